This is an optimization exercise on Yosys and OpenROAD, whose aim is a short achievable clock period and few clock cycles, not a production implementation.
Only simulation tests tie the RTL to the original design; equivalence was not proved.
The runs stand in the order in which they began. Some may have run side by side, so a run need not build on the results above it, and the first need not be the original design.
The series may have gaps, and a smaller design here may also do less where the tests do not look.
Power and IR drop assume default switching activity.

===== design/flow/config.mk =====
export PLATFORM = sky130hd
export DESIGN_NAME = SimpleCPU
export DESIGN_NICKNAME = SimpleCPU
export VERILOG_FILES = /design/flow/design.v
export SDC_FILE = /design/flow/constraint.sdc
export NUM_CORES = 4
export LEC_CHECK = 0
export CAP_MARGIN = 20
export CORE_MARGIN = 2
export CORE_UTILIZATION = 40
export SLEW_MARGIN = 20

===== design/flow/constraint.sdc =====
create_clock -name core_clock -period 10.0 [get_ports {clk}]
set_input_delay 2.0000 -clock core_clock [delete_from_list [all_inputs] [get_ports {clk}]]
set_output_delay 2.0000 -clock core_clock [all_outputs]
set_load 0.01 [all_outputs]

===== design/flow/design.v =====
`timescale 1ns / 1ps
module SimpleCPU(clk, rst, data_fromRAM, wrEn, addr_toRAM, data_toRAM);
parameter SIZE = 10;
localparam ADD  = 3'd0;
localparam NAND = 3'd1;
localparam SRL  = 3'd2;
localparam LT   = 3'd3;
localparam CP   = 3'd4;
localparam CPI  = 3'd5;
localparam BZJ  = 3'd6;
localparam MUL  = 3'd7;
localparam S_FETCH = 4'd0;   
localparam S_DEC   = 4'd1;   
localparam S_RDA   = 4'd2;   
localparam S_RDB   = 4'd3;   
localparam S_CPI1  = 4'd4;   
localparam S_CPI2  = 4'd5;   
localparam S_BZ1   = 4'd6;   
localparam S_BZ2   = 4'd7;   
localparam S_MUL1  = 4'd8;
localparam S_MUL2  = 4'd9;
localparam S_WR    = 4'd10;  
input clk, rst;
input wire [31:0] data_fromRAM;
output reg wrEn;
output reg [SIZE-1:0] addr_toRAM;
output reg [31:0] data_toRAM;
reg [3:0]  state, stateNext;
reg [SIZE-1:0] PC, PCNext;
reg [31:0] IW, IWNext;
reg        iwLive, iwLiveNext;    
reg [31:0] R1, R1Next;
reg [31:0] R2, R2Next;
reg [31:0] Res, ResNext;
reg [SIZE-1:0] WA, WANext;        
reg        Z, ZNext;
wire [31:0] iwc = iwLive ? data_fromRAM : IW;
wire [2:0]  opc = iwc[31:29];
wire        imc = iwc[28];
wire [2:0]  op  = IW[31:29];
wire        im  = IW[28];
wire [SIZE-1:0] fA = IW[SIZE+13:14];
wire [SIZE-1:0] fB = IW[SIZE-1:0];
wire [31:0] immB = {18'd0, IW[13:0]};
wire [SIZE-1:0] PC1 = PC + 1'b1;
function [31:0] alu;
	input [2:0] o;
	input [31:0] a;
	input [31:0] b;
	begin
		case (o)
			ADD:  alu = a + b;
			NAND: alu = ~(a & b);
			SRL:  alu = (b < 32) ? (a >> b[4:0]) : ((b[31:6] == 0) ? (a << b[4:0]) : 32'd0);
			LT:   alu = (a < b) ? 32'd1 : 32'd0;
			default: alu = b;
		endcase
	end
endfunction
always @(posedge clk) begin
	state  <= stateNext;
	PC     <= PCNext;
	IW     <= IWNext;
	iwLive <= iwLiveNext;
	R1     <= R1Next;
	R2     <= R2Next;
	Res    <= ResNext;
	WA     <= WANext;
	Z      <= ZNext;
end
always @(*) begin
	stateNext  = state;
	PCNext     = PC;
	IWNext     = IW;
	iwLiveNext = 1'b0;
	R1Next     = R1;
	R2Next     = R2;
	ResNext    = Res;
	WANext     = WA;
	ZNext      = Z;
	wrEn       = 1'b0;
	addr_toRAM = PC;
	data_toRAM = Res;
	if (rst) begin
		addr_toRAM = 0;
		PCNext     = 0;
		stateNext  = S_DEC;
		iwLiveNext = 1'b1;
	end else begin
		case (state)
			S_FETCH: begin
				addr_toRAM = PC;
				iwLiveNext = 1'b1;
				stateNext  = S_DEC;
			end
			S_DEC: begin
				IWNext = iwc;
				WANext = iwc[SIZE+13:14];
				R2Next = {18'd0, iwc[13:0]};
				case (opc)
					CP: begin
						if (imc) begin
							ResNext    = {18'd0, iwc[13:0]};
							addr_toRAM = PC1;
							stateNext  = S_WR;
						end else begin
							addr_toRAM = iwc[SIZE-1:0];
							stateNext  = S_RDB;
						end
					end
					CPI: begin
						if (imc) begin
							addr_toRAM = iwc[SIZE+13:14];
							stateNext  = S_RDA;
						end else begin
							addr_toRAM = iwc[SIZE-1:0];
							stateNext  = S_CPI1;
						end
					end
					BZJ: begin
						if (imc) begin
							addr_toRAM = iwc[SIZE+13:14];
							stateNext  = S_RDA;
						end else begin
							addr_toRAM = iwc[SIZE-1:0];
							stateNext  = S_BZ1;
						end
					end
					default: begin
						addr_toRAM = iwc[SIZE+13:14];
						stateNext  = S_RDA;
					end
				endcase
			end
			S_RDA: begin
				R1Next = data_fromRAM;
				case (op)
					CPI: begin        
						WANext     = data_fromRAM[SIZE-1:0];
						addr_toRAM = fB;
						stateNext  = S_RDB;
					end
					BZJ: begin        
						PCNext    = data_fromRAM[SIZE-1:0] + fB;
						stateNext = S_FETCH;
					end
					MUL: begin
						if (im) stateNext = S_MUL1;
						else begin
							addr_toRAM = fB;
							stateNext  = S_RDB;
						end
					end
					default: begin
						if (im) begin
							ResNext    = alu(op, data_fromRAM, immB);
							addr_toRAM = PC1;
							stateNext  = S_WR;
						end else begin
							addr_toRAM = fB;
							stateNext  = S_RDB;
						end
					end
				endcase
			end
			S_RDB: begin
				R2Next = data_fromRAM;
				if (op == MUL) stateNext = S_MUL1;
				else begin
					ResNext    = alu(op, R1, data_fromRAM);
					addr_toRAM = PC1;
					stateNext  = S_WR;
				end
			end
			S_CPI1: begin
				addr_toRAM = data_fromRAM[SIZE-1:0];
				stateNext  = S_CPI2;
			end
			S_CPI2: begin
				ResNext    = data_fromRAM;
				addr_toRAM = PC1;
				stateNext  = S_WR;
			end
			S_BZ1: begin
				ZNext      = (data_fromRAM == 32'd0);
				addr_toRAM = fA;
				stateNext  = S_BZ2;
			end
			S_BZ2: begin
				PCNext     = Z ? data_fromRAM[SIZE-1:0] : PC1;
				addr_toRAM = PCNext;
				iwLiveNext = 1'b1;
				stateNext  = S_DEC;
			end
			S_MUL1: begin
				ResNext   = R1 * {16'd0, R2[15:0]};
				stateNext = S_MUL2;
			end
			S_MUL2: begin
				ResNext    = Res + {R1[15:0] * R2[31:16], 16'd0};
				addr_toRAM = PC1;
				stateNext  = S_WR;
			end
			S_WR: begin
				wrEn       = 1'b1;
				addr_toRAM = WA;
				data_toRAM = Res;
				PCNext     = PC1;
				IWNext     = (WA == PC1) ? Res : data_fromRAM;
				stateNext  = S_DEC;
			end
			default: stateNext = S_FETCH;
		endcase
	end
end
endmodule

===== design/flow/run.sh =====
#!/bin/bash
# synth_recipe.tcl (not shown) runs the flow's synth.tcl, then flattens the netlist and writes it again
# the make line also repeats each setting of config.mk as NAME=value (left out here)
make -C /OpenROAD-flow-scripts/flow DESIGN_CONFIG=/design/flow/config.mk WORK_HOME=/design/flow/orfs CLKGATE_MAP_FILE= SYNTH_SCRIPT=/design/flow/synth_recipe.tcl finish

==> results of run 1 <==
[stage by stage]
stage,cells,hold slack (ns),instance area [um^2],utilization [%],setup slack [ns]
after floorplan,4383,0.4896,36000,-,3.295
after global placement,5451,0.5386,37920,42.32,2.455
after detailed placement,5454,0.5433,37960,42.37,2.305
after CTS,5486,0.5551,38560,43.03,2.273
after global routing,5486,0.5774,38560,43.03,1.800
final,5494,0.5553,38580,43.06,2.213
[registers in the layout, summed over array words and instances (netlist names)]
register	cells
Z	1
Res	32
PC	10
iwLive	1
state	4
R2	32
R1	32
WA	10
IW	28
[path summary, 6_finish.rpt]
| kind | start | endpoint | slack [ns] | cells past startpoint |
|---|---|---|---|---|
| max | R1[3] | Res[30] | 2.21 | 25 |
| min | PC[3] | PC[3] | 0.56 | 2 |
| min reg2reg | PC[3] | PC[3] | 0.56 | 2 |
| max reg2reg | R1[3] | Res[30] | 2.21 | 25 |
[cell families after synthesis]
group | share of synthesized area [%]
XOR/XNOR | 4.278
adder cells (fa/ha/maj) | 29.30
AO/OA/AOI/OAI | 16.70
multiplexers | 10.67
flip-flops | 12.09
AND/OR/NAND/NOR | 17.42
buffers and inverters | 9.536
[critical path, delay by kind of cell, from the launching register on]
kind,cells,cell delay [ns]
AO/OA/AOI/OAI,9,2.06
XOR/XNOR,1,0.25
buffers and inverters,3,0.53
adder cells (fa/ha/maj),8,3.19
AND/OR/NAND/NOR,4,0.57
flip-flops,1,0.88
[per-layer routing]
metal  up-vias  global-route usage (%)  part of all wire (%)
met5         -                       0                 0.032
met4         8                   20.21                   6.7
met3       498                   8.496                    11
met2      2296                   52.91                    42
met1     17250                   47.38                    40
li1      14730                       -                     -
[cells in the final DEF, fill, tap and decap left out, drive strengths merged, types with 41 or more instances in the layout]
master         Yosys  final
xnor2            138    138
inv              557    563
buf               77    138
mux4              85     85
mux2              57     57
a211oi            51     51
nand2            545    545
o22ai             99     99
ha               224    224
a221oi            42     42
clkdlybuf4s50      0     70
nor3              67     67
a21oi            242    242
nor2             347    347
fa               387    387
o21ai            185    185
nand3             41     41
and2             226    226
a31oi             49     49
mux2i            128    128
edfxtp           135    135
[layout make-up]
class                           count  area share [%]
Sequential cell                   150           11.29
Timing Repair Buffer              208           4.528
Multi-Input combinational cell   3357           73.30
Clock buffer                       17           1.103
Tap cell                         1176           3.814
Antenna cell                        8         0.05189
Clock inverter                     15          0.4379
Inverter                          563           5.478
==> impl_metrics.ini, run 1 <==
[yosys]
avgSynthCellArea_um2 = 8.214
synth_seq_area_share_pct = 12.09
synthFlopType = edfxtp_1
synth_top_area_share_pct = 21.52
async_reset_ff_share_pct = 0
syn-cell-area_um2 = 36000
yosys_warnings = 1
syn-num-nets = 5028
synth-edff-count = 135
synth_top_cell_by_area = fa_1
ys_types = 90
synthTopCellsByArea = fa_1 (22%), edfxtp_1 (11%), ha_1 (7.8%)
syn_inst = 4383
yosysMostFrequentCell = inv_1
ys_top_cells_by_count = inv_1 (554), nand2_1 (545), fa_1 (387)
ys_seq_elements = 150

[routing]
via_per_inst = 6.331
wirelength_um = 166500
drt_first_pass_iters = 8
wl_per_cell_um = 30.31
ant_nets = 0
drt-initial-drc-count = 4376
drc = 0
vias = 34780

[layout]
ff_latch_area_um2 = 4355
area.growth.synth_to_final_pct = 7.152
nets = 4942
fillers = 9090
drive_gt1_share_pct = 8.213
multiInputGateArea_um2 = 28280

[sta]
finalCritPeriodShare_pct = 77.87
tightest_slew_ns = 1.309
finalHoldViolCount = 0
final.setup.tns_ns = 0
rsz0062_at_grt = false
relSlewSlack_pct = 12.24
max_freq_mhz = 128.4
finalClockSkew_ns = 0.02568
final.min_clock_period_ns = 7.787
drv_slew = 0
finalSetupViolCount = 0

[setup_path]
slowest_delay_ns = 0.88
critPathLaunchType = flop
endpoint_kind = flop
cp.arrival_ns = 8.02
required_ns = 10.23
crit_type = flop to flop
crit_slowest_cell = edfxtp_1
crit_top_cell = fa_1
critPathMaxFanout = 24

[clock_tree]
cts.sinks = 150
htreeDepth = 4
cts_tree = yes
clockRootBuffer = clkbuf_16
clk_pin_slew_ns = 0.08
post_cts_buffers = 0
hold_buffers = 0
clock_latency_ns = 0.51
cts-resized-gates = 0
clock_tree.buffer_depth = 2
cts_inserted_buffers = 17

[grt]
overflow = 0
grt_first_pass_wirelength_um = 240900
grt_pass1_vias = 34010
antenna_found_initial = 16
track_usage_pct = 35.58
grt_max_degree = 75

[placed_design]
io_buffer_count = 76
gp_congestion = 1.041
hpwl_um = 124200

[floorplan]
die_x_um = 304.0
die_area_um2 = 92420
initial_core_util_pct = 40.18
core_um2 = 89600
io_pins = 77
row_count = 110
die_h_um = 304.0

[worst_hold_path]
hp-class = flop to flop

[run]
cap_violations = 0

[run_status]
status = complete, no violations
Testbench counts, summed over its fixed seeds: cycles 158,490.
Power of run 1 is left out: the tool's default activity adds up to more than one toggle a clock period on the data nets, which glitch-free logic cannot reach.
==> run 2: changes to the inputs <==
==> design/flow/design.v (replaced) <==
`timescale 1ns / 1ps
module SimpleCPU(clk, rst, data_fromRAM, wrEn, addr_toRAM, data_toRAM);
parameter SIZE = 10;
parameter NC   = 64;         
parameter PW   = 6;          
localparam ADD  = 3'd0;
localparam NAND = 3'd1;
localparam SRL  = 3'd2;
localparam LT   = 3'd3;
localparam CP   = 3'd4;
localparam CPI  = 3'd5;
localparam BZJ  = 3'd6;
localparam MUL  = 3'd7;
localparam S_EX   = 3'd0;    
localparam S_CPI2 = 3'd1;    
localparam S_CPW  = 3'd2;    
localparam S_MUL1 = 3'd3;
localparam S_MUL2 = 3'd4;
input clk, rst;
input wire [31:0] data_fromRAM;
output wire wrEn;
output reg [SIZE-1:0] addr_toRAM;
output wire [31:0] data_toRAM;
reg [2:0]      state;
reg            rflag;           
reg [SIZE-1:0] PC;
reg [31:0]     IW;
reg            IWv;
reg [SIZE-1:0] P;                
reg [31:0]     R1, R2, Res;
reg            wpend;           
reg [SIZE-1:0] WO_A;
reg [31:0]     WO_D;
reg            fillv;           
reg [SIZE-1:0] fillA;
reg            pwen;            
reg [SIZE-1:0] pwaddr;
reg [SIZE-1:0] ctag [0:NC-1];
reg [31:0]     cdat [0:NC-1];
reg [NC-1:0]   cval;
reg [PW-1:0]   ptr;
assign wrEn       = wpend & ~rst;
assign data_toRAM = WO_D;
wire [2:0]      op  = IW[31:29];
wire            im  = IW[28];
wire [SIZE-1:0] fA  = IW[SIZE+13:14];
wire [SIZE-1:0] fB  = IW[SIZE-1:0];
wire [31:0]     immB = {18'd0, IW[13:0]};
wire [SIZE-1:0] PC1 = PC + 1'b1;
wire [SIZE-1:0] laAddr = (state == S_CPW) ? P : fA;
wire [SIZE-1:0] lbAddr = (state == S_CPI2) ? P : fB;
wire [SIZE-1:0] liAddr = IWv ? PC1 : PC;
reg [NC-1:0] mA, mB, mI;
reg [31:0]   vA, vB, vI;
integer i;
always @(*) begin
	vA = 32'd0; vB = 32'd0; vI = 32'd0;
	for (i = 0; i < NC; i = i + 1) begin
		mA[i] = cval[i] && (ctag[i] == laAddr);
		mB[i] = cval[i] && (ctag[i] == lbAddr);
		mI[i] = cval[i] && (ctag[i] == liAddr);
		vA = vA | ({32{mA[i]}} & cdat[i]);
		vB = vB | ({32{mB[i]}} & cdat[i]);
		vI = vI | ({32{mI[i]}} & cdat[i]);
	end
end
wire inA = |mA;
wire inB = |mB;
wire inI = |mI;
wire hitA = inA | (fillv && fillA == laAddr);
wire hitB = inB | (fillv && fillA == lbAddr);
wire hitI = inI | (fillv && fillA == liAddr);
wire [31:0] valA = inA ? vA : data_fromRAM;
wire [31:0] valB = inB ? vB : data_fromRAM;
wire [31:0] valI = inI ? vI : data_fromRAM;
wire isALU = (op == ADD) | (op == NAND) | (op == SRL) | (op == LT);
wire needA = (op != CP) && !(op == CPI && !im);
wire needB = !im || (op == CPI);
wire ready = (!needA || hitA) && (!needB || hitB);
wire [31:0] opB = im ? immB : valB;
reg [31:0] aluOut;
always @(*) begin
	case (op)
		ADD:  aluOut = valA + opB;
		NAND: aluOut = ~(valA & opB);
		SRL:  aluOut = (opB < 32) ? (valA >> opB[4:0]) :
		               ((opB[31:6] == 0) ? (valA << opB[4:0]) : 32'd0);
		LT:   aluOut = (valA < opB) ? 32'd1 : 32'd0;
		default: aluOut = opB;       
	endcase
end
wire [31:0] mulLo = R1 * {16'd0, R2[15:0]};
wire [15:0] mulHi = R1[15:0] * R2[31:16];
reg            wen;              
reg [SIZE-1:0] waddr;
reg [31:0]     wdata;
reg            step;             
reg            rd;               
reg [SIZE-1:0] raddr;
reg [2:0]      stateN;
reg [SIZE-1:0] PCN, PN;
reg [31:0]     IWN, R1N, R2N, ResN;
reg            IWvN;
always @(*) begin
	wen = 1'b0; waddr = fA; wdata = aluOut;
	step = 1'b0;
	rd = 1'b0; raddr = PC;
	stateN = state; PCN = PC; PN = P;
	IWN = IW; IWvN = IWv;
	R1N = R1; R2N = R2; ResN = Res;
	case (state)
		S_EX: begin
			if (!IWv) begin
				if (hitI) begin
					IWN = valI; IWvN = 1'b1;
				end else begin
					rd = 1'b1; raddr = PC;
				end
			end else if (!ready) begin
				rd = 1'b1;
				raddr = (needA && !hitA) ? fA : fB;
			end else begin
				case (op)
					CP, ADD, NAND, SRL, LT: begin
						wen = 1'b1; step = 1'b1;
					end
					CPI: begin
						if (im) begin
							PN = valA[SIZE-1:0]; ResN = valB; stateN = S_CPW;
						end else begin
							PN = valB[SIZE-1:0]; stateN = S_CPI2;
						end
					end
					BZJ: begin
						if (im) begin
							PCN = valA[SIZE-1:0] + fB; IWvN = 1'b0;
						end else if (valB == 32'd0) begin
							PCN = valA[SIZE-1:0]; IWvN = 1'b0;
						end else
							step = 1'b1;
					end
					MUL: begin
						R1N = valA; R2N = opB; stateN = S_MUL1;
					end
				endcase
			end
		end
		S_CPI2: begin
			if (hitB) begin
				wen = 1'b1; wdata = valB; step = 1'b1; stateN = S_EX;
			end else begin
				rd = 1'b1; raddr = P;
			end
		end
		S_CPW: begin
			wen = 1'b1; waddr = P; wdata = Res; step = 1'b1; stateN = S_EX;
		end
		S_MUL1: begin
			ResN = mulLo; stateN = S_MUL2;
		end
		S_MUL2: begin
			wen = 1'b1; wdata = Res + {mulHi, 16'd0}; step = 1'b1; stateN = S_EX;
		end
		default: stateN = S_EX;
	endcase
	if (step) begin
		PCN = PC1;
		IWN = valI;
		IWvN = hitI && !(wen && waddr == PC1);
		if (!rd && !hitI) begin
			rd = 1'b1; raddr = PC1;
		end
	end
	if (state == S_MUL1 && !hitI) begin
		rd = 1'b1; raddr = PC1;
	end
end
wire rdgo = rd && !wpend;
always @(*) begin
	addr_toRAM = wpend ? WO_A : raddr;
end
wire allocW = wen && !inA;
wire fillOK = fillv && !(wen && waddr == fillA) && !(pwen && pwaddr == fillA);
wire [PW-1:0] ptrF = allocW ? ptr + 1'b1 : ptr;
integer j;
always @(posedge clk) begin
	if (rst) begin
		cval <= {NC{1'b0}};
		ptr  <= 0;
	end else begin
		for (j = 0; j < NC; j = j + 1) begin
			if (wen && (mA[j] || (allocW && ptr == j))) begin
				ctag[j] <= waddr; cdat[j] <= wdata; cval[j] <= 1'b1;
			end else if (fillOK && ptrF == j) begin
				ctag[j] <= fillA; cdat[j] <= data_fromRAM; cval[j] <= 1'b1;
			end
		end
		ptr <= ptr + allocW + fillOK;
	end
end
always @(posedge clk) begin
	rflag <= rst;
	if (rst) begin
		state <= S_EX;
		PC    <= 0;
		IWv   <= 1'b0;
		wpend <= 1'b0;
		pwen  <= 1'b0;
		fillv <= rflag;
		fillA <= 0;
	end else begin
		state <= stateN;
		PC    <= PCN;
		IW    <= IWN;
		IWv   <= IWvN;
		P     <= PN;
		R1    <= R1N;
		R2    <= R2N;
		Res   <= ResN;
		wpend <= wen;
		WO_A  <= waddr;
		WO_D  <= wdata;
		pwen  <= wen;
		pwaddr <= waddr;
		fillv <= rdgo;
		fillA <= raddr;
	end
end
endmodule
==> impl_metrics.ini, run 2 <==
[run_status]
status = aborted with a tool error
lastStage = 5_1_grt
error_line = [ERROR GRT-0116] Global routing finished with congestion. Check the congestion regions in the DRC Viewer.

[yosys]
synth-edff-count = 2864
syn-cell-area_um2 = 210300
yosysMostFrequentCell = edfxtp_1
avgSynthCellArea_um2 = 9.606
synthFlopType = edfxtp_1
ys_seq_elements = 2961
syn_inst = 21890
synth_top_cell_by_area = edfxtp_1
synth_top_area_share_pct = 40.90
yosys_warnings = 3
async_reset_ff_share_pct = 0
synthTopCellsByArea = edfxtp_1 (41%), xnor2_1 (5.6%), nand2_1 (4.5%)
syn-num-nets = 22520
synth_seq_area_share_pct = 41.83
ys_types = 118
ys_top_cells_by_count = edfxtp_1 (2,864), nand2_1 (2,510), clkbuf_1 (1,684)

[clock_tree]
cts.sinks = 2961
htreeDepth = 5
clockRootBuffer = clkbuf_16
cts_inserted_buffers = 363
clock_tree.buffer_depth = 4
hold_buffers = 0

[placed_design]
hpwl_um = 1533000
gp_congestion = 1.298
post_dp_cell_area_um2 = 246200
io_buffer_count = 76

[grt]
grt_pass1_vias = 239600
grt_max_degree = 68
grt_first_pass_wirelength_um = 2785000
track_usage_pct = 81.21
overflow = 10

[floorplan]
io_pins = 77
initial_core_util_pct = 40.11
row_count = 266
die_h_um = 729.0
die_x_um = 729.0
==> run 2: repair_timing <==
| item | in CTS |
|---|---|
| pin swaps | 90 |
| endpoints found under the setup margin | 388 |
| buffers inserted | 115 |
| gates cloned | 8 |
| gates resized for setup | 269 |
==> run 2: worst max path at each step <==
stage	start	end	cells after the start
floorplan	state[0]	R1[0]	20
global placement	state[1]	addr_toRAM[3]	34
detailed placement	state[1]	addr_toRAM[8]	32
CTS	state[2]	addr_toRAM[3]	30
==> run 2: per-stage QoR <==
| step | std cells | worst slack [ns] | TNS, ns |
|---|---|---|---|
| 3_3_place_gp | 29550 | -1.870 | -2061.14 |
| 2_1_floorplan | 21890 | 1.038 | 0 |
| 4_1_cts | 30370 | 0.0006617 | 0 |
| 3_5_place_dp | 29570 | -0.5138 | -10.37 |
==> run 2: cell families after synthesis <==
| kind of cell | synth area share, % |
|---|---|
| AO/OA/AOI/OAI | 20.50 |
| XOR/XNOR | 8.893 |
| adder cells (fa/ha/maj) | 4.932 |
| buffers and inverters | 6.194 |
| flip-flops | 41.83 |
| multiplexers | 4.258 |
| AND/OR/NAND/NOR | 13.39 |
==> run 2: per-layer routing <==
| layer | overflow | GRT usage [%] |
|---|---|---|
| met4 | 7 | 76.16 |
| met3 | 1 | 70.83 |
| met2 | 2 | 90.69 |
| met1 | 0 | 83.92 |
| met5 | 0 | 56.89 |
Testbench counts for the RTL of run 2, summed over its fixed seeds: cycles 79,329.
==> run 3: changes to the inputs <==
==> design/flow/design.v (replaced) <==
`timescale 1ns / 1ps
module SimpleCPU(clk, rst, data_fromRAM, wrEn, addr_toRAM, data_toRAM);
parameter SIZE = 10;
localparam ADD  = 3'd0;
localparam NAND = 3'd1;
localparam SRL  = 3'd2;
localparam LT   = 3'd3;
localparam CP   = 3'd4;
localparam CPI  = 3'd5;
localparam BZJ  = 3'd6;
localparam MUL  = 3'd7;
localparam S_FETCH = 4'd0;   
localparam S_DEC   = 4'd1;   
localparam S_RDA   = 4'd2;   
localparam S_RDB   = 4'd3;   
localparam S_CPI1  = 4'd4;   
localparam S_CPI2  = 4'd5;   
localparam S_BZ1   = 4'd6;   
localparam S_BZ2   = 4'd7;   
localparam S_MUL1  = 4'd8;
localparam S_MUL2  = 4'd9;
localparam S_WR    = 4'd10;  
input clk, rst;
input wire [31:0] data_fromRAM;
output reg wrEn;
output reg [SIZE-1:0] addr_toRAM;
output reg [31:0] data_toRAM;
reg [3:0]  state, stateNext;
reg [SIZE-1:0] PC, PCNext;
reg [31:0] IW, IWNext;
reg        iwLive, iwLiveNext;    
reg [31:0] R1, R1Next;
reg [31:0] R2, R2Next;
reg [31:0] Res, ResNext;
reg [SIZE-1:0] WA, WANext;        
reg        Z, ZNext;
wire [31:0] iwc = iwLive ? data_fromRAM : IW;
wire [2:0]  opc = iwc[31:29];
wire        imc = iwc[28];
wire [2:0]  op  = IW[31:29];
wire        im  = IW[28];
wire [SIZE-1:0] fA = IW[SIZE+13:14];
wire [SIZE-1:0] fB = IW[SIZE-1:0];
wire [31:0] immB = {18'd0, IW[13:0]};
wire [SIZE-1:0] PC1;
SimpleCPU_inc #(SIZE) pcinc (.a(PC), .s(PC1));
wire [31:0] aluA = (state == S_RDA) ? data_fromRAM : R1;
wire [31:0] aluB = (state == S_RDA) ? immB : data_fromRAM;
wire [31:0] sum, dif_unused;
wire        sumC, geC;
SimpleCPU_ksadd #(32, 5) add_ (.a(aluA), .b(aluB), .cin(1'b0), .s(sum), .cout(sumC));
SimpleCPU_ksadd #(32, 5) cmp_ (.a(aluA), .b(~aluB), .cin(1'b1), .s(dif_unused), .cout(geC));
reg [31:0] aluOut;
always @(*) begin
	case (op)
		ADD:  aluOut = sum;
		NAND: aluOut = ~(aluA & aluB);
		SRL:  aluOut = (~|aluB[31:5]) ? (aluA >> aluB[4:0]) :
		               ((~|aluB[31:6]) ? (aluA << aluB[4:0]) : 32'd0);
		LT:   aluOut = {31'd0, ~geC};
		default: aluOut = aluB;
	endcase
end
wire [31:0] csaS, csaC, prod;
wire        prodC;
reg  [31:0] MS, MC;
SimpleCPU_mulcsa mulcsa (.a(R1), .b(R2), .s(csaS), .c(csaC));
SimpleCPU_ksadd #(32, 5) mula_ (.a(MS), .b(MC), .cin(1'b0), .s(prod), .cout(prodC));
always @(posedge clk) begin
	MS <= csaS;
	MC <= csaC;
end
always @(posedge clk) begin
	state  <= stateNext;
	PC     <= PCNext;
	IW     <= IWNext;
	iwLive <= iwLiveNext;
	R1     <= R1Next;
	R2     <= R2Next;
	Res    <= ResNext;
	WA     <= WANext;
	Z      <= ZNext;
end
always @(*) begin
	stateNext  = state;
	PCNext     = PC;
	IWNext     = IW;
	iwLiveNext = 1'b0;
	R1Next     = R1;
	R2Next     = R2;
	ResNext    = Res;
	WANext     = WA;
	ZNext      = Z;
	wrEn       = 1'b0;
	addr_toRAM = PC;
	data_toRAM = Res;
	if (rst) begin
		addr_toRAM = 0;
		PCNext     = 0;
		stateNext  = S_DEC;
		iwLiveNext = 1'b1;
	end else begin
		case (state)
			S_FETCH: begin
				addr_toRAM = PC;
				iwLiveNext = 1'b1;
				stateNext  = S_DEC;
			end
			S_DEC: begin
				IWNext = iwc;
				WANext = iwc[SIZE+13:14];
				R2Next = {18'd0, iwc[13:0]};
				case (opc)
					CP: begin
						if (imc) begin
							ResNext    = {18'd0, iwc[13:0]};
							addr_toRAM = PC1;
							stateNext  = S_WR;
						end else begin
							addr_toRAM = iwc[SIZE-1:0];
							stateNext  = S_RDB;
						end
					end
					CPI: begin
						if (imc) begin
							addr_toRAM = iwc[SIZE+13:14];
							stateNext  = S_RDA;
						end else begin
							addr_toRAM = iwc[SIZE-1:0];
							stateNext  = S_CPI1;
						end
					end
					BZJ: begin
						if (imc) begin
							addr_toRAM = iwc[SIZE+13:14];
							stateNext  = S_RDA;
						end else begin
							addr_toRAM = iwc[SIZE-1:0];
							stateNext  = S_BZ1;
						end
					end
					default: begin
						addr_toRAM = iwc[SIZE+13:14];
						stateNext  = S_RDA;
					end
				endcase
			end
			S_RDA: begin
				R1Next = data_fromRAM;
				case (op)
					CPI: begin        
						WANext     = data_fromRAM[SIZE-1:0];
						addr_toRAM = fB;
						stateNext  = S_RDB;
					end
					BZJ: begin        
						PCNext    = data_fromRAM[SIZE-1:0] + fB;
						stateNext = S_FETCH;
					end
					MUL: begin
						if (im) stateNext = S_MUL1;
						else begin
							addr_toRAM = fB;
							stateNext  = S_RDB;
						end
					end
					default: begin
						if (im) begin
							ResNext    = aluOut;
							addr_toRAM = PC1;
							stateNext  = S_WR;
						end else begin
							addr_toRAM = fB;
							stateNext  = S_RDB;
						end
					end
				endcase
			end
			S_RDB: begin
				R2Next = data_fromRAM;
				if (op == MUL) stateNext = S_MUL1;
				else begin
					ResNext    = aluOut;
					addr_toRAM = PC1;
					stateNext  = S_WR;
				end
			end
			S_CPI1: begin
				addr_toRAM = data_fromRAM[SIZE-1:0];
				stateNext  = S_CPI2;
			end
			S_CPI2: begin
				ResNext    = data_fromRAM;
				addr_toRAM = PC1;
				stateNext  = S_WR;
			end
			S_BZ1: begin
				ZNext      = (data_fromRAM == 32'd0);
				addr_toRAM = fA;
				stateNext  = S_BZ2;
			end
			S_BZ2: begin
				PCNext     = Z ? data_fromRAM[SIZE-1:0] : PC1;
				addr_toRAM = PCNext;
				iwLiveNext = 1'b1;
				stateNext  = S_DEC;
			end
			S_MUL1: begin
				stateNext = S_MUL2;
			end
			S_MUL2: begin
				ResNext    = prod;
				addr_toRAM = PC1;
				stateNext  = S_WR;
			end
			S_WR: begin
				wrEn       = 1'b1;
				addr_toRAM = WA;
				data_toRAM = Res;
				PCNext     = PC1;
				IWNext     = (WA == PC1) ? Res : data_fromRAM;
				stateNext  = S_DEC;
			end
			default: stateNext = S_FETCH;
		endcase
	end
end
endmodule
module SimpleCPU_ksadd #(parameter W = 32, parameter L = 5) (a, b, cin, s, cout);
input  [W-1:0] a, b;
input          cin;
output [W-1:0] s;
output         cout;
wire [W-1:0] g [0:L];
wire [W-1:0] p [0:L];
wire [W-1:0] x = a ^ b;
assign g[0] = (a & b) | {{(W-1){1'b0}}, x[0] & cin};
assign p[0] = x;
genvar l, n;
generate
	for (l = 0; l < L; l = l + 1) begin : lv
		for (n = 0; n < W; n = n + 1) begin : bt
			if (n >= (1 << l)) begin : m
				assign g[l+1][n] = g[l][n] | (p[l][n] & g[l][n - (1 << l)]);
				assign p[l+1][n] = p[l][n] & p[l][n - (1 << l)];
			end else begin : c
				assign g[l+1][n] = g[l][n];
				assign p[l+1][n] = p[l][n];
			end
		end
	end
endgenerate
assign s    = x ^ {g[L][W-2:0], cin};
assign cout = g[L][W-1];
endmodule
module SimpleCPU_inc #(parameter W = 10) (a, s);
input  [W-1:0] a;
output [W-1:0] s;
genvar n;
generate
	for (n = 0; n < W; n = n + 1) begin : bt
		if (n == 0) begin : z
			assign s[n] = ~a[0];
		end else begin : o
			assign s[n] = a[n] ^ (&a[n-1:0]);
		end
	end
endgenerate
endmodule
module SimpleCPU_mulcsa(a, b, s, c);
input [31:0] a, b;
output [31:0] s, c;
wire t1;
wire t2;
wire t3;
wire t4;
wire t5;
wire t6;
wire t7;
wire t8;
wire t9;
wire t10;
wire t11;
wire t12;
wire t13;
wire t14;
wire t15;
wire t16;
wire t17;
wire t18;
wire t19;
wire t20;
wire t21;
wire t22;
wire t23;
wire t24;
wire t25;
wire t26;
wire t27;
wire t28;
wire t29;
wire t30;
wire t31;
wire t32;
wire t33;
wire t34;
wire t35;
wire t36;
wire t37;
wire t38;
wire t39;
wire t40;
wire t41;
wire t42;
wire t43;
wire t44;
wire t45;
wire t46;
wire t47;
wire t48;
wire t49;
wire t50;
wire t51;
wire t52;
wire t53;
wire t54;
wire t55;
wire t56;
wire t57;
wire t58;
wire t59;
wire t60;
wire t61;
wire t62;
wire t63;
wire t64;
wire t65;
wire t66;
wire t67;
wire t68;
wire t69;
wire t70;
wire t71;
wire t72;
wire t73;
wire t74;
wire t75;
wire t76;
wire t77;
wire t78;
wire t79;
wire t80;
wire t81;
wire t82;
wire t83;
wire t84;
wire t85;
wire t86;
wire t87;
wire t88;
wire t89;
wire t90;
wire t91;
wire t92;
wire t93;
wire t94;
wire t95;
wire t96;
wire t97;
wire t98;
wire t99;
wire t100;
wire t101;
wire t102;
wire t103;
wire t104;
wire t105;
wire t106;
wire t107;
wire t108;
wire t109;
wire t110;
wire t111;
wire t112;
wire t113;
wire t114;
wire t115;
wire t116;
wire t117;
wire t118;
wire t119;
wire t120;
wire t121;
wire t122;
wire t123;
wire t124;
wire t125;
wire t126;
wire t127;
wire t128;
wire t129;
wire t130;
wire t131;
wire t132;
wire t133;
wire t134;
wire t135;
wire t136;
wire t137;
wire t138;
wire t139;
wire t140;
wire t141;
wire t142;
wire t143;
wire t144;
wire t145;
wire t146;
wire t147;
wire t148;
wire t149;
wire t150;
wire t151;
wire t152;
wire t153;
wire t154;
wire t155;
wire t156;
wire t157;
wire t158;
wire t159;
wire t160;
wire t161;
wire t162;
wire t163;
wire t164;
wire t165;
wire t166;
wire t167;
wire t168;
wire t169;
wire t170;
wire t171;
wire t172;
wire t173;
wire t174;
wire t175;
wire t176;
wire t177;
wire t178;
wire t179;
wire t180;
wire t181;
wire t182;
wire t183;
wire t184;
wire t185;
wire t186;
wire t187;
wire t188;
wire t189;
wire t190;
wire t191;
wire t192;
wire t193;
wire t194;
wire t195;
wire t196;
wire t197;
wire t198;
wire t199;
wire t200;
wire t201;
wire t202;
wire t203;
wire t204;
wire t205;
wire t206;
wire t207;
wire t208;
wire t209;
wire t210;
wire t211;
wire t212;
wire t213;
wire t214;
wire t215;
wire t216;
wire t217;
wire t218;
wire t219;
wire t220;
wire t221;
wire t222;
wire t223;
wire t224;
wire t225;
wire t226;
wire t227;
wire t228;
wire t229;
wire t230;
wire t231;
wire t232;
wire t233;
wire t234;
wire t235;
wire t236;
wire t237;
wire t238;
wire t239;
wire t240;
wire t241;
wire t242;
wire t243;
wire t244;
wire t245;
wire t246;
wire t247;
wire t248;
wire t249;
wire t250;
wire t251;
wire t252;
wire t253;
wire t254;
wire t255;
wire t256;
wire t257;
wire t258;
wire t259;
wire t260;
wire t261;
wire t262;
wire t263;
wire t264;
wire t265;
wire t266;
wire t267;
wire t268;
wire t269;
wire t270;
wire t271;
wire t272;
wire t273;
wire t274;
wire t275;
wire t276;
wire t277;
wire t278;
wire t279;
wire t280;
wire t281;
wire t282;
wire t283;
wire t284;
wire t285;
wire t286;
wire t287;
wire t288;
wire t289;
wire t290;
wire t291;
wire t292;
wire t293;
wire t294;
wire t295;
wire t296;
wire t297;
wire t298;
wire t299;
wire t300;
wire t301;
wire t302;
wire t303;
wire t304;
wire t305;
wire t306;
wire t307;
wire t308;
wire t309;
wire t310;
wire t311;
wire t312;
wire t313;
wire t314;
wire t315;
wire t316;
wire t317;
wire t318;
wire t319;
wire t320;
wire t321;
wire t322;
wire t323;
wire t324;
wire t325;
wire t326;
wire t327;
wire t328;
wire t329;
wire t330;
wire t331;
wire t332;
wire t333;
wire t334;
wire t335;
wire t336;
wire t337;
wire t338;
wire t339;
wire t340;
wire t341;
wire t342;
wire t343;
wire t344;
wire t345;
wire t346;
wire t347;
wire t348;
wire t349;
wire t350;
wire t351;
wire t352;
wire t353;
wire t354;
wire t355;
wire t356;
wire t357;
wire t358;
wire t359;
wire t360;
wire t361;
wire t362;
wire t363;
wire t364;
wire t365;
wire t366;
wire t367;
wire t368;
wire t369;
wire t370;
wire t371;
wire t372;
wire t373;
wire t374;
wire t375;
wire t376;
wire t377;
wire t378;
wire t379;
wire t380;
wire t381;
wire t382;
wire t383;
wire t384;
wire t385;
wire t386;
wire t387;
wire t388;
wire t389;
wire t390;
wire t391;
wire t392;
wire t393;
wire t394;
wire t395;
wire t396;
wire t397;
wire t398;
wire t399;
wire t400;
wire t401;
wire t402;
wire t403;
wire t404;
wire t405;
wire t406;
wire t407;
wire t408;
wire t409;
wire t410;
wire t411;
wire t412;
wire t413;
wire t414;
wire t415;
wire t416;
wire t417;
wire t418;
wire t419;
wire t420;
wire t421;
wire t422;
wire t423;
wire t424;
wire t425;
wire t426;
wire t427;
wire t428;
wire t429;
wire t430;
wire t431;
wire t432;
wire t433;
wire t434;
wire t435;
wire t436;
wire t437;
wire t438;
wire t439;
wire t440;
wire t441;
wire t442;
wire t443;
wire t444;
wire t445;
wire t446;
wire t447;
wire t448;
wire t449;
wire t450;
wire t451;
wire t452;
wire t453;
wire t454;
wire t455;
wire t456;
wire t457;
wire t458;
wire t459;
wire t460;
wire t461;
wire t462;
wire t463;
wire t464;
wire t465;
wire t466;
wire t467;
wire t468;
wire t469;
wire t470;
wire t471;
wire t472;
wire t473;
wire t474;
wire t475;
wire t476;
wire t477;
wire t478;
wire t479;
wire t480;
wire t481;
wire t482;
wire t483;
wire t484;
wire t485;
wire t486;
wire t487;
wire t488;
wire t489;
wire t490;
wire t491;
wire t492;
wire t493;
wire t494;
wire t495;
wire t496;
wire t497;
wire t498;
wire t499;
wire t500;
wire t501;
wire t502;
wire t503;
wire t504;
wire t505;
wire t506;
wire t507;
wire t508;
wire t509;
wire t510;
wire t511;
wire t512;
wire t513;
wire t514;
wire t515;
wire t516;
wire t517;
wire t518;
wire t519;
wire t520;
wire t521;
wire t522;
wire t523;
wire t524;
wire t525;
wire t526;
wire t527;
wire t528;
wire t529;
wire t530;
wire t531;
wire t532;
wire t533;
wire t534;
wire t535;
wire t536;
wire t537;
wire t538;
wire t539;
wire t540;
wire t541;
wire t542;
wire t543;
wire t544;
wire t545;
wire t546;
wire t547;
wire t548;
wire t549;
wire t550;
wire t551;
wire t552;
wire t553;
wire t554;
wire t555;
wire t556;
wire t557;
wire t558;
wire t559;
wire t560;
wire t561;
wire t562;
wire t563;
wire t564;
wire t565;
wire t566;
wire t567;
wire t568;
wire t569;
wire t570;
wire t571;
wire t572;
wire t573;
wire t574;
wire t575;
wire t576;
wire t577;
wire t578;
wire t579;
wire t580;
wire t581;
wire t582;
wire t583;
wire t584;
wire t585;
wire t586;
wire t587;
wire t588;
wire t589;
wire t590;
wire t591;
wire t592;
wire t593;
wire t594;
wire t595;
wire t596;
wire t597;
wire t598;
wire t599;
wire t600;
wire t601;
wire t602;
wire t603;
wire t604;
wire t605;
wire t606;
wire t607;
wire t608;
wire t609;
wire t610;
wire t611;
wire t612;
wire t613;
wire t614;
wire t615;
wire t616;
wire t617;
wire t618;
wire t619;
wire t620;
wire t621;
wire t622;
wire t623;
wire t624;
wire t625;
wire t626;
wire t627;
wire t628;
wire t629;
wire t630;
wire t631;
wire t632;
wire t633;
wire t634;
wire t635;
wire t636;
wire t637;
wire t638;
wire t639;
wire t640;
wire t641;
wire t642;
wire t643;
wire t644;
wire t645;
wire t646;
wire t647;
wire t648;
wire t649;
wire t650;
wire t651;
wire t652;
wire t653;
wire t654;
wire t655;
wire t656;
wire t657;
wire t658;
wire t659;
wire t660;
wire t661;
wire t662;
wire t663;
wire t664;
wire t665;
wire t666;
wire t667;
wire t668;
wire t669;
wire t670;
wire t671;
wire t672;
wire t673;
wire t674;
wire t675;
wire t676;
wire t677;
wire t678;
wire t679;
wire t680;
wire t681;
wire t682;
wire t683;
wire t684;
wire t685;
wire t686;
wire t687;
wire t688;
wire t689;
wire t690;
wire t691;
wire t692;
wire t693;
wire t694;
wire t695;
wire t696;
wire t697;
wire t698;
wire t699;
wire t700;
wire t701;
wire t702;
wire t703;
wire t704;
wire t705;
wire t706;
wire t707;
wire t708;
wire t709;
wire t710;
wire t711;
wire t712;
wire t713;
wire t714;
wire t715;
wire t716;
wire t717;
wire t718;
wire t719;
wire t720;
wire t721;
wire t722;
wire t723;
wire t724;
wire t725;
wire t726;
wire t727;
wire t728;
wire t729;
wire t730;
wire t731;
wire t732;
wire t733;
wire t734;
wire t735;
wire t736;
wire t737;
wire t738;
wire t739;
wire t740;
wire t741;
wire t742;
wire t743;
wire t744;
wire t745;
wire t746;
wire t747;
wire t748;
wire t749;
wire t750;
wire t751;
wire t752;
wire t753;
wire t754;
wire t755;
wire t756;
wire t757;
wire t758;
wire t759;
wire t760;
wire t761;
wire t762;
wire t763;
wire t764;
wire t765;
wire t766;
wire t767;
wire t768;
wire t769;
wire t770;
wire t771;
wire t772;
wire t773;
wire t774;
wire t775;
wire t776;
wire t777;
wire t778;
wire t779;
wire t780;
wire t781;
wire t782;
wire t783;
wire t784;
wire t785;
wire t786;
wire t787;
wire t788;
wire t789;
wire t790;
wire t791;
wire t792;
wire t793;
wire t794;
wire t795;
wire t796;
wire t797;
wire t798;
wire t799;
wire t800;
wire t801;
wire t802;
wire t803;
wire t804;
wire t805;
wire t806;
wire t807;
wire t808;
wire t809;
wire t810;
wire t811;
wire t812;
wire t813;
wire t814;
wire t815;
wire t816;
wire t817;
wire t818;
wire t819;
wire t820;
wire t821;
wire t822;
wire t823;
wire t824;
wire t825;
wire t826;
wire t827;
wire t828;
wire t829;
wire t830;
wire t831;
wire t832;
wire t833;
wire t834;
wire t835;
wire t836;
wire t837;
wire t838;
wire t839;
wire t840;
wire t841;
wire t842;
wire t843;
wire t844;
wire t845;
wire t846;
wire t847;
wire t848;
wire t849;
wire t850;
wire t851;
wire t852;
wire t853;
wire t854;
wire t855;
wire t856;
wire t857;
wire t858;
wire t859;
wire t860;
wire t861;
wire t862;
wire t863;
wire t864;
wire t865;
wire t866;
wire t867;
wire t868;
wire t869;
wire t870;
wire t871;
wire t872;
wire t873;
wire t874;
wire t875;
wire t876;
wire t877;
wire t878;
wire t879;
wire t880;
wire t881;
wire t882;
wire t883;
wire t884;
wire t885;
wire t886;
wire t887;
wire t888;
wire t889;
wire t890;
wire t891;
wire t892;
wire t893;
wire t894;
wire t895;
wire t896;
wire t897;
wire t898;
wire t899;
wire t900;
wire t901;
wire t902;
wire t903;
wire t904;
wire t905;
wire t906;
wire t907;
wire t908;
wire t909;
wire t910;
wire t911;
wire t912;
wire t913;
wire t914;
wire t915;
wire t916;
wire t917;
wire t918;
wire t919;
wire t920;
wire t921;
wire t922;
wire t923;
wire t924;
wire t925;
wire t926;
wire t927;
wire t928;
wire t929;
assign t1 = (a[0] & b[2]) ^ (a[1] & b[1]) ^ (a[2] & b[0]);
assign t2 = ((a[0] & b[2]) & (a[1] & b[1])) | ((a[0] & b[2]) & (a[2] & b[0])) | ((a[1] & b[1]) & (a[2] & b[0]));
assign t3 = (a[0] & b[3]) ^ (a[1] & b[2]) ^ (a[2] & b[1]);
assign t4 = ((a[0] & b[3]) & (a[1] & b[2])) | ((a[0] & b[3]) & (a[2] & b[1])) | ((a[1] & b[2]) & (a[2] & b[1]));
assign t5 = (a[0] & b[4]) ^ (a[1] & b[3]) ^ (a[2] & b[2]);
assign t6 = ((a[0] & b[4]) & (a[1] & b[3])) | ((a[0] & b[4]) & (a[2] & b[2])) | ((a[1] & b[3]) & (a[2] & b[2]));
assign t7 = (a[3] & b[1]) ^ (a[4] & b[0]);
assign t8 = (a[3] & b[1]) & (a[4] & b[0]);
assign t9 = (a[0] & b[5]) ^ (a[1] & b[4]) ^ (a[2] & b[3]);
assign t10 = ((a[0] & b[5]) & (a[1] & b[4])) | ((a[0] & b[5]) & (a[2] & b[3])) | ((a[1] & b[4]) & (a[2] & b[3]));
assign t11 = (a[3] & b[2]) ^ (a[4] & b[1]) ^ (a[5] & b[0]);
assign t12 = ((a[3] & b[2]) & (a[4] & b[1])) | ((a[3] & b[2]) & (a[5] & b[0])) | ((a[4] & b[1]) & (a[5] & b[0]));
assign t13 = (a[0] & b[6]) ^ (a[1] & b[5]) ^ (a[2] & b[4]);
assign t14 = ((a[0] & b[6]) & (a[1] & b[5])) | ((a[0] & b[6]) & (a[2] & b[4])) | ((a[1] & b[5]) & (a[2] & b[4]));
assign t15 = (a[3] & b[3]) ^ (a[4] & b[2]) ^ (a[5] & b[1]);
assign t16 = ((a[3] & b[3]) & (a[4] & b[2])) | ((a[3] & b[3]) & (a[5] & b[1])) | ((a[4] & b[2]) & (a[5] & b[1]));
assign t17 = (a[0] & b[7]) ^ (a[1] & b[6]) ^ (a[2] & b[5]);
assign t18 = ((a[0] & b[7]) & (a[1] & b[6])) | ((a[0] & b[7]) & (a[2] & b[5])) | ((a[1] & b[6]) & (a[2] & b[5]));
assign t19 = (a[3] & b[4]) ^ (a[4] & b[3]) ^ (a[5] & b[2]);
assign t20 = ((a[3] & b[4]) & (a[4] & b[3])) | ((a[3] & b[4]) & (a[5] & b[2])) | ((a[4] & b[3]) & (a[5] & b[2]));
assign t21 = (a[6] & b[1]) ^ (a[7] & b[0]);
assign t22 = (a[6] & b[1]) & (a[7] & b[0]);
assign t23 = (a[0] & b[8]) ^ (a[1] & b[7]) ^ (a[2] & b[6]);
assign t24 = ((a[0] & b[8]) & (a[1] & b[7])) | ((a[0] & b[8]) & (a[2] & b[6])) | ((a[1] & b[7]) & (a[2] & b[6]));
assign t25 = (a[3] & b[5]) ^ (a[4] & b[4]) ^ (a[5] & b[3]);
assign t26 = ((a[3] & b[5]) & (a[4] & b[4])) | ((a[3] & b[5]) & (a[5] & b[3])) | ((a[4] & b[4]) & (a[5] & b[3]));
assign t27 = (a[6] & b[2]) ^ (a[7] & b[1]) ^ (a[8] & b[0]);
assign t28 = ((a[6] & b[2]) & (a[7] & b[1])) | ((a[6] & b[2]) & (a[8] & b[0])) | ((a[7] & b[1]) & (a[8] & b[0]));
assign t29 = (a[0] & b[9]) ^ (a[1] & b[8]) ^ (a[2] & b[7]);
assign t30 = ((a[0] & b[9]) & (a[1] & b[8])) | ((a[0] & b[9]) & (a[2] & b[7])) | ((a[1] & b[8]) & (a[2] & b[7]));
assign t31 = (a[3] & b[6]) ^ (a[4] & b[5]) ^ (a[5] & b[4]);
assign t32 = ((a[3] & b[6]) & (a[4] & b[5])) | ((a[3] & b[6]) & (a[5] & b[4])) | ((a[4] & b[5]) & (a[5] & b[4]));
assign t33 = (a[6] & b[3]) ^ (a[7] & b[2]) ^ (a[8] & b[1]);
assign t34 = ((a[6] & b[3]) & (a[7] & b[2])) | ((a[6] & b[3]) & (a[8] & b[1])) | ((a[7] & b[2]) & (a[8] & b[1]));
assign t35 = (a[0] & b[10]) ^ (a[1] & b[9]) ^ (a[2] & b[8]);
assign t36 = ((a[0] & b[10]) & (a[1] & b[9])) | ((a[0] & b[10]) & (a[2] & b[8])) | ((a[1] & b[9]) & (a[2] & b[8]));
assign t37 = (a[3] & b[7]) ^ (a[4] & b[6]) ^ (a[5] & b[5]);
assign t38 = ((a[3] & b[7]) & (a[4] & b[6])) | ((a[3] & b[7]) & (a[5] & b[5])) | ((a[4] & b[6]) & (a[5] & b[5]));
assign t39 = (a[6] & b[4]) ^ (a[7] & b[3]) ^ (a[8] & b[2]);
assign t40 = ((a[6] & b[4]) & (a[7] & b[3])) | ((a[6] & b[4]) & (a[8] & b[2])) | ((a[7] & b[3]) & (a[8] & b[2]));
assign t41 = (a[9] & b[1]) ^ (a[10] & b[0]);
assign t42 = (a[9] & b[1]) & (a[10] & b[0]);
assign t43 = (a[0] & b[11]) ^ (a[1] & b[10]) ^ (a[2] & b[9]);
assign t44 = ((a[0] & b[11]) & (a[1] & b[10])) | ((a[0] & b[11]) & (a[2] & b[9])) | ((a[1] & b[10]) & (a[2] & b[9]));
assign t45 = (a[3] & b[8]) ^ (a[4] & b[7]) ^ (a[5] & b[6]);
assign t46 = ((a[3] & b[8]) & (a[4] & b[7])) | ((a[3] & b[8]) & (a[5] & b[6])) | ((a[4] & b[7]) & (a[5] & b[6]));
assign t47 = (a[6] & b[5]) ^ (a[7] & b[4]) ^ (a[8] & b[3]);
assign t48 = ((a[6] & b[5]) & (a[7] & b[4])) | ((a[6] & b[5]) & (a[8] & b[3])) | ((a[7] & b[4]) & (a[8] & b[3]));
assign t49 = (a[9] & b[2]) ^ (a[10] & b[1]) ^ (a[11] & b[0]);
assign t50 = ((a[9] & b[2]) & (a[10] & b[1])) | ((a[9] & b[2]) & (a[11] & b[0])) | ((a[10] & b[1]) & (a[11] & b[0]));
assign t51 = (a[0] & b[12]) ^ (a[1] & b[11]) ^ (a[2] & b[10]);
assign t52 = ((a[0] & b[12]) & (a[1] & b[11])) | ((a[0] & b[12]) & (a[2] & b[10])) | ((a[1] & b[11]) & (a[2] & b[10]));
assign t53 = (a[3] & b[9]) ^ (a[4] & b[8]) ^ (a[5] & b[7]);
assign t54 = ((a[3] & b[9]) & (a[4] & b[8])) | ((a[3] & b[9]) & (a[5] & b[7])) | ((a[4] & b[8]) & (a[5] & b[7]));
assign t55 = (a[6] & b[6]) ^ (a[7] & b[5]) ^ (a[8] & b[4]);
assign t56 = ((a[6] & b[6]) & (a[7] & b[5])) | ((a[6] & b[6]) & (a[8] & b[4])) | ((a[7] & b[5]) & (a[8] & b[4]));
assign t57 = (a[9] & b[3]) ^ (a[10] & b[2]) ^ (a[11] & b[1]);
assign t58 = ((a[9] & b[3]) & (a[10] & b[2])) | ((a[9] & b[3]) & (a[11] & b[1])) | ((a[10] & b[2]) & (a[11] & b[1]));
assign t59 = (a[0] & b[13]) ^ (a[1] & b[12]) ^ (a[2] & b[11]);
assign t60 = ((a[0] & b[13]) & (a[1] & b[12])) | ((a[0] & b[13]) & (a[2] & b[11])) | ((a[1] & b[12]) & (a[2] & b[11]));
assign t61 = (a[3] & b[10]) ^ (a[4] & b[9]) ^ (a[5] & b[8]);
assign t62 = ((a[3] & b[10]) & (a[4] & b[9])) | ((a[3] & b[10]) & (a[5] & b[8])) | ((a[4] & b[9]) & (a[5] & b[8]));
assign t63 = (a[6] & b[7]) ^ (a[7] & b[6]) ^ (a[8] & b[5]);
assign t64 = ((a[6] & b[7]) & (a[7] & b[6])) | ((a[6] & b[7]) & (a[8] & b[5])) | ((a[7] & b[6]) & (a[8] & b[5]));
assign t65 = (a[9] & b[4]) ^ (a[10] & b[3]) ^ (a[11] & b[2]);
assign t66 = ((a[9] & b[4]) & (a[10] & b[3])) | ((a[9] & b[4]) & (a[11] & b[2])) | ((a[10] & b[3]) & (a[11] & b[2]));
assign t67 = (a[12] & b[1]) ^ (a[13] & b[0]);
assign t68 = (a[12] & b[1]) & (a[13] & b[0]);
assign t69 = (a[0] & b[14]) ^ (a[1] & b[13]) ^ (a[2] & b[12]);
assign t70 = ((a[0] & b[14]) & (a[1] & b[13])) | ((a[0] & b[14]) & (a[2] & b[12])) | ((a[1] & b[13]) & (a[2] & b[12]));
assign t71 = (a[3] & b[11]) ^ (a[4] & b[10]) ^ (a[5] & b[9]);
assign t72 = ((a[3] & b[11]) & (a[4] & b[10])) | ((a[3] & b[11]) & (a[5] & b[9])) | ((a[4] & b[10]) & (a[5] & b[9]));
assign t73 = (a[6] & b[8]) ^ (a[7] & b[7]) ^ (a[8] & b[6]);
assign t74 = ((a[6] & b[8]) & (a[7] & b[7])) | ((a[6] & b[8]) & (a[8] & b[6])) | ((a[7] & b[7]) & (a[8] & b[6]));
assign t75 = (a[9] & b[5]) ^ (a[10] & b[4]) ^ (a[11] & b[3]);
assign t76 = ((a[9] & b[5]) & (a[10] & b[4])) | ((a[9] & b[5]) & (a[11] & b[3])) | ((a[10] & b[4]) & (a[11] & b[3]));
assign t77 = (a[12] & b[2]) ^ (a[13] & b[1]) ^ (a[14] & b[0]);
assign t78 = ((a[12] & b[2]) & (a[13] & b[1])) | ((a[12] & b[2]) & (a[14] & b[0])) | ((a[13] & b[1]) & (a[14] & b[0]));
assign t79 = (a[0] & b[15]) ^ (a[1] & b[14]) ^ (a[2] & b[13]);
assign t80 = ((a[0] & b[15]) & (a[1] & b[14])) | ((a[0] & b[15]) & (a[2] & b[13])) | ((a[1] & b[14]) & (a[2] & b[13]));
assign t81 = (a[3] & b[12]) ^ (a[4] & b[11]) ^ (a[5] & b[10]);
assign t82 = ((a[3] & b[12]) & (a[4] & b[11])) | ((a[3] & b[12]) & (a[5] & b[10])) | ((a[4] & b[11]) & (a[5] & b[10]));
assign t83 = (a[6] & b[9]) ^ (a[7] & b[8]) ^ (a[8] & b[7]);
assign t84 = ((a[6] & b[9]) & (a[7] & b[8])) | ((a[6] & b[9]) & (a[8] & b[7])) | ((a[7] & b[8]) & (a[8] & b[7]));
assign t85 = (a[9] & b[6]) ^ (a[10] & b[5]) ^ (a[11] & b[4]);
assign t86 = ((a[9] & b[6]) & (a[10] & b[5])) | ((a[9] & b[6]) & (a[11] & b[4])) | ((a[10] & b[5]) & (a[11] & b[4]));
assign t87 = (a[12] & b[3]) ^ (a[13] & b[2]) ^ (a[14] & b[1]);
assign t88 = ((a[12] & b[3]) & (a[13] & b[2])) | ((a[12] & b[3]) & (a[14] & b[1])) | ((a[13] & b[2]) & (a[14] & b[1]));
assign t89 = (a[0] & b[16]) ^ (a[1] & b[15]) ^ (a[2] & b[14]);
assign t90 = ((a[0] & b[16]) & (a[1] & b[15])) | ((a[0] & b[16]) & (a[2] & b[14])) | ((a[1] & b[15]) & (a[2] & b[14]));
assign t91 = (a[3] & b[13]) ^ (a[4] & b[12]) ^ (a[5] & b[11]);
assign t92 = ((a[3] & b[13]) & (a[4] & b[12])) | ((a[3] & b[13]) & (a[5] & b[11])) | ((a[4] & b[12]) & (a[5] & b[11]));
assign t93 = (a[6] & b[10]) ^ (a[7] & b[9]) ^ (a[8] & b[8]);
assign t94 = ((a[6] & b[10]) & (a[7] & b[9])) | ((a[6] & b[10]) & (a[8] & b[8])) | ((a[7] & b[9]) & (a[8] & b[8]));
assign t95 = (a[9] & b[7]) ^ (a[10] & b[6]) ^ (a[11] & b[5]);
assign t96 = ((a[9] & b[7]) & (a[10] & b[6])) | ((a[9] & b[7]) & (a[11] & b[5])) | ((a[10] & b[6]) & (a[11] & b[5]));
assign t97 = (a[12] & b[4]) ^ (a[13] & b[3]) ^ (a[14] & b[2]);
assign t98 = ((a[12] & b[4]) & (a[13] & b[3])) | ((a[12] & b[4]) & (a[14] & b[2])) | ((a[13] & b[3]) & (a[14] & b[2]));
assign t99 = (a[15] & b[1]) ^ (a[16] & b[0]);
assign t100 = (a[15] & b[1]) & (a[16] & b[0]);
assign t101 = (a[0] & b[17]) ^ (a[1] & b[16]) ^ (a[2] & b[15]);
assign t102 = ((a[0] & b[17]) & (a[1] & b[16])) | ((a[0] & b[17]) & (a[2] & b[15])) | ((a[1] & b[16]) & (a[2] & b[15]));
assign t103 = (a[3] & b[14]) ^ (a[4] & b[13]) ^ (a[5] & b[12]);
assign t104 = ((a[3] & b[14]) & (a[4] & b[13])) | ((a[3] & b[14]) & (a[5] & b[12])) | ((a[4] & b[13]) & (a[5] & b[12]));
assign t105 = (a[6] & b[11]) ^ (a[7] & b[10]) ^ (a[8] & b[9]);
assign t106 = ((a[6] & b[11]) & (a[7] & b[10])) | ((a[6] & b[11]) & (a[8] & b[9])) | ((a[7] & b[10]) & (a[8] & b[9]));
assign t107 = (a[9] & b[8]) ^ (a[10] & b[7]) ^ (a[11] & b[6]);
assign t108 = ((a[9] & b[8]) & (a[10] & b[7])) | ((a[9] & b[8]) & (a[11] & b[6])) | ((a[10] & b[7]) & (a[11] & b[6]));
assign t109 = (a[12] & b[5]) ^ (a[13] & b[4]) ^ (a[14] & b[3]);
assign t110 = ((a[12] & b[5]) & (a[13] & b[4])) | ((a[12] & b[5]) & (a[14] & b[3])) | ((a[13] & b[4]) & (a[14] & b[3]));
assign t111 = (a[15] & b[2]) ^ (a[16] & b[1]) ^ (a[17] & b[0]);
assign t112 = ((a[15] & b[2]) & (a[16] & b[1])) | ((a[15] & b[2]) & (a[17] & b[0])) | ((a[16] & b[1]) & (a[17] & b[0]));
assign t113 = (a[0] & b[18]) ^ (a[1] & b[17]) ^ (a[2] & b[16]);
assign t114 = ((a[0] & b[18]) & (a[1] & b[17])) | ((a[0] & b[18]) & (a[2] & b[16])) | ((a[1] & b[17]) & (a[2] & b[16]));
assign t115 = (a[3] & b[15]) ^ (a[4] & b[14]) ^ (a[5] & b[13]);
assign t116 = ((a[3] & b[15]) & (a[4] & b[14])) | ((a[3] & b[15]) & (a[5] & b[13])) | ((a[4] & b[14]) & (a[5] & b[13]));
assign t117 = (a[6] & b[12]) ^ (a[7] & b[11]) ^ (a[8] & b[10]);
assign t118 = ((a[6] & b[12]) & (a[7] & b[11])) | ((a[6] & b[12]) & (a[8] & b[10])) | ((a[7] & b[11]) & (a[8] & b[10]));
assign t119 = (a[9] & b[9]) ^ (a[10] & b[8]) ^ (a[11] & b[7]);
assign t120 = ((a[9] & b[9]) & (a[10] & b[8])) | ((a[9] & b[9]) & (a[11] & b[7])) | ((a[10] & b[8]) & (a[11] & b[7]));
assign t121 = (a[12] & b[6]) ^ (a[13] & b[5]) ^ (a[14] & b[4]);
assign t122 = ((a[12] & b[6]) & (a[13] & b[5])) | ((a[12] & b[6]) & (a[14] & b[4])) | ((a[13] & b[5]) & (a[14] & b[4]));
assign t123 = (a[15] & b[3]) ^ (a[16] & b[2]) ^ (a[17] & b[1]);
assign t124 = ((a[15] & b[3]) & (a[16] & b[2])) | ((a[15] & b[3]) & (a[17] & b[1])) | ((a[16] & b[2]) & (a[17] & b[1]));
assign t125 = (a[0] & b[19]) ^ (a[1] & b[18]) ^ (a[2] & b[17]);
assign t126 = ((a[0] & b[19]) & (a[1] & b[18])) | ((a[0] & b[19]) & (a[2] & b[17])) | ((a[1] & b[18]) & (a[2] & b[17]));
assign t127 = (a[3] & b[16]) ^ (a[4] & b[15]) ^ (a[5] & b[14]);
assign t128 = ((a[3] & b[16]) & (a[4] & b[15])) | ((a[3] & b[16]) & (a[5] & b[14])) | ((a[4] & b[15]) & (a[5] & b[14]));
assign t129 = (a[6] & b[13]) ^ (a[7] & b[12]) ^ (a[8] & b[11]);
assign t130 = ((a[6] & b[13]) & (a[7] & b[12])) | ((a[6] & b[13]) & (a[8] & b[11])) | ((a[7] & b[12]) & (a[8] & b[11]));
assign t131 = (a[9] & b[10]) ^ (a[10] & b[9]) ^ (a[11] & b[8]);
assign t132 = ((a[9] & b[10]) & (a[10] & b[9])) | ((a[9] & b[10]) & (a[11] & b[8])) | ((a[10] & b[9]) & (a[11] & b[8]));
assign t133 = (a[12] & b[7]) ^ (a[13] & b[6]) ^ (a[14] & b[5]);
assign t134 = ((a[12] & b[7]) & (a[13] & b[6])) | ((a[12] & b[7]) & (a[14] & b[5])) | ((a[13] & b[6]) & (a[14] & b[5]));
assign t135 = (a[15] & b[4]) ^ (a[16] & b[3]) ^ (a[17] & b[2]);
assign t136 = ((a[15] & b[4]) & (a[16] & b[3])) | ((a[15] & b[4]) & (a[17] & b[2])) | ((a[16] & b[3]) & (a[17] & b[2]));
assign t137 = (a[18] & b[1]) ^ (a[19] & b[0]);
assign t138 = (a[18] & b[1]) & (a[19] & b[0]);
assign t139 = (a[0] & b[20]) ^ (a[1] & b[19]) ^ (a[2] & b[18]);
assign t140 = ((a[0] & b[20]) & (a[1] & b[19])) | ((a[0] & b[20]) & (a[2] & b[18])) | ((a[1] & b[19]) & (a[2] & b[18]));
assign t141 = (a[3] & b[17]) ^ (a[4] & b[16]) ^ (a[5] & b[15]);
assign t142 = ((a[3] & b[17]) & (a[4] & b[16])) | ((a[3] & b[17]) & (a[5] & b[15])) | ((a[4] & b[16]) & (a[5] & b[15]));
assign t143 = (a[6] & b[14]) ^ (a[7] & b[13]) ^ (a[8] & b[12]);
assign t144 = ((a[6] & b[14]) & (a[7] & b[13])) | ((a[6] & b[14]) & (a[8] & b[12])) | ((a[7] & b[13]) & (a[8] & b[12]));
assign t145 = (a[9] & b[11]) ^ (a[10] & b[10]) ^ (a[11] & b[9]);
assign t146 = ((a[9] & b[11]) & (a[10] & b[10])) | ((a[9] & b[11]) & (a[11] & b[9])) | ((a[10] & b[10]) & (a[11] & b[9]));
assign t147 = (a[12] & b[8]) ^ (a[13] & b[7]) ^ (a[14] & b[6]);
assign t148 = ((a[12] & b[8]) & (a[13] & b[7])) | ((a[12] & b[8]) & (a[14] & b[6])) | ((a[13] & b[7]) & (a[14] & b[6]));
assign t149 = (a[15] & b[5]) ^ (a[16] & b[4]) ^ (a[17] & b[3]);
assign t150 = ((a[15] & b[5]) & (a[16] & b[4])) | ((a[15] & b[5]) & (a[17] & b[3])) | ((a[16] & b[4]) & (a[17] & b[3]));
assign t151 = (a[18] & b[2]) ^ (a[19] & b[1]) ^ (a[20] & b[0]);
assign t152 = ((a[18] & b[2]) & (a[19] & b[1])) | ((a[18] & b[2]) & (a[20] & b[0])) | ((a[19] & b[1]) & (a[20] & b[0]));
assign t153 = (a[0] & b[21]) ^ (a[1] & b[20]) ^ (a[2] & b[19]);
assign t154 = ((a[0] & b[21]) & (a[1] & b[20])) | ((a[0] & b[21]) & (a[2] & b[19])) | ((a[1] & b[20]) & (a[2] & b[19]));
assign t155 = (a[3] & b[18]) ^ (a[4] & b[17]) ^ (a[5] & b[16]);
assign t156 = ((a[3] & b[18]) & (a[4] & b[17])) | ((a[3] & b[18]) & (a[5] & b[16])) | ((a[4] & b[17]) & (a[5] & b[16]));
assign t157 = (a[6] & b[15]) ^ (a[7] & b[14]) ^ (a[8] & b[13]);
assign t158 = ((a[6] & b[15]) & (a[7] & b[14])) | ((a[6] & b[15]) & (a[8] & b[13])) | ((a[7] & b[14]) & (a[8] & b[13]));
assign t159 = (a[9] & b[12]) ^ (a[10] & b[11]) ^ (a[11] & b[10]);
assign t160 = ((a[9] & b[12]) & (a[10] & b[11])) | ((a[9] & b[12]) & (a[11] & b[10])) | ((a[10] & b[11]) & (a[11] & b[10]));
assign t161 = (a[12] & b[9]) ^ (a[13] & b[8]) ^ (a[14] & b[7]);
assign t162 = ((a[12] & b[9]) & (a[13] & b[8])) | ((a[12] & b[9]) & (a[14] & b[7])) | ((a[13] & b[8]) & (a[14] & b[7]));
assign t163 = (a[15] & b[6]) ^ (a[16] & b[5]) ^ (a[17] & b[4]);
assign t164 = ((a[15] & b[6]) & (a[16] & b[5])) | ((a[15] & b[6]) & (a[17] & b[4])) | ((a[16] & b[5]) & (a[17] & b[4]));
assign t165 = (a[18] & b[3]) ^ (a[19] & b[2]) ^ (a[20] & b[1]);
assign t166 = ((a[18] & b[3]) & (a[19] & b[2])) | ((a[18] & b[3]) & (a[20] & b[1])) | ((a[19] & b[2]) & (a[20] & b[1]));
assign t167 = (a[0] & b[22]) ^ (a[1] & b[21]) ^ (a[2] & b[20]);
assign t168 = ((a[0] & b[22]) & (a[1] & b[21])) | ((a[0] & b[22]) & (a[2] & b[20])) | ((a[1] & b[21]) & (a[2] & b[20]));
assign t169 = (a[3] & b[19]) ^ (a[4] & b[18]) ^ (a[5] & b[17]);
assign t170 = ((a[3] & b[19]) & (a[4] & b[18])) | ((a[3] & b[19]) & (a[5] & b[17])) | ((a[4] & b[18]) & (a[5] & b[17]));
assign t171 = (a[6] & b[16]) ^ (a[7] & b[15]) ^ (a[8] & b[14]);
assign t172 = ((a[6] & b[16]) & (a[7] & b[15])) | ((a[6] & b[16]) & (a[8] & b[14])) | ((a[7] & b[15]) & (a[8] & b[14]));
assign t173 = (a[9] & b[13]) ^ (a[10] & b[12]) ^ (a[11] & b[11]);
assign t174 = ((a[9] & b[13]) & (a[10] & b[12])) | ((a[9] & b[13]) & (a[11] & b[11])) | ((a[10] & b[12]) & (a[11] & b[11]));
assign t175 = (a[12] & b[10]) ^ (a[13] & b[9]) ^ (a[14] & b[8]);
assign t176 = ((a[12] & b[10]) & (a[13] & b[9])) | ((a[12] & b[10]) & (a[14] & b[8])) | ((a[13] & b[9]) & (a[14] & b[8]));
assign t177 = (a[15] & b[7]) ^ (a[16] & b[6]) ^ (a[17] & b[5]);
assign t178 = ((a[15] & b[7]) & (a[16] & b[6])) | ((a[15] & b[7]) & (a[17] & b[5])) | ((a[16] & b[6]) & (a[17] & b[5]));
assign t179 = (a[18] & b[4]) ^ (a[19] & b[3]) ^ (a[20] & b[2]);
assign t180 = ((a[18] & b[4]) & (a[19] & b[3])) | ((a[18] & b[4]) & (a[20] & b[2])) | ((a[19] & b[3]) & (a[20] & b[2]));
assign t181 = (a[21] & b[1]) ^ (a[22] & b[0]);
assign t182 = (a[21] & b[1]) & (a[22] & b[0]);
assign t183 = (a[0] & b[23]) ^ (a[1] & b[22]) ^ (a[2] & b[21]);
assign t184 = ((a[0] & b[23]) & (a[1] & b[22])) | ((a[0] & b[23]) & (a[2] & b[21])) | ((a[1] & b[22]) & (a[2] & b[21]));
assign t185 = (a[3] & b[20]) ^ (a[4] & b[19]) ^ (a[5] & b[18]);
assign t186 = ((a[3] & b[20]) & (a[4] & b[19])) | ((a[3] & b[20]) & (a[5] & b[18])) | ((a[4] & b[19]) & (a[5] & b[18]));
assign t187 = (a[6] & b[17]) ^ (a[7] & b[16]) ^ (a[8] & b[15]);
assign t188 = ((a[6] & b[17]) & (a[7] & b[16])) | ((a[6] & b[17]) & (a[8] & b[15])) | ((a[7] & b[16]) & (a[8] & b[15]));
assign t189 = (a[9] & b[14]) ^ (a[10] & b[13]) ^ (a[11] & b[12]);
assign t190 = ((a[9] & b[14]) & (a[10] & b[13])) | ((a[9] & b[14]) & (a[11] & b[12])) | ((a[10] & b[13]) & (a[11] & b[12]));
assign t191 = (a[12] & b[11]) ^ (a[13] & b[10]) ^ (a[14] & b[9]);
assign t192 = ((a[12] & b[11]) & (a[13] & b[10])) | ((a[12] & b[11]) & (a[14] & b[9])) | ((a[13] & b[10]) & (a[14] & b[9]));
assign t193 = (a[15] & b[8]) ^ (a[16] & b[7]) ^ (a[17] & b[6]);
assign t194 = ((a[15] & b[8]) & (a[16] & b[7])) | ((a[15] & b[8]) & (a[17] & b[6])) | ((a[16] & b[7]) & (a[17] & b[6]));
assign t195 = (a[18] & b[5]) ^ (a[19] & b[4]) ^ (a[20] & b[3]);
assign t196 = ((a[18] & b[5]) & (a[19] & b[4])) | ((a[18] & b[5]) & (a[20] & b[3])) | ((a[19] & b[4]) & (a[20] & b[3]));
assign t197 = (a[21] & b[2]) ^ (a[22] & b[1]) ^ (a[23] & b[0]);
assign t198 = ((a[21] & b[2]) & (a[22] & b[1])) | ((a[21] & b[2]) & (a[23] & b[0])) | ((a[22] & b[1]) & (a[23] & b[0]));
assign t199 = (a[0] & b[24]) ^ (a[1] & b[23]) ^ (a[2] & b[22]);
assign t200 = ((a[0] & b[24]) & (a[1] & b[23])) | ((a[0] & b[24]) & (a[2] & b[22])) | ((a[1] & b[23]) & (a[2] & b[22]));
assign t201 = (a[3] & b[21]) ^ (a[4] & b[20]) ^ (a[5] & b[19]);
assign t202 = ((a[3] & b[21]) & (a[4] & b[20])) | ((a[3] & b[21]) & (a[5] & b[19])) | ((a[4] & b[20]) & (a[5] & b[19]));
assign t203 = (a[6] & b[18]) ^ (a[7] & b[17]) ^ (a[8] & b[16]);
assign t204 = ((a[6] & b[18]) & (a[7] & b[17])) | ((a[6] & b[18]) & (a[8] & b[16])) | ((a[7] & b[17]) & (a[8] & b[16]));
assign t205 = (a[9] & b[15]) ^ (a[10] & b[14]) ^ (a[11] & b[13]);
assign t206 = ((a[9] & b[15]) & (a[10] & b[14])) | ((a[9] & b[15]) & (a[11] & b[13])) | ((a[10] & b[14]) & (a[11] & b[13]));
assign t207 = (a[12] & b[12]) ^ (a[13] & b[11]) ^ (a[14] & b[10]);
assign t208 = ((a[12] & b[12]) & (a[13] & b[11])) | ((a[12] & b[12]) & (a[14] & b[10])) | ((a[13] & b[11]) & (a[14] & b[10]));
assign t209 = (a[15] & b[9]) ^ (a[16] & b[8]) ^ (a[17] & b[7]);
assign t210 = ((a[15] & b[9]) & (a[16] & b[8])) | ((a[15] & b[9]) & (a[17] & b[7])) | ((a[16] & b[8]) & (a[17] & b[7]));
assign t211 = (a[18] & b[6]) ^ (a[19] & b[5]) ^ (a[20] & b[4]);
assign t212 = ((a[18] & b[6]) & (a[19] & b[5])) | ((a[18] & b[6]) & (a[20] & b[4])) | ((a[19] & b[5]) & (a[20] & b[4]));
assign t213 = (a[21] & b[3]) ^ (a[22] & b[2]) ^ (a[23] & b[1]);
assign t214 = ((a[21] & b[3]) & (a[22] & b[2])) | ((a[21] & b[3]) & (a[23] & b[1])) | ((a[22] & b[2]) & (a[23] & b[1]));
assign t215 = (a[0] & b[25]) ^ (a[1] & b[24]) ^ (a[2] & b[23]);
assign t216 = ((a[0] & b[25]) & (a[1] & b[24])) | ((a[0] & b[25]) & (a[2] & b[23])) | ((a[1] & b[24]) & (a[2] & b[23]));
assign t217 = (a[3] & b[22]) ^ (a[4] & b[21]) ^ (a[5] & b[20]);
assign t218 = ((a[3] & b[22]) & (a[4] & b[21])) | ((a[3] & b[22]) & (a[5] & b[20])) | ((a[4] & b[21]) & (a[5] & b[20]));
assign t219 = (a[6] & b[19]) ^ (a[7] & b[18]) ^ (a[8] & b[17]);
assign t220 = ((a[6] & b[19]) & (a[7] & b[18])) | ((a[6] & b[19]) & (a[8] & b[17])) | ((a[7] & b[18]) & (a[8] & b[17]));
assign t221 = (a[9] & b[16]) ^ (a[10] & b[15]) ^ (a[11] & b[14]);
assign t222 = ((a[9] & b[16]) & (a[10] & b[15])) | ((a[9] & b[16]) & (a[11] & b[14])) | ((a[10] & b[15]) & (a[11] & b[14]));
assign t223 = (a[12] & b[13]) ^ (a[13] & b[12]) ^ (a[14] & b[11]);
assign t224 = ((a[12] & b[13]) & (a[13] & b[12])) | ((a[12] & b[13]) & (a[14] & b[11])) | ((a[13] & b[12]) & (a[14] & b[11]));
assign t225 = (a[15] & b[10]) ^ (a[16] & b[9]) ^ (a[17] & b[8]);
assign t226 = ((a[15] & b[10]) & (a[16] & b[9])) | ((a[15] & b[10]) & (a[17] & b[8])) | ((a[16] & b[9]) & (a[17] & b[8]));
assign t227 = (a[18] & b[7]) ^ (a[19] & b[6]) ^ (a[20] & b[5]);
assign t228 = ((a[18] & b[7]) & (a[19] & b[6])) | ((a[18] & b[7]) & (a[20] & b[5])) | ((a[19] & b[6]) & (a[20] & b[5]));
assign t229 = (a[21] & b[4]) ^ (a[22] & b[3]) ^ (a[23] & b[2]);
assign t230 = ((a[21] & b[4]) & (a[22] & b[3])) | ((a[21] & b[4]) & (a[23] & b[2])) | ((a[22] & b[3]) & (a[23] & b[2]));
assign t231 = (a[24] & b[1]) ^ (a[25] & b[0]);
assign t232 = (a[24] & b[1]) & (a[25] & b[0]);
assign t233 = (a[0] & b[26]) ^ (a[1] & b[25]) ^ (a[2] & b[24]);
assign t234 = ((a[0] & b[26]) & (a[1] & b[25])) | ((a[0] & b[26]) & (a[2] & b[24])) | ((a[1] & b[25]) & (a[2] & b[24]));
assign t235 = (a[3] & b[23]) ^ (a[4] & b[22]) ^ (a[5] & b[21]);
assign t236 = ((a[3] & b[23]) & (a[4] & b[22])) | ((a[3] & b[23]) & (a[5] & b[21])) | ((a[4] & b[22]) & (a[5] & b[21]));
assign t237 = (a[6] & b[20]) ^ (a[7] & b[19]) ^ (a[8] & b[18]);
assign t238 = ((a[6] & b[20]) & (a[7] & b[19])) | ((a[6] & b[20]) & (a[8] & b[18])) | ((a[7] & b[19]) & (a[8] & b[18]));
assign t239 = (a[9] & b[17]) ^ (a[10] & b[16]) ^ (a[11] & b[15]);
assign t240 = ((a[9] & b[17]) & (a[10] & b[16])) | ((a[9] & b[17]) & (a[11] & b[15])) | ((a[10] & b[16]) & (a[11] & b[15]));
assign t241 = (a[12] & b[14]) ^ (a[13] & b[13]) ^ (a[14] & b[12]);
assign t242 = ((a[12] & b[14]) & (a[13] & b[13])) | ((a[12] & b[14]) & (a[14] & b[12])) | ((a[13] & b[13]) & (a[14] & b[12]));
assign t243 = (a[15] & b[11]) ^ (a[16] & b[10]) ^ (a[17] & b[9]);
assign t244 = ((a[15] & b[11]) & (a[16] & b[10])) | ((a[15] & b[11]) & (a[17] & b[9])) | ((a[16] & b[10]) & (a[17] & b[9]));
assign t245 = (a[18] & b[8]) ^ (a[19] & b[7]) ^ (a[20] & b[6]);
assign t246 = ((a[18] & b[8]) & (a[19] & b[7])) | ((a[18] & b[8]) & (a[20] & b[6])) | ((a[19] & b[7]) & (a[20] & b[6]));
assign t247 = (a[21] & b[5]) ^ (a[22] & b[4]) ^ (a[23] & b[3]);
assign t248 = ((a[21] & b[5]) & (a[22] & b[4])) | ((a[21] & b[5]) & (a[23] & b[3])) | ((a[22] & b[4]) & (a[23] & b[3]));
assign t249 = (a[24] & b[2]) ^ (a[25] & b[1]) ^ (a[26] & b[0]);
assign t250 = ((a[24] & b[2]) & (a[25] & b[1])) | ((a[24] & b[2]) & (a[26] & b[0])) | ((a[25] & b[1]) & (a[26] & b[0]));
assign t251 = (a[0] & b[27]) ^ (a[1] & b[26]) ^ (a[2] & b[25]);
assign t252 = ((a[0] & b[27]) & (a[1] & b[26])) | ((a[0] & b[27]) & (a[2] & b[25])) | ((a[1] & b[26]) & (a[2] & b[25]));
assign t253 = (a[3] & b[24]) ^ (a[4] & b[23]) ^ (a[5] & b[22]);
assign t254 = ((a[3] & b[24]) & (a[4] & b[23])) | ((a[3] & b[24]) & (a[5] & b[22])) | ((a[4] & b[23]) & (a[5] & b[22]));
assign t255 = (a[6] & b[21]) ^ (a[7] & b[20]) ^ (a[8] & b[19]);
assign t256 = ((a[6] & b[21]) & (a[7] & b[20])) | ((a[6] & b[21]) & (a[8] & b[19])) | ((a[7] & b[20]) & (a[8] & b[19]));
assign t257 = (a[9] & b[18]) ^ (a[10] & b[17]) ^ (a[11] & b[16]);
assign t258 = ((a[9] & b[18]) & (a[10] & b[17])) | ((a[9] & b[18]) & (a[11] & b[16])) | ((a[10] & b[17]) & (a[11] & b[16]));
assign t259 = (a[12] & b[15]) ^ (a[13] & b[14]) ^ (a[14] & b[13]);
assign t260 = ((a[12] & b[15]) & (a[13] & b[14])) | ((a[12] & b[15]) & (a[14] & b[13])) | ((a[13] & b[14]) & (a[14] & b[13]));
assign t261 = (a[15] & b[12]) ^ (a[16] & b[11]) ^ (a[17] & b[10]);
assign t262 = ((a[15] & b[12]) & (a[16] & b[11])) | ((a[15] & b[12]) & (a[17] & b[10])) | ((a[16] & b[11]) & (a[17] & b[10]));
assign t263 = (a[18] & b[9]) ^ (a[19] & b[8]) ^ (a[20] & b[7]);
assign t264 = ((a[18] & b[9]) & (a[19] & b[8])) | ((a[18] & b[9]) & (a[20] & b[7])) | ((a[19] & b[8]) & (a[20] & b[7]));
assign t265 = (a[21] & b[6]) ^ (a[22] & b[5]) ^ (a[23] & b[4]);
assign t266 = ((a[21] & b[6]) & (a[22] & b[5])) | ((a[21] & b[6]) & (a[23] & b[4])) | ((a[22] & b[5]) & (a[23] & b[4]));
assign t267 = (a[24] & b[3]) ^ (a[25] & b[2]) ^ (a[26] & b[1]);
assign t268 = ((a[24] & b[3]) & (a[25] & b[2])) | ((a[24] & b[3]) & (a[26] & b[1])) | ((a[25] & b[2]) & (a[26] & b[1]));
assign t269 = (a[0] & b[28]) ^ (a[1] & b[27]) ^ (a[2] & b[26]);
assign t270 = ((a[0] & b[28]) & (a[1] & b[27])) | ((a[0] & b[28]) & (a[2] & b[26])) | ((a[1] & b[27]) & (a[2] & b[26]));
assign t271 = (a[3] & b[25]) ^ (a[4] & b[24]) ^ (a[5] & b[23]);
assign t272 = ((a[3] & b[25]) & (a[4] & b[24])) | ((a[3] & b[25]) & (a[5] & b[23])) | ((a[4] & b[24]) & (a[5] & b[23]));
assign t273 = (a[6] & b[22]) ^ (a[7] & b[21]) ^ (a[8] & b[20]);
assign t274 = ((a[6] & b[22]) & (a[7] & b[21])) | ((a[6] & b[22]) & (a[8] & b[20])) | ((a[7] & b[21]) & (a[8] & b[20]));
assign t275 = (a[9] & b[19]) ^ (a[10] & b[18]) ^ (a[11] & b[17]);
assign t276 = ((a[9] & b[19]) & (a[10] & b[18])) | ((a[9] & b[19]) & (a[11] & b[17])) | ((a[10] & b[18]) & (a[11] & b[17]));
assign t277 = (a[12] & b[16]) ^ (a[13] & b[15]) ^ (a[14] & b[14]);
assign t278 = ((a[12] & b[16]) & (a[13] & b[15])) | ((a[12] & b[16]) & (a[14] & b[14])) | ((a[13] & b[15]) & (a[14] & b[14]));
assign t279 = (a[15] & b[13]) ^ (a[16] & b[12]) ^ (a[17] & b[11]);
assign t280 = ((a[15] & b[13]) & (a[16] & b[12])) | ((a[15] & b[13]) & (a[17] & b[11])) | ((a[16] & b[12]) & (a[17] & b[11]));
assign t281 = (a[18] & b[10]) ^ (a[19] & b[9]) ^ (a[20] & b[8]);
assign t282 = ((a[18] & b[10]) & (a[19] & b[9])) | ((a[18] & b[10]) & (a[20] & b[8])) | ((a[19] & b[9]) & (a[20] & b[8]));
assign t283 = (a[21] & b[7]) ^ (a[22] & b[6]) ^ (a[23] & b[5]);
assign t284 = ((a[21] & b[7]) & (a[22] & b[6])) | ((a[21] & b[7]) & (a[23] & b[5])) | ((a[22] & b[6]) & (a[23] & b[5]));
assign t285 = (a[24] & b[4]) ^ (a[25] & b[3]) ^ (a[26] & b[2]);
assign t286 = ((a[24] & b[4]) & (a[25] & b[3])) | ((a[24] & b[4]) & (a[26] & b[2])) | ((a[25] & b[3]) & (a[26] & b[2]));
assign t287 = (a[27] & b[1]) ^ (a[28] & b[0]);
assign t288 = (a[27] & b[1]) & (a[28] & b[0]);
assign t289 = (a[0] & b[29]) ^ (a[1] & b[28]) ^ (a[2] & b[27]);
assign t290 = ((a[0] & b[29]) & (a[1] & b[28])) | ((a[0] & b[29]) & (a[2] & b[27])) | ((a[1] & b[28]) & (a[2] & b[27]));
assign t291 = (a[3] & b[26]) ^ (a[4] & b[25]) ^ (a[5] & b[24]);
assign t292 = ((a[3] & b[26]) & (a[4] & b[25])) | ((a[3] & b[26]) & (a[5] & b[24])) | ((a[4] & b[25]) & (a[5] & b[24]));
assign t293 = (a[6] & b[23]) ^ (a[7] & b[22]) ^ (a[8] & b[21]);
assign t294 = ((a[6] & b[23]) & (a[7] & b[22])) | ((a[6] & b[23]) & (a[8] & b[21])) | ((a[7] & b[22]) & (a[8] & b[21]));
assign t295 = (a[9] & b[20]) ^ (a[10] & b[19]) ^ (a[11] & b[18]);
assign t296 = ((a[9] & b[20]) & (a[10] & b[19])) | ((a[9] & b[20]) & (a[11] & b[18])) | ((a[10] & b[19]) & (a[11] & b[18]));
assign t297 = (a[12] & b[17]) ^ (a[13] & b[16]) ^ (a[14] & b[15]);
assign t298 = ((a[12] & b[17]) & (a[13] & b[16])) | ((a[12] & b[17]) & (a[14] & b[15])) | ((a[13] & b[16]) & (a[14] & b[15]));
assign t299 = (a[15] & b[14]) ^ (a[16] & b[13]) ^ (a[17] & b[12]);
assign t300 = ((a[15] & b[14]) & (a[16] & b[13])) | ((a[15] & b[14]) & (a[17] & b[12])) | ((a[16] & b[13]) & (a[17] & b[12]));
assign t301 = (a[18] & b[11]) ^ (a[19] & b[10]) ^ (a[20] & b[9]);
assign t302 = ((a[18] & b[11]) & (a[19] & b[10])) | ((a[18] & b[11]) & (a[20] & b[9])) | ((a[19] & b[10]) & (a[20] & b[9]));
assign t303 = (a[21] & b[8]) ^ (a[22] & b[7]) ^ (a[23] & b[6]);
assign t304 = ((a[21] & b[8]) & (a[22] & b[7])) | ((a[21] & b[8]) & (a[23] & b[6])) | ((a[22] & b[7]) & (a[23] & b[6]));
assign t305 = (a[24] & b[5]) ^ (a[25] & b[4]) ^ (a[26] & b[3]);
assign t306 = ((a[24] & b[5]) & (a[25] & b[4])) | ((a[24] & b[5]) & (a[26] & b[3])) | ((a[25] & b[4]) & (a[26] & b[3]));
assign t307 = (a[27] & b[2]) ^ (a[28] & b[1]) ^ (a[29] & b[0]);
assign t308 = ((a[27] & b[2]) & (a[28] & b[1])) | ((a[27] & b[2]) & (a[29] & b[0])) | ((a[28] & b[1]) & (a[29] & b[0]));
assign t309 = (a[0] & b[30]) ^ (a[1] & b[29]) ^ (a[2] & b[28]);
assign t310 = ((a[0] & b[30]) & (a[1] & b[29])) | ((a[0] & b[30]) & (a[2] & b[28])) | ((a[1] & b[29]) & (a[2] & b[28]));
assign t311 = (a[3] & b[27]) ^ (a[4] & b[26]) ^ (a[5] & b[25]);
assign t312 = ((a[3] & b[27]) & (a[4] & b[26])) | ((a[3] & b[27]) & (a[5] & b[25])) | ((a[4] & b[26]) & (a[5] & b[25]));
assign t313 = (a[6] & b[24]) ^ (a[7] & b[23]) ^ (a[8] & b[22]);
assign t314 = ((a[6] & b[24]) & (a[7] & b[23])) | ((a[6] & b[24]) & (a[8] & b[22])) | ((a[7] & b[23]) & (a[8] & b[22]));
assign t315 = (a[9] & b[21]) ^ (a[10] & b[20]) ^ (a[11] & b[19]);
assign t316 = ((a[9] & b[21]) & (a[10] & b[20])) | ((a[9] & b[21]) & (a[11] & b[19])) | ((a[10] & b[20]) & (a[11] & b[19]));
assign t317 = (a[12] & b[18]) ^ (a[13] & b[17]) ^ (a[14] & b[16]);
assign t318 = ((a[12] & b[18]) & (a[13] & b[17])) | ((a[12] & b[18]) & (a[14] & b[16])) | ((a[13] & b[17]) & (a[14] & b[16]));
assign t319 = (a[15] & b[15]) ^ (a[16] & b[14]) ^ (a[17] & b[13]);
assign t320 = ((a[15] & b[15]) & (a[16] & b[14])) | ((a[15] & b[15]) & (a[17] & b[13])) | ((a[16] & b[14]) & (a[17] & b[13]));
assign t321 = (a[18] & b[12]) ^ (a[19] & b[11]) ^ (a[20] & b[10]);
assign t322 = ((a[18] & b[12]) & (a[19] & b[11])) | ((a[18] & b[12]) & (a[20] & b[10])) | ((a[19] & b[11]) & (a[20] & b[10]));
assign t323 = (a[21] & b[9]) ^ (a[22] & b[8]) ^ (a[23] & b[7]);
assign t324 = ((a[21] & b[9]) & (a[22] & b[8])) | ((a[21] & b[9]) & (a[23] & b[7])) | ((a[22] & b[8]) & (a[23] & b[7]));
assign t325 = (a[24] & b[6]) ^ (a[25] & b[5]) ^ (a[26] & b[4]);
assign t326 = ((a[24] & b[6]) & (a[25] & b[5])) | ((a[24] & b[6]) & (a[26] & b[4])) | ((a[25] & b[5]) & (a[26] & b[4]));
assign t327 = (a[27] & b[3]) ^ (a[28] & b[2]) ^ (a[29] & b[1]);
assign t328 = ((a[27] & b[3]) & (a[28] & b[2])) | ((a[27] & b[3]) & (a[29] & b[1])) | ((a[28] & b[2]) & (a[29] & b[1]));
assign t329 = (a[0] & b[31]) ^ (a[1] & b[30]) ^ (a[2] & b[29]);
assign t330 = (a[3] & b[28]) ^ (a[4] & b[27]) ^ (a[5] & b[26]);
assign t331 = (a[6] & b[25]) ^ (a[7] & b[24]) ^ (a[8] & b[23]);
assign t332 = (a[9] & b[22]) ^ (a[10] & b[21]) ^ (a[11] & b[20]);
assign t333 = (a[12] & b[19]) ^ (a[13] & b[18]) ^ (a[14] & b[17]);
assign t334 = (a[15] & b[16]) ^ (a[16] & b[15]) ^ (a[17] & b[14]);
assign t335 = (a[18] & b[13]) ^ (a[19] & b[12]) ^ (a[20] & b[11]);
assign t336 = (a[21] & b[10]) ^ (a[22] & b[9]) ^ (a[23] & b[8]);
assign t337 = (a[24] & b[7]) ^ (a[25] & b[6]) ^ (a[26] & b[5]);
assign t338 = (a[27] & b[4]) ^ (a[28] & b[3]) ^ (a[29] & b[2]);
assign t339 = (a[30] & b[1]) ^ (a[31] & b[0]);
assign t340 = t2 ^ t3 ^ (a[3] & b[0]);
assign t341 = (t2 & t3) | (t2 & (a[3] & b[0])) | (t3 & (a[3] & b[0]));
assign t342 = t4 ^ t5 ^ t7;
assign t343 = (t4 & t5) | (t4 & t7) | (t5 & t7);
assign t344 = t6 ^ t8 ^ t9;
assign t345 = (t6 & t8) | (t6 & t9) | (t8 & t9);
assign t346 = t10 ^ t12 ^ t13;
assign t347 = (t10 & t12) | (t10 & t13) | (t12 & t13);
assign t348 = t15 ^ (a[6] & b[0]);
assign t349 = t15 & (a[6] & b[0]);
assign t350 = t14 ^ t16 ^ t17;
assign t351 = (t14 & t16) | (t14 & t17) | (t16 & t17);
assign t352 = t19 ^ t21;
assign t353 = t19 & t21;
assign t354 = t18 ^ t20 ^ t22;
assign t355 = (t18 & t20) | (t18 & t22) | (t20 & t22);
assign t356 = t23 ^ t25 ^ t27;
assign t357 = (t23 & t25) | (t23 & t27) | (t25 & t27);
assign t358 = t24 ^ t26 ^ t28;
assign t359 = (t24 & t26) | (t24 & t28) | (t26 & t28);
assign t360 = t29 ^ t31 ^ t33;
assign t361 = (t29 & t31) | (t29 & t33) | (t31 & t33);
assign t362 = t30 ^ t32 ^ t34;
assign t363 = (t30 & t32) | (t30 & t34) | (t32 & t34);
assign t364 = t35 ^ t37 ^ t39;
assign t365 = (t35 & t37) | (t35 & t39) | (t37 & t39);
assign t366 = t36 ^ t38 ^ t40;
assign t367 = (t36 & t38) | (t36 & t40) | (t38 & t40);
assign t368 = t42 ^ t43 ^ t45;
assign t369 = (t42 & t43) | (t42 & t45) | (t43 & t45);
assign t370 = t47 ^ t49;
assign t371 = t47 & t49;
assign t372 = t44 ^ t46 ^ t48;
assign t373 = (t44 & t46) | (t44 & t48) | (t46 & t48);
assign t374 = t50 ^ t51 ^ t53;
assign t375 = (t50 & t51) | (t50 & t53) | (t51 & t53);
assign t376 = t55 ^ t57 ^ (a[12] & b[0]);
assign t377 = (t55 & t57) | (t55 & (a[12] & b[0])) | (t57 & (a[12] & b[0]));
assign t378 = t52 ^ t54 ^ t56;
assign t379 = (t52 & t54) | (t52 & t56) | (t54 & t56);
assign t380 = t58 ^ t59 ^ t61;
assign t381 = (t58 & t59) | (t58 & t61) | (t59 & t61);
assign t382 = t63 ^ t65 ^ t67;
assign t383 = (t63 & t65) | (t63 & t67) | (t65 & t67);
assign t384 = t60 ^ t62 ^ t64;
assign t385 = (t60 & t62) | (t60 & t64) | (t62 & t64);
assign t386 = t66 ^ t68 ^ t69;
assign t387 = (t66 & t68) | (t66 & t69) | (t68 & t69);
assign t388 = t71 ^ t73 ^ t75;
assign t389 = (t71 & t73) | (t71 & t75) | (t73 & t75);
assign t390 = t70 ^ t72 ^ t74;
assign t391 = (t70 & t72) | (t70 & t74) | (t72 & t74);
assign t392 = t76 ^ t78 ^ t79;
assign t393 = (t76 & t78) | (t76 & t79) | (t78 & t79);
assign t394 = t81 ^ t83 ^ t85;
assign t395 = (t81 & t83) | (t81 & t85) | (t83 & t85);
assign t396 = t87 ^ (a[15] & b[0]);
assign t397 = t87 & (a[15] & b[0]);
assign t398 = t80 ^ t82 ^ t84;
assign t399 = (t80 & t82) | (t80 & t84) | (t82 & t84);
assign t400 = t86 ^ t88 ^ t89;
assign t401 = (t86 & t88) | (t86 & t89) | (t88 & t89);
assign t402 = t91 ^ t93 ^ t95;
assign t403 = (t91 & t93) | (t91 & t95) | (t93 & t95);
assign t404 = t97 ^ t99;
assign t405 = t97 & t99;
assign t406 = t90 ^ t92 ^ t94;
assign t407 = (t90 & t92) | (t90 & t94) | (t92 & t94);
assign t408 = t96 ^ t98 ^ t100;
assign t409 = (t96 & t98) | (t96 & t100) | (t98 & t100);
assign t410 = t101 ^ t103 ^ t105;
assign t411 = (t101 & t103) | (t101 & t105) | (t103 & t105);
assign t412 = t107 ^ t109 ^ t111;
assign t413 = (t107 & t109) | (t107 & t111) | (t109 & t111);
assign t414 = t102 ^ t104 ^ t106;
assign t415 = (t102 & t104) | (t102 & t106) | (t104 & t106);
assign t416 = t108 ^ t110 ^ t112;
assign t417 = (t108 & t110) | (t108 & t112) | (t110 & t112);
assign t418 = t113 ^ t115 ^ t117;
assign t419 = (t113 & t115) | (t113 & t117) | (t115 & t117);
assign t420 = t119 ^ t121 ^ t123;
assign t421 = (t119 & t121) | (t119 & t123) | (t121 & t123);
assign t422 = t114 ^ t116 ^ t118;
assign t423 = (t114 & t116) | (t114 & t118) | (t116 & t118);
assign t424 = t120 ^ t122 ^ t124;
assign t425 = (t120 & t122) | (t120 & t124) | (t122 & t124);
assign t426 = t125 ^ t127 ^ t129;
assign t427 = (t125 & t127) | (t125 & t129) | (t127 & t129);
assign t428 = t131 ^ t133 ^ t135;
assign t429 = (t131 & t133) | (t131 & t135) | (t133 & t135);
assign t430 = t126 ^ t128 ^ t130;
assign t431 = (t126 & t128) | (t126 & t130) | (t128 & t130);
assign t432 = t132 ^ t134 ^ t136;
assign t433 = (t132 & t134) | (t132 & t136) | (t134 & t136);
assign t434 = t138 ^ t139 ^ t141;
assign t435 = (t138 & t139) | (t138 & t141) | (t139 & t141);
assign t436 = t143 ^ t145 ^ t147;
assign t437 = (t143 & t145) | (t143 & t147) | (t145 & t147);
assign t438 = t149 ^ t151;
assign t439 = t149 & t151;
assign t440 = t140 ^ t142 ^ t144;
assign t441 = (t140 & t142) | (t140 & t144) | (t142 & t144);
assign t442 = t146 ^ t148 ^ t150;
assign t443 = (t146 & t148) | (t146 & t150) | (t148 & t150);
assign t444 = t152 ^ t153 ^ t155;
assign t445 = (t152 & t153) | (t152 & t155) | (t153 & t155);
assign t446 = t157 ^ t159 ^ t161;
assign t447 = (t157 & t159) | (t157 & t161) | (t159 & t161);
assign t448 = t163 ^ t165 ^ (a[21] & b[0]);
assign t449 = (t163 & t165) | (t163 & (a[21] & b[0])) | (t165 & (a[21] & b[0]));
assign t450 = t154 ^ t156 ^ t158;
assign t451 = (t154 & t156) | (t154 & t158) | (t156 & t158);
assign t452 = t160 ^ t162 ^ t164;
assign t453 = (t160 & t162) | (t160 & t164) | (t162 & t164);
assign t454 = t166 ^ t167 ^ t169;
assign t455 = (t166 & t167) | (t166 & t169) | (t167 & t169);
assign t456 = t171 ^ t173 ^ t175;
assign t457 = (t171 & t173) | (t171 & t175) | (t173 & t175);
assign t458 = t177 ^ t179 ^ t181;
assign t459 = (t177 & t179) | (t177 & t181) | (t179 & t181);
assign t460 = t168 ^ t170 ^ t172;
assign t461 = (t168 & t170) | (t168 & t172) | (t170 & t172);
assign t462 = t174 ^ t176 ^ t178;
assign t463 = (t174 & t176) | (t174 & t178) | (t176 & t178);
assign t464 = t180 ^ t182 ^ t183;
assign t465 = (t180 & t182) | (t180 & t183) | (t182 & t183);
assign t466 = t185 ^ t187 ^ t189;
assign t467 = (t185 & t187) | (t185 & t189) | (t187 & t189);
assign t468 = t191 ^ t193 ^ t195;
assign t469 = (t191 & t193) | (t191 & t195) | (t193 & t195);
assign t470 = t184 ^ t186 ^ t188;
assign t471 = (t184 & t186) | (t184 & t188) | (t186 & t188);
assign t472 = t190 ^ t192 ^ t194;
assign t473 = (t190 & t192) | (t190 & t194) | (t192 & t194);
assign t474 = t196 ^ t198 ^ t199;
assign t475 = (t196 & t198) | (t196 & t199) | (t198 & t199);
assign t476 = t201 ^ t203 ^ t205;
assign t477 = (t201 & t203) | (t201 & t205) | (t203 & t205);
assign t478 = t207 ^ t209 ^ t211;
assign t479 = (t207 & t209) | (t207 & t211) | (t209 & t211);
assign t480 = t213 ^ (a[24] & b[0]);
assign t481 = t213 & (a[24] & b[0]);
assign t482 = t200 ^ t202 ^ t204;
assign t483 = (t200 & t202) | (t200 & t204) | (t202 & t204);
assign t484 = t206 ^ t208 ^ t210;
assign t485 = (t206 & t208) | (t206 & t210) | (t208 & t210);
assign t486 = t212 ^ t214 ^ t215;
assign t487 = (t212 & t214) | (t212 & t215) | (t214 & t215);
assign t488 = t217 ^ t219 ^ t221;
assign t489 = (t217 & t219) | (t217 & t221) | (t219 & t221);
assign t490 = t223 ^ t225 ^ t227;
assign t491 = (t223 & t225) | (t223 & t227) | (t225 & t227);
assign t492 = t229 ^ t231;
assign t493 = t229 & t231;
assign t494 = t216 ^ t218 ^ t220;
assign t495 = (t216 & t218) | (t216 & t220) | (t218 & t220);
assign t496 = t222 ^ t224 ^ t226;
assign t497 = (t222 & t224) | (t222 & t226) | (t224 & t226);
assign t498 = t228 ^ t230 ^ t232;
assign t499 = (t228 & t230) | (t228 & t232) | (t230 & t232);
assign t500 = t233 ^ t235 ^ t237;
assign t501 = (t233 & t235) | (t233 & t237) | (t235 & t237);
assign t502 = t239 ^ t241 ^ t243;
assign t503 = (t239 & t241) | (t239 & t243) | (t241 & t243);
assign t504 = t245 ^ t247 ^ t249;
assign t505 = (t245 & t247) | (t245 & t249) | (t247 & t249);
assign t506 = t234 ^ t236 ^ t238;
assign t507 = (t234 & t236) | (t234 & t238) | (t236 & t238);
assign t508 = t240 ^ t242 ^ t244;
assign t509 = (t240 & t242) | (t240 & t244) | (t242 & t244);
assign t510 = t246 ^ t248 ^ t250;
assign t511 = (t246 & t248) | (t246 & t250) | (t248 & t250);
assign t512 = t251 ^ t253 ^ t255;
assign t513 = (t251 & t253) | (t251 & t255) | (t253 & t255);
assign t514 = t257 ^ t259 ^ t261;
assign t515 = (t257 & t259) | (t257 & t261) | (t259 & t261);
assign t516 = t263 ^ t265 ^ t267;
assign t517 = (t263 & t265) | (t263 & t267) | (t265 & t267);
assign t518 = t252 ^ t254 ^ t256;
assign t519 = (t252 & t254) | (t252 & t256) | (t254 & t256);
assign t520 = t258 ^ t260 ^ t262;
assign t521 = (t258 & t260) | (t258 & t262) | (t260 & t262);
assign t522 = t264 ^ t266 ^ t268;
assign t523 = (t264 & t266) | (t264 & t268) | (t266 & t268);
assign t524 = t269 ^ t271 ^ t273;
assign t525 = (t269 & t271) | (t269 & t273) | (t271 & t273);
assign t526 = t275 ^ t277 ^ t279;
assign t527 = (t275 & t277) | (t275 & t279) | (t277 & t279);
assign t528 = t281 ^ t283 ^ t285;
assign t529 = (t281 & t283) | (t281 & t285) | (t283 & t285);
assign t530 = t270 ^ t272 ^ t274;
assign t531 = (t270 & t272) | (t270 & t274) | (t272 & t274);
assign t532 = t276 ^ t278 ^ t280;
assign t533 = (t276 & t278) | (t276 & t280) | (t278 & t280);
assign t534 = t282 ^ t284 ^ t286;
assign t535 = (t282 & t284) | (t282 & t286) | (t284 & t286);
assign t536 = t288 ^ t289 ^ t291;
assign t537 = (t288 & t289) | (t288 & t291) | (t289 & t291);
assign t538 = t293 ^ t295 ^ t297;
assign t539 = (t293 & t295) | (t293 & t297) | (t295 & t297);
assign t540 = t299 ^ t301 ^ t303;
assign t541 = (t299 & t301) | (t299 & t303) | (t301 & t303);
assign t542 = t305 ^ t307;
assign t543 = t305 & t307;
assign t544 = t290 ^ t292 ^ t294;
assign t545 = (t290 & t292) | (t290 & t294) | (t292 & t294);
assign t546 = t296 ^ t298 ^ t300;
assign t547 = (t296 & t298) | (t296 & t300) | (t298 & t300);
assign t548 = t302 ^ t304 ^ t306;
assign t549 = (t302 & t304) | (t302 & t306) | (t304 & t306);
assign t550 = t308 ^ t309 ^ t311;
assign t551 = (t308 & t309) | (t308 & t311) | (t309 & t311);
assign t552 = t313 ^ t315 ^ t317;
assign t553 = (t313 & t315) | (t313 & t317) | (t315 & t317);
assign t554 = t319 ^ t321 ^ t323;
assign t555 = (t319 & t321) | (t319 & t323) | (t321 & t323);
assign t556 = t325 ^ t327 ^ (a[30] & b[0]);
assign t557 = (t325 & t327) | (t325 & (a[30] & b[0])) | (t327 & (a[30] & b[0]));
assign t558 = t310 ^ t312 ^ t314;
assign t559 = t316 ^ t318 ^ t320;
assign t560 = t322 ^ t324 ^ t326;
assign t561 = t328 ^ t329 ^ t330;
assign t562 = t331 ^ t332 ^ t333;
assign t563 = t334 ^ t335 ^ t336;
assign t564 = t337 ^ t338 ^ t339;
assign t565 = t343 ^ t344 ^ t11;
assign t566 = (t343 & t344) | (t343 & t11) | (t344 & t11);
assign t567 = t345 ^ t346 ^ t348;
assign t568 = (t345 & t346) | (t345 & t348) | (t346 & t348);
assign t569 = t347 ^ t349 ^ t350;
assign t570 = (t347 & t349) | (t347 & t350) | (t349 & t350);
assign t571 = t351 ^ t353 ^ t354;
assign t572 = (t351 & t353) | (t351 & t354) | (t353 & t354);
assign t573 = t355 ^ t357 ^ t358;
assign t574 = (t355 & t357) | (t355 & t358) | (t357 & t358);
assign t575 = t360 ^ (a[9] & b[0]);
assign t576 = t360 & (a[9] & b[0]);
assign t577 = t359 ^ t361 ^ t362;
assign t578 = (t359 & t361) | (t359 & t362) | (t361 & t362);
assign t579 = t364 ^ t41;
assign t580 = t364 & t41;
assign t581 = t363 ^ t365 ^ t366;
assign t582 = (t363 & t365) | (t363 & t366) | (t365 & t366);
assign t583 = t368 ^ t370;
assign t584 = t368 & t370;
assign t585 = t367 ^ t369 ^ t371;
assign t586 = (t367 & t369) | (t367 & t371) | (t369 & t371);
assign t587 = t372 ^ t374 ^ t376;
assign t588 = (t372 & t374) | (t372 & t376) | (t374 & t376);
assign t589 = t373 ^ t375 ^ t377;
assign t590 = (t373 & t375) | (t373 & t377) | (t375 & t377);
assign t591 = t378 ^ t380 ^ t382;
assign t592 = (t378 & t380) | (t378 & t382) | (t380 & t382);
assign t593 = t379 ^ t381 ^ t383;
assign t594 = (t379 & t381) | (t379 & t383) | (t381 & t383);
assign t595 = t384 ^ t386 ^ t388;
assign t596 = (t384 & t386) | (t384 & t388) | (t386 & t388);
assign t597 = t385 ^ t387 ^ t389;
assign t598 = (t385 & t387) | (t385 & t389) | (t387 & t389);
assign t599 = t390 ^ t392 ^ t394;
assign t600 = (t390 & t392) | (t390 & t394) | (t392 & t394);
assign t601 = t391 ^ t393 ^ t395;
assign t602 = (t391 & t393) | (t391 & t395) | (t393 & t395);
assign t603 = t397 ^ t398 ^ t400;
assign t604 = (t397 & t398) | (t397 & t400) | (t398 & t400);
assign t605 = t402 ^ t404;
assign t606 = t402 & t404;
assign t607 = t399 ^ t401 ^ t403;
assign t608 = (t399 & t401) | (t399 & t403) | (t401 & t403);
assign t609 = t405 ^ t406 ^ t408;
assign t610 = (t405 & t406) | (t405 & t408) | (t406 & t408);
assign t611 = t410 ^ t412;
assign t612 = t410 & t412;
assign t613 = t407 ^ t409 ^ t411;
assign t614 = (t407 & t409) | (t407 & t411) | (t409 & t411);
assign t615 = t413 ^ t414 ^ t416;
assign t616 = (t413 & t414) | (t413 & t416) | (t414 & t416);
assign t617 = t418 ^ t420 ^ (a[18] & b[0]);
assign t618 = (t418 & t420) | (t418 & (a[18] & b[0])) | (t420 & (a[18] & b[0]));
assign t619 = t415 ^ t417 ^ t419;
assign t620 = (t415 & t417) | (t415 & t419) | (t417 & t419);
assign t621 = t421 ^ t422 ^ t424;
assign t622 = (t421 & t422) | (t421 & t424) | (t422 & t424);
assign t623 = t426 ^ t428 ^ t137;
assign t624 = (t426 & t428) | (t426 & t137) | (t428 & t137);
assign t625 = t423 ^ t425 ^ t427;
assign t626 = (t423 & t425) | (t423 & t427) | (t425 & t427);
assign t627 = t429 ^ t430 ^ t432;
assign t628 = (t429 & t430) | (t429 & t432) | (t430 & t432);
assign t629 = t434 ^ t436 ^ t438;
assign t630 = (t434 & t436) | (t434 & t438) | (t436 & t438);
assign t631 = t431 ^ t433 ^ t435;
assign t632 = (t431 & t433) | (t431 & t435) | (t433 & t435);
assign t633 = t437 ^ t439 ^ t440;
assign t634 = (t437 & t439) | (t437 & t440) | (t439 & t440);
assign t635 = t442 ^ t444 ^ t446;
assign t636 = (t442 & t444) | (t442 & t446) | (t444 & t446);
assign t637 = t441 ^ t443 ^ t445;
assign t638 = (t441 & t443) | (t441 & t445) | (t443 & t445);
assign t639 = t447 ^ t449 ^ t450;
assign t640 = (t447 & t449) | (t447 & t450) | (t449 & t450);
assign t641 = t452 ^ t454 ^ t456;
assign t642 = (t452 & t454) | (t452 & t456) | (t454 & t456);
assign t643 = t451 ^ t453 ^ t455;
assign t644 = (t451 & t453) | (t451 & t455) | (t453 & t455);
assign t645 = t457 ^ t459 ^ t460;
assign t646 = (t457 & t459) | (t457 & t460) | (t459 & t460);
assign t647 = t462 ^ t464 ^ t466;
assign t648 = (t462 & t464) | (t462 & t466) | (t464 & t466);
assign t649 = t468 ^ t197;
assign t650 = t468 & t197;
assign t651 = t461 ^ t463 ^ t465;
assign t652 = (t461 & t463) | (t461 & t465) | (t463 & t465);
assign t653 = t467 ^ t469 ^ t470;
assign t654 = (t467 & t469) | (t467 & t470) | (t469 & t470);
assign t655 = t472 ^ t474 ^ t476;
assign t656 = (t472 & t474) | (t472 & t476) | (t474 & t476);
assign t657 = t478 ^ t480;
assign t658 = t478 & t480;
assign t659 = t471 ^ t473 ^ t475;
assign t660 = (t471 & t473) | (t471 & t475) | (t473 & t475);
assign t661 = t477 ^ t479 ^ t481;
assign t662 = (t477 & t479) | (t477 & t481) | (t479 & t481);
assign t663 = t482 ^ t484 ^ t486;
assign t664 = (t482 & t484) | (t482 & t486) | (t484 & t486);
assign t665 = t488 ^ t490 ^ t492;
assign t666 = (t488 & t490) | (t488 & t492) | (t490 & t492);
assign t667 = t483 ^ t485 ^ t487;
assign t668 = (t483 & t485) | (t483 & t487) | (t485 & t487);
assign t669 = t489 ^ t491 ^ t493;
assign t670 = (t489 & t491) | (t489 & t493) | (t491 & t493);
assign t671 = t494 ^ t496 ^ t498;
assign t672 = (t494 & t496) | (t494 & t498) | (t496 & t498);
assign t673 = t500 ^ t502 ^ t504;
assign t674 = (t500 & t502) | (t500 & t504) | (t502 & t504);
assign t675 = t495 ^ t497 ^ t499;
assign t676 = (t495 & t497) | (t495 & t499) | (t497 & t499);
assign t677 = t501 ^ t503 ^ t505;
assign t678 = (t501 & t503) | (t501 & t505) | (t503 & t505);
assign t679 = t506 ^ t508 ^ t510;
assign t680 = (t506 & t508) | (t506 & t510) | (t508 & t510);
assign t681 = t512 ^ t514 ^ t516;
assign t682 = (t512 & t514) | (t512 & t516) | (t514 & t516);
assign t683 = t507 ^ t509 ^ t511;
assign t684 = (t507 & t509) | (t507 & t511) | (t509 & t511);
assign t685 = t513 ^ t515 ^ t517;
assign t686 = (t513 & t515) | (t513 & t517) | (t515 & t517);
assign t687 = t518 ^ t520 ^ t522;
assign t688 = (t518 & t520) | (t518 & t522) | (t520 & t522);
assign t689 = t524 ^ t526 ^ t528;
assign t690 = (t524 & t526) | (t524 & t528) | (t526 & t528);
assign t691 = t519 ^ t521 ^ t523;
assign t692 = (t519 & t521) | (t519 & t523) | (t521 & t523);
assign t693 = t525 ^ t527 ^ t529;
assign t694 = (t525 & t527) | (t525 & t529) | (t527 & t529);
assign t695 = t530 ^ t532 ^ t534;
assign t696 = (t530 & t532) | (t530 & t534) | (t532 & t534);
assign t697 = t536 ^ t538 ^ t540;
assign t698 = (t536 & t538) | (t536 & t540) | (t538 & t540);
assign t699 = t531 ^ t533 ^ t535;
assign t700 = (t531 & t533) | (t531 & t535) | (t533 & t535);
assign t701 = t537 ^ t539 ^ t541;
assign t702 = (t537 & t539) | (t537 & t541) | (t539 & t541);
assign t703 = t543 ^ t544 ^ t546;
assign t704 = (t543 & t544) | (t543 & t546) | (t544 & t546);
assign t705 = t548 ^ t550 ^ t552;
assign t706 = (t548 & t550) | (t548 & t552) | (t550 & t552);
assign t707 = t554 ^ t556;
assign t708 = t554 & t556;
assign t709 = t545 ^ t547 ^ t549;
assign t710 = t551 ^ t553 ^ t555;
assign t711 = t557 ^ t558 ^ t559;
assign t712 = t560 ^ t561 ^ t562;
assign t713 = t563 ^ t564;
assign t714 = t568 ^ t569 ^ t352;
assign t715 = (t568 & t569) | (t568 & t352) | (t569 & t352);
assign t716 = t570 ^ t571 ^ t356;
assign t717 = (t570 & t571) | (t570 & t356) | (t571 & t356);
assign t718 = t572 ^ t573 ^ t575;
assign t719 = (t572 & t573) | (t572 & t575) | (t573 & t575);
assign t720 = t574 ^ t576 ^ t577;
assign t721 = (t574 & t576) | (t574 & t577) | (t576 & t577);
assign t722 = t578 ^ t580 ^ t581;
assign t723 = (t578 & t580) | (t578 & t581) | (t580 & t581);
assign t724 = t582 ^ t584 ^ t585;
assign t725 = (t582 & t584) | (t582 & t585) | (t584 & t585);
assign t726 = t586 ^ t588 ^ t589;
assign t727 = (t586 & t588) | (t586 & t589) | (t588 & t589);
assign t728 = t590 ^ t592 ^ t593;
assign t729 = (t590 & t592) | (t590 & t593) | (t592 & t593);
assign t730 = t595 ^ t77;
assign t731 = t595 & t77;
assign t732 = t594 ^ t596 ^ t597;
assign t733 = (t594 & t596) | (t594 & t597) | (t596 & t597);
assign t734 = t599 ^ t396;
assign t735 = t599 & t396;
assign t736 = t598 ^ t600 ^ t601;
assign t737 = (t598 & t600) | (t598 & t601) | (t600 & t601);
assign t738 = t603 ^ t605;
assign t739 = t603 & t605;
assign t740 = t602 ^ t604 ^ t606;
assign t741 = (t602 & t604) | (t602 & t606) | (t604 & t606);
assign t742 = t607 ^ t609 ^ t611;
assign t743 = (t607 & t609) | (t607 & t611) | (t609 & t611);
assign t744 = t608 ^ t610 ^ t612;
assign t745 = (t608 & t610) | (t608 & t612) | (t610 & t612);
assign t746 = t613 ^ t615 ^ t617;
assign t747 = (t613 & t615) | (t613 & t617) | (t615 & t617);
assign t748 = t614 ^ t616 ^ t618;
assign t749 = (t614 & t616) | (t614 & t618) | (t616 & t618);
assign t750 = t619 ^ t621 ^ t623;
assign t751 = (t619 & t621) | (t619 & t623) | (t621 & t623);
assign t752 = t620 ^ t622 ^ t624;
assign t753 = (t620 & t622) | (t620 & t624) | (t622 & t624);
assign t754 = t625 ^ t627 ^ t629;
assign t755 = (t625 & t627) | (t625 & t629) | (t627 & t629);
assign t756 = t626 ^ t628 ^ t630;
assign t757 = (t626 & t628) | (t626 & t630) | (t628 & t630);
assign t758 = t631 ^ t633 ^ t635;
assign t759 = (t631 & t633) | (t631 & t635) | (t633 & t635);
assign t760 = t632 ^ t634 ^ t636;
assign t761 = (t632 & t634) | (t632 & t636) | (t634 & t636);
assign t762 = t637 ^ t639 ^ t641;
assign t763 = (t637 & t639) | (t637 & t641) | (t639 & t641);
assign t764 = t638 ^ t640 ^ t642;
assign t765 = (t638 & t640) | (t638 & t642) | (t640 & t642);
assign t766 = t643 ^ t645 ^ t647;
assign t767 = (t643 & t645) | (t643 & t647) | (t645 & t647);
assign t768 = t644 ^ t646 ^ t648;
assign t769 = (t644 & t646) | (t644 & t648) | (t646 & t648);
assign t770 = t650 ^ t651 ^ t653;
assign t771 = (t650 & t651) | (t650 & t653) | (t651 & t653);
assign t772 = t655 ^ t657;
assign t773 = t655 & t657;
assign t774 = t652 ^ t654 ^ t656;
assign t775 = (t652 & t654) | (t652 & t656) | (t654 & t656);
assign t776 = t658 ^ t659 ^ t661;
assign t777 = (t658 & t659) | (t658 & t661) | (t659 & t661);
assign t778 = t663 ^ t665;
assign t779 = t663 & t665;
assign t780 = t660 ^ t662 ^ t664;
assign t781 = (t660 & t662) | (t660 & t664) | (t662 & t664);
assign t782 = t666 ^ t667 ^ t669;
assign t783 = (t666 & t667) | (t666 & t669) | (t667 & t669);
assign t784 = t671 ^ t673;
assign t785 = t671 & t673;
assign t786 = t668 ^ t670 ^ t672;
assign t787 = (t668 & t670) | (t668 & t672) | (t670 & t672);
assign t788 = t674 ^ t675 ^ t677;
assign t789 = (t674 & t675) | (t674 & t677) | (t675 & t677);
assign t790 = t679 ^ t681 ^ (a[27] & b[0]);
assign t791 = (t679 & t681) | (t679 & (a[27] & b[0])) | (t681 & (a[27] & b[0]));
assign t792 = t676 ^ t678 ^ t680;
assign t793 = (t676 & t678) | (t676 & t680) | (t678 & t680);
assign t794 = t682 ^ t683 ^ t685;
assign t795 = (t682 & t683) | (t682 & t685) | (t683 & t685);
assign t796 = t687 ^ t689 ^ t287;
assign t797 = (t687 & t689) | (t687 & t287) | (t689 & t287);
assign t798 = t684 ^ t686 ^ t688;
assign t799 = (t684 & t686) | (t684 & t688) | (t686 & t688);
assign t800 = t690 ^ t691 ^ t693;
assign t801 = (t690 & t691) | (t690 & t693) | (t691 & t693);
assign t802 = t695 ^ t697 ^ t542;
assign t803 = (t695 & t697) | (t695 & t542) | (t697 & t542);
assign t804 = t692 ^ t694 ^ t696;
assign t805 = (t692 & t694) | (t692 & t696) | (t694 & t696);
assign t806 = t698 ^ t699 ^ t701;
assign t807 = (t698 & t699) | (t698 & t701) | (t699 & t701);
assign t808 = t703 ^ t705 ^ t707;
assign t809 = (t703 & t705) | (t703 & t707) | (t705 & t707);
assign t810 = t700 ^ t702 ^ t704;
assign t811 = t706 ^ t708 ^ t709;
assign t812 = t710 ^ t711 ^ t712;
assign t813 = t719 ^ t720 ^ t579;
assign t814 = (t719 & t720) | (t719 & t579) | (t720 & t579);
assign t815 = t721 ^ t722 ^ t583;
assign t816 = (t721 & t722) | (t721 & t583) | (t722 & t583);
assign t817 = t723 ^ t724 ^ t587;
assign t818 = (t723 & t724) | (t723 & t587) | (t724 & t587);
assign t819 = t725 ^ t726 ^ t591;
assign t820 = (t725 & t726) | (t725 & t591) | (t726 & t591);
assign t821 = t727 ^ t728 ^ t730;
assign t822 = (t727 & t728) | (t727 & t730) | (t728 & t730);
assign t823 = t729 ^ t731 ^ t732;
assign t824 = (t729 & t731) | (t729 & t732) | (t731 & t732);
assign t825 = t733 ^ t735 ^ t736;
assign t826 = (t733 & t735) | (t733 & t736) | (t735 & t736);
assign t827 = t737 ^ t739 ^ t740;
assign t828 = (t737 & t739) | (t737 & t740) | (t739 & t740);
assign t829 = t741 ^ t743 ^ t744;
assign t830 = (t741 & t743) | (t741 & t744) | (t743 & t744);
assign t831 = t745 ^ t747 ^ t748;
assign t832 = (t745 & t747) | (t745 & t748) | (t747 & t748);
assign t833 = t749 ^ t751 ^ t752;
assign t834 = (t749 & t751) | (t749 & t752) | (t751 & t752);
assign t835 = t753 ^ t755 ^ t756;
assign t836 = (t753 & t755) | (t753 & t756) | (t755 & t756);
assign t837 = t758 ^ t448;
assign t838 = t758 & t448;
assign t839 = t757 ^ t759 ^ t760;
assign t840 = (t757 & t759) | (t757 & t760) | (t759 & t760);
assign t841 = t762 ^ t458;
assign t842 = t762 & t458;
assign t843 = t761 ^ t763 ^ t764;
assign t844 = (t761 & t763) | (t761 & t764) | (t763 & t764);
assign t845 = t766 ^ t649;
assign t846 = t766 & t649;
assign t847 = t765 ^ t767 ^ t768;
assign t848 = (t765 & t767) | (t765 & t768) | (t767 & t768);
assign t849 = t770 ^ t772;
assign t850 = t770 & t772;
assign t851 = t769 ^ t771 ^ t773;
assign t852 = (t769 & t771) | (t769 & t773) | (t771 & t773);
assign t853 = t774 ^ t776 ^ t778;
assign t854 = (t774 & t776) | (t774 & t778) | (t776 & t778);
assign t855 = t775 ^ t777 ^ t779;
assign t856 = (t775 & t777) | (t775 & t779) | (t777 & t779);
assign t857 = t780 ^ t782 ^ t784;
assign t858 = (t780 & t782) | (t780 & t784) | (t782 & t784);
assign t859 = t781 ^ t783 ^ t785;
assign t860 = (t781 & t783) | (t781 & t785) | (t783 & t785);
assign t861 = t786 ^ t788 ^ t790;
assign t862 = (t786 & t788) | (t786 & t790) | (t788 & t790);
assign t863 = t787 ^ t789 ^ t791;
assign t864 = (t787 & t789) | (t787 & t791) | (t789 & t791);
assign t865 = t792 ^ t794 ^ t796;
assign t866 = (t792 & t794) | (t792 & t796) | (t794 & t796);
assign t867 = t793 ^ t795 ^ t797;
assign t868 = (t793 & t795) | (t793 & t797) | (t795 & t797);
assign t869 = t798 ^ t800 ^ t802;
assign t870 = (t798 & t800) | (t798 & t802) | (t800 & t802);
assign t871 = t799 ^ t801 ^ t803;
assign t872 = (t799 & t801) | (t799 & t803) | (t801 & t803);
assign t873 = t804 ^ t806 ^ t808;
assign t874 = (t804 & t806) | (t804 & t808) | (t806 & t808);
assign t875 = t805 ^ t807 ^ t809;
assign t876 = t810 ^ t811 ^ t812;
assign t877 = t822 ^ t823 ^ t734;
assign t878 = (t822 & t823) | (t822 & t734) | (t823 & t734);
assign t879 = t824 ^ t825 ^ t738;
assign t880 = (t824 & t825) | (t824 & t738) | (t825 & t738);
assign t881 = t826 ^ t827 ^ t742;
assign t882 = (t826 & t827) | (t826 & t742) | (t827 & t742);
assign t883 = t828 ^ t829 ^ t746;
assign t884 = (t828 & t829) | (t828 & t746) | (t829 & t746);
assign t885 = t830 ^ t831 ^ t750;
assign t886 = (t830 & t831) | (t830 & t750) | (t831 & t750);
assign t887 = t832 ^ t833 ^ t754;
assign t888 = (t832 & t833) | (t832 & t754) | (t833 & t754);
assign t889 = t834 ^ t835 ^ t837;
assign t890 = (t834 & t835) | (t834 & t837) | (t835 & t837);
assign t891 = t836 ^ t838 ^ t839;
assign t892 = (t836 & t838) | (t836 & t839) | (t838 & t839);
assign t893 = t840 ^ t842 ^ t843;
assign t894 = (t840 & t842) | (t840 & t843) | (t842 & t843);
assign t895 = t844 ^ t846 ^ t847;
assign t896 = (t844 & t846) | (t844 & t847) | (t846 & t847);
assign t897 = t848 ^ t850 ^ t851;
assign t898 = (t848 & t850) | (t848 & t851) | (t850 & t851);
assign t899 = t852 ^ t854 ^ t855;
assign t900 = (t852 & t854) | (t852 & t855) | (t854 & t855);
assign t901 = t856 ^ t858 ^ t859;
assign t902 = (t856 & t858) | (t856 & t859) | (t858 & t859);
assign t903 = t860 ^ t862 ^ t863;
assign t904 = (t860 & t862) | (t860 & t863) | (t862 & t863);
assign t905 = t864 ^ t866 ^ t867;
assign t906 = (t864 & t866) | (t864 & t867) | (t866 & t867);
assign t907 = t868 ^ t870 ^ t871;
assign t908 = (t868 & t870) | (t868 & t871) | (t870 & t871);
assign t909 = t872 ^ t874 ^ t875;
assign t910 = t876 ^ t713;
assign t911 = t890 ^ t891 ^ t841;
assign t912 = (t890 & t891) | (t890 & t841) | (t891 & t841);
assign t913 = t892 ^ t893 ^ t845;
assign t914 = (t892 & t893) | (t892 & t845) | (t893 & t845);
assign t915 = t894 ^ t895 ^ t849;
assign t916 = (t894 & t895) | (t894 & t849) | (t895 & t849);
assign t917 = t896 ^ t897 ^ t853;
assign t918 = (t896 & t897) | (t896 & t853) | (t897 & t853);
assign t919 = t898 ^ t899 ^ t857;
assign t920 = (t898 & t899) | (t898 & t857) | (t899 & t857);
assign t921 = t900 ^ t901 ^ t861;
assign t922 = (t900 & t901) | (t900 & t861) | (t901 & t861);
assign t923 = t902 ^ t903 ^ t865;
assign t924 = (t902 & t903) | (t902 & t865) | (t903 & t865);
assign t925 = t904 ^ t905 ^ t869;
assign t926 = (t904 & t905) | (t904 & t869) | (t905 & t869);
assign t927 = t906 ^ t907 ^ t873;
assign t928 = (t906 & t907) | (t906 & t873) | (t907 & t873);
assign t929 = t908 ^ t909 ^ t910;
assign s[0] = (a[0] & b[0]);
assign c[0] = 1'b0;
assign s[1] = (a[0] & b[1]);
assign c[1] = (a[1] & b[0]);
assign s[2] = t1;
assign c[2] = 1'b0;
assign s[3] = t340;
assign c[3] = 1'b0;
assign s[4] = t341;
assign c[4] = t342;
assign s[5] = t565;
assign c[5] = 1'b0;
assign s[6] = t566;
assign c[6] = t567;
assign s[7] = t714;
assign c[7] = 1'b0;
assign s[8] = t715;
assign c[8] = t716;
assign s[9] = t717;
assign c[9] = t718;
assign s[10] = t813;
assign c[10] = 1'b0;
assign s[11] = t814;
assign c[11] = t815;
assign s[12] = t816;
assign c[12] = t817;
assign s[13] = t818;
assign c[13] = t819;
assign s[14] = t820;
assign c[14] = t821;
assign s[15] = t877;
assign c[15] = 1'b0;
assign s[16] = t878;
assign c[16] = t879;
assign s[17] = t880;
assign c[17] = t881;
assign s[18] = t882;
assign c[18] = t883;
assign s[19] = t884;
assign c[19] = t885;
assign s[20] = t886;
assign c[20] = t887;
assign s[21] = t888;
assign c[21] = t889;
assign s[22] = t911;
assign c[22] = 1'b0;
assign s[23] = t912;
assign c[23] = t913;
assign s[24] = t914;
assign c[24] = t915;
assign s[25] = t916;
assign c[25] = t917;
assign s[26] = t918;
assign c[26] = t919;
assign s[27] = t920;
assign c[27] = t921;
assign s[28] = t922;
assign c[28] = t923;
assign s[29] = t924;
assign c[29] = t925;
assign s[30] = t926;
assign c[30] = t927;
assign s[31] = t928;
assign c[31] = t929;
endmodule
--- a/design/flow/config.mk
+++ b/design/flow/config.mk
@@ -6,6 +6,9 @@
 export NUM_CORES = 4
 export LEC_CHECK = 0
+export ABC_CLOCK_PERIOD_IN_PS = 4000
 export CAP_MARGIN = 20
 export CORE_MARGIN = 2
 export CORE_UTILIZATION = 40
+export SETUP_SLACK_MARGIN = 5
 export SLEW_MARGIN = 20
+export TNS_END_PERCENT = 100
==> impl_metrics.ini, run 3 <==
[routing]
drt_first_pass_iters = 8
via_per_inst = 6.153
wirelength_um = 157800
vias = 32120
drc = 0
wl_per_cell_um = 30.22
drt-initial-drc-count = 4568
ant_nets = 0

[sta]
finalCritPeriodShare_pct = 55.96
tightest_slew_ns = 1.204
finalWorstSetupSlack_ns = 4.404
relSlewSlack_pct = 18.91
max_freq_mhz = 178.7
finalSetupViolCount = 0
finalHoldViolCount = 0
rsz0062_at_grt = true
drv_slew = 0
final.setup.tns_ns = 0
final.min_clock_period_ns = 5.596
finalClockSkew_ns = 0.03205

[yosys]
syn-cell-area_um2 = 33860
synth_top_area_share_pct = 24.48
yosys_warnings = 2
synth_seq_area_share_pct = 16.17
synthFlopType = edfxtp_1
syn-num-nets = 4573
synth_top_cell_by_area = fa_1
ys_seq_elements = 206
ys_types = 90
yosysMostFrequentCell = nand2_1
ys_top_cells_by_count = nand2_1 (522), inv_1 (457), fa_1 (414)
synth-edff-count = 135
synthTopCellsByArea = fa_1 (24%), edfxtp_1 (12%), mux2i_1 (8.1%)
async_reset_ff_share_pct = 0
avgSynthCellArea_um2 = 8.493
syn_inst = 3987

[setup_path]
reg2reg_setup_slack_ns = 5.03
timing.rr.end = MC[31]
required_ns = 8.00
crit_type = primary input to output pin
endpoint_kind = output pin
rr_startpoint = R1[5]
endpoint = addr_toRAM[7]
rr_worst_depth = 16
cp.arrival_ns = 3.60
critPathLaunchType = primary input
cp-startpoint = data_fromRAM[30]
critPathMaxFanout = 5

[layout]
ff_latch_area_um2 = 5483
fillers = 8026
final_cell_mix = nand2_1 (504), inv_1 (449), fa_1 (406)
multiInputGateArea_um2 = 26490
nets = 4647
area.growth.synth_to_final_pct = 17.60
drive_gt1_share_pct = 14.43
layout_commonest_cell = nand2_1

[clock_tree]
hold_buffers = 0
cts.sinks = 206
clk_pin_slew_ns = 0.07
htreeDepth = 1
clock_tree.buffer_depth = 3
clockRootBuffer = clkbuf_16
cts_tree = yes
cts_inserted_buffers = 28
clock_latency_ns = 0.61

[floorplan]
core_um2 = 83690
io_pins = 77
die_x_um = 295.0
die_h_um = 295.0
initial_core_util_pct = 40.46
die_area_um2 = 87000
row_count = 106

[placed_design]
gp_congestion = 1.015
post-place-ws_ns = 3.023
hpwl_um = 109100
io_buffer_count = 76

[grt]
grt_first_pass_wirelength_um = 225300
grt_max_degree = 62
overflow = 0
antenna_found_initial = 11
grt_pass1_vias = 31440
track_usage_pct = 35.80

[run]
cap_violations = 0

[worst_hold_path]
hp-class = flop to flop

[run_status]
status = complete, no violations
==> run 3: changes by cell type after synthesis, sizes merged, moves of 934 or more <==
cell and delta:
clkbuf -1448, xnor2 -1257, nand2 -1988, nor2 -1211
o21ai -1061, a21oi -934, edfxtp -2729
==> run 3: final cells by class <==
cell class | instances | share of cell area, %
inverters | 462 | 4.440
repair buffers | 345 | 9.323
multi-input cells | 3018 | 66.52
diodes | 3 | 0.01885
clock inverters | 14 | 0.4085
well taps | 1134 | 3.563
flip-flops and latches | 206 | 13.77
clock buffers | 38 | 1.958
==> run 3: layer usage <==
| layer | wire length [um] | track usage [%] |
|---|---|---|
| met4 | 10010 | 18.21 |
| met2 | 66310 | 52.21 |
| met3 | 18930 | 8.525 |
| met1 | 62470 | 49.37 |
| met5 | 39 | 0 |
==> run 3: through the flow <==
step	area, um^2	utilization (%)	hold WS [ns]	cells
after floorplan	34380	-	0.5124	3987
after global placement	35960	42.97	0.5438	5003
after detailed placement	35960	42.97	0.5514	5003
after CTS	38790	46.35	0.5691	5166
after global routing	39810	47.57	0.6167	5217
final	39820	47.58	0.5731	5220
==> run 3: worst min-delay path by stage <==
stage | from | to | slack (ns) | cells past startpoint
3_5_place_dp | PC[4] | PC[4] | 0.55 | 2
6_report | PC[4] | PC[4] | 0.57 | 2
2_1_floorplan | PC[1] | PC[1] | 0.51 | 2
3_3_place_gp | PC[4] | PC[4] | 0.54 | 2
4_1_cts | PC[4] | PC[4] | 0.57 | 2
5_1_grt | PC[4] | PC[4] | 0.62 | 2
==> run 3: timing repair <==
item	CTS	global route
buffers inserted	98	47
gates cloned	13	4
resized for setup	279	148
pin swaps	43	51
endpoints found under the setup margin	58	45
==> run 3: cells by family (layout without fill, tap and decap cells) <==
| family | Yosys count | in the layout | synth area share (%) |
|---|---|---|---|
| AND/OR/NAND/NOR | 1285 | 1288 | 17.96 |
| other | 0 | 3 | 0 |
| adder cells (fa/ha/maj) | 552 | 552 | 29.57 |
| XOR/XNOR | 134 | 134 | 3.466 |
| AO/OA/AOI/OAI | 707 | 707 | 13.87 |
| multiplexers | 335 | 337 | 10.22 |
| flip-flops | 206 | 206 | 16.17 |
| buffers and inverters | 768 | 859 | 8.731 |
==> run 3: critical path: stages <==
cell and delay, ns:
buf_6 0.07, buf_12 0.12, buf_4 0.13, nand2_4 0.05, a31oi_4 0.23, nand2b_4 0.23, o221ai_2 0.14, a2111oi_4 0.38
nor2_1 0.07, buf_2 0.15
Testbench counts for the RTL of run 3, summed over its fixed seeds: cycles 158,490.
Power of run 3 is left out for the same reason.
==> run 4: changes to the inputs <==
--- a/design/flow/design.v
+++ b/design/flow/design.v
@@ -21,9 +21,10 @@
 localparam S_MUL2  = 4'd9;
 localparam S_WR    = 4'd10;  
+localparam S_CPF   = 4'd12;  
 input clk, rst;
 input wire [31:0] data_fromRAM;
-output reg wrEn;
-output reg [SIZE-1:0] addr_toRAM;
-output reg [31:0] data_toRAM;
+output wire wrEn;
+output wire [SIZE-1:0] addr_toRAM;
+output wire [31:0] data_toRAM;
 reg [3:0]  state, stateNext;
 reg [SIZE-1:0] PC, PCNext;
@@ -35,4 +36,6 @@
 reg [SIZE-1:0] WA, WANext;        
 reg        Z, ZNext;
+reg [SIZE-1:0] aOld;
+wire [3:0] st = state;
 wire [31:0] iwc = iwLive ? data_fromRAM : IW;
 wire [2:0]  opc = iwc[31:29];
@@ -82,4 +85,29 @@
 	Z      <= ZNext;
 end
+wire dSelB = !data_fromRAM[28] && data_fromRAM[31] && !(data_fromRAM[30] && data_fromRAM[29]);
+wire [SIZE-1:0] dfrAddr = (st == S_DEC && !dSelB) ? data_fromRAM[SIZE+13:14] : data_fromRAM[SIZE-1:0];
+wire liveSel = (st == S_DEC && iwLive) || (st == S_CPI1) || (st == S_BZ2 && Z);
+reg [SIZE-1:0] regAddr;
+always @(*) begin
+	regAddr = PC;
+	case (st)
+		S_DEC: begin
+			if (op == CP && im) regAddr = PC1;
+			else if (!im && (op == CP || op == CPI || op == BZJ)) regAddr = fB;
+			else regAddr = fA;
+		end
+		S_RDA: begin
+			if (op == CPI || (!im && op != BZJ)) regAddr = fB;
+			else regAddr = PC1;
+		end
+		S_RDB, S_CPI2, S_BZ2, S_MUL2, S_CPF: regAddr = PC1;
+		S_BZ1: regAddr = fA;
+		S_WR:  regAddr = WA;
+		default: regAddr = PC;
+	endcase
+end
+assign addr_toRAM = liveSel ? dfrAddr : regAddr;
+assign wrEn       = (state == S_WR) & ~rst;
+assign data_toRAM = Res;
 always @(*) begin
 	stateNext  = state;
@@ -92,16 +120,12 @@
 	WANext     = WA;
 	ZNext      = Z;
-	wrEn       = 1'b0;
-	addr_toRAM = PC;
-	data_toRAM = Res;
+	aOld = PC;
 	if (rst) begin
-		addr_toRAM = 0;
 		PCNext     = 0;
-		stateNext  = S_DEC;
-		iwLiveNext = 1'b1;
+		stateNext  = S_FETCH;
 	end else begin
-		case (state)
+		case (st)
 			S_FETCH: begin
-				addr_toRAM = PC;
+				aOld = PC;
 				iwLiveNext = 1'b1;
 				stateNext  = S_DEC;
@@ -115,8 +139,8 @@
 						if (imc) begin
 							ResNext    = {18'd0, iwc[13:0]};
-							addr_toRAM = PC1;
-							stateNext  = S_WR;
+							aOld = PC1;
+							stateNext  = iwLive ? S_CPF : S_WR;
 						end else begin
-							addr_toRAM = iwc[SIZE-1:0];
+							aOld = iwc[SIZE-1:0];
 							stateNext  = S_RDB;
 						end
@@ -124,8 +148,8 @@
 					CPI: begin
 						if (imc) begin
-							addr_toRAM = iwc[SIZE+13:14];
+							aOld = iwc[SIZE+13:14];
 							stateNext  = S_RDA;
 						end else begin
-							addr_toRAM = iwc[SIZE-1:0];
+							aOld = iwc[SIZE-1:0];
 							stateNext  = S_CPI1;
 						end
@@ -133,13 +157,13 @@
 					BZJ: begin
 						if (imc) begin
-							addr_toRAM = iwc[SIZE+13:14];
+							aOld = iwc[SIZE+13:14];
 							stateNext  = S_RDA;
 						end else begin
-							addr_toRAM = iwc[SIZE-1:0];
+							aOld = iwc[SIZE-1:0];
 							stateNext  = S_BZ1;
 						end
 					end
 					default: begin
-						addr_toRAM = iwc[SIZE+13:14];
+						aOld = iwc[SIZE+13:14];
 						stateNext  = S_RDA;
 					end
@@ -151,5 +175,5 @@
 					CPI: begin        
 						WANext     = data_fromRAM[SIZE-1:0];
-						addr_toRAM = fB;
+						aOld = fB;
 						stateNext  = S_RDB;
 					end
@@ -161,5 +185,5 @@
 						if (im) stateNext = S_MUL1;
 						else begin
-							addr_toRAM = fB;
+							aOld = fB;
 							stateNext  = S_RDB;
 						end
@@ -168,8 +192,8 @@
 						if (im) begin
 							ResNext    = aluOut;
-							addr_toRAM = PC1;
+							aOld = PC1;
 							stateNext  = S_WR;
 						end else begin
-							addr_toRAM = fB;
+							aOld = fB;
 							stateNext  = S_RDB;
 						end
@@ -182,25 +206,25 @@
 				else begin
 					ResNext    = aluOut;
-					addr_toRAM = PC1;
+					aOld = PC1;
 					stateNext  = S_WR;
 				end
 			end
 			S_CPI1: begin
-				addr_toRAM = data_fromRAM[SIZE-1:0];
+				aOld = data_fromRAM[SIZE-1:0];
 				stateNext  = S_CPI2;
 			end
 			S_CPI2: begin
 				ResNext    = data_fromRAM;
-				addr_toRAM = PC1;
+				aOld = PC1;
 				stateNext  = S_WR;
 			end
 			S_BZ1: begin
 				ZNext      = (data_fromRAM == 32'd0);
-				addr_toRAM = fA;
+				aOld = fA;
 				stateNext  = S_BZ2;
 			end
 			S_BZ2: begin
 				PCNext     = Z ? data_fromRAM[SIZE-1:0] : PC1;
-				addr_toRAM = PCNext;
+				aOld = PCNext;
 				iwLiveNext = 1'b1;
 				stateNext  = S_DEC;
@@ -211,12 +235,13 @@
 			S_MUL2: begin
 				ResNext    = prod;
-				addr_toRAM = PC1;
+				aOld = PC1;
 				stateNext  = S_WR;
 			end
+			S_CPF: begin
+				stateNext = S_WR;
+			end
 			S_WR: begin
-				wrEn       = 1'b1;
-				addr_toRAM = WA;
-				data_toRAM = Res;
-				PCNext     = PC1;
+				aOld = WA;
+							PCNext     = PC1;
 				IWNext     = (WA == PC1) ? Res : data_fromRAM;
 				stateNext  = S_DEC;
==> impl_metrics.ini, run 4 <==
[floorplan]
initial_core_util_pct = 40.42
die_h_um = 295.0
io_pins = 77
die_x_um = 295.0
die_area_um2 = 87050
core_um2 = 83820
row_count = 106

[setup_path]
timing.rr.end = MC[31]
reg2reg_setup_slack_ns = 4.96
endpoint_kind = output pin
critPathMaxFanout = 11
crit_type = primary input to output pin
crit_slowest_cell = mux2_2
crit_cells = 8
rr_worst_depth = 15
rr_startpoint = R1[23]
slowest_delay_ns = 0.32
path_buf_inv = 3
path_delay_family = buffers and inverters
crit_path_cell_trace = buf_4 -> nand2_2 -> a21oi_4 -> buf_12 -> mux2_2 -> nand2_1 -> o21ai_0 -> buf_2
cp.arrival_ns = 3.35
cp-startpoint = data_fromRAM[30]
required_ns = 8.00
endpoint = addr_toRAM[9]
critPathLaunchType = primary input

[routing]
wl_per_cell_um = 30.22
wirelength_um = 158600
drc = 0
ant_nets = 0
via_per_inst = 6.192
drt_first_pass_iters = 8
vias = 32480
drt-initial-drc-count = 4123

[yosys]
ys_top_cells_by_count = nand2_1 (584), inv_1 (442), fa_1 (414)
yosys_warnings = 2
synthFlopType = edfxtp_1
async_reset_ff_share_pct = 0
syn-cell-area_um2 = 33880
synthTopCellsByArea = fa_1 (24%), edfxtp_1 (12%), mux2i_1 (6.8%)
synth_seq_area_share_pct = 16.16
syn_inst = 3992
avgSynthCellArea_um2 = 8.488
syn-num-nets = 4578
ys_seq_elements = 206
synth-edff-count = 135
synth_top_area_share_pct = 24.46
ys_types = 86
yosysMostFrequentCell = nand2_1
synth_top_cell_by_area = fa_1

[power]
power_mw = 11.94
irDropWorstVdd_mv = 0.3823
p_per_area_nw_per_um2 = 299.2
p_leak_nw = 17.29

[layout]
post-route-cell-area_um2 = 39910
drive_gt1_share_pct = 16.21
area.growth.synth_to_final_pct = 17.79
fillers = 8223
final_cell_mix = nand2_1 (552), inv_1 (433), fa_1 (407)
layout_commonest_cell = nand2_1
nets = 4675

[clock_tree]
clockRootBuffer = clkbuf_16
clock_latency_ns = 0.59
clock_tree.buffer_depth = 3
cts_tree = yes
cts_inserted_buffers = 27
hold_buffers = 0
clk_pin_slew_ns = 0.07
htreeDepth = 1
cts.sinks = 206

[sta]
finalSetupViolCount = 0
rsz0062_at_grt = true
finalHoldViolCount = 0
holdWs_ns = 0.5469
relSlewSlack_pct = 28.30
finalCritPeriodShare_pct = 53.48
drv_slew = 0
max_freq_mhz = 187.0
final.setup.tns_ns = 0
tightest_slew_ns = 1.062
final.min_clock_period_ns = 5.348
finalClockSkew_ns = 0.03615

[placed_design]
hpwl_um = 107700
gp_congestion = 1.041
io_buffer_count = 76
post_dp_cell_area_um2 = 35990

[run_status]
status = complete, no violations

[run]
cap_violations = 0

[grt]
antenna_found_initial = 4
grt_first_pass_wirelength_um = 224100
grt_max_degree = 61
track_usage_pct = 35.43
overflow = 0
grt_pass1_vias = 32260

[worst_hold_path]
hp-class = flop to flop
hold_path.startpoint = PC[1]
==> run 4: changes by cell type in the layout (fill, tap and decap cells not counted), sizes merged, moves of 10 or more <==
cell	previous run	this run
o221a	4	28
inv	459	441
buf	272	308
mux2i	276	231
or3	4	31
o22ai	39	13
a31oi	40	26
nor3	58	48
nand3	36	72
nand2	522	584
nor2	233	195
and3	34	21
a311oi	3	14
==> run 4: worst min-delay path by stage <==
stage	endpoint	slack, ns	depth (start not counted)
after floorplan	PC[1]	0.49	2
after global placement	PC[2]	0.52	2
after detailed placement	PC[1]	0.53	2
after CTS	PC[1]	0.54	2
after global routing	PC[1]	0.55	2
final	PC[1]	0.55	2
==> run 4: tightest hold or removal path, delay by kind of cell, from the launching register on <==
kind	cells	cell delay (ns)
flops	1	0.34
simple gates	1	0.11
compound gates	1	0.05
==> run 4: routing by layer <==
metal	track usage [%]	vias up	wire [um]	share of wire, %
met2	53.40	2200	67430	43
met3	7.901	571	18430	12
met5	0	-	12	0.0076
li1	-	13540	-	-
met1	45.67	16170	58780	37
met4	23.52	2	13890	8.8
==> run 4: cell type report <==
| class | instances | area [um^2] | area share, % |
|---|---|---|---|
| multi-input cells | 3022 | 26490 | 66.38 |
| flip-flops and latches | 206 | 5483 | 13.74 |
| repair buffers | 384 | 3934 | 9.857 |
| inverters | 447 | 1705 | 4.273 |
| well taps | 1134 | 1419 | 3.555 |
| clock buffers | 35 | 768.2 | 1.925 |
| clock inverters | 14 | 97.59 | 0.2445 |
| diodes | 3 | 7.507 | 0.01881 |
| repair inverters | 1 | 5.005 | 0.01254 |
==> run 4: stage by stage <==
step / instances / setup slack [ns] / utilization [%]
3_3_place_gp: 5001 / 3.086 / 42.91
2_1_floorplan: 3992 / 4.556 / -
3_5_place_dp: 5002 / 3.011 / 42.94
5_1_grt: 5243 / 4.615 / 47.60
4_1_cts: 5168 / 4.668 / 46.21
6_report: 5246 / 4.652 / 47.61
==> run 4: timing repair <==
item / in CTS / in global routing
endpoints found under the setup margin: 58 / 34
pin swaps: 28 / 47
buffers inserted: 103 / 68
gates cloned: 14 / 7
gates resized for setup: 254 / 138
==> run 4: cells by family (layout without fill, tap and decap cells) <==
| kind of cell | after synthesis | after routing | share of synthesized area [%] |
|---|---|---|---|
| and+or+nand+nor | 1353 | 1353 | 19.05 |
| buffers and inverters | 766 | 881 | 8.781 |
| AOI/OAI and AO/OA | 682 | 682 | 13.55 |
| adders and majority gates | 552 | 552 | 29.56 |
| muxes | 298 | 300 | 9.417 |
| DFF | 206 | 206 | 16.16 |
| xor gates and xnor gates | 135 | 135 | 3.490 |
| other | 0 | 3 | 0 |
==> run 4: power breakdown <==
group / internal [mW] / leakage, nW / switching (mW)
clock: 0.545 / 0.421 / 0.436
combinational: 3.90 / 15.0 / 5.56
sequential: 1.31 / 1.87 / 0.188
Testbench counts for the RTL of run 4, summed over its fixed seeds: cycles 159,730.
==> run 5: changes to the inputs <==
--- a/design/flow/design.v
+++ b/design/flow/design.v
@@ -85,6 +85,5 @@
 	Z      <= ZNext;
 end
-wire dSelB = !data_fromRAM[28] && data_fromRAM[31] && !(data_fromRAM[30] && data_fromRAM[29]);
-wire [SIZE-1:0] dfrAddr = (st == S_DEC && !dSelB) ? data_fromRAM[SIZE+13:14] : data_fromRAM[SIZE-1:0];
+wire [SIZE-1:0] dfrAddr = (st == S_DEC) ? data_fromRAM[SIZE+13:14] : data_fromRAM[SIZE-1:0];
 wire liveSel = (st == S_DEC && iwLive) || (st == S_CPI1) || (st == S_BZ2 && Z);
 reg [SIZE-1:0] regAddr;
@@ -135,4 +134,7 @@
 				WANext = iwc[SIZE+13:14];
 				R2Next = {18'd0, iwc[13:0]};
+				if (iwLive && (opc == CP || (!imc && (opc == CPI || opc == BZJ)))) begin
+					stateNext = S_DEC;
+				end else
 				case (opc)
 					CP: begin
@@ -140,5 +142,5 @@
 							ResNext    = {18'd0, iwc[13:0]};
 							aOld = PC1;
-							stateNext  = iwLive ? S_CPF : S_WR;
+							stateNext  = S_WR;
 						end else begin
 							aOld = iwc[SIZE-1:0];
==> impl_metrics.ini, run 5 <==
[run_status]
status = complete, no violations

[floorplan]
die_h_um = 294.0
core_um2 = 83420
row_count = 106
io_pins = 77
die_area_um2 = 86460
initial_core_util_pct = 40.34
die_x_um = 294.0

[layout]
layout_commonest_cell = nand2_1
fillers = 8083
nets = 4715
area.growth.synth_to_final_pct = 17.79
drive_gt1_share_pct = 13.88
final_cell_mix = nand2_1 (538), inv_1 (472), fa_1 (407)
ff_latch_area_um2 = 5499
multiInputGateArea_um2 = 25930

[clock_tree]
cts_inserted_buffers = 28
cts.sinks = 206
clock_tree.buffer_depth = 3
cts_tree = yes
htreeDepth = 1
hold_buffers = 0
clock_latency_ns = 0.64
clockRootBuffer = clkbuf_16
clk_pin_slew_ns = 0.07

[setup_path]
endpoint_kind = flop
slowest_delay_ns = 0.59
critPathMaxFanout = 2
cp.arrival_ns = 5.50
crit_type = flop to flop
crit_top_cell = xnor2_1
crit_slowest_cell = fa_2
rr_worst_depth = 16
crit_path_cell_trace = buf_6 -> and2_4 -> fa_1 -> inv_2 -> fa_1 -> fa_2 -> fa_2 -> fa_2 -> fa_2 -> xnor2_2 -> xnor2_1 -> xnor2_1 -> xnor2_1 -> xnor2_1 -> xnor2_1 -> xnor2_1
critPathLaunchType = flop
required_ns = 10.48

[yosys]
synth_compound_area_share_pct = 14.82
synth_seq_area_share_pct = 16.27
syn-cell-area_um2 = 33650
ys_seq_elements = 206
synth_top_cell_by_area = fa_1
synth_adder_area_share_pct = 29.79
yosys_warnings = 2
synth-edff-count = 135
yosysMostFrequentCell = nand2_1
synthTopCellsByArea = fa_1 (25%), edfxtp_1 (12%), mux2i_1 (6.8%)
async_reset_ff_share_pct = 0
synth-simple-area-share_pct = 18.29
synth_mux_area_share_pct = 8.400
ys_types = 88
syn_inst = 4012
synth_xor_area_share_pct = 3.358
ys_top_cells_by_count = nand2_1 (543), inv_1 (485), fa_1 (414)
synthFlopType = edfxtp_1
synth_top_family_by_area = adder cells
syn-num-nets = 4598
avgSynthCellArea_um2 = 8.387
synth_top_area_share_pct = 24.63

[routing]
wl_met3_um = 21890
wl_per_cell_um = 30.96
via_per_inst = 6.226
drt-initial-drc-count = 4306
wl_met1_um = 62250
vias = 32590
top_layer = met5
ant_nets = 0
drt_first_pass_iters = 9
met2_length_um = 65970
drc = 0
wirelength_um = 162100

[sta]
final.setup.tns_ns = 0
tightest_slew_ns = 1.253
relSlewSlack_pct = 16.45
finalHoldViolCount = 0
max_freq_mhz = 198.9
finalCritPeriodShare_pct = 50.28
finalClockSkew_ns = 0.07065
final.min_clock_period_ns = 5.028
finalSetupViolCount = 0
drv_slew = 0
rsz0062_at_grt = true
finalWorstSetupSlack_ns = 4.972

[placed_design]
gp_congestion = 1.038
post-place-ws_ns = 3.332
hpwl_um = 110200
io_buffer_count = 76

[grt]
antenna_found_initial = 7
track_usage_pct = 36.23
grt_max_degree = 125
overflow = 0
grt_first_pass_wirelength_um = 226300
grt_pass1_vias = 31300

[worst_hold_path]
hp-class = flop to flop
hold_depth = 2

[run]
cap_violations = 0
## run 5: cell count changes after synthesis, sizes merged, moves of 10 or more
cell	change
a2111oi	-12
a21oi	+37
a221oi	+11
a222oi	-12
inv	+44
mux2	-23
nand2	-41
nor2b	+10
nor3	+13
o211ai	+20
o221a	-26
o22ai	+25
or3	-19
## run 5: layout make-up
type                       count  area share (%)
antenna                        5         0.03157
tap                         1080           3.409
clock inverter                19          0.5935
timing repair buffer         393           10.02
sequential                   206           13.87
multi-input combinational   3009           65.42
clock buffer                  32           1.831
inverter                     491           4.817
## run 5: kinds of logic (layout without fill, tap and decap cells)
logic type,after synthesis,after routing
flops,206,206
buf+inv,799,935
compound gates,767,767
simple gates,1289,1291
other cells,0,5
xor+xnor,129,129
mux,269,269
fa+ha+maj,553,553
## run 5: per-stage QoR
step	instance area [um^2]	util, %	instances	hold WS, ns
global route	39630	47.50	5231	0.5787
finish	39640	47.51	5235	0.5532
detailed placement	35630	42.71	4969	0.5429
CTS	38310	45.92	5139	0.5276
floorplan	33980	-	4012	0.4946
global placement	35630	42.71	4968	0.5408
## run 5: final timing paths
path / from / to / slack [ns]
worst max-delay path: R1[17] / MC[31] / 4.97
worst min register to register: PC[1] / PC[1] / 0.55
worst min-delay path: PC[1] / PC[1] / 0.55
worst max register to register: R1[17] / MC[31] / 4.97
## run 5: timing repair
| action | in CTS | in global routing |
|---|---|---|
| pin swaps | 21 | 43 |
| endpoints found under the hold margin | 0 | 0 |
| cloned | 7 | 12 |
| buffers inserted | 112 | 79 |
| gates resized for setup | 274 | 111 |
| endpoints found under the setup margin | 62 | 34 |
## run 5: worst max-delay path: cells and delay by family (launching register included)
family / cells / cell delay [ns]
XOR/XNOR: 7 / 1.15
flip-flops: 1 / 0.51
adder cells (fa/ha/maj): 6 / 2.82
buffers and inverters: 2 / 0.22
AND/OR/NAND/NOR: 1 / 0.15
## run 5: routing by layer
layer / up-vias / track usage, %
met5: - / 0
met4: 10 / 19.72
met3: 544 / 12.35
met2: 2442 / 51.65
met1: 15990 / 48.03
li1: 13600 / -
Testbench counts for the RTL of run 5, summed over its fixed seeds: cycles 160,989.
Power of run 5 is not shown: default switching activity piles up to over one toggle a cycle in this logic, so the estimate is an artifact.
--- run 6: outline of the changes from run 5 ---
design/flow/design.v: 2222 -> 2408 lines; modules unchanged: 2
  SimpleCPU: edited, 254 -> 262 lines
  SimpleCPU_mulh1: new, 1496 lines, shown in part
  SimpleCPU_mulh2: new, 608 lines
  removed: SimpleCPU_mulcsa
==> module SimpleCPU, changes in run 6 <==
@@ -19,4 +19,5 @@
 localparam S_MUL1  = 4'd8;
 localparam S_MUL2  = 4'd9;
+localparam S_MULX  = 4'd13;  
 localparam S_WR    = 4'd10;  
 localparam S_CPF   = 4'd12;  
@@ -66,10 +67,14 @@
 wire [31:0] csaS, csaC, prod;
 wire        prodC;
-reg  [31:0] MS, MC;
-SimpleCPU_mulcsa mulcsa (.a(R1), .b(R2), .s(csaS), .c(csaC));
+reg  [31:0] MS, MC, MS1, MC1;
+wire [31:0] h1S, h1C;
+SimpleCPU_mulh1 mulh1 (.a(R1), .b(R2), .s(h1S), .c(h1C));
+SimpleCPU_mulh2 mulh2 (.a(R1), .b(R2), .x(MS1), .y(MC1), .s(csaS), .c(csaC));
 SimpleCPU_ksadd #(32, 5) mula_ (.a(MS), .b(MC), .cin(1'b0), .s(prod), .cout(prodC));
 always @(posedge clk) begin
-	MS <= csaS;
-	MC <= csaC;
+	MS1 <= h1S;
+	MC1 <= h1C;
+	MS  <= csaS;
+	MC  <= csaC;
 end
 always @(posedge clk) begin
@@ -232,4 +237,7 @@
 			end
 			S_MUL1: begin
+				stateNext = S_MULX;
+			end
+			S_MULX: begin
 				stateNext = S_MUL2;
 			end
==> module SimpleCPU_mulh1 as of run 6, first 169 of 1496 lines <==
module SimpleCPU_mulh1(a, b, s, c);
input [31:0] a, b;
output [31:0] s, c;
wire t1;
wire t2;
wire t3;
wire t4;
wire t5;
wire t6;
wire t7;
wire t8;
wire t9;
wire t10;
wire t11;
wire t12;
wire t13;
wire t14;
wire t15;
wire t16;
wire t17;
wire t18;
wire t19;
wire t20;
wire t21;
wire t22;
wire t23;
wire t24;
wire t25;
wire t26;
wire t27;
wire t28;
wire t29;
wire t30;
wire t31;
wire t32;
wire t33;
wire t34;
wire t35;
wire t36;
wire t37;
wire t38;
wire t39;
wire t40;
wire t41;
wire t42;
wire t43;
wire t44;
wire t45;
wire t46;
wire t47;
wire t48;
wire t49;
wire t50;
wire t51;
wire t52;
wire t53;
wire t54;
wire t55;
wire t56;
wire t57;
wire t58;
wire t59;
wire t60;
wire t61;
wire t62;
wire t63;
wire t64;
wire t65;
wire t66;
wire t67;
wire t68;
wire t69;
wire t70;
wire t71;
wire t72;
wire t73;
wire t74;
wire t75;
wire t76;
wire t77;
wire t78;
wire t79;
wire t80;
wire t81;
wire t82;
wire t83;
wire t84;
wire t85;
wire t86;
wire t87;
wire t88;
wire t89;
wire t90;
wire t91;
wire t92;
wire t93;
wire t94;
wire t95;
wire t96;
wire t97;
wire t98;
wire t99;
wire t100;
wire t101;
wire t102;
wire t103;
wire t104;
wire t105;
wire t106;
wire t107;
wire t108;
wire t109;
wire t110;
wire t111;
wire t112;
wire t113;
wire t114;
wire t115;
wire t116;
wire t117;
wire t118;
wire t119;
wire t120;
wire t121;
wire t122;
wire t123;
wire t124;
wire t125;
wire t126;
wire t127;
wire t128;
wire t129;
wire t130;
wire t131;
wire t132;
wire t133;
wire t134;
wire t135;
wire t136;
wire t137;
wire t138;
wire t139;
wire t140;
wire t141;
wire t142;
wire t143;
wire t144;
wire t145;
wire t146;
wire t147;
wire t148;
wire t149;
wire t150;
wire t151;
wire t152;
wire t153;
wire t154;
wire t155;
wire t156;
wire t157;
wire t158;
wire t159;
wire t160;
wire t161;
wire t162;
wire t163;
wire t164;
wire t165;
wire t166;
==> module SimpleCPU_mulh2 as of run 6 <==
module SimpleCPU_mulh2(a, b, x, y, s, c);
input [31:0] a, b;
input [31:0] x;
input [31:0] y;
output [31:0] s, c;
wire t1;
wire t2;
wire t3;
wire t4;
wire t5;
wire t6;
wire t7;
wire t8;
wire t9;
wire t10;
wire t11;
wire t12;
wire t13;
wire t14;
wire t15;
wire t16;
wire t17;
wire t18;
wire t19;
wire t20;
wire t21;
wire t22;
wire t23;
wire t24;
wire t25;
wire t26;
wire t27;
wire t28;
wire t29;
wire t30;
wire t31;
wire t32;
wire t33;
wire t34;
wire t35;
wire t36;
wire t37;
wire t38;
wire t39;
wire t40;
wire t41;
wire t42;
wire t43;
wire t44;
wire t45;
wire t46;
wire t47;
wire t48;
wire t49;
wire t50;
wire t51;
wire t52;
wire t53;
wire t54;
wire t55;
wire t56;
wire t57;
wire t58;
wire t59;
wire t60;
wire t61;
wire t62;
wire t63;
wire t64;
wire t65;
wire t66;
wire t67;
wire t68;
wire t69;
wire t70;
wire t71;
wire t72;
wire t73;
wire t74;
wire t75;
wire t76;
wire t77;
wire t78;
wire t79;
wire t80;
wire t81;
wire t82;
wire t83;
wire t84;
wire t85;
wire t86;
wire t87;
wire t88;
wire t89;
wire t90;
wire t91;
wire t92;
wire t93;
wire t94;
wire t95;
wire t96;
wire t97;
wire t98;
wire t99;
wire t100;
wire t101;
wire t102;
wire t103;
wire t104;
wire t105;
wire t106;
wire t107;
wire t108;
wire t109;
wire t110;
wire t111;
wire t112;
wire t113;
wire t114;
wire t115;
wire t116;
wire t117;
wire t118;
wire t119;
wire t120;
wire t121;
wire t122;
wire t123;
wire t124;
wire t125;
wire t126;
wire t127;
wire t128;
wire t129;
wire t130;
wire t131;
wire t132;
wire t133;
wire t134;
wire t135;
wire t136;
wire t137;
wire t138;
wire t139;
wire t140;
wire t141;
wire t142;
wire t143;
wire t144;
wire t145;
wire t146;
wire t147;
wire t148;
wire t149;
wire t150;
wire t151;
wire t152;
wire t153;
wire t154;
wire t155;
wire t156;
wire t157;
wire t158;
wire t159;
wire t160;
wire t161;
wire t162;
wire t163;
wire t164;
wire t165;
wire t166;
wire t167;
wire t168;
wire t169;
wire t170;
wire t171;
wire t172;
wire t173;
wire t174;
wire t175;
wire t176;
wire t177;
wire t178;
wire t179;
wire t180;
wire t181;
wire t182;
wire t183;
wire t184;
wire t185;
wire t186;
wire t187;
wire t188;
wire t189;
wire t190;
wire t191;
wire t192;
wire t193;
wire t194;
wire t195;
wire t196;
wire t197;
wire t198;
wire t199;
wire t200;
wire t201;
wire t202;
wire t203;
wire t204;
wire t205;
wire t206;
wire t207;
wire t208;
wire t209;
wire t210;
wire t211;
wire t212;
wire t213;
wire t214;
wire t215;
wire t216;
wire t217;
wire t218;
wire t219;
wire t220;
wire t221;
wire t222;
wire t223;
wire t224;
wire t225;
wire t226;
wire t227;
wire t228;
wire t229;
wire t230;
wire t231;
wire t232;
wire t233;
wire t234;
wire t235;
wire t236;
wire t237;
wire t238;
wire t239;
wire t240;
wire t241;
wire t242;
wire t243;
wire t244;
wire t245;
wire t246;
wire t247;
wire t248;
wire t249;
wire t250;
wire t251;
wire t252;
wire t253;
wire t254;
wire t255;
wire t256;
wire t257;
wire t258;
wire t259;
wire t260;
wire t261;
wire t262;
wire t263;
wire t264;
wire t265;
wire t266;
wire t267;
wire t268;
wire t269;
assign t1 = (a[0] & b[16]) ^ x[16] ^ y[16];
assign t2 = ((a[0] & b[16]) & x[16]) | ((a[0] & b[16]) & y[16]) | (x[16] & y[16]);
assign t3 = (a[1] & b[16]) ^ (a[0] & b[17]) ^ x[17];
assign t4 = ((a[1] & b[16]) & (a[0] & b[17])) | ((a[1] & b[16]) & x[17]) | ((a[0] & b[17]) & x[17]);
assign t5 = (a[2] & b[16]) ^ (a[1] & b[17]) ^ (a[0] & b[18]);
assign t6 = ((a[2] & b[16]) & (a[1] & b[17])) | ((a[2] & b[16]) & (a[0] & b[18])) | ((a[1] & b[17]) & (a[0] & b[18]));
assign t7 = x[18] ^ y[18];
assign t8 = x[18] & y[18];
assign t9 = (a[3] & b[16]) ^ (a[2] & b[17]) ^ (a[1] & b[18]);
assign t10 = ((a[3] & b[16]) & (a[2] & b[17])) | ((a[3] & b[16]) & (a[1] & b[18])) | ((a[2] & b[17]) & (a[1] & b[18]));
assign t11 = (a[0] & b[19]) ^ x[19] ^ y[19];
assign t12 = ((a[0] & b[19]) & x[19]) | ((a[0] & b[19]) & y[19]) | (x[19] & y[19]);
assign t13 = (a[4] & b[16]) ^ (a[3] & b[17]) ^ (a[2] & b[18]);
assign t14 = ((a[4] & b[16]) & (a[3] & b[17])) | ((a[4] & b[16]) & (a[2] & b[18])) | ((a[3] & b[17]) & (a[2] & b[18]));
assign t15 = (a[1] & b[19]) ^ (a[0] & b[20]) ^ x[20];
assign t16 = ((a[1] & b[19]) & (a[0] & b[20])) | ((a[1] & b[19]) & x[20]) | ((a[0] & b[20]) & x[20]);
assign t17 = (a[5] & b[16]) ^ (a[4] & b[17]) ^ (a[3] & b[18]);
assign t18 = ((a[5] & b[16]) & (a[4] & b[17])) | ((a[5] & b[16]) & (a[3] & b[18])) | ((a[4] & b[17]) & (a[3] & b[18]));
assign t19 = (a[2] & b[19]) ^ (a[1] & b[20]) ^ (a[0] & b[21]);
assign t20 = ((a[2] & b[19]) & (a[1] & b[20])) | ((a[2] & b[19]) & (a[0] & b[21])) | ((a[1] & b[20]) & (a[0] & b[21]));
assign t21 = x[21] ^ y[21];
assign t22 = x[21] & y[21];
assign t23 = (a[6] & b[16]) ^ (a[5] & b[17]) ^ (a[4] & b[18]);
assign t24 = ((a[6] & b[16]) & (a[5] & b[17])) | ((a[6] & b[16]) & (a[4] & b[18])) | ((a[5] & b[17]) & (a[4] & b[18]));
assign t25 = (a[3] & b[19]) ^ (a[2] & b[20]) ^ (a[1] & b[21]);
assign t26 = ((a[3] & b[19]) & (a[2] & b[20])) | ((a[3] & b[19]) & (a[1] & b[21])) | ((a[2] & b[20]) & (a[1] & b[21]));
assign t27 = (a[0] & b[22]) ^ x[22] ^ y[22];
assign t28 = ((a[0] & b[22]) & x[22]) | ((a[0] & b[22]) & y[22]) | (x[22] & y[22]);
assign t29 = (a[7] & b[16]) ^ (a[6] & b[17]) ^ (a[5] & b[18]);
assign t30 = ((a[7] & b[16]) & (a[6] & b[17])) | ((a[7] & b[16]) & (a[5] & b[18])) | ((a[6] & b[17]) & (a[5] & b[18]));
assign t31 = (a[4] & b[19]) ^ (a[3] & b[20]) ^ (a[2] & b[21]);
assign t32 = ((a[4] & b[19]) & (a[3] & b[20])) | ((a[4] & b[19]) & (a[2] & b[21])) | ((a[3] & b[20]) & (a[2] & b[21]));
assign t33 = (a[1] & b[22]) ^ (a[0] & b[23]) ^ x[23];
assign t34 = ((a[1] & b[22]) & (a[0] & b[23])) | ((a[1] & b[22]) & x[23]) | ((a[0] & b[23]) & x[23]);
assign t35 = (a[8] & b[16]) ^ (a[7] & b[17]) ^ (a[6] & b[18]);
assign t36 = ((a[8] & b[16]) & (a[7] & b[17])) | ((a[8] & b[16]) & (a[6] & b[18])) | ((a[7] & b[17]) & (a[6] & b[18]));
assign t37 = (a[5] & b[19]) ^ (a[4] & b[20]) ^ (a[3] & b[21]);
assign t38 = ((a[5] & b[19]) & (a[4] & b[20])) | ((a[5] & b[19]) & (a[3] & b[21])) | ((a[4] & b[20]) & (a[3] & b[21]));
assign t39 = (a[2] & b[22]) ^ (a[1] & b[23]) ^ (a[0] & b[24]);
assign t40 = ((a[2] & b[22]) & (a[1] & b[23])) | ((a[2] & b[22]) & (a[0] & b[24])) | ((a[1] & b[23]) & (a[0] & b[24]));
assign t41 = x[24] ^ y[24];
assign t42 = x[24] & y[24];
assign t43 = (a[9] & b[16]) ^ (a[8] & b[17]) ^ (a[7] & b[18]);
assign t44 = ((a[9] & b[16]) & (a[8] & b[17])) | ((a[9] & b[16]) & (a[7] & b[18])) | ((a[8] & b[17]) & (a[7] & b[18]));
assign t45 = (a[6] & b[19]) ^ (a[5] & b[20]) ^ (a[4] & b[21]);
assign t46 = ((a[6] & b[19]) & (a[5] & b[20])) | ((a[6] & b[19]) & (a[4] & b[21])) | ((a[5] & b[20]) & (a[4] & b[21]));
assign t47 = (a[3] & b[22]) ^ (a[2] & b[23]) ^ (a[1] & b[24]);
assign t48 = ((a[3] & b[22]) & (a[2] & b[23])) | ((a[3] & b[22]) & (a[1] & b[24])) | ((a[2] & b[23]) & (a[1] & b[24]));
assign t49 = (a[0] & b[25]) ^ x[25] ^ y[25];
assign t50 = ((a[0] & b[25]) & x[25]) | ((a[0] & b[25]) & y[25]) | (x[25] & y[25]);
assign t51 = (a[10] & b[16]) ^ (a[9] & b[17]) ^ (a[8] & b[18]);
assign t52 = ((a[10] & b[16]) & (a[9] & b[17])) | ((a[10] & b[16]) & (a[8] & b[18])) | ((a[9] & b[17]) & (a[8] & b[18]));
assign t53 = (a[7] & b[19]) ^ (a[6] & b[20]) ^ (a[5] & b[21]);
assign t54 = ((a[7] & b[19]) & (a[6] & b[20])) | ((a[7] & b[19]) & (a[5] & b[21])) | ((a[6] & b[20]) & (a[5] & b[21]));
assign t55 = (a[4] & b[22]) ^ (a[3] & b[23]) ^ (a[2] & b[24]);
assign t56 = ((a[4] & b[22]) & (a[3] & b[23])) | ((a[4] & b[22]) & (a[2] & b[24])) | ((a[3] & b[23]) & (a[2] & b[24]));
assign t57 = (a[1] & b[25]) ^ (a[0] & b[26]) ^ x[26];
assign t58 = ((a[1] & b[25]) & (a[0] & b[26])) | ((a[1] & b[25]) & x[26]) | ((a[0] & b[26]) & x[26]);
assign t59 = (a[11] & b[16]) ^ (a[10] & b[17]) ^ (a[9] & b[18]);
assign t60 = ((a[11] & b[16]) & (a[10] & b[17])) | ((a[11] & b[16]) & (a[9] & b[18])) | ((a[10] & b[17]) & (a[9] & b[18]));
assign t61 = (a[8] & b[19]) ^ (a[7] & b[20]) ^ (a[6] & b[21]);
assign t62 = ((a[8] & b[19]) & (a[7] & b[20])) | ((a[8] & b[19]) & (a[6] & b[21])) | ((a[7] & b[20]) & (a[6] & b[21]));
assign t63 = (a[5] & b[22]) ^ (a[4] & b[23]) ^ (a[3] & b[24]);
assign t64 = ((a[5] & b[22]) & (a[4] & b[23])) | ((a[5] & b[22]) & (a[3] & b[24])) | ((a[4] & b[23]) & (a[3] & b[24]));
assign t65 = (a[2] & b[25]) ^ (a[1] & b[26]) ^ (a[0] & b[27]);
assign t66 = ((a[2] & b[25]) & (a[1] & b[26])) | ((a[2] & b[25]) & (a[0] & b[27])) | ((a[1] & b[26]) & (a[0] & b[27]));
assign t67 = x[27] ^ y[27];
assign t68 = x[27] & y[27];
assign t69 = (a[12] & b[16]) ^ (a[11] & b[17]) ^ (a[10] & b[18]);
assign t70 = ((a[12] & b[16]) & (a[11] & b[17])) | ((a[12] & b[16]) & (a[10] & b[18])) | ((a[11] & b[17]) & (a[10] & b[18]));
assign t71 = (a[9] & b[19]) ^ (a[8] & b[20]) ^ (a[7] & b[21]);
assign t72 = ((a[9] & b[19]) & (a[8] & b[20])) | ((a[9] & b[19]) & (a[7] & b[21])) | ((a[8] & b[20]) & (a[7] & b[21]));
assign t73 = (a[6] & b[22]) ^ (a[5] & b[23]) ^ (a[4] & b[24]);
assign t74 = ((a[6] & b[22]) & (a[5] & b[23])) | ((a[6] & b[22]) & (a[4] & b[24])) | ((a[5] & b[23]) & (a[4] & b[24]));
assign t75 = (a[3] & b[25]) ^ (a[2] & b[26]) ^ (a[1] & b[27]);
assign t76 = ((a[3] & b[25]) & (a[2] & b[26])) | ((a[3] & b[25]) & (a[1] & b[27])) | ((a[2] & b[26]) & (a[1] & b[27]));
assign t77 = (a[0] & b[28]) ^ x[28] ^ y[28];
assign t78 = ((a[0] & b[28]) & x[28]) | ((a[0] & b[28]) & y[28]) | (x[28] & y[28]);
assign t79 = (a[13] & b[16]) ^ (a[12] & b[17]) ^ (a[11] & b[18]);
assign t80 = ((a[13] & b[16]) & (a[12] & b[17])) | ((a[13] & b[16]) & (a[11] & b[18])) | ((a[12] & b[17]) & (a[11] & b[18]));
assign t81 = (a[10] & b[19]) ^ (a[9] & b[20]) ^ (a[8] & b[21]);
assign t82 = ((a[10] & b[19]) & (a[9] & b[20])) | ((a[10] & b[19]) & (a[8] & b[21])) | ((a[9] & b[20]) & (a[8] & b[21]));
assign t83 = (a[7] & b[22]) ^ (a[6] & b[23]) ^ (a[5] & b[24]);
assign t84 = ((a[7] & b[22]) & (a[6] & b[23])) | ((a[7] & b[22]) & (a[5] & b[24])) | ((a[6] & b[23]) & (a[5] & b[24]));
assign t85 = (a[4] & b[25]) ^ (a[3] & b[26]) ^ (a[2] & b[27]);
assign t86 = ((a[4] & b[25]) & (a[3] & b[26])) | ((a[4] & b[25]) & (a[2] & b[27])) | ((a[3] & b[26]) & (a[2] & b[27]));
assign t87 = (a[1] & b[28]) ^ (a[0] & b[29]) ^ x[29];
assign t88 = ((a[1] & b[28]) & (a[0] & b[29])) | ((a[1] & b[28]) & x[29]) | ((a[0] & b[29]) & x[29]);
assign t89 = (a[14] & b[16]) ^ (a[13] & b[17]) ^ (a[12] & b[18]);
assign t90 = ((a[14] & b[16]) & (a[13] & b[17])) | ((a[14] & b[16]) & (a[12] & b[18])) | ((a[13] & b[17]) & (a[12] & b[18]));
assign t91 = (a[11] & b[19]) ^ (a[10] & b[20]) ^ (a[9] & b[21]);
assign t92 = ((a[11] & b[19]) & (a[10] & b[20])) | ((a[11] & b[19]) & (a[9] & b[21])) | ((a[10] & b[20]) & (a[9] & b[21]));
assign t93 = (a[8] & b[22]) ^ (a[7] & b[23]) ^ (a[6] & b[24]);
assign t94 = ((a[8] & b[22]) & (a[7] & b[23])) | ((a[8] & b[22]) & (a[6] & b[24])) | ((a[7] & b[23]) & (a[6] & b[24]));
assign t95 = (a[5] & b[25]) ^ (a[4] & b[26]) ^ (a[3] & b[27]);
assign t96 = ((a[5] & b[25]) & (a[4] & b[26])) | ((a[5] & b[25]) & (a[3] & b[27])) | ((a[4] & b[26]) & (a[3] & b[27]));
assign t97 = (a[2] & b[28]) ^ (a[1] & b[29]) ^ (a[0] & b[30]);
assign t98 = ((a[2] & b[28]) & (a[1] & b[29])) | ((a[2] & b[28]) & (a[0] & b[30])) | ((a[1] & b[29]) & (a[0] & b[30]));
assign t99 = x[30] ^ y[30];
assign t100 = x[30] & y[30];
assign t101 = (a[15] & b[16]) ^ (a[14] & b[17]) ^ (a[13] & b[18]);
assign t102 = (a[12] & b[19]) ^ (a[11] & b[20]) ^ (a[10] & b[21]);
assign t103 = (a[9] & b[22]) ^ (a[8] & b[23]) ^ (a[7] & b[24]);
assign t104 = (a[6] & b[25]) ^ (a[5] & b[26]) ^ (a[4] & b[27]);
assign t105 = (a[3] & b[28]) ^ (a[2] & b[29]) ^ (a[1] & b[30]);
assign t106 = (a[0] & b[31]) ^ x[31] ^ y[31];
assign t107 = t2 ^ t3 ^ y[17];
assign t108 = (t2 & t3) | (t2 & y[17]) | (t3 & y[17]);
assign t109 = t4 ^ t5 ^ t7;
assign t110 = (t4 & t5) | (t4 & t7) | (t5 & t7);
assign t111 = t6 ^ t8 ^ t9;
assign t112 = (t6 & t8) | (t6 & t9) | (t8 & t9);
assign t113 = t10 ^ t12 ^ t13;
assign t114 = (t10 & t12) | (t10 & t13) | (t12 & t13);
assign t115 = t15 ^ y[20];
assign t116 = t15 & y[20];
assign t117 = t14 ^ t16 ^ t17;
assign t118 = (t14 & t16) | (t14 & t17) | (t16 & t17);
assign t119 = t19 ^ t21;
assign t120 = t19 & t21;
assign t121 = t18 ^ t20 ^ t22;
assign t122 = (t18 & t20) | (t18 & t22) | (t20 & t22);
assign t123 = t23 ^ t25 ^ t27;
assign t124 = (t23 & t25) | (t23 & t27) | (t25 & t27);
assign t125 = t24 ^ t26 ^ t28;
assign t126 = (t24 & t26) | (t24 & t28) | (t26 & t28);
assign t127 = t29 ^ t31 ^ t33;
assign t128 = (t29 & t31) | (t29 & t33) | (t31 & t33);
assign t129 = t30 ^ t32 ^ t34;
assign t130 = (t30 & t32) | (t30 & t34) | (t32 & t34);
assign t131 = t35 ^ t37 ^ t39;
assign t132 = (t35 & t37) | (t35 & t39) | (t37 & t39);
assign t133 = t36 ^ t38 ^ t40;
assign t134 = (t36 & t38) | (t36 & t40) | (t38 & t40);
assign t135 = t42 ^ t43 ^ t45;
assign t136 = (t42 & t43) | (t42 & t45) | (t43 & t45);
assign t137 = t47 ^ t49;
assign t138 = t47 & t49;
assign t139 = t44 ^ t46 ^ t48;
assign t140 = (t44 & t46) | (t44 & t48) | (t46 & t48);
assign t141 = t50 ^ t51 ^ t53;
assign t142 = (t50 & t51) | (t50 & t53) | (t51 & t53);
assign t143 = t55 ^ t57 ^ y[26];
assign t144 = (t55 & t57) | (t55 & y[26]) | (t57 & y[26]);
assign t145 = t52 ^ t54 ^ t56;
assign t146 = (t52 & t54) | (t52 & t56) | (t54 & t56);
assign t147 = t58 ^ t59 ^ t61;
assign t148 = (t58 & t59) | (t58 & t61) | (t59 & t61);
assign t149 = t63 ^ t65 ^ t67;
assign t150 = (t63 & t65) | (t63 & t67) | (t65 & t67);
assign t151 = t60 ^ t62 ^ t64;
assign t152 = (t60 & t62) | (t60 & t64) | (t62 & t64);
assign t153 = t66 ^ t68 ^ t69;
assign t154 = (t66 & t68) | (t66 & t69) | (t68 & t69);
assign t155 = t71 ^ t73 ^ t75;
assign t156 = (t71 & t73) | (t71 & t75) | (t73 & t75);
assign t157 = t70 ^ t72 ^ t74;
assign t158 = (t70 & t72) | (t70 & t74) | (t72 & t74);
assign t159 = t76 ^ t78 ^ t79;
assign t160 = (t76 & t78) | (t76 & t79) | (t78 & t79);
assign t161 = t81 ^ t83 ^ t85;
assign t162 = (t81 & t83) | (t81 & t85) | (t83 & t85);
assign t163 = t87 ^ y[29];
assign t164 = t87 & y[29];
assign t165 = t80 ^ t82 ^ t84;
assign t166 = (t80 & t82) | (t80 & t84) | (t82 & t84);
assign t167 = t86 ^ t88 ^ t89;
assign t168 = (t86 & t88) | (t86 & t89) | (t88 & t89);
assign t169 = t91 ^ t93 ^ t95;
assign t170 = (t91 & t93) | (t91 & t95) | (t93 & t95);
assign t171 = t97 ^ t99;
assign t172 = t97 & t99;
assign t173 = t90 ^ t92 ^ t94;
assign t174 = t96 ^ t98 ^ t100;
assign t175 = t101 ^ t102 ^ t103;
assign t176 = t104 ^ t105 ^ t106;
assign t177 = t110 ^ t111 ^ t11;
assign t178 = (t110 & t111) | (t110 & t11) | (t111 & t11);
assign t179 = t112 ^ t113 ^ t115;
assign t180 = (t112 & t113) | (t112 & t115) | (t113 & t115);
assign t181 = t114 ^ t116 ^ t117;
assign t182 = (t114 & t116) | (t114 & t117) | (t116 & t117);
assign t183 = t118 ^ t120 ^ t121;
assign t184 = (t118 & t120) | (t118 & t121) | (t120 & t121);
assign t185 = t122 ^ t124 ^ t125;
assign t186 = (t122 & t124) | (t122 & t125) | (t124 & t125);
assign t187 = t127 ^ y[23];
assign t188 = t127 & y[23];
assign t189 = t126 ^ t128 ^ t129;
assign t190 = (t126 & t128) | (t126 & t129) | (t128 & t129);
assign t191 = t131 ^ t41;
assign t192 = t131 & t41;
assign t193 = t130 ^ t132 ^ t133;
assign t194 = (t130 & t132) | (t130 & t133) | (t132 & t133);
assign t195 = t135 ^ t137;
assign t196 = t135 & t137;
assign t197 = t134 ^ t136 ^ t138;
assign t198 = (t134 & t136) | (t134 & t138) | (t136 & t138);
assign t199 = t139 ^ t141 ^ t143;
assign t200 = (t139 & t141) | (t139 & t143) | (t141 & t143);
assign t201 = t140 ^ t142 ^ t144;
assign t202 = (t140 & t142) | (t140 & t144) | (t142 & t144);
assign t203 = t145 ^ t147 ^ t149;
assign t204 = (t145 & t147) | (t145 & t149) | (t147 & t149);
assign t205 = t146 ^ t148 ^ t150;
assign t206 = (t146 & t148) | (t146 & t150) | (t148 & t150);
assign t207 = t151 ^ t153 ^ t155;
assign t208 = (t151 & t153) | (t151 & t155) | (t153 & t155);
assign t209 = t152 ^ t154 ^ t156;
assign t210 = (t152 & t154) | (t152 & t156) | (t154 & t156);
assign t211 = t157 ^ t159 ^ t161;
assign t212 = (t157 & t159) | (t157 & t161) | (t159 & t161);
assign t213 = t158 ^ t160 ^ t162;
assign t214 = (t158 & t160) | (t158 & t162) | (t160 & t162);
assign t215 = t164 ^ t165 ^ t167;
assign t216 = (t164 & t165) | (t164 & t167) | (t165 & t167);
assign t217 = t169 ^ t171;
assign t218 = t169 & t171;
assign t219 = t166 ^ t168 ^ t170;
assign t220 = t172 ^ t173 ^ t174;
assign t221 = t175 ^ t176;
assign t222 = t180 ^ t181 ^ t119;
assign t223 = (t180 & t181) | (t180 & t119) | (t181 & t119);
assign t224 = t182 ^ t183 ^ t123;
assign t225 = (t182 & t183) | (t182 & t123) | (t183 & t123);
assign t226 = t184 ^ t185 ^ t187;
assign t227 = (t184 & t185) | (t184 & t187) | (t185 & t187);
assign t228 = t186 ^ t188 ^ t189;
assign t229 = (t186 & t188) | (t186 & t189) | (t188 & t189);
assign t230 = t190 ^ t192 ^ t193;
assign t231 = (t190 & t192) | (t190 & t193) | (t192 & t193);
assign t232 = t194 ^ t196 ^ t197;
assign t233 = (t194 & t196) | (t194 & t197) | (t196 & t197);
assign t234 = t198 ^ t200 ^ t201;
assign t235 = (t198 & t200) | (t198 & t201) | (t200 & t201);
assign t236 = t202 ^ t204 ^ t205;
assign t237 = (t202 & t204) | (t202 & t205) | (t204 & t205);
assign t238 = t207 ^ t77;
assign t239 = t207 & t77;
assign t240 = t206 ^ t208 ^ t209;
assign t241 = (t206 & t208) | (t206 & t209) | (t208 & t209);
assign t242 = t211 ^ t163;
assign t243 = t211 & t163;
assign t244 = t210 ^ t212 ^ t213;
assign t245 = (t210 & t212) | (t210 & t213) | (t212 & t213);
assign t246 = t215 ^ t217;
assign t247 = t215 & t217;
assign t248 = t214 ^ t216 ^ t218;
assign t249 = t219 ^ t220 ^ t221;
assign t250 = t227 ^ t228 ^ t191;
assign t251 = (t227 & t228) | (t227 & t191) | (t228 & t191);
assign t252 = t229 ^ t230 ^ t195;
assign t253 = (t229 & t230) | (t229 & t195) | (t230 & t195);
assign t254 = t231 ^ t232 ^ t199;
assign t255 = (t231 & t232) | (t231 & t199) | (t232 & t199);
assign t256 = t233 ^ t234 ^ t203;
assign t257 = (t233 & t234) | (t233 & t203) | (t234 & t203);
assign t258 = t235 ^ t236 ^ t238;
assign t259 = (t235 & t236) | (t235 & t238) | (t236 & t238);
assign t260 = t237 ^ t239 ^ t240;
assign t261 = (t237 & t239) | (t237 & t240) | (t239 & t240);
assign t262 = t241 ^ t243 ^ t244;
assign t263 = (t241 & t243) | (t241 & t244) | (t243 & t244);
assign t264 = t245 ^ t247 ^ t248;
assign t265 = t259 ^ t260 ^ t242;
assign t266 = (t259 & t260) | (t259 & t242) | (t260 & t242);
assign t267 = t261 ^ t262 ^ t246;
assign t268 = (t261 & t262) | (t261 & t246) | (t262 & t246);
assign t269 = t263 ^ t264 ^ t249;
assign s[0] = x[0];
assign c[0] = y[0];
assign s[1] = x[1];
assign c[1] = y[1];
assign s[2] = x[2];
assign c[2] = y[2];
assign s[3] = x[3];
assign c[3] = y[3];
assign s[4] = x[4];
assign c[4] = y[4];
assign s[5] = x[5];
assign c[5] = y[5];
assign s[6] = x[6];
assign c[6] = y[6];
assign s[7] = x[7];
assign c[7] = y[7];
assign s[8] = x[8];
assign c[8] = y[8];
assign s[9] = x[9];
assign c[9] = y[9];
assign s[10] = x[10];
assign c[10] = y[10];
assign s[11] = x[11];
assign c[11] = y[11];
assign s[12] = x[12];
assign c[12] = y[12];
assign s[13] = x[13];
assign c[13] = y[13];
assign s[14] = x[14];
assign c[14] = y[14];
assign s[15] = x[15];
assign c[15] = y[15];
assign s[16] = t1;
assign c[16] = 1'b0;
assign s[17] = t107;
assign c[17] = 1'b0;
assign s[18] = t108;
assign c[18] = t109;
assign s[19] = t177;
assign c[19] = 1'b0;
assign s[20] = t178;
assign c[20] = t179;
assign s[21] = t222;
assign c[21] = 1'b0;
assign s[22] = t223;
assign c[22] = t224;
assign s[23] = t225;
assign c[23] = t226;
assign s[24] = t250;
assign c[24] = 1'b0;
assign s[25] = t251;
assign c[25] = t252;
assign s[26] = t253;
assign c[26] = t254;
assign s[27] = t255;
assign c[27] = t256;
assign s[28] = t257;
assign c[28] = t258;
assign s[29] = t265;
assign c[29] = 1'b0;
assign s[30] = t266;
assign c[30] = t267;
assign s[31] = t268;
assign c[31] = t269;
endmodule
==> impl_metrics.ini, run 6 <==
[setup_path]
critPathMaxFanout = 2
crit_top_cell = and3_4
critPathLaunchType = flop
slowest_delay_ns = 0.35
rr_startpoint = state[1]
timing.rr.end = Res[30]
cp-startpoint = PC[0]
path_delay_family = simple AND/OR/NAND/NOR gates
crit_type = flop to output pin
rr_worst_depth = 14
path_buf_inv = 1
crit_path_cell_trace = ha_4 -> and3_4 -> and3_4 -> and3_4 -> ha_4 -> xor2_4 -> o211ai_1 -> nand4_1 -> o21a_1 -> o22ai_1 -> o21ai_1 -> buf_2
crit_cells = 12
reg2reg_setup_slack_ns = 5.13
endpoint_kind = output pin
cp.arrival_ns = 3.04
endpoint = addr_toRAM[9]
crit_slowest_cell = dfxtp_4
required_ns = 8.00

[floorplan]
io_pins = 77
die_h_um = 300.0
row_count = 108
die_area_um2 = 90000
initial_core_util_pct = 40.40
core_um2 = 86750
die_x_um = 300.0

[sta]
drv_slew = 0
final.min_clock_period_ns = 5.044
finalHoldViolCount = 0
max_freq_mhz = 198.3
relSlewSlack_pct = 24.65
final.setup.tns_ns = 0
rsz0062_at_grt = true
finalCritPeriodShare_pct = 50.44
finalSetupViolCount = 0
finalClockSkew_ns = 0.04507
tightest_slew_ns = 1.120

[yosys]
ys_seq_elements = 258
synthTopCellsByArea = fa_1 (24%), edfxtp_1 (12%), dfxtp_1 (7.0%)
syn-cell-area_um2 = 35040
synth_top_area_share_pct = 23.71
yosys_warnings = 2
syn_inst = 4092
avgSynthCellArea_um2 = 8.564
synth_top_cell_by_area = fa_1
ys_types = 85
synth_seq_area_share_pct = 18.59
synthFlopType = edfxtp_1
syn-num-nets = 4698
async_reset_ff_share_pct = 0
ys_top_cells_by_count = nand2_1 (533), inv_1 (510), fa_1 (415)
yosysMostFrequentCell = nand2_1
synth-edff-count = 135

[grt]
antenna_found_initial = 8
overflow = 0
track_usage_pct = 32.72
grt_util_met3_pct = 9.430
top_usage_layer = met2
grt_first_pass_wirelength_um = 216200
grt_util_met1_pct = 43.16
use_met2_pct = 48.08
grt_pass1_vias = 31410
grt_max_degree = 59

[placed_design]
gp_congestion = 1.065
hpwl_um = 101100
io_buffer_count = 76

[routing]
drt_first_pass_iters = 10
via_per_inst = 6.032
vias = 31870
drc = 0
drt-initial-drc-count = 3804
ant_nets = 0
wl_per_cell_um = 28.05
wirelength_um = 148200

[clock_tree]
clock_latency_ns = 0.59
cts_tree = yes
htreeDepth = 2
clockRootBuffer = clkbuf_16
cts.sinks = 258
clock_tree.buffer_depth = 3
cts_inserted_buffers = 34
clk_pin_slew_ns = 0.06
hold_buffers = 0

[layout]
final_cell_mix = nand2_1 (529), inv_1 (507), fa_1 (415)
final_util_pct = 45.64
drive_gt1_share_pct = 10.33
nets = 4703
layout_commonest_cell = nand2_1
area.growth.synth_to_final_pct = 12.97

[run_status]
status = complete, no violations

[worst_hold_path]
hp-class = flop to flop

[run]
cap_violations = 0
## run 6: cell count changes after synthesis, sizes merged, moves of 11 or more
cell    change
clkbuf     -11
nand2b     -15
mux2i      -12
a21oi      -59
and2       +29
mux2       +19
ha         +19
nor2       +40
dfxtp      +52
and3       +17
inv        +26
nor4       +11
## run 6: logic make-up after synthesis
| group | count (synthesis) | share of synthesized area [%] |
|---|---|---|
| AOI/OAI and AO/OA | 678 | 12.82 |
| xor gates and xnor gates | 137 | 3.424 |
| adders and majority gates | 574 | 29.37 |
| buffers and inverters | 821 | 9.126 |
| DFF | 258 | 18.59 |
| muxes | 273 | 8.130 |
| and+or+nand+nor | 1351 | 18.53 |
## run 6: worst min path at each step
stage	from	end	slack, ns	depth (start not counted)
after detailed placement	MS1[0]	MS[0]	0.31	0
after CTS	MS1[9]	MS[9]	0.32	0
after floorplan	MC1[11]	MC[11]	0.31	0
final	MC1[6]	MC[6]	0.33	0
after global placement	MS1[2]	MS[2]	0.31	0
after global routing	MS1[9]	MS[9]	0.32	0
## run 6: routing by layer
metal	part of all wire (%)	routed length, um	vias to the layer above
li1	-	-	13560
met1	39	57240	15810
met2	42	62290	2037
met3	13	18770	459
met4	6.6	9805	8
met5	0.065	96	-
## run 6: final cells by class
| type | count | area [um^2] |
|---|---|---|
| Inverter | 515 | 1949 |
| Tap cell | 1155 | 1445 |
| Timing Repair Buffer | 272 | 2651 |
| Antenna cell | 6 | 15.01 |
| Fill cell | 8519 | 47160 |
| Multi-Input combinational cell | 3015 | 25840 |
| Timing Repair inverter | 1 | 5.005 |
| Clock inverter | 23 | 230.2 |
| Clock buffer | 39 | 922.1 |
| Sequential cell | 258 | 6533 |
## run 6: metrics by stage
stage	hold slack, ns	instances	area [um^2]	setup slack, ns
floorplan	0.3096	4092	35160	5.003
global placement	0.3102	5136	36990	3.610
detailed placement	0.3121	5136	36990	3.615
CTS	0.3226	5266	39320	4.915
global route	0.3236	5278	39580	4.882
finish	0.3256	5284	39590	4.956
## run 6: what timing repair did
item	4_1_cts	5_1_grt
endpoints found under the setup margin	40	33
gates cloned	8	1
pin swaps	14	11
buffers inserted	60	10
gates resized for setup	201	41
Testbench counts for the RTL of run 6, summed over its fixed seeds: cycles 164,208.
Power of run 6 is not shown: the default activity estimate is doubtful for this run.
==> run 7: changes to the inputs <==
--- a/design/flow/config.mk
+++ b/design/flow/config.mk
@@ -9,5 +9,5 @@
 export CAP_MARGIN = 20
 export CORE_MARGIN = 2
-export CORE_UTILIZATION = 40
+export CORE_UTILIZATION = 30
 export SETUP_SLACK_MARGIN = 5
 export SLEW_MARGIN = 20
==> impl_metrics.ini, run 7 <==
[sta]
rsz0062_at_grt = true
max_freq_mhz = 200.0
final.min_clock_period_ns = 5.000
drv_slew = 0
tightest_slew_ns = 1.278
finalCritPeriodShare_pct = 50.00
final.setup.tns_ns = 0
finalClockSkew_ns = 0.03881
relSlewSlack_pct = 14.81
finalHoldViolCount = 0
finalSetupViolCount = 0

[layout]
final_cell_mix = nand2_1 (530), inv_1 (508), fa_1 (415)
ff_latch_area_um2 = 6530
fillers = 12050
nets = 4702
layout_commonest_cell = nand2_1
area.growth.synth_to_final_pct = 14.17
multiInputGateArea_um2 = 25780
drive_gt1_share_pct = 10.07

[clock_tree]
htreeDepth = 2
clock_tree.buffer_depth = 3
cts_tree = yes
cts_inserted_buffers = 34
clockRootBuffer = clkbuf_16
clock_latency_ns = 0.59
clk_pin_slew_ns = 0.06
cts.sinks = 258

[yosys]
synth_mux_area_share_pct = 8.130
avgSynthCellArea_um2 = 8.564
yosys_warnings = 2
async_reset_ff_share_pct = 0
ys_seq_elements = 258
syn-num-nets = 4698
yosysMostFrequentCell = nand2_1
synthFlopType = edfxtp_1
syn_inst = 4092
synth_seq_area_share_pct = 18.59
synth-edff-count = 135
synthTopCellsByArea = fa_1 (24%), edfxtp_1 (12%), dfxtp_1 (7.0%)
synth_top_cell_by_area = fa_1
synth_top_family_by_area = adder cells
ys_types = 85
synth_xor_area_share_pct = 3.424
synth_compound_area_share_pct = 12.82
synth_top_area_share_pct = 23.71
synth-simple-area-share_pct = 18.53
ys_top_cells_by_count = nand2_1 (533), inv_1 (510), fa_1 (415)
synth_adder_area_share_pct = 29.37
syn-cell-area_um2 = 35040

[grt]
grt_first_pass_wirelength_um = 220400
grt_pass1_vias = 31940
overflow = 0
antenna_found_initial = 14
track_usage_pct = 24.81
grt_max_degree = 115

[placed_design]
hpwl_um = 104700
io_buffer_count = 76
gp_congestion = 0.9868

[setup_path]
crit_path_cell_trace = ha_4 -> and3_4 -> and3_4 -> and3_4 -> ha_4 -> xor2_4 -> o211ai_1 -> nand4_1 -> o21a_1 -> o22ai_2 -> o21ai_2 -> buf_2
crit_type = flop to output pin
required_ns = 8.00
critPathMaxFanout = 3
cp.arrival_ns = 3.00
slowest_delay_ns = 0.35
crit_top_cell = and3_4
critPathLaunchType = flop
endpoint_kind = output pin
crit_slowest_cell = dfxtp_4

[floorplan]
core_um2 = 116000
initial_core_util_pct = 30.20
die_h_um = 345.8
die_area_um2 = 119600
row_count = 125
io_pins = 77
die_x_um = 345.8

[routing]
drt_first_pass_iters = 6
ant_nets = 0
via_per_inst = 5.678
wirelength_um = 152200
vias = 32090
drt-initial-drc-count = 3810
drc = 0
wl_per_cell_um = 26.93

[run]
cap_violations = 0

[run_status]
status = complete, no violations

[worst_hold_path]
hp-class = flop to flop
-- run 7: stage by stage --
stage	util (%)	hold WS (ns)	instance area (um^2)	instances	setup WS [ns]
6_report	34.48	0.3209	40010	5651	5.000
4_1_cts	34.10	0.3148	39580	5618	4.982
2_1_floorplan	-	0.3096	35160	4092	5.003
3_3_place_gp	32.21	0.3109	37380	5493	3.686
3_5_place_dp	32.21	0.3121	37380	5493	3.707
5_1_grt	34.47	0.3283	40000	5646	4.937
-- run 7: worst max-delay path: cells and delay by family (launching register included) --
| kind | cells | cell delay (ns) |
|---|---|---|
| AOI/OAI and AO/OA | 4 | 0.67 |
| adders and majority gates | 2 | 0.32 |
| xor gates and xnor gates | 1 | 0.16 |
| and+or+nand+nor | 4 | 0.77 |
| buffers and inverters | 1 | 0.14 |
| DFF | 1 | 0.35 |
-- run 7: cell type report --
class	instances	share of cell area [%]
antenna	6	0.03753
multi-input combinational	3015	64.45
timing repair buffer	271	6.639
clock buffer	44	2.402
inverter	515	4.872
sequential	258	16.32
tap	1524	4.766
timing repair inverter	1	0.01251
clock inverter	17	0.5035
-- run 7: logic make-up after synthesis --
group                    count (synthesis)
multiplexers                           273
flip-flops                             258
buffers and inverters                  821
AND/OR/NAND/NOR                       1351
XOR/XNOR                               137
adder cells (fa/ha/maj)                574
AO/OA/AOI/OAI                          678
-- run 7: repair_timing --
| action | in CTS | in global routing |
|---|---|---|
| resized for setup | 195 | 49 |
| gates cloned | 6 | 5 |
| hold buffers | 0 | 0 |
| setup buffers | 58 | 22 |
| setup endpoints to repair | 43 | 33 |
| pin swaps | 15 | 18 |
-- run 7: final timing paths --
path | from | slack, ns | end | cells after the start
hold reg to reg | MS1[15] | 0.32 | MS[15] | 0
hold / removal | MS1[15] | 0.32 | MS[15] | 0
setup reg to reg | state[0] | 5.33 | Res[22] | 16
setup / recovery | PC[0] | 5.00 | addr_toRAM[9] | 12
-- run 7: layer usage --
| layer | track usage (%) | wire length (um) | vias to the layer above |
|---|---|---|---|
| met2 | 37.45 | 64860 | 1984 |
| met3 | 5.599 | 16490 | 451 |
| met1 | 32.45 | 60060 | 16070 |
| li1 | - | - | 13570 |
| met4 | 14.54 | 10600 | 20 |
| met5 | 0 | 175 | - |
Power of run 7 is not shown: the default activity estimate is doubtful for this run.
==> run 8: changes to the inputs <==
--- a/design/flow/design.v
+++ b/design/flow/design.v
@@ -47,6 +47,8 @@
 wire [SIZE-1:0] fB = IW[SIZE-1:0];
 wire [31:0] immB = {18'd0, IW[13:0]};
-wire [SIZE-1:0] PC1;
-SimpleCPU_inc #(SIZE) pcinc (.a(PC), .s(PC1));
+reg  [SIZE-1:0] PC1;
+wire [SIZE-1:0] PCNext1;
+SimpleCPU_inc #(SIZE) pcinc (.a(PCNext), .s(PCNext1));
+always @(posedge clk) PC1 <= PCNext1;
 wire [31:0] aluA = (state == S_RDA) ? data_fromRAM : R1;
 wire [31:0] aluB = (state == S_RDA) ? immB : data_fromRAM;
==> impl_metrics.ini, run 8 <==
[sta]
final.min_clock_period_ns = 4.995
drv_slew = 0
final.setup.tns_ns = 0
finalClockSkew_ns = 0.02523
finalHoldViolCount = 0
relSlewSlack_pct = 26.71
rsz0062_at_grt = false
finalSetupViolCount = 0
max_freq_mhz = 200.2
tightest_slew_ns = 1.099
finalCritPeriodShare_pct = 49.95

[setup_path]
path_buf_inv = 2
critPathLaunchType = primary input
critPathMaxFanout = 12
crit_type = primary input to output pin
timing.rr.end = MC1[31]
rr_startpoint = R2[0]
slowest_delay_ns = 0.54
endpoint_kind = output pin
crit_slowest_cell = clkdlybuf4s15_2
reg2reg_setup_slack_ns = 5.32
cp.arrival_ns = 3.00
rr_worst_depth = 14
crit_path_cell_trace = clkdlybuf4s15_2 -> nand2_1 -> a31oi_1 -> buf_2
required_ns = 8.00
path_delay_family = buffers and inverters

[layout]
nets = 4727
layout_commonest_cell = nand2_1
area.growth.synth_to_final_pct = 13.90
final_cell_mix = nand2_1 (581), inv_1 (498), fa_1 (415)
post-route-cell-area_um2 = 40410
drive_gt1_share_pct = 10.43

[yosys]
ys_top_cells_by_count = nand2_1 (585), inv_1 (503), fa_1 (415)
synth-edff-count = 135
ys_seq_elements = 268
async_reset_ff_share_pct = 0
synth_seq_area_share_pct = 18.93
yosysMostFrequentCell = nand2_1
synthFlopType = edfxtp_1
synth_top_area_share_pct = 23.42
synth_top_cell_by_area = fa_1
avgSynthCellArea_um2 = 8.602
synthTopCellsByArea = fa_1 (23%), edfxtp_1 (11%), dfxtp_1 (7.5%)
syn-cell-area_um2 = 35480
syn_inst = 4124
syn-num-nets = 4730
ys_types = 100
yosys_warnings = 2

[routing]
wl_per_cell_um = 26.52
drt_first_pass_iters = 7
wirelength_um = 150900
ant_nets = 0
drt-initial-drc-count = 3946
vias = 31950
drc = 0
via_per_inst = 5.614

[clock_tree]
clockRootBuffer = clkbuf_16
clock_latency_ns = 0.60
clock_tree.buffer_depth = 3
clk_pin_slew_ns = 0.06
htreeDepth = 2
cts.sinks = 268
cts_inserted_buffers = 38
cts_tree = yes

[worst_hold_path]
hp-class = flop to flop
hold_depth = 0
hold_path.startpoint = MC1[13]
worstHoldEndpoint = MC[13]

[grt]
antenna_found_initial = 22
track_usage_pct = 24.24
grt_first_pass_wirelength_um = 218000
overflow = 0
grt_max_degree = 74
grt_pass1_vias = 31960

[run_status]
status = complete, no violations

[floorplan]
die_area_um2 = 121000
io_pins = 77
die_x_um = 347.9
die_h_um = 347.9
core_um2 = 117600
initial_core_util_pct = 30.16
row_count = 126

[placed_design]
post_dp_cell_area_um2 = 37830
hpwl_um = 103300
gp_congestion = 1.009
io_buffer_count = 76

[run]
cap_violations = 0
-- run 8: layout make-up --
cell class | instances | area, um^2
Fill cell | 12220 | 77200
Tap cell | 1536 | 1922
Inverter | 507 | 1929
Timing Repair Buffer | 264 | 2576
Clock inverter | 19 | 138.9
Antenna cell | 4 | 10.01
Multi-Input combinational cell | 3042 | 26020
Sequential cell | 268 | 6733
Clock buffer | 51 | 1082
-- run 8: metrics by stage --
stage | worst slack [ns] | hold WS [ns] | std cells | util, %
after detailed placement | 3.462 | 0.3121 | 5536 | 32.17
after global placement | 3.514 | 0.3107 | 5536 | 32.17
after global routing | 4.990 | 0.3388 | 5689 | 34.35
after floorplan | 4.954 | 0.3096 | 4124 | -
after CTS | 4.874 | 0.3260 | 5662 | 34.00
final | 5.005 | 0.3251 | 5691 | 34.36
-- run 8: cell families after synthesis --
group / Yosys count / synth area share (%)
muxes: 281 / 8.200
xor gates and xnor gates: 141 / 3.481
AOI/OAI and AO/OA: 684 / 13.02
and+or+nand+nor: 1363 / 18.45
adders and majority gates: 572 / 28.96
buffers and inverters: 815 / 8.966
DFF: 268 / 18.93
-- run 8: worst reg2reg max path, delay by kind of cell, from the launching register on --
kind / cells / cell delay [ns]
XOR/XNOR: 5 / 0.91
adder cells (fa/ha/maj): 5 / 2.35
buffers and inverters: 3 / 0.53
flip-flops: 1 / 0.57
AND/OR/NAND/NOR: 1 / 0.19
-- run 8: repair_timing --
action,4_1_cts,5_1_grt
buffers inserted,52,20
hold buffers,0,0
gates resized for setup,191,64
cloned,4,4
pin swaps,16,13
setup endpoints to repair,44,32
-- run 8: per-layer routing --
layer | share of wire, % | wire, um | global-route usage [%]
met5 | 0.14 | 207 | 0
met4 | 4.9 | 7371 | 10.26
met3 | 12 | 17840 | 6.460
met2 | 43 | 65430 | 37.28
met1 | 40 | 60100 | 32.01
-- run 8: worst max-delay path by stage --
stage                          start       endpoint  slack [ns]  cells after the start
finish              data_fromRAM[18]  addr_toRAM[4]        5.00                      4
global route                  IW[29]  addr_toRAM[8]        4.99                     12
CTS                  data_fromRAM[9]  addr_toRAM[9]        4.87                      5
detailed placement   data_fromRAM[0]        Res[26]        3.46                     17
global placement     data_fromRAM[0]        Res[26]        3.51                     17
floorplan            data_fromRAM[1]        Res[26]        4.95                     19
Testbench counts for the RTL of run 8, summed over its fixed seeds: cycles 164,208.
Power of run 8 is not shown: the default activity estimate is doubtful for this run.

==> re-timing with driven ports <==
Ports are ideal in the flow. The routed layouts listed here were re-timed in OpenROAD.
Step 1 assumes that a clkbuf_16 drives the clock port and a buf_2 every other input.
Step 2 also shifts input and output timing later by t, the mid clock arrival at the registers, as if the neighbouring blocks saw the same clock.
a / b / c = ideal / step 1 / step 2; a / b = the first two.
run | t (ns) | setup WS [ns] | clock arrival spread, ns | slew at the worst register clock pin (ns) | worst data-port slew with drivers (ns)
run 1 | 0.548 | 2.213 / 2.213 / 2.213 | 0.026 / 0.026 | 0.09 / 0.09 | 0.07
run 3 | 0.656 | 4.404 / 4.367 / 4.367 | 0.032 / 0.032 | 0.07 / 0.07 | 0.17
run 4 | 0.655 | 4.652 / 4.616 / 4.403 | 0.036 / 0.036 | 0.07 / 0.07 | 0.08
run 5 | 0.672 | 4.972 / 4.953 / 4.349 | 0.071 / 0.071 | 0.07 / 0.07 | 0.05
run 6 | 0.637 | 4.956 / 4.888 / 4.375 | 0.046 / 0.045 | 0.07 / 0.07 | 0.19
run 7 | 0.641 | 5.000 / 4.925 / 4.446 | 0.039 / 0.039 | 0.07 / 0.07 | 0.13
run 8 | 0.654 | 5.005 / 4.882 / 4.447 | 0.027 / 0.026 | 0.06 / 0.06 | 0.13
After both steps every run listed still meets setup and hold. For run 5, which loses most, drivers alone change the setup slack by -0.019 ns; drivers and shift together by -0.623 ns.
